Source: an optimization exercise on an open RTL-to-GDS flow (aim: small area). Production flows keep margins and buffers that such runs may drop.
The RTL was checked by simulation tests, not by an equivalence proof against the original design.
The runs stand in the order in which they began. Some may have run side by side, so a run need not build on the results above it, and the first need not be the original design.
Not every run is shown, and edits may drop behaviour that the tests do not exercise.
Power figures rest on the tool's default switching activity, not on a simulated workload.

## flow/run.sh

```bash
#!/bin/bash
# synth_recipe.tcl (not shown) runs the flow's synth.tcl, then flattens the netlist and writes it again
# the make line also repeats each setting of config.mk as NAME=value (left out here)
make -C /OpenROAD-flow-scripts/flow DESIGN_CONFIG=/design/flow/config.mk WORK_HOME=/design/flow/orfs CLKGATE_MAP_FILE= SYNTH_SCRIPT=/design/flow/synth_recipe.tcl finish
```

## flow/config.mk

```make
export PLATFORM = sky130hd
export DESIGN_NAME = scaler_top
export DESIGN_NICKNAME = scaler_top
export VERILOG_FILES = /design/flow/design.v
export SDC_FILE = /design/flow/constraint.sdc
export NUM_CORES = 4
export LEC_CHECK = 0
export CAP_MARGIN = 20
export CORE_MARGIN = 2
export CORE_UTILIZATION = 40
export SLEW_MARGIN = 20
```

## flow/constraint.sdc

```tcl
create_clock -name core_clock -period 20.0 [get_ports {clk}]
set_input_delay 4.0000 -clock core_clock [delete_from_list [all_inputs] [get_ports {clk}]]
set_output_delay 4.0000 -clock core_clock [all_outputs]
set_load 0.01 [all_outputs]
```

## flow/design.v

```verilog
module single_port_ram #(
  parameter					ADDR_WIDTH = 256,
  parameter					DATA_WIDTH = 30,
  parameter					RAM_DEPTH = 1 << ADDR_WIDTH
)
  (
    input						clk,
    input						i_cs,
    input						i_we,
    input	[ADDR_WIDTH-1:0]	i_addr,
    input	[DATA_WIDTH-1:0]	i_din,
    output	[DATA_WIDTH-1:0]	o_dout
  );
    reg [DATA_WIDTH-1:0]    r_mem   [0:RAM_DEPTH-1];
    assign o_dout = (i_cs && !i_we) ? r_mem[i_addr] : 'b0;
    always @(posedge clk) begin
        if (i_cs && i_we)
            r_mem[i_addr] <= i_din;
    end
endmodule
`timescale 1ns / 1ps
module line_buf_ctrl #(
    parameter int VSW        = 1,
    parameter int VBP        = 1,
    parameter int VACT       = 4,
    parameter int VFP        = 1,
    parameter int VTOTAL     = 7,
    parameter int HSW        = 1,
    parameter int HBP        = 2,
    parameter int HACT       = 10,
    parameter int HFP        = 1,
    parameter int HTOTAL     = 14,
    parameter int ADDR_WIDTH = 10,
    parameter int DATA_WIDTH = 30,
    parameter int VSYNC_POL  = 0,     
    parameter int HSYNC_POL  = 0      
)(
    input                    clk,
    input                    rstn,
    input       [1:0]        i_mode,
    input                    i_vsync,
    input                    i_hsync,
    input                    i_de,
    input       [9:0]        i_r_data,
    input       [9:0]        i_g_data,
    input       [9:0]        i_b_data,
    output  logic            o_vsync,
    output  logic            o_hsync,
    output  logic            o_de,
    output  logic [9:0]  o_cur_r,  
    output  logic [9:0]  o_cur_g,  
    output  logic [9:0]  o_cur_b,
    output  logic [9:0]  o_tap0_r, 
    output  logic [9:0]  o_tap0_g,
    output  logic [9:0]  o_tap0_b,
    output  logic [9:0]  o_tap1_r, 
    output  logic [9:0]  o_tap1_g, 
    output  logic [9:0]  o_tap1_b,
    output logic [11:0] o_x_cnt,
    output logic [11:0] o_y_cnt,
    output logic        o_y_half,    
    output logic [1:0]  o_y_third,   
    output logic        last_line,
    output logic             o_cs1,
    output logic             o_we1,
    output logic             o_cs2,
    output logic             o_we2,
    output logic [ADDR_WIDTH-1:0] o_addr1,
    output logic [DATA_WIDTH-1:0] o_din1,
    output logic [ADDR_WIDTH-1:0] o_addr2,
    output logic [DATA_WIDTH-1:0] o_din2,
    input  logic [DATA_WIDTH-1:0] i_dout1,
    input  logic [DATA_WIDTH-1:0] i_dout2
);
    wire vsync_act = (VSYNC_POL == 0) ? i_vsync : ~i_vsync;
    wire hsync_act = (HSYNC_POL == 0) ? i_hsync : ~i_hsync; 
    wire de_act    = i_de;   
    logic vsync_d, de_d;
    always_ff @(posedge clk or negedge rstn) begin
        if (!rstn) begin
            vsync_d <= 1'b0;
            de_d    <= 1'b0;
        end else begin
            vsync_d <= vsync_act;
            de_d    <= de_act;
        end
    end
    wire vsync_rise = (~vsync_d &  vsync_act);    
    wire de_rise    = (~de_d    &  de_act);       
    typedef enum int {
        ST_IDLE           = 0,
        ST_LINE_DELAY     = 1,
        ST_VSW            = 2,
        ST_FIRST_DE_WAIT  = 3, 
        ST_FIRST_LINE_ACT = 4, 
        ST_ACTIVE_WAIT    = 5,
        ST_LINE_ACTIVE    = 6,
        ST_LAST_LINE_WAIT = 7,
        ST_LAST_LINE_ACT  = 8,
        ST_END            = 9
    } state_t;
    state_t state;
    int p_cnt;
    int cnt_hact;
    int cnt_vact;
    logic v_sync_start;
    int last_cnt;
    wire vsync_pol = (VSYNC_POL==0)? 1'b1 :1'b0;
    wire hsync_pol = (HSYNC_POL==0)? 1'b1 :1'b0;
    always_ff @(posedge clk or negedge rstn) begin 
        if (!rstn) begin
            state   <= ST_IDLE;
            p_cnt     <= 0;
            cnt_hact  <= 0;
            cnt_vact  <= 0;
            last_cnt <=0;
            o_cs1   <= 1'b0; o_we1   <= 1'b0;
            o_cs2   <= 1'b0; o_we2   <= 1'b0;
            o_vsync <= ~vsync_pol;
            o_hsync <= ~hsync_pol;
            o_de    <= 1'b0;
            o_addr1 <= '0;
            o_addr2 <= '0;
            o_din1  <= '0;
            o_din2  <= '0;
            last_line <= 1'b0;
        end else begin
            last_cnt <=0;
            o_cs1   <= 1'b0; o_we1   <= 1'b0;
            o_cs2   <= 1'b0; o_we2   <= 1'b0;
            o_vsync <= ~vsync_pol;
            o_hsync <= ~hsync_pol;
            o_de    <= 1'b0;
            o_addr1 <= '0;
            o_addr2 <= '0;
            o_din1  <= '0;
            o_din2  <= '0;
            last_line <= 1'b0;
            if (i_mode == 2'b00) begin
                o_vsync <= i_vsync;
                o_hsync <= i_hsync;
                o_de    <= i_de;
                state   <= ST_IDLE;  
            end else begin
            case (state) 
                ST_IDLE : begin
                    if (vsync_rise) begin
                        p_cnt    <= 0;
                        cnt_vact <= 0;
                        state    <= ST_LINE_DELAY;
                    end
                end
                ST_LINE_DELAY : begin
                    if (p_cnt == HTOTAL-1) begin
                        p_cnt <= 0;
                        state <= ST_VSW;
                        o_vsync <= vsync_pol;       
                        o_hsync <= i_hsync;
                        v_sync_start <=1'b1;     
                    end else begin
                        p_cnt <= p_cnt + 1;
                    end
                end 
                ST_VSW : begin
                    o_vsync <= vsync_pol;       
                    o_hsync <= i_hsync; 
                    v_sync_start <=1'b0;       
                    if (p_cnt == (HTOTAL*VSW)-1) begin
                        p_cnt <= 0;
                        state <= ST_FIRST_DE_WAIT;
                        o_vsync <= ~vsync_pol;
                        o_hsync <= i_hsync;
                    end else begin
                        p_cnt <= p_cnt + 1;
                    end
                end 
                ST_FIRST_DE_WAIT : begin
                    o_vsync <= ~vsync_pol;
                    o_hsync <= i_hsync;
                    if (de_rise) begin
                        p_cnt    <= 0;
                        state    <= ST_FIRST_LINE_ACT;
                        cnt_vact <= 0;
                        o_vsync <= ~vsync_pol;
                        o_hsync <= i_hsync;
                        o_de    <= 1'b0; 
                        o_cs1   <= 1'b1; o_we1 <= 1'b1;
                        o_cs2   <= 1'b0; o_we2 <= 1'b0;
                        o_addr1 <= p_cnt; 
                        o_addr2 <= '0;
                        o_din1  <= {i_r_data, i_g_data, i_b_data};
                        o_din2  <= '0;
                    end
                end
                ST_FIRST_LINE_ACT : begin
                    o_vsync <= ~vsync_pol;
                    o_hsync <= i_hsync;
                    o_de    <= 1'b0; 
                    o_cs1   <= 1'b1; o_we1 <= 1'b1;
                    o_cs2   <= 1'b0; o_we2 <= 1'b0;
                    o_addr1 <= p_cnt+1; 
                    o_addr2 <= '0;
                    o_din1  <= {i_r_data, i_g_data, i_b_data};
                    o_din2  <= '0;
                  if (p_cnt == HACT-1) begin
                        p_cnt    <= 0;
                        state    <= ST_ACTIVE_WAIT;
                        cnt_vact <=  1;
                        o_de <= 1'b0;
                        o_vsync <= ~vsync_pol;
                        o_hsync <= i_hsync;
                        o_cs1   <= 1'b0; o_we1 <= 1'b0;
                        o_cs2   <= 1'b0; o_we2 <= 1'b0;
                        o_addr1 <= '0; 
                        o_addr2 <= '0;
                        o_din1  <= '0;
                        o_din2  <= '0;
                    end else begin
                        p_cnt <= p_cnt + 1;
                    end
                end 
                ST_ACTIVE_WAIT : begin
                    o_de <= 1'b0;
                    o_vsync <= ~vsync_pol;
                    o_hsync <= i_hsync;
                    p_cnt <= 0;
                    if (de_rise) begin  
                        p_cnt <= 0;
                        state <= ST_LINE_ACTIVE;
                        o_de    <= 1'b1;
                        case (i_mode)
                           2'b01 : begin  
                            if ((cnt_vact % 2) == 1) begin  
                                o_cs1   <= 1'b1; o_we1 <= 1'b0;
                                o_cs2   <= 1'b1; o_we2 <= 1'b1;
                                o_addr1 <= p_cnt; 
                                o_addr2 <= p_cnt;   
                                o_din1  <= '0;
                                o_din2  <= {i_r_data, i_g_data, i_b_data};
                                end else begin             
                                    o_cs1   <= 1'b1; o_we1 <= 1'b1;
                                    o_cs2   <= 1'b1; o_we2 <= 1'b0;
                                    o_addr1 <= p_cnt; 
                                    o_addr2 <= p_cnt;
                                    o_din1  <= {i_r_data, i_g_data, i_b_data};
                                    o_din2  <= '0;
                                end
                            end
                           2'b10 : begin  
                                case (cnt_vact % 3)
                                    2'd0: begin
                                        o_cs1   <= 1'b1; o_we1 <= 1'b1;
                                        o_cs2   <= 1'b0; o_we2 <= 1'b0;
                                        o_addr1 <= p_cnt;
                                        o_din1  <= {i_r_data, i_g_data, i_b_data};
                                    end
                                    2'd1: begin
                                        o_cs1   <= 1'b0; o_we1 <= 1'b0;
                                        o_cs2   <= 1'b1; o_we2 <= 1'b1;
                                        o_addr2 <= p_cnt;
                                        o_din2  <= {i_r_data, i_g_data, i_b_data};
                                    end
                                    2'd2: begin
                                        o_cs1   <= 1'b1; o_we1 <= 1'b0;
                                        o_cs2   <= 1'b1; o_we2 <= 1'b0;
                                        o_addr1 <= p_cnt;
                                        o_addr2 <= p_cnt;
                                    end
                                endcase
                           end
                        endcase
                end
                end
                ST_LINE_ACTIVE : begin
                    o_vsync <= ~vsync_pol;
                    o_hsync <= i_hsync;
                    o_de    <= 1'b1;
                    case (i_mode)
                           2'b01 : begin  
                            if ((cnt_vact % 2) == 1) begin  
                                o_cs1   <= 1'b1; o_we1 <= 1'b0;
                                o_cs2   <= 1'b1; o_we2 <= 1'b1;
                                o_addr1 <= p_cnt+1;
                                o_addr2 <= p_cnt+1;   
                                o_din1  <= '0;
                                o_din2  <= {i_r_data, i_g_data, i_b_data};
                                end else begin             
                                    o_cs1   <= 1'b1; o_we1 <= 1'b1;
                                    o_cs2   <= 1'b1; o_we2 <= 1'b0;
                                    o_addr1 <= p_cnt+1; 
                                    o_addr2 <= p_cnt+1;
                                    o_din1  <= {i_r_data, i_g_data, i_b_data};
                                    o_din2  <= '0;
                                end
                            end
                           2'b10 : begin  
                                case (cnt_vact % 3)
                                    2'd0: begin
                                        o_cs1   <= 1'b1; o_we1 <= 1'b1;
                                        o_cs2   <= 1'b0; o_we2 <= 1'b0;
                                        o_addr1 <= p_cnt+1;
                                        o_din1  <= {i_r_data, i_g_data, i_b_data};
                                    end
                                    2'd1: begin
                                        o_cs1   <= 1'b0; o_we1 <= 1'b0;
                                        o_cs2   <= 1'b1; o_we2 <= 1'b1;
                                        o_addr2 <= p_cnt+1;
                                        o_din2  <= {i_r_data, i_g_data, i_b_data};
                                    end
                                    2'd2: begin                  
                                        o_cs1   <= 1'b1; o_we1 <= 1'b0;
                                        o_cs2   <= 1'b1; o_we2 <= 1'b0;
                                        o_addr1 <= p_cnt+1;
                                        o_addr2 <= p_cnt+1;
                                    end
                                endcase
                           end
                        endcase
                  if (p_cnt == HACT-1) begin
                        if (cnt_vact == VACT-1) begin
                            cnt_vact <= cnt_vact + 1;
                            state    <= ST_LAST_LINE_WAIT;
                            o_de <= 1'b0;
                            o_vsync <= ~vsync_pol;
                            o_hsync <= i_hsync;
                            o_cs1   <= 1'b0; o_we1 <= 1'b0;
                            o_cs2   <= 1'b0; o_we2 <= 1'b0;
                            o_addr1 <= '0; 
                            o_addr2 <= '0;
                            o_din1  <= '0;
                            o_din2  <= '0;
                        end else begin
                            cnt_vact <= cnt_vact + 1;
                            state    <= ST_ACTIVE_WAIT;
                            o_de <= 1'b0;
                            o_vsync <= ~vsync_pol;
                            o_hsync <= i_hsync;
                            o_cs1   <= 1'b0; o_we1 <= 1'b0;
                            o_cs2   <= 1'b0; o_we2 <= 1'b0;
                            o_addr1 <= '0; 
                            o_addr2 <= '0;
                            o_din1  <= '0;
                            o_din2  <= '0;
                        end
                    end else begin
                        p_cnt <= p_cnt + 1;
                    end
                end
                ST_LAST_LINE_WAIT : begin
                    p_cnt <=0;
                    o_hsync <= i_hsync;
                    if (last_cnt == (HFP + HBP + HSW) - 1) begin
                        last_line <= 1'b1;  
                        last_cnt <= 0;
                        p_cnt <=0;
                        state <= ST_LAST_LINE_ACT;
                        o_vsync <= ~vsync_pol;
                        o_hsync <= i_hsync;
                        o_de    <= 1'b1;
                        case (i_mode)
                           2'b01 : begin  
                            if ((cnt_vact % 2) == 1) begin  
                                o_cs1   <= 1'b1; o_we1 <= 1'b0;
                                o_cs2   <= 1'b0; o_we2 <= 1'b0;
                                o_addr1 <= '0;   o_addr2 <= '0;  
                                o_din1  <= '0;   o_din2  <= '0;
                                end else begin             
                                    o_cs1   <= 1'b0; o_we1 <= 1'b0;
                                    o_cs2   <= 1'b1; o_we2 <= 1'b0;
                                    o_addr1 <= '0; o_addr2 <= '0;
                                    o_din1  <= '0;
                                    o_din2  <= '0;
                                end
                            end
                           2'b10 : begin  
                                case (cnt_vact % 3)
                                    2'd0: begin
                                    end
                                    2'd1: begin
                                        o_cs1   <= 1'b1; o_we1 <= 1'b0;
                                        o_cs2   <= 1'b0; o_we2 <= 1'b0;
                                        o_addr2 <= '0;
                                    end
                                    2'd2: begin
                                        o_cs1   <= 1'b1; o_we1 <= 1'b0;
                                        o_cs2   <= 1'b1; o_we2 <= 1'b0;
                                        o_addr1 <= '0;
                                        o_addr2 <= '0;
                                    end
                                endcase
                           end
                        endcase
                    end else begin
                        last_cnt <= last_cnt + 1;
                    end
                end 
                ST_LAST_LINE_ACT : begin
                    last_line <= 1'b1;
                    o_vsync <= ~vsync_pol;
                    o_hsync <= i_hsync;
                    o_de    <= 1'b1;  
                     case (i_mode)
                           2'b01 : begin  
                            if ((cnt_vact % 2) == 1) begin  
                                o_cs1   <= 1'b1; o_we1 <= 1'b0;
                                o_cs2   <= 1'b0; o_we2 <= 1'b0;
                                o_addr1 <= p_cnt+1;  o_addr2 <= '0;  
                                o_din1  <= '0;       o_din2  <= '0;
                            end else begin  
                                o_cs1   <= 1'b0; o_we1 <= 1'b0;
                                o_cs2   <= 1'b1; o_we2 <= 1'b0;
                                o_addr1 <= '0;   o_addr2 <= p_cnt+1;
                                o_din1  <= '0;   o_din2  <= '0;
                             end
                            end
                           2'b10 : begin  
                                case (cnt_vact % 3)
                                    2'd0: begin
                                        ;
                                    end
                                    2'd1: begin
                                        o_cs1   <= 1'b1; o_we1 <= 1'b0;
                                        o_cs2   <= 1'b0; o_we2 <= 1'b0;
                                        o_addr1 <= p_cnt+1; ;
                                    end
                                    2'd2: begin
                                        o_cs1   <= 1'b1; o_we1 <= 1'b0;
                                        o_cs2   <= 1'b1; o_we2 <= 1'b0;
                                        o_addr1 <= p_cnt+1;;
                                        o_addr2 <= p_cnt+1;;
                                    end
                                endcase
                           end
                        endcase
                    if (p_cnt == HACT-1) begin
                        state <= ST_END;
                        last_line <= 1'b0;
                        o_vsync <= ~vsync_pol;
                        o_hsync <= i_hsync;
                        o_de    <= 1'b0;
                        o_cs1   <= 1'b0; o_we1 <= 1'b0;
                        o_cs2   <= 1'b0; o_we2 <= 1'b0;
                        o_addr1 <= '0; 
                        o_addr2 <= '0;  
                        o_din1  <= '0;
                        o_din2  <= '0;
                    end else begin
                        p_cnt <= p_cnt + 1;
                    end
                end
                ST_END : begin
                    o_vsync <= ~vsync_pol;
                    o_hsync <= i_hsync;
                    o_de    <= 1'b0;
                    if (vsync_rise) begin
                        p_cnt    <= 0;
                        cnt_vact <= 0;
                        state    <= ST_LINE_DELAY;
                    end
                end
            endcase
        end
        end
    end
logic [DATA_WIDTH-1:0] tap0_bus;  
logic [DATA_WIDTH-1:0] tap1_bus;  
always_comb begin
    tap0_bus = '0;
    tap1_bus = '0;
    case (i_mode)
        2'b01: begin 
            if (o_de) begin
                if ((cnt_vact % 2) == 1) tap0_bus = i_dout1;
                else tap0_bus = i_dout2;
            end
        end
        2'b10: begin  
            if (o_de && (cnt_vact % 3) == 2) begin
                tap1_bus = i_dout1; 
                tap0_bus = i_dout2; 
            end else if(last_line && (cnt_vact % 3) == 2)begin
                tap1_bus = i_dout1;  
                tap0_bus = i_dout2; 
            end else if(last_line && (cnt_vact % 3) == 1)begin
                tap0_bus = i_dout1; 
            end
        end
        default: begin
            tap0_bus = '0;
            tap1_bus = '0;
        end
    endcase
end
logic [9:0] d_cur_r, d_cur_g, d_cur_b;
always_ff @( posedge clk or negedge rstn ) begin : blockName
    if(!rstn) begin
        d_cur_r <= 10'd0;
        d_cur_g <= 10'd0;
        d_cur_b <= 10'd0;
    end else begin
        d_cur_r <= i_r_data;
        d_cur_g <= i_g_data;
        d_cur_b <= i_b_data;
    end
end
always_comb begin
    o_cur_r  = 10'd0;
    o_cur_g  = 10'd0;
    o_cur_b  = 10'd0;
    o_tap0_r = 10'd0;
    o_tap0_g = 10'd0;
    o_tap0_b = 10'd0;
    o_tap1_r = 10'd0;
    o_tap1_g = 10'd0;
    o_tap1_b = 10'd0;
    if (!rstn) begin
    end else begin
        if (i_mode == 2'b00) begin
            if (o_de) begin
                o_cur_r = d_cur_r;
                o_cur_g = d_cur_g;
                o_cur_b = d_cur_b;
            end
        end else begin
            if (o_de) begin
                o_cur_r = d_cur_r;
                o_cur_g = d_cur_g;
                o_cur_b = d_cur_b;
            end
            if (o_de) begin
                o_tap0_r = tap0_bus[29:20];
                o_tap0_g = tap0_bus[19:10];
                o_tap0_b = tap0_bus[9:0];
                o_tap1_r = tap1_bus[29:20];
                o_tap1_g = tap1_bus[19:10];
                o_tap1_b = tap1_bus[9:0];
            end
        end
    end
end
logic [11:0] y_cnt , x_cnt;
assign x_cnt = p_cnt;
assign y_cnt = cnt_vact;
assign o_x_cnt         = x_cnt;
assign o_y_cnt         = y_cnt;
assign o_y_half  = y_cnt[0];       
assign o_y_third = y_cnt % 3;      
endmodule
module scaler_core #(
    parameter int DATA_WIDTH = 10
)(
    input  logic                  clk,
    input  logic                  rstn,
    input  logic                  i_vsync,
    input  logic                  i_hsync,
    input  logic [1:0]            i_mode,        
    input  logic [1:0]            i_method,        
    input  logic                  i_de,
    input  logic [DATA_WIDTH-1:0] i_cur_r,
    input  logic [DATA_WIDTH-1:0] i_cur_g,
    input  logic [DATA_WIDTH-1:0] i_cur_b,
    input  logic [DATA_WIDTH-1:0] i_tap0_r,
    input  logic [DATA_WIDTH-1:0] i_tap0_g,
    input  logic [DATA_WIDTH-1:0] i_tap0_b,
    input  logic [DATA_WIDTH-1:0] i_tap1_r,
    input  logic [DATA_WIDTH-1:0] i_tap1_g,
    input  logic [DATA_WIDTH-1:0] i_tap1_b,
    input  logic [11:0]           i_x_cnt,
    input  logic [11:0]           i_y_cnt,
    input  logic                  i_y_half,    
    input  logic [1:0]            i_y_third,   
    input  logic                  last_line,
    output logic                  o_de_scaled,
    output logic [DATA_WIDTH-1:0] o_r_scaled,
    output logic [DATA_WIDTH-1:0] o_g_scaled,
    output logic [DATA_WIDTH-1:0] o_b_scaled,
    output logic o_vsync,
    output logic o_hsync
);
reg d_de, d_last_line;
wire fall_de;
reg fall_last_line;
always_ff @( posedge clk or negedge rstn ) begin 
    if(!rstn)begin
        d_de <=0;
        d_last_line <=0;
        fall_last_line <=0;  
    end else begin
        d_de <= i_de;
        d_last_line <= last_line;
        if((d_last_line==1'b1) && (last_line == 1'b0)) begin
            fall_last_line <= 1'b1;
        end else begin
            fall_last_line <= 1'b0;
        end
    end
end
assign fall_de = (d_de==1'b1) && (i_de==1'b0);
    logic [DATA_WIDTH-1:0] cur_r_d0_2,  cur_r_d1_2;
    logic [DATA_WIDTH-1:0] cur_g_d0_2,  cur_g_d1_2;
    logic [DATA_WIDTH-1:0] cur_b_d0_2,  cur_b_d1_2;
    logic [DATA_WIDTH-1:0] tap0_r_d0_2, tap0_r_d1_2;
    logic [DATA_WIDTH-1:0] tap0_g_d0_2, tap0_g_d1_2;
    logic [DATA_WIDTH-1:0] tap0_b_d0_2, tap0_b_d1_2;
    always_ff @(posedge clk or negedge rstn) begin
        if (!rstn) begin
            cur_r_d0_2  <= '0; cur_r_d1_2  <= '0;
            cur_g_d0_2  <= '0; cur_g_d1_2  <= '0;
            cur_b_d0_2  <= '0; cur_b_d1_2  <= '0;
            tap0_r_d0_2 <= '0; tap0_r_d1_2 <= '0;
            tap0_g_d0_2 <= '0; tap0_g_d1_2 <= '0;
            tap0_b_d0_2 <= '0; tap0_b_d1_2 <= '0;
        end
        else if (i_de) begin
            cur_r_d1_2  <= cur_r_d0_2;
            cur_r_d0_2  <= i_cur_r;
            cur_g_d1_2  <= cur_g_d0_2;
            cur_g_d0_2  <= i_cur_g;
            cur_b_d1_2  <= cur_b_d0_2;
            cur_b_d0_2  <= i_cur_b;
            tap0_r_d1_2 <= tap0_r_d0_2;
            tap0_r_d0_2 <= i_tap0_r;
            tap0_g_d1_2 <= tap0_g_d0_2;
            tap0_g_d0_2 <= i_tap0_g;
            tap0_b_d1_2 <= tap0_b_d0_2;
            tap0_b_d0_2 <= i_tap0_b;
        end
    end
    logic calc_en_half ;
    logic last_pix_pad;   
    logic last_pix_pad_line;  
    always_ff @( posedge clk or negedge  rstn ) begin 
        if(!rstn) begin
            calc_en_half <= 1'b0;
            last_pix_pad <= 1'b0;
            last_pix_pad_line<=1'b0;
        end else begin
            if(last_line && (i_y_cnt%2==0))begin
                calc_en_half <=1'b0;  
            end else if (last_line && (i_y_cnt%2 ==1) && (i_y_half) && (i_x_cnt%2==1)) begin
                calc_en_half <= 1'b1;  
            end else if (i_de && (i_y_half) && (i_x_cnt%2==1) ) begin
                calc_en_half <= 1'b1; 
            end else if (!((d_last_line==1'b1) && (last_line == 1'b0) ) &&
                        fall_de && (i_x_cnt%2==0)&& (!i_y_half)) begin
                calc_en_half <= 1'b1; 
                last_pix_pad <= 1'b1;
            end else if ((d_last_line==1'b1) && (last_line == 1'b0) 
                        && fall_de && (i_x_cnt%2==0) && (i_y_half))  begin
                calc_en_half <= 1'b1; 
                last_pix_pad_line <= 1'b1;  
            end else begin
                calc_en_half <= 1'b0;
                last_pix_pad <= 1'b0;
                last_pix_pad_line <=1'b0;
            end
        end
    end
    logic [DATA_WIDTH+1:0] sum_r2, sum_g2, sum_b2;
    logic [DATA_WIDTH-1:0] avg_r2, avg_g2, avg_b2;
    logic [DATA_WIDTH-1:0] samp_r2, samp_g2, samp_b2;
    always_comb begin
        if (last_pix_pad_line) begin
            sum_r2 = (tap0_r_d0_2)*4;
            sum_g2 = (tap0_g_d0_2)*4;
            sum_b2 = (tap0_b_d0_2)*4;
        end else if (last_line) begin
            sum_r2 = (tap0_r_d0_2 + tap0_r_d1_2)*2;
            sum_g2 = (tap0_g_d0_2 + tap0_g_d1_2)*2;
            sum_b2 = (tap0_b_d0_2 + tap0_b_d1_2)*2;
        end else if(last_pix_pad)begin
            sum_r2 = (cur_r_d0_2 + tap0_r_d0_2)*2;
            sum_g2 = (cur_g_d0_2 + tap0_g_d0_2)*2;
            sum_b2 = (cur_b_d0_2 + tap0_b_d0_2)*2;
        end else begin
            sum_r2 = cur_r_d0_2  + cur_r_d1_2
               + tap0_r_d0_2 + tap0_r_d1_2;
            sum_g2 = cur_g_d0_2  + cur_g_d1_2
               + tap0_g_d0_2 + tap0_g_d1_2;
            sum_b2 = cur_b_d0_2  + cur_b_d1_2
               + tap0_b_d0_2 + tap0_b_d1_2;
        end
        avg_r2 = sum_r2 >> 2;    
        avg_g2 = sum_g2 >> 2;
        avg_b2 = sum_b2 >> 2;
        if (last_pix_pad_line) begin
            samp_r2 = tap0_r_d0_2;   
            samp_g2 = tap0_g_d0_2;
            samp_b2 = tap0_b_d0_2;
        end else if (last_line) begin
            samp_r2 = tap0_r_d1_2;   
            samp_g2 = tap0_g_d1_2;
            samp_b2 = tap0_b_d1_2;
        end else if(last_pix_pad)begin
            samp_r2 = tap0_r_d0_2;   
            samp_g2 = tap0_g_d0_2;
            samp_b2 = tap0_b_d0_2;
        end else begin
            samp_r2 = tap0_r_d1_2;   
            samp_g2 = tap0_g_d1_2;
            samp_b2 = tap0_b_d1_2;
        end
    end
    logic [DATA_WIDTH-1:0] cur_r_d0,  cur_r_d1_3,  cur_r_d2_3;
    logic [DATA_WIDTH-1:0] cur_g_d0,  cur_g_d1_3,  cur_g_d2_3;
    logic [DATA_WIDTH-1:0] cur_b_d0,  cur_b_d1_3,  cur_b_d2_3;
    logic [DATA_WIDTH-1:0] tap0_r_d0, tap0_r_d1_3, tap0_r_d2_3;
    logic [DATA_WIDTH-1:0] tap0_g_d0, tap0_g_d1_3, tap0_g_d2_3;
    logic [DATA_WIDTH-1:0] tap0_b_d0, tap0_b_d1_3, tap0_b_d2_3;
    logic [DATA_WIDTH-1:0] tap1_r_d0, tap1_r_d1_3, tap1_r_d2_3;
    logic [DATA_WIDTH-1:0] tap1_g_d0, tap1_g_d1_3, tap1_g_d2_3;
    logic [DATA_WIDTH-1:0] tap1_b_d0, tap1_b_d1_3, tap1_b_d2_3;
    always_ff @(posedge clk or negedge rstn) begin
        if (!rstn) begin
            cur_r_d0  <= '0; cur_r_d1_3  <= '0; cur_r_d2_3  <= '0;
            cur_g_d0  <= '0; cur_g_d1_3  <= '0; cur_g_d2_3  <= '0;
            cur_b_d0  <= '0; cur_b_d1_3  <= '0; cur_b_d2_3  <= '0;
            tap0_r_d0 <= '0; tap0_r_d1_3 <= '0; tap0_r_d2_3 <= '0;
            tap0_g_d0 <= '0; tap0_g_d1_3 <= '0; tap0_g_d2_3 <= '0;
            tap0_b_d0 <= '0; tap0_b_d1_3 <= '0; tap0_b_d2_3 <= '0;
            tap1_r_d0 <= '0; tap1_r_d1_3 <= '0; tap1_r_d2_3 <= '0;
            tap1_g_d0 <= '0; tap1_g_d1_3 <= '0; tap1_g_d2_3 <= '0;
            tap1_b_d0 <= '0; tap1_b_d1_3 <= '0; tap1_b_d2_3 <= '0;
        end
        else if (i_de) begin
            cur_r_d2_3 <= cur_r_d1_3;
            cur_r_d1_3 <= cur_r_d0;
            cur_r_d0   <= i_cur_r;
            cur_g_d2_3 <= cur_g_d1_3;
            cur_g_d1_3 <= cur_g_d0;
            cur_g_d0   <= i_cur_g;
            cur_b_d2_3 <= cur_b_d1_3;
            cur_b_d1_3 <= cur_b_d0;
            cur_b_d0   <= i_cur_b;
            tap0_r_d2_3 <= tap0_r_d1_3;
            tap0_r_d1_3 <= tap0_r_d0;
            tap0_r_d0   <= i_tap0_r;
            tap0_g_d2_3 <= tap0_g_d1_3;
            tap0_g_d1_3 <= tap0_g_d0;
            tap0_g_d0   <= i_tap0_g;
            tap0_b_d2_3 <= tap0_b_d1_3;
            tap0_b_d1_3 <= tap0_b_d0;
            tap0_b_d0   <= i_tap0_b;
            tap1_r_d2_3 <= tap1_r_d1_3;
            tap1_r_d1_3 <= tap1_r_d0;
            tap1_r_d0   <= i_tap1_r;
            tap1_g_d2_3 <= tap1_g_d1_3;
            tap1_g_d1_3 <= tap1_g_d0;
            tap1_g_d0   <= i_tap1_g;
            tap1_b_d2_3 <= tap1_b_d1_3;
            tap1_b_d1_3 <= tap1_b_d0;
            tap1_b_d0   <= i_tap1_b;
        end
    end
    logic [1:0] x_mod3;
    always_ff @(posedge clk or negedge rstn) begin
        if (!rstn) begin
            x_mod3 <= 2'd0;
        end
        else if (!i_de) begin
            x_mod3 <= 2'd0;
        end
        else if (x_mod3 == 2'd2) begin
            x_mod3 <= 2'd0;
        end
        else begin
            x_mod3 <= x_mod3 + 2'd1;
        end
    end
    logic calc_en_third;
    logic last_pix_pad_3_1;
    logic last_pix_pad_3_2;
    logic last_pix_pad_en;
    logic last_line_3_1;
    always_ff @( posedge clk or negedge  rstn ) begin 
        if(!rstn) begin
            calc_en_third <= 1'b0;
            last_line_3_1 <=1'b0;
        end else begin
            if (last_line && (i_y_third==2'd2)&&(x_mod3==2'd2))begin
                calc_en_third <= 1'b1;
                last_line_3_1 <=1'b1;
            end
            else if(i_de&& (i_y_third==2'd2)&&(x_mod3==2'd2)) begin
                calc_en_third <= 1'b1; 
            end else if (fall_de&& (i_y_third==2'd0)
                &&(x_mod3==2'd2)&&(i_x_cnt!=0)) begin
                calc_en_third <= 1'b1; 
            end else if (last_pix_pad_en) begin
                calc_en_third <= 1'b1; 
            end else begin
                calc_en_third <= 1'b0; 
                last_line_3_1 <=1'b0;
            end
        end
    end
    always_ff @( posedge clk or negedge  rstn ) begin 
        if(!rstn) begin
            last_pix_pad_3_1<= 1'b0;
            last_pix_pad_3_2<= 1'b0;
        end else begin
            if(fall_de&& (i_y_third==2'd0)&&
                (x_mod3==2'd2)&&(i_x_cnt!=0)) begin
                last_pix_pad_3_1<= 1'b1; 
            end else if(last_pix_pad_en) begin
                last_pix_pad_3_2<= 1'b1; 
            end else begin
                last_pix_pad_3_1<= 1'b0; 
                last_pix_pad_3_2<= 1'b0;
            end
        end
    end
    always_ff @( posedge clk or negedge rstn ) begin : blockName
        if(!rstn) begin
            last_pix_pad_en <=0;
        end else begin
            if(fall_de&& (i_y_third==2'd0)&&
                (x_mod3==2'd1) &&(i_x_cnt!=0)) begin
                last_pix_pad_en <=1; 
            end else begin
                last_pix_pad_en <=0;
            end
        end
    end
    logic [DATA_WIDTH+3:0] sum_r3, sum_g3, sum_b3;
    logic [DATA_WIDTH-1:0] avg_r3, avg_g3, avg_b3;
    logic [DATA_WIDTH-1:0] samp_r3, samp_g3, samp_b3;
    logic [DATA_WIDTH-1:0] cross_r3, cross_g3, cross_b3;
    logic [DATA_WIDTH+2:0] sum_r3_cross, sum_g3_cross, sum_b3_cross;
    always_comb begin
        if (last_line_3_1) begin  
            sum_r3 = (tap0_r_d2_3+tap0_r_d1_3 + tap0_r_d0 ) *2
                    + (tap1_r_d2_3 + tap1_r_d1_3 + tap1_r_d0 ) ;
            sum_g3 = (tap0_g_d2_3+tap0_g_d1_3 + tap0_g_d0 ) *2
                    + (tap1_g_d2_3 + tap1_g_d1_3 + tap1_g_d0 ) ;
            sum_b3 = (tap0_b_d2_3+tap0_b_d1_3 + tap0_b_d0 ) *2
                    + (tap1_b_d2_3 + tap1_b_d1_3 + tap1_b_d0 ) ;
        end  else if(last_pix_pad_3_2) begin  
           sum_r3 = (tap1_r_d0 + tap0_r_d0 + cur_r_d0)*3;  
           sum_g3 = (tap1_g_d0 + tap0_g_d0 + cur_g_d0)*3; 
           sum_b3 = (tap1_b_d0 + tap0_b_d0 + cur_b_d0)*3; 
        end else if ( last_pix_pad_3_1)begin  
           sum_r3 = (tap1_r_d0 + tap0_r_d0 + cur_r_d0)*2
                    +tap1_r_d1_3 + tap0_r_d1_3 + cur_r_d1_3 ;  
           sum_g3 = (tap1_g_d0 + tap0_g_d0 + cur_g_d0)*2
                    +tap1_g_d1_3 + tap0_g_d1_3 + cur_g_d1_3 ; 
           sum_b3 = (tap1_b_d0 + tap0_b_d0 + cur_b_d0)*2
                    +tap1_b_d1_3 + tap0_b_d1_3 + cur_b_d1_3 ;
        end else begin
            sum_r3 = tap1_r_d2_3 + tap1_r_d1_3 + tap1_r_d0
               + tap0_r_d2_3 + tap0_r_d1_3 + tap0_r_d0
               + cur_r_d2_3  + cur_r_d1_3  + cur_r_d0;
            sum_g3 = tap1_g_d2_3 + tap1_g_d1_3 + tap1_g_d0
                + tap0_g_d2_3 + tap0_g_d1_3 + tap0_g_d0
                + cur_g_d2_3  + cur_g_d1_3  + cur_g_d0;
            sum_b3 = tap1_b_d2_3 + tap1_b_d1_3 + tap1_b_d0
                + tap0_b_d2_3 + tap0_b_d1_3 + tap0_b_d0
                + cur_b_d2_3  + cur_b_d1_3  + cur_b_d0;
        end
        avg_r3 = sum_r3 / 9;
        avg_g3 = sum_g3 / 9;
        avg_b3 = sum_b3 / 9;
         if(last_pix_pad_3_2)begin
            samp_r3 = tap1_r_d0;
            samp_g3 = tap1_g_d0;
            samp_b3 = tap1_b_d0;
        end else if(last_pix_pad_3_1) begin
            samp_r3 = tap1_r_d1_3;
            samp_g3 = tap1_g_d1_3;
            samp_b3 = tap1_b_d1_3;
        end else begin
            samp_r3 = tap1_r_d2_3;
            samp_g3 = tap1_g_d2_3;
            samp_b3 = tap1_b_d2_3;
        end
        if(last_pix_pad_3_2)begin
            sum_r3_cross = tap1_r_d0 + cur_r_d0 + tap0_r_d0*4;
            sum_g3_cross = tap1_g_d0 + cur_g_d0 + tap0_g_d0*4;
            sum_b3_cross = tap1_b_d0 + cur_b_d0 + tap0_b_d0*4;
        end else if(last_pix_pad_3_1) begin
            sum_r3_cross = tap1_r_d0 + cur_r_d0 + tap0_r_d0*3 + tap0_r_d1_3;
            sum_g3_cross = tap1_g_d0 + cur_g_d0 + tap0_g_d0*3 + tap0_g_d1_3;
            sum_b3_cross = tap1_b_d0 + cur_b_d0 + tap0_b_d0*3 + tap0_b_d1_3;
        end else begin
            sum_r3_cross = tap1_r_d1_3 + cur_r_d1_3 + tap0_r_d1_3*2
                    + tap0_r_d0   + tap0_r_d2_3;
            sum_g3_cross = tap1_g_d1_3 + cur_g_d1_3 + tap0_g_d1_3*2
                        + tap0_g_d0   + tap0_g_d2_3;
            sum_b3_cross = tap1_b_d1_3 + cur_b_d1_3 + tap0_b_d1_3*2
                        + tap0_b_d0   + tap0_b_d2_3;
        end
        cross_r3 = sum_r3_cross / 6;
        cross_g3 = sum_g3_cross / 6;
        cross_b3 = sum_b3_cross / 6;
    end
    logic vsync_d0, vsync_d1, vsync_d2;
    logic hsync_d0, hsync_d1, hsync_d2;
    always_ff @(posedge clk or negedge rstn) begin
        if (!rstn) begin
            vsync_d0 <= 1'b0;
            vsync_d1 <= 1'b0;
            vsync_d2 <= 1'b0;
            hsync_d0 <= 1'b0;
            hsync_d1 <= 1'b0;
            hsync_d2 <= 1'b0;
        end
        else begin
            vsync_d0 <= i_vsync;
            vsync_d1 <= vsync_d0;
            vsync_d2 <= vsync_d1;
            hsync_d0 <= i_hsync;
            hsync_d1 <= hsync_d0;
            hsync_d2 <= hsync_d1;
        end
    end
    always_ff @( posedge clk or negedge rstn ) begin 
        if(!rstn) begin
            o_vsync <= 1'b0;
            o_hsync <= 1'b0;
        end else begin
            if(i_mode==2'b00) begin  
                o_vsync <= i_vsync;  
                o_hsync <= i_hsync;
            end else if(i_mode==2'b01) begin
                o_vsync <=vsync_d1; 
                o_hsync <=hsync_d1;
            end else if(i_mode==2'b10)begin
                o_vsync <= vsync_d2; 
                o_hsync <= hsync_d2;
            end
        end
    end
    always_ff @(posedge clk or negedge rstn) begin
        if (!rstn) begin
            o_de_scaled <= 1'b0;
            o_r_scaled  <= '0;
            o_g_scaled  <= '0;
            o_b_scaled  <= '0;
        end
        else begin
             case (i_mode)
                2'b00: begin  
                    o_de_scaled <= i_de;
                    if (i_de) begin
                        o_r_scaled <= i_cur_r;
                        o_g_scaled <= i_cur_g;
                        o_b_scaled <= i_cur_b;
                    end
                    else begin
                        o_r_scaled <= '0;
                        o_g_scaled <= '0;
                        o_b_scaled <= '0;
                    end
                end
                2'b01: begin  
                    o_de_scaled <= calc_en_half;
                    if (calc_en_half) begin
                        if (i_method[0] == 1'b0) begin
                            o_r_scaled <= samp_r2;
                            o_g_scaled <= samp_g2;
                            o_b_scaled <= samp_b2;
                        end
                        else begin
                            o_r_scaled <= avg_r2;
                            o_g_scaled <= avg_g2;
                            o_b_scaled <= avg_b2;
                        end
                    end
                    else begin
                        o_r_scaled <= '0;
                        o_g_scaled <= '0;
                        o_b_scaled <= '0;
                    end
                end
                2'b10: begin  
                    o_de_scaled <= calc_en_third;
                    if (calc_en_third) begin
                        unique case (i_method)
                            2'b00: begin  
                                o_r_scaled <= samp_r3;
                                o_g_scaled <= samp_g3;
                                o_b_scaled <= samp_b3;
                            end
                            2'b01: begin  
                                o_r_scaled <= avg_r3;
                                o_g_scaled <= avg_g3;
                                o_b_scaled <= avg_b3;
                            end
                            2'b10: begin  
                                o_r_scaled <= cross_r3;
                                o_g_scaled <= cross_g3;
                                o_b_scaled <= cross_b3;
                            end
                            default: begin
                                o_r_scaled <= avg_r3;
                                o_g_scaled <= avg_g3;
                                o_b_scaled <= avg_b3;
                            end
                        endcase
                    end
                    else begin
                        o_r_scaled <= '0;
                        o_g_scaled <= '0;
                        o_b_scaled <= '0;
                    end
                end
                default: begin
                    o_de_scaled <= 1'b0;
                    o_r_scaled  <= '0;
                    o_g_scaled  <= '0;
                    o_b_scaled  <= '0;
                end
            endcase
        end
    end
endmodule
`timescale 1ns / 1ps
module scaler_top #(
    parameter int VSW   = 2,
    parameter int VBP   = 2,
    parameter int VACT  = 11,
    parameter int VFP   = 2,
    parameter int HSW   = 4,
    parameter int HBP   = 8,
    parameter int HACT  = 31,
    parameter int HFP   = 8,
    parameter int ADDR_WIDTH     = 5,
    parameter int RGB_WIDTH      = 10,    
    parameter int RAM_DATA_WIDTH = 30,    
    parameter int VSYNC_POL      = 0,     
    parameter int HSYNC_POL      = 0
)(
    input  logic                   clk,         
    input  logic                   rstn,
    input  logic [1:0]             i_mode,      
    input  logic [1:0]             i_method, 
    input  logic                   i_vsync,
    input  logic                   i_hsync,
    input  logic                   i_de,
    input  logic [RGB_WIDTH-1:0]   i_r_data,
    input  logic [RGB_WIDTH-1:0]   i_g_data,
    input  logic [RGB_WIDTH-1:0]   i_b_data,
    output logic                   o_vsync,
    output logic                   o_hsync,
    output logic                   o_de_scaled,
    output logic [RGB_WIDTH-1:0]   o_r_scaled,
    output logic [RGB_WIDTH-1:0]   o_g_scaled,
    output logic [RGB_WIDTH-1:0]   o_b_scaled
);
    localparam int VTOTAL = VSW + VBP + VACT + VFP;
    localparam int HTOTAL = HSW + HBP + HACT + HFP;
    logic                   cs1, we1;
    logic                   cs2, we2;
    logic [ADDR_WIDTH-1:0]  addr1, addr2;
    logic [RAM_DATA_WIDTH-1:0] din1,  din2;
    logic [RAM_DATA_WIDTH-1:0] dout1, dout2;
    logic                    de_lb;
    logic [RGB_WIDTH-1:0]    cur_r,  cur_g,  cur_b;
    logic [RGB_WIDTH-1:0]    tap0_r, tap0_g, tap0_b;
    logic [RGB_WIDTH-1:0]    tap1_r, tap1_g, tap1_b;
    logic [11:0]             x_cnt;
    logic [11:0]             y_cnt;
    logic                    y_half;
    logic [1:0]              y_third;
    logic last_line;
    logic w_o_hsync,w_o_vsync;
    line_buf_ctrl #(
        .VSW        (VSW),
        .VBP        (VBP),
        .VACT       (VACT),
        .VFP        (VFP),
        .VTOTAL     (VTOTAL),
        .HSW        (HSW),
        .HBP        (HBP),
        .HACT       (HACT),
        .HFP        (HFP),
        .HTOTAL     (HTOTAL),
        .ADDR_WIDTH (ADDR_WIDTH),
        .DATA_WIDTH (RAM_DATA_WIDTH),
        .VSYNC_POL  (VSYNC_POL),
        .HSYNC_POL  (HSYNC_POL)
    ) u_line_buf_ctrl (
        .clk            (clk),
        .rstn           (rstn),
        .i_mode         (i_mode),
        .i_vsync        (i_vsync),
        .i_hsync        (i_hsync),
        .i_de           (i_de),
        .i_r_data       (i_r_data),
        .i_g_data       (i_g_data),
        .i_b_data       (i_b_data),
        .o_vsync        (w_o_vsync),
        .o_hsync        (w_o_hsync),
        .o_de           (de_lb),
        .o_cur_r        (cur_r),
        .o_cur_g        (cur_g),
        .o_cur_b        (cur_b),
        .o_tap0_r       (tap0_r),
        .o_tap0_g       (tap0_g),
        .o_tap0_b       (tap0_b),
        .o_tap1_r       (tap1_r),
        .o_tap1_g       (tap1_g),
        .o_tap1_b       (tap1_b),
        .o_x_cnt        (x_cnt),
        .o_y_cnt        (y_cnt),
        .o_y_half (y_half),
        .o_y_third(y_third),
        .last_line(last_line),
        .o_cs1          (cs1),
        .o_we1          (we1),
        .o_cs2          (cs2),
        .o_we2          (we2),
        .o_addr1        (addr1),
        .o_din1         (din1),
        .o_addr2        (addr2),
        .o_din2         (din2),
        .i_dout1        (dout1),
        .i_dout2        (dout2)
    );
    single_port_ram #(
        .ADDR_WIDTH (ADDR_WIDTH),
        .DATA_WIDTH (RAM_DATA_WIDTH)
    ) u_sram1 (
        .clk    (clk),
        .i_cs   (cs1),
        .i_we   (we1),
        .i_addr (addr1),
        .i_din  (din1),
        .o_dout (dout1)
    );
    single_port_ram #(
        .ADDR_WIDTH (ADDR_WIDTH),
        .DATA_WIDTH (RAM_DATA_WIDTH)
    ) u_sram2 (
        .clk    (clk),
        .i_cs   (cs2),
        .i_we   (we2),
        .i_addr (addr2),
        .i_din  (din2),
        .o_dout (dout2)
    );
    scaler_core #(
        .DATA_WIDTH (RGB_WIDTH)
    ) u_scaler_core (
        .clk             (clk),
        .rstn            (rstn),
        .i_mode          (i_mode),
        .i_method        (i_method),
        .i_vsync        (w_o_vsync),
        .i_hsync        (w_o_hsync),
        .o_hsync        (o_hsync),
        .o_vsync        (o_vsync),
        .i_de            (de_lb),
        .i_cur_r         (cur_r),
        .i_cur_g         (cur_g),
        .i_cur_b         (cur_b),
        .i_tap0_r        (tap0_r),
        .i_tap0_g        (tap0_g),
        .i_tap0_b        (tap0_b),
        .i_tap1_r        (tap1_r),
        .i_tap1_g        (tap1_g),
        .i_tap1_b        (tap1_b),
        .i_x_cnt         (x_cnt),
        .i_y_cnt         (y_cnt),
        .i_y_half  (y_half),
        .i_y_third (y_third),
        .last_line(last_line),
        .o_de_scaled     (o_de_scaled),
        .o_r_scaled      (o_r_scaled),
        .o_g_scaled      (o_g_scaled),
        .o_b_scaled      (o_b_scaled)
    );
endmodule
```

==> impl_metrics.py, run 1 <==
metrics = {
    "sta": {
        "slew_viol_final": 0,
        "tightest_slew_ns": 1.24,
        "timing.final.crit_share_pct": 84.5,
        "max_slew_margin_pct": 16.5,
        "finalSetupTns_ns": 0,
        "finClkSkew_ns": 0.0418,
        "grt_setup_unrepaired": "no",
        "setup-violations-final": 0,
        "fmax_mhz": 59.2,
        "finalHoldViolCount": 0,
        "min_period_ns": 16.90,
    },
    "worst_setup_path": {
        "r2r-end": "u_scaler_core.o_r_scaled[0]$_DFF_PN0_",
        "critPathKind": "register to register",
        "path_buf_inv": 4,
        "required_ns": 20.77,
        "cp.depth": 56,
        "cp_max_fo": 11,
        "cp_common_cell": "a21oi_1",
        "reg2reg_slack_ns": 3.10,
        "slowest_stage": "a2111oi_2",
        "rr_worst_depth": 56,
        "worst_r2r_startpoint": "u_scaler_core.tap1_r_d1_3[1]$_DFFE_PN0P_",
        "crit_path_end_kind": "register",
        "crit_path_start_kind": "register",
        "slowest_delay_ns": 0.80,
        "cp_data_arrival_time_ns": 17.67,
        "crit_family": "compound AO/OA/AOI/OAI gates",
    },
    "clock_tree": {
        "clkLatencyLatePin_ns": 0.92,
        "cts_buffer_depth": 4,
        "numCtsBuffers": 248,
        "hold_buffers": 0,
        "cts_tree": "yes",
        "cts.clk_slew.worst_paths_ns": 0.07,
        "post_cts_buffers": 0,
        "clock-sinks": 2451,
        "cts_resized": 0,
        "clock-root-buffer": "clkbuf_16",
        "h-tree-depth": 4,
    },
    "logic_synthesis": {
        "synth_edf_count": 1920,
        "yosys.area_share.adder_pct": 11.6,
        "synth_cells": 12200,
        "synthMuxAreaShare_pct": 9.05,
        "ys_async_sr_fraction_pct": 21.7,
        "synth-xor-area-share_pct": 3.90,
        "syn_area_per_cell_um2": 12.1,
        "yosys_register_bits": 2451,
        "synth_top_family_by_area": "compound AO/OA/AOI/OAI gates",
        "synth_flop_cell": "edfxtp_1",
        "syn_area_um2": 147000,
        "synth_compound_area_share_pct": 14.7,
        "ys_types": 152,
        "yosys_warnings": 3,
        "seq_area_frac_synth_pct": 48.2,
        "synth_fp_nets": 13300,
        "yosys.area_share.simple_pct": 8.67,
    },
    "global_route": {
        "grt_first_pass_wirelength_mm": 668,
        "antenna_found_initial": 30,
        "grt_overflow": 0,
        "grtUsageTotal_pct": 24.0,
        "grt_start_max_net_pins": 166,
        "grt_pass1_vias": 99000,
    },
    "drt": {
        "wl_per_cell_um": 26.6,
        "drc": 0,
        "vias_per_cell": 5.99,
        "wl_met3_mm": 33.6,
        "wl_met1_mm": 194,
        "route.met2.wl_mm": 211,
        "ant_nets": 0,
        "routed.top_layer": "met5",
        "vias": 103000,
        "drtIter0Drc": 11600,
        "first_pass_iters": 9,
        "routed_wl_mm": 457,
    },
    "job": {
        "max_cap_violations": 0,
    },
    "layout": {
        "layout_commonest_cell": "edfxtp_1",
        "synthToLayoutAreaGrowth_pct": 10.5,
        "final_cell_mix": "edfxtp_1 (1920), inv_1 (923), a21oi_1 (745)",
        "nNetsFinal": 13300,
        "drive_gt1_share_pct": 12.1,
        "fill_cells": 33100,
    },
    "floorplanning": {
        "die_x_um": 610,
        "io_pins": 72,
        "placementRows": 222,
        "die_h_um": 610,
        "die_area_um2": 373000,
        "core_area_um2": 366000,
        "start_util_pct": 40.2,
    },
    "worst_hold_path": {
        "min_delay_path_depth": 0,
        "hold_path_end": "u_scaler_core.vsync_d1$_DFF_PN0_",
        "min_path_type": "register to register",
        "worstHoldStart": "u_scaler_core.vsync_d0$_DFF_PN0_",
    },
    "placed_design": {
        "routabilityCongestion": 0.904,
        "io_buffers": 71,
        "dp_hpwl_mm": 316,
    },
    "run_status": {
        "run_status": "timing/DRC/antenna clean",
    },
}
registers in the layout, indices dropped and copies added (netlist names), 30 cells and up:
| name | flops |
|---|---|
| u_line_buf_ctrl.cnt_vact | 32 |
| u_line_buf_ctrl.last_cnt | 32 |
| u_line_buf_ctrl.o_din1 | 30 |
| u_line_buf_ctrl.o_din2 | 30 |
| u_line_buf_ctrl.p_cnt | 32 |
| u_sram1.r_mem | 960 |
| u_sram2.r_mem | 960 |
layout make-up:
cell class / count / area (um2) / area share, %
Multi-Input combinational cell: 8238 / 71100 / 43.8
Sequential cell: 2451 / 71000 / 43.7
Clock buffer: 348 / 6980 / 4.29
Tap cell: 4816 / 6030 / 3.71
Inverter: 938 / 3520 / 2.17
Timing Repair Buffer: 305 / 2540 / 1.56
Clock inverter: 108 / 1280 / 0.785
Antenna cell: 22 / 55.1 / 0.0339
logic make-up (layout without fill, tap and decap cells):
family / Yosys count / after routing
AOI/OAI and AO/OA: 3160 / 3160
and+or+nand+nor: 2611 / 2611
DFF: 2451 / 2451
buffers and inverters: 1467 / 1699
adders and majority gates: 1099 / 1099
muxes: 714 / 714
xor gates and xnor gates: 654 / 654
other: 0 / 22
stage by stage:
stage | area (um2) | hold slack, ns | worst slack, ns | cells | utilization (%)
2_1_floorplan | 147000 | 0.331 | 5.84 | 12200 | -
3_3_place_gp | 154000 | 0.333 | 3.48 | 16700 | 42.2
3_5_place_dp | 154000 | 0.335 | 3.38 | 16700 | 42.2
4_1_cts | 162000 | 0.343 | 3.32 | 17200 | 44.4
5_1_grt | 162000 | 0.347 | 1.66 | 17200 | 44.4
6_report | 163000 | 0.343 | 3.10 | 17200 | 44.4
cell usage after synthesis (25+ instances only):
master     count  area (um2)
edfxtp_1    1920       57700
inv_1        927        3480
nor2_1       781        2930
a21oi_1      745        3730
nand2_1      686        2570
ha_1         613        7670
dfrtp_1      531       13300
o21ai_0      524        2620
xnor2_1      483        4230
mux4_2       480       10800
fa_1         459        9190
clkbuf_1     383        1440
a22oi_1      254        1910
o21bai_1     224        1680
nand3_1      195         976
a211oi_1     169        1270
xor2_1       169        1480
nor3_1       168         841
a21o_1       165        1240
and2_1       127         795
mux2i_1      125        1250
mux2_2       103        1160
buf_1         96         360
o31ai_1       95         713
o211ai_1      93         698
nand2b_1      91         569
o21a_1        90         676
a31oi_1       87         544
nor2b_1       79         494
o22ai_1       72         450
or3_1         66         413
and3_1        63         394
nand4_1       63         394
nor4_1        63         394
or2_2         53         332
a41oi_1       44         385
a22o_1        42         368
a41o_1        37         370
a211o_1       36         315
a221oi_1      35         307
o21ai_1       35         175
buf_2         31         155
o2111ai_1     29         254
o221ai_1      25         219
worst max-delay path by stage:
stage                                             startpoint  slack, ns                                     to
global placement    u_scaler_core.tap1_r_d1_3[1]$_DFFE_PN0P_       3.48  u_scaler_core.o_r_scaled[0]$_DFF_PN0_
floorplan           u_scaler_core.tap1_b_d1_3[0]$_DFFE_PN0P_       5.84  u_scaler_core.o_b_scaled[0]$_DFF_PN0_
detailed placement  u_scaler_core.tap1_r_d1_3[1]$_DFFE_PN0P_       3.38  u_scaler_core.o_r_scaled[0]$_DFF_PN0_
global route        u_scaler_core.tap1_r_d1_3[1]$_DFFE_PN0P_       1.66  u_scaler_core.o_r_scaled[0]$_DFF_PN0_
CTS                 u_scaler_core.tap1_r_d1_3[1]$_DFFE_PN0P_       3.32  u_scaler_core.o_r_scaled[0]$_DFF_PN0_
finish              u_scaler_core.tap1_r_d1_3[1]$_DFFE_PN0P_       3.10  u_scaler_core.o_r_scaled[0]$_DFF_PN0_
routing by layer:
metal	vias up	GRT usage (%)
li1	45900	-
met1	52800	33.5
met2	3972	38.3
met3	652	3.32
met4	4	8.83
met5	-	0
Power of run 1 is not shown: the default activity estimate is doubtful for this run.
==> run 2: changes to the inputs <==
==> flow/design.v (replaced) <==
module scaler_chan (
    input  logic       clk,
    input  logic       m_third,
    input  logic [9:0] i_pix,
    input  logic       ws,
    input  logic       step,
    input  logic       use_t,
    input  logic       w1,
    input  logic       w2,
    input  logic       w4,
    input  logic       push_res,
    input  logic       f_sh2,
    input  logic       f_d3,
    input  logic       f_d6,
    input  logic       f_d9,
    output logic [9:0] o_res
);
    function automatic [11:0] div3_14(input [13:0] v);
        logic [1:0] r;
        logic [2:0] t;
        integer i;
        r = 2'd0;
        div3_14 = '0;
        for (i = 13; i >= 0; i--) begin
            t = {r, v[i]};
            if (t >= 3'd3) begin
                if (i < 12) div3_14[i] = 1'b1;
                r = t - 3'd3;
            end else begin
                r = t[1:0];
            end
        end
    endfunction
    function automatic [9:0] div3_12(input [11:0] v);
        logic [1:0] r;
        logic [2:0] t;
        integer i;
        r = 2'd0;
        div3_12 = '0;
        for (i = 11; i >= 0; i--) begin
            t = {r, v[i]};
            if (t >= 3'd3) begin
                if (i < 10) div3_12[i] = 1'b1;
                r = t - 3'd3;
            end else begin
                r = t[1:0];
            end
        end
    endfunction
    logic [13:0] acc;
    logic [12:0] fa [0:10];    
    logic [10:0] fb [0:4];     
    logic [12:0] tail;
    logic [9:0]  fres;
    logic [11:0] d3;
    logic [9:0]  d9;
    assign tail = m_third ? fa[10] : {2'b00, fb[4]};
    wire [11:0] wp = ({12{w1}} & {2'b00, i_pix}) |
                     ({12{w2}} & {1'b0, i_pix, 1'b0}) |
                     ({12{w4}} & {i_pix, 2'b00});
    wire [13:0] base = ws ? (use_t ? {1'b0, tail} : 14'd0) : acc;
    wire [13:0] acc_n = base + {2'b00, wp};
    assign d3 = div3_14(acc);
    assign d9 = div3_12(d3);
    always_comb begin
        if (f_d9)       fres = d9;
        else if (f_d6)  fres = d3[10:1];
        else if (f_d3)  fres = d3[9:0];
        else if (f_sh2) fres = acc[11:2];
        else            fres = acc[9:0];
    end
    wire [12:0] head = push_res ? {3'b000, fres} : acc[12:0];
    always_ff @(posedge clk) begin
        acc <= acc_n;
        if (step) begin
            o_res <= fres;
            fa[0] <= head;
            for (int k = 1; k < 11; k++) fa[k] <= fa[k-1];
            fb[0] <= fa[10][10:0];
            for (int k = 1; k < 5; k++) fb[k] <= fb[k-1];
        end
    end
endmodule
`timescale 1ns / 1ps
module scaler_top #(
    parameter int VSW   = 2,
    parameter int VBP   = 2,
    parameter int VACT  = 11,
    parameter int VFP   = 2,
    parameter int HSW   = 4,
    parameter int HBP   = 8,
    parameter int HACT  = 31,
    parameter int HFP   = 8,
    parameter int ADDR_WIDTH     = 5,
    parameter int RGB_WIDTH      = 10,
    parameter int RAM_DATA_WIDTH = 30,
    parameter int VSYNC_POL      = 0,
    parameter int HSYNC_POL      = 0
)(
    input  logic                   clk,
    input  logic                   rstn,
    input  logic [1:0]             i_mode,
    input  logic [1:0]             i_method,
    input  logic                   i_vsync,
    input  logic                   i_hsync,
    input  logic                   i_de,
    input  logic [RGB_WIDTH-1:0]   i_r_data,
    input  logic [RGB_WIDTH-1:0]   i_g_data,
    input  logic [RGB_WIDTH-1:0]   i_b_data,
    output logic                   o_vsync,
    output logic                   o_hsync,
    output logic                   o_de_scaled,
    output logic [RGB_WIDTH-1:0]   o_r_scaled,
    output logic [RGB_WIDTH-1:0]   o_g_scaled,
    output logic [RGB_WIDTH-1:0]   o_b_scaled
);
    wire m_byp  = (i_mode == 2'b00);
    wire m_half = (i_mode == 2'b01);
    wire m_third= (i_mode == 2'b10);
    wire avg    = i_method[0];
    wire m_cross  = m_third && (i_method == 2'b10);
    logic [4:0] lc;
    logic [5:0] hc;
    logic       first;    
    always_ff @(posedge clk or negedge rstn) begin
        if (!rstn) begin
            lc    <= 5'd17;
            hc    <= 6'd0;
            first <= 1'b1;
        end else if (lc == 5'd17) begin
            if (i_vsync) begin
                lc <= 5'd0;
                hc <= 6'd1;
            end
        end else begin
            if (hc == 6'd50) begin
                hc <= 6'd0;
                lc <= lc + 5'd1;
            end else begin
                hc <= hc + 6'd1;
            end
            if (lc == 5'd16) first <= 1'b0;
        end
    end
    wire inx   = (hc >= 6'd12) && (hc <= 6'd42);
    wire [5:0] x = hc - 6'd12;
    wire [1:0] xm3 = x % 3;
    wire x30   = (hc == 6'd42);
    wire x33   = (hc == 6'd45);
    wire row10 = (lc == 5'd14);
    wire row11 = (lc == 5'd15);
    wire r0    = (lc == 5'd4) || (lc == 5'd7) || (lc == 5'd10) || (lc == 5'd13);
    wire r1    = (lc == 5'd5) || (lc == 5'd8) || (lc == 5'd11) || (lc == 5'd14);
    wire r2    = (lc == 5'd6) || (lc == 5'd9) || (lc == 5'd12);
    logic ws;
    always_comb begin
        if (m_byp)       ws = 1'b1;
        else if (m_half) ws = inx && !x[0];
        else             ws = inx && (xm3 == 2'd0);
    end
    wire step = ws || (!m_byp && x33);
    wire use_t = !m_byp && (m_half ? lc[0] : !r0);
    logic w1, w2, w4;
    always_comb begin
        w1 = 1'b0; w2 = 1'b0; w4 = 1'b0;
        if (m_byp) w1 = 1'b1;
        else if (m_half) begin
            if (avg) begin
                if (x30) begin
                    if (row10) w4 = 1'b1; else w2 = 1'b1;
                end else begin
                    if (row10) w2 = 1'b1; else w1 = 1'b1;
                end
            end else begin
                w1 = !lc[0] && !x[0];
            end
        end else begin
            if (m_cross) begin
                if (r1) begin
                    if (x30) w4 = 1'b1;
                    else if (xm3 == 2'd1) w2 = 1'b1;
                    else w1 = 1'b1;
                end else begin
                    w1 = x30 || (xm3 == 2'd1);
                end
            end else if (avg) begin
                if (row10) w2 = 1'b1; else w1 = 1'b1;
            end else begin
                w1 = r0 && (xm3 == 2'd0);
            end
        end
    end
    logic f_sh2, f_d3, f_d6, f_d9;
    always_comb begin
        f_sh2 = 1'b0; f_d3 = 1'b0; f_d6 = 1'b0; f_d9 = 1'b0;
        if (!row11) begin
            if (m_half && avg) f_sh2 = 1'b1;
            else if (m_cross)    f_d6  = 1'b1;
            else if (m_third && avg) begin
                if (x33) f_d3 = 1'b1; else f_d9 = 1'b1;
            end
        end
    end
    logic vs_d, hs_d, de_d;
    logic vs_n, hs_n, de_n;
    always_comb begin
        vs_n = 1'b0; hs_n = 1'b0; de_n = 1'b0;
        if (m_byp) begin
            vs_n = vs_d; hs_n = hs_d; de_n = de_d;
        end else if (m_half) begin
            vs_n = ((lc == 5'd1) && (hc >= 6'd3)) || (lc == 5'd2) || ((lc == 5'd3) && (hc <= 6'd2));
            hs_n = (lc <= 5'd16) && (hc >= 6'd3) && (hc <= 6'd6) && ((lc != 5'd0) || ((hc == 6'd3) && !first));
            de_n = (lc[0] && (lc >= 5'd5) && (lc <= 5'd15)) && (hc >= 6'd15) && (hc <= 6'd45) && hc[0];
        end else if (m_third) begin
            vs_n = ((lc == 5'd1) && (hc >= 6'd4)) || (lc == 5'd2) || ((lc == 5'd3) && (hc <= 6'd3));
            hs_n = (lc <= 5'd16) && (hc >= 6'd4) && (hc <= 6'd7) && ((lc != 5'd0) || ((hc == 6'd4) && !first));
            de_n = ((r2 && (hc <= 6'd46)) || (row11 && (hc <= 6'd43))) && (hc >= 6'd16) && (xm3 == 2'd1);
        end
    end
    always_ff @(posedge clk or negedge rstn) begin
        if (!rstn) begin
            vs_d <= 1'b0; hs_d <= 1'b0; de_d <= 1'b0;
            o_vsync <= 1'b0; o_hsync <= 1'b0; o_de_scaled <= 1'b0;
        end else begin
            vs_d <= i_vsync; hs_d <= i_hsync; de_d <= i_de;
            o_vsync <= vs_n; o_hsync <= hs_n; o_de_scaled <= de_n;
        end
    end
    logic [9:0] res_r, res_g, res_b;
    scaler_chan u_r (.clk(clk), .m_third(m_third), .i_pix(i_r_data), .ws(ws), .step(step),
                     .use_t(use_t), .w1(w1), .w2(w2), .w4(w4), .push_res(row10),
                     .f_sh2(f_sh2), .f_d3(f_d3), .f_d6(f_d6), .f_d9(f_d9), .o_res(res_r));
    scaler_chan u_g (.clk(clk), .m_third(m_third), .i_pix(i_g_data), .ws(ws), .step(step),
                     .use_t(use_t), .w1(w1), .w2(w2), .w4(w4), .push_res(row10),
                     .f_sh2(f_sh2), .f_d3(f_d3), .f_d6(f_d6), .f_d9(f_d9), .o_res(res_g));
    scaler_chan u_b (.clk(clk), .m_third(m_third), .i_pix(i_b_data), .ws(ws), .step(step),
                     .use_t(use_t), .w1(w1), .w2(w2), .w4(w4), .push_res(row10),
                     .f_sh2(f_sh2), .f_d3(f_d3), .f_d6(f_d6), .f_d9(f_d9), .o_res(res_b));
    assign o_r_scaled = res_r & {10{o_de_scaled}};
    assign o_g_scaled = res_g & {10{o_de_scaled}};
    assign o_b_scaled = res_b & {10{o_de_scaled}};
endmodule
==> run 2 against run 1 <==
  * Still clean
  * Clock-buffer cell count decreased by 255
  * Synthesized area shrank 78%
  * Cell count shrank 79%
  * Clock skew down 0.023 ns
  * Utilization is 1.1 points higher
  * Setup slack improved by 2.5 ns
  * Critical path type unchanged
  * Largest cell class is now registers
==> impl_metrics.py, run 2 <==
metrics = {
    "drt": {
        "first_pass_iters": 5,
        "vias_per_cell": 5.57,
        "drc": 0,
        "ant_nets": 0,
        "wl_met1_mm": 34.0,
        "routed.top_layer": "met4",
        "wl_met3_mm": 3.23,
        "vias": 20600,
        "wl_per_cell_um": 19.2,
        "drtIter0Drc": 1755,
        "route.met2.wl_mm": 31.8,
        "routed_wl_mm": 70.9,
    },
    "floorplanning": {
        "die_x_um": 288,
        "die_h_um": 288,
        "placementRows": 104,
        "core_area_um2": 80000,
        "io_pins": 72,
        "start_util_pct": 40.2,
        "die_area_um2": 82700,
    },
    "logic_synthesis": {
        "syn_area_per_cell_um2": 12.8,
        "yosysTopAreaCellShare_pct": 58.2,
        "synth_fp_nets": 2685,
        "seq_area_frac_synth_pct": 62.2,
        "synth.most_common_cell": "edfxtp_1",
        "yosys_warnings": 4,
        "synth_flop_cell": "edfxtp_1",
        "synth.top_cells.by_count": "edfxtp_1 (624), nand2_1 (202), a21oi_1 (152)",
        "synthTopCellsByArea": "edfxtp_1 (58%), ha_1 (4.7%), dfxtp_1 (2.6%)",
        "ys_async_sr_fraction_pct": 2.63,
        "syn_area_um2": 32200,
        "synth_edf_count": 624,
        "synth_top_cell_by_area": "edfxtp_1",
        "yosys_register_bits": 684,
        "ys_types": 114,
        "synth_cells": 2523,
    },
    "worst_setup_path": {
        "slowest_stage": "or4_1",
        "cp_common_cell": "ha_1",
        "slowest_delay_ns": 0.56,
        "critPathKind": "register to register",
        "required_ns": 20.32,
        "crit_path_start_kind": "register",
        "cp_max_fo": 8,
        "cp_data_arrival_time_ns": 14.71,
        "crit_path_end_kind": "register",
    },
    "worst_hold_path": {
        "min_path_type": "register to register",
    },
    "clock_tree": {
        "cts.clk_slew.worst_paths_ns": 0.06,
        "clkLatencyLatePin_ns": 0.62,
        "cts_tree": "yes",
        "cts_resized": 0,
        "post_cts_buffers": 0,
        "h-tree-depth": 3,
        "cts_buffer_depth": 3,
        "hold_buffers": 0,
        "numCtsBuffers": 72,
        "clock-root-buffer": "clkbuf_16",
        "clock-sinks": 684,
    },
    "layout": {
        "reg.largest.list": "u_b.fa x143, u_g.fa x143, u_r.fa x143",
        "drive_gt1_share_pct": 9.32,
        "final_cell_mix": "edfxtp_1 (624), nand2_1 (201), a21oi_1 (151)",
        "fill_cells": 7084,
        "synthToLayoutAreaGrowth_pct": 13.3,
        "nNetsFinal": 2742,
        "layout_commonest_cell": "edfxtp_1",
        "num_antenna_cells": 0,
    },
    "sta": {
        "min_period_ns": 14.39,
        "finalSetupTns_ns": 0,
        "finClkSkew_ns": 0.0186,
        "finalHoldViolCount": 0,
        "tightest_slew_ns": 1.06,
        "timing.final.crit_share_pct": 71.9,
        "grt_setup_unrepaired": "no",
        "setup-violations-final": 0,
        "max_slew_margin_pct": 29.4,
        "fmax_mhz": 69.5,
        "slew_viol_final": 0,
    },
    "job": {
        "max_cap_violations": 0,
    },
    "placed_design": {
        "dp_hpwl_mm": 45.4,
        "io_buffers": 71,
        "routabilityCongestion": 0.859,
    },
    "global_route": {
        "grt_overflow": 0,
        "grtUsageTotal_pct": 16.9,
        "grt_pass1_vias": 20000,
        "antenna_found_initial": 1,
        "grt_start_max_net_pins": 170,
        "grt_first_pass_wirelength_mm": 111,
    },
    "run_status": {
        "run_status": "timing/DRC/antenna clean",
    },
}
[run 2: cell types whose count changed in the layout (fill, tap and decap cells not counted), sizes merged, moves of 247 or more]
| cell | change |
|---|---|
| a21oi | -593 |
| a22oi | -247 |
| clkbuf | -255 |
| dfrtp | -516 |
| edfxtp | -1296 |
| fa | -456 |
| ha | -493 |
| inv | -813 |
| mux4 | -480 |
| nand2 | -487 |
| nor2 | -664 |
| o21ai | -447 |
| xnor2 | -448 |
[run 2: logic make-up (layout without fill, tap and decap cells)]
family | Yosys count | count (layout) | share of synthesized area [%]
flip-flops | 684 | 684 | 62.2
XOR/XNOR | 52 | 52 | 1.42
adder cells (fa/ha/maj) | 123 | 123 | 4.85
AO/OA/AOI/OAI | 691 | 691 | 15.4
multiplexers | 101 | 101 | 3.30
buffers and inverters | 230 | 346 | 2.77
AND/OR/NAND/NOR | 642 | 642 | 10.1
[run 2: final timing paths]
kind | start | endpoint | slack [ns] | depth (start not counted)
max reg2reg | u_r.acc[13]$_DFF_P_ | u_r.fa[0][0]$_DFFE_PP_ | 5.61 | 61
min | u_b.fa[0][0]$_DFFE_PP_ | u_b.fa[1][0]$_DFFE_PP_ | 0.40 | 0
max in group asynchronous | rstn | hc[1]$_DFFE_PN0P_ | 15.60 | 1
max | u_r.acc[13]$_DFF_P_ | u_r.fa[0][0]$_DFFE_PP_ | 5.61 | 61
min in group asynchronous | rstn | vs_d$_DFF_PN0_ | 3.88 | 1
min reg2reg | u_b.fa[0][0]$_DFFE_PP_ | u_b.fa[1][0]$_DFFE_PP_ | 0.40 | 0
[run 2: layer usage]
| metal | track usage (%) | vias up |
|---|---|---|
| met5 | 0 | - |
| met4 | 5.69 | 0 |
| met3 | 2.39 | 129 |
| met2 | 26.4 | 522 |
| met1 | 24.4 | 10200 |
| li1 | - | 9772 |
[run 2: worst max-delay path, delay by kind of cell (launching register included)]
family / cells / cell delay, ns
adder cells (fa/ha/maj): 11 / 2.96
AND/OR/NAND/NOR: 20 / 4.80
AO/OA/AOI/OAI: 28 / 5.67
flip-flops: 1 / 0.43
buffers and inverters: 2 / 0.22
[run 2: per-stage QoR]
step	hold WS [ns]	setup WS (ns)	cells	util [%]	cell area (um2)
final	0.404	5.61	3699	45.6	36500
after global routing	0.407	4.52	3699	45.6	36500
after CTS	0.405	5.77	3699	45.6	36500
after detailed placement	0.405	5.88	3566	42.6	34100
after global placement	0.401	6.61	3566	42.6	34100
after floorplan	0.400	5.92	2523	-	32200
[run 2: layout make-up]
type | instances | area (um2) | area share (%)
Sequential cell | 684 | 20000 | 54.9
Multi-Input combinational cell | 1609 | 11300 | 31.1
Clock buffer | 93 | 1960 | 5.38
Tap cell | 1060 | 1330 | 3.64
Timing Repair Buffer | 94 | 908 | 2.49
Clock inverter | 40 | 449 | 1.23
Inverter | 119 | 447 | 1.22
Power of run 2 is not shown: default switching activity piles up to over one toggle a cycle in this logic, so the estimate is an artifact.
==> run 3: changes to the inputs <==
--- a/flow/design.v
+++ b/flow/design.v
@@ -8,7 +8,7 @@
     input  logic       w1,
     input  logic       w2,
     input  logic       w4,
-    input  logic       push_res,
+    input  logic       f_sh1,
     input  logic       f_sh2,
     input  logic       f_d3,
     input  logic       f_d6,
@@ -48,17 +48,32 @@
         end
     endfunction
     logic [13:0] acc;
-    logic [12:0] fa [0:10];    
-    logic [10:0] fb [0:4];     
-    logic [12:0] tail;
+    logic [10:0] ff [0:15];    
+    logic [10:0] fn [0:15];    
+    logic [13:0] tail;
     logic [9:0]  fres;
     logic [11:0] d3;
     logic [9:0]  d9;
-    assign tail = m_third ? fa[10] : {2'b00, fb[4]};
+    always_comb begin
+        fn[0] = acc[10:0];
+        for (int k = 1; k < 16; k++) fn[k] = ff[k-1];
+        if (m_third) begin
+            fn[11][0] = acc[11];
+            fn[11][1] = ff[15][0];
+            fn[11][2] = ff[15][1];
+            fn[12][2] = acc[12];
+            fn[11][3] = ff[15][2];
+            fn[11][4] = ff[15][3];
+            fn[13][4] = acc[13];
+            fn[11][5] = ff[15][4];
+            fn[11][6] = ff[15][5];
+        end
+    end
+    assign tail = m_third ? {ff[13][6], ff[12][4], ff[11][2], ff[10]} : {3'b000, ff[15]};
     wire [11:0] wp = ({12{w1}} & {2'b00, i_pix}) |
                      ({12{w2}} & {1'b0, i_pix, 1'b0}) |
                      ({12{w4}} & {i_pix, 2'b00});
-    wire [13:0] base = ws ? (use_t ? {1'b0, tail} : 14'd0) : acc;
+    wire [13:0] base = ws ? (use_t ? tail : 14'd0) : acc;
     wire [13:0] acc_n = base + {2'b00, wp};
     assign d3 = div3_14(acc);
     assign d9 = div3_12(d3);
@@ -67,17 +82,14 @@
         else if (f_d6)  fres = d3[10:1];
         else if (f_d3)  fres = d3[9:0];
         else if (f_sh2) fres = acc[11:2];
+        else if (f_sh1) fres = acc[10:1];
         else            fres = acc[9:0];
     end
-    wire [12:0] head = push_res ? {3'b000, fres} : acc[12:0];
     always_ff @(posedge clk) begin
         acc <= acc_n;
         if (step) begin
             o_res <= fres;
-            fa[0] <= head;
-            for (int k = 1; k < 11; k++) fa[k] <= fa[k-1];
-            fb[0] <= fa[10][10:0];
-            for (int k = 1; k < 5; k++) fb[k] <= fb[k-1];
+            for (int k = 0; k < 16; k++) ff[k] <= fn[k];
         end
     end
 endmodule
@@ -166,11 +178,7 @@
         if (m_byp) w1 = 1'b1;
         else if (m_half) begin
             if (avg) begin
-                if (x30) begin
-                    if (row10) w4 = 1'b1; else w2 = 1'b1;
-                end else begin
-                    if (row10) w2 = 1'b1; else w1 = 1'b1;
-                end
+                if (x30) w2 = 1'b1; else w1 = 1'b1;
             end else begin
                 w1 = !lc[0] && !x[0];
             end
@@ -190,15 +198,14 @@
             end
         end
     end
-    logic f_sh2, f_d3, f_d6, f_d9;
-    always_comb begin
-        f_sh2 = 1'b0; f_d3 = 1'b0; f_d6 = 1'b0; f_d9 = 1'b0;
-        if (!row11) begin
-            if (m_half && avg) f_sh2 = 1'b1;
-            else if (m_cross)    f_d6  = 1'b1;
-            else if (m_third && avg) begin
-                if (x33) f_d3 = 1'b1; else f_d9 = 1'b1;
-            end
+    logic f_sh1, f_sh2, f_d3, f_d6, f_d9;
+    always_comb begin
+        f_sh1 = 1'b0; f_sh2 = 1'b0; f_d3 = 1'b0; f_d6 = 1'b0; f_d9 = 1'b0;
+        if (m_half && avg) begin
+            if (row11) f_sh1 = 1'b1; else f_sh2 = 1'b1;
+        end else if (m_cross) f_d6 = 1'b1;
+        else if (m_third && avg) begin
+            if (x33) f_d3 = 1'b1; else f_d9 = 1'b1;
         end
     end
     logic vs_d, hs_d, de_d;
@@ -228,14 +235,11 @@
     end
     logic [9:0] res_r, res_g, res_b;
     scaler_chan u_r (.clk(clk), .m_third(m_third), .i_pix(i_r_data), .ws(ws), .step(step),
-                     .use_t(use_t), .w1(w1), .w2(w2), .w4(w4), .push_res(row10),
-                     .f_sh2(f_sh2), .f_d3(f_d3), .f_d6(f_d6), .f_d9(f_d9), .o_res(res_r));
+                     .use_t(use_t), .w1(w1), .w2(w2), .w4(w4), .f_sh1(f_sh1), .f_sh2(f_sh2), .f_d3(f_d3), .f_d6(f_d6), .f_d9(f_d9), .o_res(res_r));
     scaler_chan u_g (.clk(clk), .m_third(m_third), .i_pix(i_g_data), .ws(ws), .step(step),
-                     .use_t(use_t), .w1(w1), .w2(w2), .w4(w4), .push_res(row10),
-                     .f_sh2(f_sh2), .f_d3(f_d3), .f_d6(f_d6), .f_d9(f_d9), .o_res(res_g));
+                     .use_t(use_t), .w1(w1), .w2(w2), .w4(w4), .f_sh1(f_sh1), .f_sh2(f_sh2), .f_d3(f_d3), .f_d6(f_d6), .f_d9(f_d9), .o_res(res_g));
     scaler_chan u_b (.clk(clk), .m_third(m_third), .i_pix(i_b_data), .ws(ws), .step(step),
-                     .use_t(use_t), .w1(w1), .w2(w2), .w4(w4), .push_res(row10),
-                     .f_sh2(f_sh2), .f_d3(f_d3), .f_d6(f_d6), .f_d9(f_d9), .o_res(res_b));
+                     .use_t(use_t), .w1(w1), .w2(w2), .w4(w4), .f_sh1(f_sh1), .f_sh2(f_sh2), .f_d3(f_d3), .f_d6(f_d6), .f_d9(f_d9), .o_res(res_b));
     assign o_r_scaled = res_r & {10{o_de_scaled}};
     assign o_g_scaled = res_g & {10{o_de_scaled}};
     assign o_b_scaled = res_b & {10{o_de_scaled}};
--- a/flow/config.mk
+++ b/flow/config.mk
@@ -5,6 +5,7 @@
 export SDC_FILE = /design/flow/constraint.sdc
 export NUM_CORES = 4
 export LEC_CHECK = 0
+export ABC_AREA = 1
 export CAP_MARGIN = 20
 export CORE_MARGIN = 2
 export CORE_UTILIZATION = 40
==> run 3 against run 2 <==
  * Still clean
  * Register-to-register slack better by 5.6 ns
  * Sequential share of layout area down 0.091 points
  * Maximum frequency up 53%
  * Cell count up 2.2%
  * Critical path depth down 31
  * Routed wire length down 5.8%
  * Die area down 10%
  * Highest routed layer unchanged
==> impl_metrics.py, run 3 <==
metrics = {
    "run_status": {
        "run_status": "timing/DRC/antenna clean",
    },
    "worst_hold_path": {
        "min_path_type": "register to register",
    },
    "logic_synthesis": {
        "seq_area_frac_synth_pct": 62.5,
        "synth_cells": 2675,
        "synthTopCellsByArea": "edfxtp_1 (58%), nand2_1 (7.8%), ha_1 (5.1%)",
        "synth.top_cells.by_count": "nand2_1 (603), edfxtp_1 (558), inv_1 (312)",
        "yosys_warnings": 4,
        "syn_area_um2": 28900,
        "ys_types": 66,
        "syn_area_per_cell_um2": 10.8,
        "ys_async_sr_fraction_pct": 2.91,
        "synth_flop_cell": "edfxtp_1",
        "synth_top_cell_by_area": "edfxtp_1",
        "yosysTopAreaCellShare_pct": 58.0,
        "synth.most_common_cell": "nand2_1",
        "yosys_register_bits": 618,
        "synth_fp_nets": 2834,
        "synth_edf_count": 558,
    },
    "drt": {
        "drtIter0Drc": 1835,
        "routed_wl_mm": 66.7,
        "drc": 0,
        "wl_per_cell_um": 17.7,
        "ant_nets": 0,
        "first_pass_iters": 7,
        "vias_per_cell": 5.21,
        "vias": 19700,
    },
    "sta": {
        "timing.final.crit_share_pct": 46.9,
        "min_period_ns": 9.37,
        "finClkSkew_ns": 0.0287,
        "grt_setup_unrepaired": "no",
        "slew_viol_final": 0,
        "tightest_slew_ns": 1.07,
        "finalSetupTns_ns": 0,
        "max_slew_margin_pct": 28.8,
        "fmax_mhz": 107,
        "finalHoldViolCount": 0,
        "setup-violations-final": 0,
    },
    "layout": {
        "synthToLayoutAreaGrowth_pct": 13.9,
        "drive_gt1_share_pct": 10.3,
        "multi_input_comb_area_um2": 9330,
        "ff_latch_area_um2": 18100,
        "fill_cells": 6461,
        "layout_commonest_cell": "nand2_1",
        "final_cell_mix": "nand2_1 (602), edfxtp_1 (558), inv_1 (312)",
        "reg.largest.list": "u_b.ff x176, u_g.ff x176, u_r.ff x176",
        "nNetsFinal": 2937,
    },
    "global_route": {
        "grt_start_max_net_pins": 214,
        "grt_pass1_vias": 18700,
        "grtUsageTotal_pct": 17.7,
        "grt_first_pass_wirelength_mm": 103,
        "antenna_found_initial": 0,
        "grt_overflow": 0,
    },
    "clock_tree": {
        "cts_resized": 0,
        "hold_buffers": 0,
        "cts_buffer_depth": 3,
        "h-tree-depth": 3,
        "clkLatencyLatePin_ns": 0.63,
        "cts.clk_slew.worst_paths_ns": 0.06,
        "clock-root-buffer": "clkbuf_16",
        "clock-sinks": 618,
        "post_cts_buffers": 0,
        "numCtsBuffers": 68,
        "cts_tree": "yes",
    },
    "worst_setup_path": {
        "reg2reg_slack_ns": 11.24,
        "cp_max_fo": 58,
        "crit_path_end_kind": "register",
        "slowest_stage": "inv_2",
        "required_ns": 20.50,
        "cp_common_cell": "nand2_1",
        "cp_data_arrival_time_ns": 9.87,
        "critPathKind": "primary input to register",
        "slowest_delay_ns": 0.55,
        "crit_path_start_kind": "primary input",
    },
    "floorplanning": {
        "die_x_um": 273,
        "start_util_pct": 40.4,
        "die_area_um2": 74400,
        "placementRows": 98,
        "die_h_um": 273,
        "core_area_um2": 71500,
        "io_pins": 72,
    },
    "job": {
        "max_cap_violations": 0,
    },
    "placed_design": {
        "dp_hpwl_mm": 45.1,
        "io_buffers": 71,
        "routabilityCongestion": 0.853,
    },
}
-- run 3: metrics by stage --
step / hold slack [ns] / util [%] / setup slack [ns] / area [um2] / cells
global route: 0.402 / 46.0 / 10.17 / 32900 / 3779
global placement: 0.400 / 43.0 / 10.25 / 30700 / 3657
finish: 0.400 / 46.0 / 10.63 / 32900 / 3780
CTS: 0.395 / 46.0 / 10.71 / 32900 / 3778
detailed placement: 0.405 / 43.0 / 10.12 / 30700 / 3657
floorplan: 0.400 / - / 2.25 / 28900 / 2675
-- run 3: worst paths after layout --
check	cells past startpoint	startpoint	to
hold reg to reg	0	u_r.ff[0][5]$_DFFE_PP_	u_r.ff[1][5]$_DFFE_PP_
hold / removal	0	u_r.ff[0][5]$_DFFE_PP_	u_r.ff[1][5]$_DFFE_PP_
setup / recovery	30	i_mode[1]	u_r.acc[13]$_DFF_P_
min in group asynchronous	1	rstn	lc[1]$_DFFE_PN0P_
max in group asynchronous	1	rstn	o_de_scaled$_DFF_PN0_
setup reg to reg	71	u_g.acc[12]$_DFF_P_	u_g.o_res[0]$_DFFE_PP_
-- run 3: cells by family (layout without fill, tap and decap cells) --
group,count (synthesis),after routing,synth area share (%)
flops,618,618,62.5
fa+ha+maj,120,120,5.27
other cells,0,1,0
buf+inv,397,551,5.38
xor+xnor,43,43,1.38
simple gates,1084,1084,17.0
compound gates,413,413,8.48
-- run 3: area by class of cell --
type / instances / area share, %
Inverter: 337 / 3.85
Sequential cell: 618 / 54.8
Timing Repair Buffer: 93 / 2.76
Multi-Input combinational cell: 1660 / 28.3
Tap cell: 950 / 3.61
Clock buffer: 83 / 5.34
Antenna cell: 1 / 0.00760
Clock inverter: 38 / 1.26
-- run 3: worst max-delay path, delay by kind of cell --
| family | cells | cell delay (ns) |
|---|---|---|
| simple gates | 14 | 1.57 |
| fa+ha+maj | 1 | 0.28 |
| compound gates | 8 | 1.53 |
| buf+inv | 7 | 2.42 |
-- run 3: routing by layer --
layer / share of wire [%] / vias to the layer above / track usage (%)
met5: 0 / - / 0
met4: 2.8 / 0 / 6.62
met3: 6.1 / 133 / 2.55
met2: 43 / 658 / 26.6
met1: 48 / 9467 / 26.1
li1: - / 9449 / -
Power of run 3 is left out for the same reason.
==> run 4: changes to the inputs <==
--- a/flow/design.v
+++ b/flow/design.v
@@ -50,45 +50,46 @@
     logic [13:0] acc;
     logic [10:0] ff [0:15];    
     logic [10:0] fn [0:15];    
+    logic        fx;           
     logic [13:0] tail;
-    logic [9:0]  fres;
+    logic [13:0] head;
     logic [11:0] d3;
     logic [9:0]  d9;
     always_comb begin
         fn[0] = acc[10:0];
         for (int k = 1; k < 16; k++) fn[k] = ff[k-1];
         if (m_third) begin
-            fn[11][0] = acc[11];
+            fn[11][0] = fx;
             fn[11][1] = ff[15][0];
-            fn[11][2] = ff[15][1];
-            fn[12][2] = acc[12];
+            fn[11][2] = acc[12];
             fn[11][3] = ff[15][2];
             fn[11][4] = ff[15][3];
-            fn[13][4] = acc[13];
+            fn[12][4] = acc[13];
             fn[11][5] = ff[15][4];
             fn[11][6] = ff[15][5];
         end
     end
-    assign tail = m_third ? {ff[13][6], ff[12][4], ff[11][2], ff[10]} : {3'b000, ff[15]};
+    assign tail = m_third ? {ff[12][6], ff[11][4], ff[15][1], ff[10]} : {3'b000, ff[15]};
+    assign head = {ff[12][4], ff[11][2], fx, ff[0]};
     wire [11:0] wp = ({12{w1}} & {2'b00, i_pix}) |
                      ({12{w2}} & {1'b0, i_pix, 1'b0}) |
                      ({12{w4}} & {i_pix, 2'b00});
     wire [13:0] base = ws ? (use_t ? tail : 14'd0) : acc;
     wire [13:0] acc_n = base + {2'b00, wp};
-    assign d3 = div3_14(acc);
+    assign d3 = div3_14(head);
     assign d9 = div3_12(d3);
     always_comb begin
-        if (f_d9)       fres = d9;
-        else if (f_d6)  fres = d3[10:1];
-        else if (f_d3)  fres = d3[9:0];
-        else if (f_sh2) fres = acc[11:2];
-        else if (f_sh1) fres = acc[10:1];
-        else            fres = acc[9:0];
+        if (f_d9)       o_res = d9;
+        else if (f_d6)  o_res = d3[10:1];
+        else if (f_d3)  o_res = d3[9:0];
+        else if (f_sh2) o_res = head[11:2];
+        else if (f_sh1) o_res = head[10:1];
+        else            o_res = head[9:0];
     end
     always_ff @(posedge clk) begin
         acc <= acc_n;
         if (step) begin
-            o_res <= fres;
+            fx <= acc[11];
             for (int k = 0; k < 16; k++) ff[k] <= fn[k];
         end
     end
@@ -205,7 +206,7 @@
             if (row11) f_sh1 = 1'b1; else f_sh2 = 1'b1;
         end else if (m_cross) f_d6 = 1'b1;
         else if (m_third && avg) begin
-            if (x33) f_d3 = 1'b1; else f_d9 = 1'b1;
+            if (hc == 6'd47) f_d3 = 1'b1; else f_d9 = 1'b1;
         end
     end
     logic vs_d, hs_d, de_d;
==> run 4 against run 3 <==
  * Flip-flop and latch count shrank 27
  * Synthesized area decreased by 2.0%
  * Register-to-register slack gained 0.03 ns
  * Design area is 2.9% lower
  * Highest routed layer unchanged
  * Critical path type is now register to primary output
  * Synthesized cell count decreased by 0.49%
  * Routed wire length is 6.4% lower
==> impl_metrics.py, run 4 <==
metrics = {
    "run_status": {
        "run_status": "timing/DRC/antenna clean",
    },
    "logic_synthesis": {
        "synthTopCellsByArea": "edfxtp_1 (56%), nand2_1 (8.2%), ha_1 (5.2%)",
        "ys_types": 65,
        "synth_edf_count": 531,
        "yosysTopAreaCellShare_pct": 56.3,
        "synth.top_cells.by_count": "nand2_1 (617), edfxtp_1 (531), inv_1 (331)",
        "yosys_register_bits": 591,
        "seq_area_frac_synth_pct": 60.9,
        "yosys_warnings": 4,
        "synth_flop_cell": "edfxtp_1",
        "syn_area_per_cell_um2": 10.6,
        "synth.most_common_cell": "nand2_1",
        "synth_top_cell_by_area": "edfxtp_1",
        "ys_async_sr_fraction_pct": 3.05,
        "synth_cells": 2662,
        "syn_area_um2": 28300,
        "synth_fp_nets": 2821,
    },
    "global_route": {
        "antenna_found_initial": 4,
        "grt_overflow": 0,
        "grtUsageTotal_pct": 16.9,
        "grt_first_pass_wirelength_mm": 98.8,
        "grt_pass1_vias": 18300,
        "grt_start_max_net_pins": 208,
    },
    "worst_setup_path": {
        "cp_data_arrival_time_ns": 9.81,
        "cp_common_cell": "nand2_1",
        "critPathKind": "register to primary output",
        "slowest_delay_ns": 0.57,
        "required_ns": 16.00,
        "slowest_stage": "clkdlybuf4s50_1",
        "r2r-end": "u_r.ff[15][1]$_DFFE_PP_",
        "worst_r2r_startpoint": "hc[2]$_DFFE_PN0P_",
        "crit_path_end_kind": "primary output",
        "crit_path_start_kind": "register",
        "cp_max_fo": 7,
        "rr_worst_depth": 33,
        "reg2reg_slack_ns": 11.27,
    },
    "drt": {
        "wl_per_cell_um": 16.7,
        "first_pass_iters": 7,
        "drc": 0,
        "vias": 19000,
        "routed_wl_mm": 62.4,
        "vias_per_cell": 5.07,
        "drtIter0Drc": 1523,
        "ant_nets": 0,
    },
    "clock_tree": {
        "clock-sinks": 591,
        "numCtsBuffers": 60,
        "post_cts_buffers": 0,
        "h-tree-depth": 2,
        "hold_buffers": 0,
        "clock-root-buffer": "clkbuf_16",
        "cts_buffer_depth": 3,
        "clkLatencyLatePin_ns": 0.61,
        "cts_tree": "yes",
        "cts.clk_slew.worst_paths_ns": 0.06,
        "cts_resized": 0,
    },
    "pwr": {
        "peakVddDrop_mv": 0.195,
        "powerDensity_nw_per_um2": 145,
        "p_int_mw": 2.77,
        "p_sw_mw": 1.88,
        "p_leak_nw": 13.0,
        "power.share.switching_pct": 40.4,
        "seqPwrFrac_pct": 32.8,
        "clockPowerShare_pct": 23.5,
        "combPwrFrac_pct": 43.7,
    },
    "job": {
        "max_cap_violations": 0,
    },
    "sta": {
        "finalHoldViolCount": 0,
        "setup-violations-final": 0,
        "grt_setup_unrepaired": "no",
        "slew_viol_final": 0,
        "finalSetupTns_ns": 0,
        "timing.final.crit_share_pct": 69.0,
        "fin_ws_ns": 6.19,
        "max_slew_margin_pct": 30.3,
        "finClkSkew_ns": 0.0132,
        "fmax_mhz": 72.4,
        "min_period_ns": 13.81,
        "tightest_slew_ns": 1.05,
    },
    "floorplanning": {
        "die_h_um": 270,
        "io_pins": 72,
        "die_area_um2": 72900,
        "placementRows": 97,
        "die_x_um": 270,
        "core_area_um2": 70000,
        "start_util_pct": 40.4,
    },
    "layout": {
        "nNetsFinal": 2911,
        "fin_util_pct": 45.7,
        "drive_gt1_share_pct": 11.0,
        "layout_commonest_cell": "nand2_1",
        "num_antenna_cells": 0,
        "final_cell_mix": "nand2_1 (616), edfxtp_1 (531), inv_1 (331)",
        "reg.largest.list": "u_b.ff x176, u_g.ff x176, u_r.ff x176",
        "fill_cells": 6396,
        "synthToLayoutAreaGrowth_pct": 12.9,
    },
    "placed_design": {
        "post-place-ws_ns": 6.86,
        "dp_hpwl_mm": 42.2,
        "io_buffers": 71,
        "routabilityCongestion": 0.835,
    },
    "worst_hold_path": {
        "worstHoldStart": "u_g.ff[8][7]$_DFFE_PP_",
        "min_delay_path_depth": 0,
        "min_path_type": "register to register",
        "hold_path_end": "u_g.ff[9][7]$_DFFE_PP_",
    },
}
[run 4: cells by family after synthesis]
kind of cell / Yosys count / share of synthesized area, %
AND/OR/NAND/NOR: 1015 / 16.4
flip-flops: 591 / 60.9
AO/OA/AOI/OAI: 482 / 9.97
buffers and inverters: 408 / 5.85
adder cells (fa/ha/maj): 120 / 5.38
XOR/XNOR: 46 / 1.52
[run 4: power groups by stage]
stage	registers, mW	logic, mW	clock network [mW]
floorplan	1.52	1.64	0
global placement	1.54	1.91	0
detailed placement	1.54	2.01	0
CTS	1.52	2.03	1.12
global route	1.53	2.36	1.17
finish	1.53	2.03	1.09
[run 4: critical path: cells and delay by family, from the launching register on]
kind / cells / cell delay (ns)
AOI/OAI and AO/OA: 6 / 1.09
adders and majority gates: 12 / 2.28
buffers and inverters: 11 / 1.21
DFF: 1 / 0.43
and+or+nand+nor: 39 / 4.17
[run 4: how the worst max path moves through the flow]
stage / start / end / depth (start not counted)
global route: u_g.ff[12][4]$_DFFE_PP_ / o_g_scaled[0] / 70
finish: u_g.ff[12][4]$_DFFE_PP_ / o_g_scaled[0] / 68
global placement: u_b.ff[12][4]$_DFFE_PP_ / o_b_scaled[0] / 67
CTS: u_g.ff[12][4]$_DFFE_PP_ / o_g_scaled[0] / 70
floorplan: i_mode[0] / u_b.ff[0][0]$_DFFE_PP_ / 8
detailed placement: u_g.ff[12][4]$_DFFE_PP_ / o_g_scaled[0] / 70
[run 4: area by class of cell]
type / count / area (um2) / share of cell area, %
Timing Repair Buffer: 88 / 875 / 2.74
Clock inverter: 37 / 304 / 0.951
Inverter: 348 / 1310 / 4.09
Sequential cell: 591 / 17200 / 53.9
Multi-Input combinational cell: 1663 / 9440 / 29.5
Tap cell: 940 / 1180 / 3.68
Clock buffer: 76 / 1620 / 5.08
[run 4: routing by layer]
metal  vias up  GRT usage, %  share of wire (%)
li1       9351             -                  -
met1      9086          25.0                 49
met2       468          25.5                 43
met3        82          3.18                5.7
met4         0          4.36                1.9
met5         -             0                  0
[run 4: per-stage QoR]
| step | instances | hold slack, ns | power (mW) | area, um2 |
|---|---|---|---|---|
| 6_report | 3743 | 0.409 | 4.65 | 32000 |
| 4_1_cts | 3741 | 0.414 | 4.68 | 31900 |
| 5_1_grt | 3743 | 0.418 | 5.06 | 32000 |
| 3_5_place_dp | 3628 | 0.405 | 3.56 | 30000 |
| 3_3_place_gp | 3628 | 0.400 | 3.45 | 30000 |
| 2_1_floorplan | 2662 | 0.400 | 3.16 | 28300 |
==> run 5: changes to the inputs <==
==> flow/design.v (replaced) <==
module scaler_chan (
    input  logic       clk,
    input  logic       m_third,
    input  logic [9:0] i_pix,
    input  logic       ws,
    input  logic       ws_t,
    input  logic       step,
    input  logic       w1,
    input  logic       w2,
    input  logic       w4,
    input  logic       s_id,
    input  logic       s_sh1,
    input  logic       s_sh2,
    input  logic       s_d3,
    input  logic       s_d6,
    input  logic       s_d9,
    output logic [9:0] o_pix
);
    logic [13:0] acc;
    logic [10:0] ff [0:15];
    logic [10:0] fn [0:15];
    logic        fx;
    always_comb begin
        fn[0] = acc[10:0];
        for (int k = 1; k < 16; k++) fn[k] = ff[k-1];
        if (m_third) begin
            fn[11][0] = fx;
            fn[11][1] = ff[15][0];
            fn[11][2] = acc[12];
            fn[11][3] = ff[15][2];
            fn[11][4] = ff[15][3];
            fn[12][4] = acc[13];
            fn[11][5] = ff[15][4];
            fn[11][6] = ff[15][5];
        end
    end
    always_ff @(posedge clk) begin
        if (step) begin
            fx <= acc[11];
            for (int k = 0; k < 16; k++) ff[k] <= fn[k];
        end
    end
    wire [13:0] t3 = {ff[12][6], ff[11][4], ff[15][1], ff[10]};
    wire [13:0] t2 = {3'b000, ff[15]};
    wire        ws_t3 = ws_t && m_third;
    wire        ws_t2 = ws_t && !m_third;
    wire [13:0] base = ({14{ws_t3}} & t3) | ({14{ws_t2}} & t2) | ({14{!ws}} & acc);
    wire [13:0] wp   = {2'b00, ({10{w1}} & i_pix)} |
                       {1'b0, ({10{w2}} & i_pix), 1'b0} |
                       {({10{w4}} & i_pix), 2'b00};
    logic [14:0] c;
    logic [13:0] acc_n;
    always_comb begin
        c[0] = 1'b0;
        for (int i = 0; i < 14; i++) begin
            acc_n[i] = base[i] ^ wp[i] ^ c[i];
            c[i+1]   = (base[i] & wp[i]) | ((base[i] ^ wp[i]) & c[i]);
        end
    end
    always_ff @(posedge clk) acc <= acc_n;
    wire [13:0] h = {ff[12][4], ff[11][2], fx, ff[0]};
    logic [11:0] d3;
    logic [9:0]  d9;
    logic        r1, r0, n1, n0;
    always_comb begin
        r1 = 1'b0; r0 = 1'b0;
        d3 = '0;
        for (int i = 13; i >= 0; i--) begin
            if (i < 12) d3[i] = r1 | (r0 & h[i]);
            n1 = h[i] ? r1 : r0;
            n0 = h[i] ? ~(r1 | r0) : r1;
            r1 = n1; r0 = n0;
        end
        r1 = 1'b0; r0 = 1'b0;
        d9 = '0;
        for (int i = 11; i >= 0; i--) begin
            if (i < 10) d9[i] = r1 | (r0 & d3[i]);
            n1 = d3[i] ? r1 : r0;
            n0 = d3[i] ? ~(r1 | r0) : r1;
            r1 = n1; r0 = n0;
        end
    end
    assign o_pix = ({10{s_id}}  & h[9:0])   |
                   ({10{s_sh1}} & h[10:1])  |
                   ({10{s_sh2}} & h[11:2])  |
                   ({10{s_d3}}  & d3[9:0])  |
                   ({10{s_d6}}  & d3[10:1]) |
                   ({10{s_d9}}  & d9);
endmodule
`timescale 1ns / 1ps
module scaler_top #(
    parameter int VSW   = 2,
    parameter int VBP   = 2,
    parameter int VACT  = 11,
    parameter int VFP   = 2,
    parameter int HSW   = 4,
    parameter int HBP   = 8,
    parameter int HACT  = 31,
    parameter int HFP   = 8,
    parameter int ADDR_WIDTH     = 5,
    parameter int RGB_WIDTH      = 10,
    parameter int RAM_DATA_WIDTH = 30,
    parameter int VSYNC_POL      = 0,
    parameter int HSYNC_POL      = 0
)(
    input  logic                   clk,
    input  logic                   rstn,
    input  logic [1:0]             i_mode,
    input  logic [1:0]             i_method,
    input  logic                   i_vsync,
    input  logic                   i_hsync,
    input  logic                   i_de,
    input  logic [RGB_WIDTH-1:0]   i_r_data,
    input  logic [RGB_WIDTH-1:0]   i_g_data,
    input  logic [RGB_WIDTH-1:0]   i_b_data,
    output logic                   o_vsync,
    output logic                   o_hsync,
    output logic                   o_de_scaled,
    output logic [RGB_WIDTH-1:0]   o_r_scaled,
    output logic [RGB_WIDTH-1:0]   o_g_scaled,
    output logic [RGB_WIDTH-1:0]   o_b_scaled
);
    wire m_byp   = (i_mode == 2'b00);
    wire m_half  = (i_mode == 2'b01);
    wire m_third = (i_mode == 2'b10);
    wire avg     = i_method[0];
    wire m_cross = m_third && (i_method == 2'b10);
    wire samp    = (i_mode == 2'b01) ? !i_method[0] : (i_method == 2'b00);
    logic [4:0] lc;
    logic [5:0] hc;
    logic [1:0] m3;
    logic       first;    
    always_ff @(posedge clk or negedge rstn) begin
        if (!rstn) begin
            lc    <= 5'd17;
            hc    <= 6'd0;
            m3    <= 2'd0;
            first <= 1'b1;
        end else if (lc == 5'd17) begin
            if (i_vsync) begin
                lc <= 5'd0;
                hc <= 6'd1;
                m3 <= 2'd1;
            end
        end else begin
            if (hc == 6'd50) begin
                hc <= 6'd0;
                lc <= lc + 5'd1;
            end else begin
                hc <= hc + 6'd1;
            end
            m3 <= (m3 == 2'd2) ? 2'd0 : m3 + 2'd1;
            if (lc == 5'd16) first <= 1'b0;
        end
    end
    wire inx   = (hc >= 6'd12) && (hc <= 6'd42);    
    wire x30   = (hc == 6'd42);
    wire x33   = (hc == 6'd45);
    wire row10 = (lc == 5'd14);
    wire row11 = (lc == 5'd15);
    wire r0    = (lc == 5'd4) || (lc == 5'd7) || (lc == 5'd10) || (lc == 5'd13);
    wire r1    = (lc == 5'd5) || (lc == 5'd8) || (lc == 5'd11) || (lc == 5'd14);
    wire r2    = (lc == 5'd6) || (lc == 5'd9) || (lc == 5'd12);
    wire ws    = m_byp || (inx && (m_half ? !hc[0] : (m3 == 2'd0)));
    wire step  = ws || x33;
    wire use_t = m_half ? lc[0] : (m_third && !r0);
    wire ws_t  = ws && use_t;
    wire w1 = m_byp
            || (m_half && avg && !x30)
            || (m_half && !avg && !lc[0] && !hc[0])
            || (m_cross && r1 && !x30 && (m3 != 2'd1))
            || (m_cross && !r1 && (x30 || (m3 == 2'd1)))
            || (m_third && avg && !row10)
            || (m_third && samp && r0 && (m3 == 2'd0));
    wire w2 = (m_half && avg && x30)
            || (m_cross && r1 && !x30 && (m3 == 2'd1))
            || (m_third && avg && row10);
    wire w4 = m_cross && r1 && x30;
    logic vs_d, hs_d, de_d;
    logic vs_n, hs_n, de_n;
    always_comb begin
        vs_n = 1'b0; hs_n = 1'b0; de_n = 1'b0;
        if (m_byp) begin
            vs_n = vs_d; hs_n = hs_d; de_n = de_d;
        end else if (m_half) begin
            vs_n = ((lc == 5'd1) && (hc >= 6'd3)) || (lc == 5'd2) || ((lc == 5'd3) && (hc <= 6'd2));
            hs_n = (lc <= 5'd16) && (hc >= 6'd3) && (hc <= 6'd6) && ((lc != 5'd0) || ((hc == 6'd3) && !first));
            de_n = lc[0] && (lc >= 5'd5) && (lc <= 5'd15) && (hc >= 6'd15) && (hc <= 6'd45) && hc[0];
        end else if (m_third) begin
            vs_n = ((lc == 5'd1) && (hc >= 6'd4)) || (lc == 5'd2) || ((lc == 5'd3) && (hc <= 6'd3));
            hs_n = (lc <= 5'd16) && (hc >= 6'd4) && (hc <= 6'd7) && ((lc != 5'd0) || ((hc == 6'd4) && !first));
            de_n = ((r2 && (hc <= 6'd46)) || (row11 && (hc <= 6'd43))) && (hc >= 6'd16) && (m3 == 2'd1);
        end
    end
    always_ff @(posedge clk or negedge rstn) begin
        if (!rstn) begin
            vs_d <= 1'b0; hs_d <= 1'b0; de_d <= 1'b0;
            o_vsync <= 1'b0; o_hsync <= 1'b0; o_de_scaled <= 1'b0;
        end else begin
            vs_d <= i_vsync; hs_d <= i_hsync; de_d <= i_de;
            o_vsync <= vs_n; o_hsync <= hs_n; o_de_scaled <= de_n;
        end
    end
    wire s_id  = o_de_scaled && (m_byp || samp);
    wire s_sh2 = o_de_scaled && m_half && avg && !row11;
    wire s_sh1 = o_de_scaled && m_half && avg && row11;
    wire s_d3  = o_de_scaled && m_third && avg && (hc == 6'd47);
    wire s_d9  = o_de_scaled && m_third && avg && (hc != 6'd47);
    wire s_d6  = o_de_scaled && m_cross;
    scaler_chan u_r (.clk(clk), .m_third(m_third), .i_pix(i_r_data), .ws(ws), .ws_t(ws_t), .step(step),
                     .w1(w1), .w2(w2), .w4(w4), .s_id(s_id), .s_sh1(s_sh1), .s_sh2(s_sh2),
                     .s_d3(s_d3), .s_d6(s_d6), .s_d9(s_d9), .o_pix(o_r_scaled));
    scaler_chan u_g (.clk(clk), .m_third(m_third), .i_pix(i_g_data), .ws(ws), .ws_t(ws_t), .step(step),
                     .w1(w1), .w2(w2), .w4(w4), .s_id(s_id), .s_sh1(s_sh1), .s_sh2(s_sh2),
                     .s_d3(s_d3), .s_d6(s_d6), .s_d9(s_d9), .o_pix(o_g_scaled));
    scaler_chan u_b (.clk(clk), .m_third(m_third), .i_pix(i_b_data), .ws(ws), .ws_t(ws_t), .step(step),
                     .w1(w1), .w2(w2), .w4(w4), .s_id(s_id), .s_sh1(s_sh1), .s_sh2(s_sh2),
                     .s_d3(s_d3), .s_d6(s_d6), .s_d9(s_d9), .o_pix(o_b_scaled));
endmodule
==> run 5 against run 4 <==
  * Die area shrank 12%
  * Cell count fell by 21%
  * Critical path type is now primary input to primary output
  * Still clean
  * Critical path depth shrank 55
  * Via count shrank 20%
  * Largest cell class unchanged
  * Global-route usage increased by 0.093 points
==> impl_metrics.py, run 5 <==
metrics = {
    "run_status": {
        "run_status": "timing/DRC/antenna clean",
    },
    "global_route": {
        "antenna_found_initial": 1,
        "grt_overflow": 0,
        "grt_use_met3_pct": 3.37,
        "use_met2_pct": 25.6,
        "grtUsageTotal_pct": 17.0,
        "grt_start_max_net_pins": 213,
        "grt_busiest_layer": "met2",
        "met1_usage_pct": 24.7,
        "grt_first_pass_wirelength_mm": 82.8,
        "grt_pass1_vias": 14800,
    },
    "placed_design": {
        "io_buffers": 71,
        "dp_hpwl_mm": 37.3,
        "routabilityCongestion": 0.866,
        "dp.cells": 2854,
        "dpl_cell_area_um2": 26700,
    },
    "logic_synthesis": {
        "synth.most_common_cell": "edfxtp_1",
        "yosysTopAreaCellShare_pct": 64.1,
        "synthTopCellsByArea": "edfxtp_1 (64%), nand2_1 (6.5%), dfxtp_1 (3.4%)",
        "yosys_warnings": 4,
        "synth.top_cells.by_count": "edfxtp_1 (531), nand2_1 (428), inv_1 (205)",
        "synth_top_cell_by_area": "edfxtp_1",
        "ys_async_sr_fraction_pct": 3.37,
        "syn_area_um2": 24900,
        "synth_cells": 1968,
        "synth_edf_count": 531,
        "synth_flop_cell": "edfxtp_1",
        "ys_types": 45,
        "yosys_register_bits": 593,
        "synth_fp_nets": 2068,
        "syn_area_per_cell_um2": 12.6,
        "seq_area_frac_synth_pct": 69.6,
    },
    "clock_tree": {
        "clock-sinks": 593,
        "post_cts_buffers": 0,
        "cts_buffer_depth": 3,
        "hold_buffers": 0,
        "clock-root-buffer": "clkbuf_16",
        "cts.clk_slew.worst_paths_ns": 0.06,
        "clkLatencyLatePin_ns": 0.61,
        "h-tree-depth": 2,
        "numCtsBuffers": 59,
        "cts_resized": 0,
        "cts_tree": "yes",
    },
    "floorplanning": {
        "core_area_um2": 61600,
        "io_pins": 72,
        "placementRows": 91,
        "die_h_um": 253,
        "start_util_pct": 40.4,
        "die_x_um": 253,
        "die_area_um2": 64200,
    },
    "worst_setup_path": {
        "path_buf_inv": 7,
        "slowest_stage": "clkdlybuf4s50_1",
        "critPathKind": "primary input to primary output",
        "required_ns": 16.00,
        "slowest_delay_ns": 0.61,
        "cp_data_arrival_time_ns": 7.58,
        "crit_path_end_kind": "primary output",
        "cp_common_cell": "inv_1",
        "crit_path_start_kind": "primary input",
        "crit_chain": "clkdlybuf4s50_1, inv_1, nor2_4, inv_1, nor3_1, inv_1, nor2_2, buf_4, clkinv_1, o22ai_1, a221oi_1, o211ai_1, clkdlybuf4s50_1",
        "crit_family": "buffers and inverters",
        "cp_max_fo": 22,
    },
    "drt": {
        "drtIter0Drc": 1488,
        "first_pass_iters": 5,
        "wl_per_cell_um": 18.5,
        "vias": 15300,
        "routed_wl_mm": 54.8,
        "ant_nets": 0,
        "drc": 0,
        "vias_per_cell": 5.15,
    },
    "sta": {
        "max_slew_margin_pct": 20.4,
        "finalHoldViolCount": 0,
        "setup-violations-final": 0,
        "timing.hold.ws_ns": 0.409,
        "finClkSkew_ns": 0.0147,
        "fmax_mhz": 86.4,
        "tightest_slew_ns": 1.19,
        "min_period_ns": 11.58,
        "finalSetupTns_ns": 0,
        "grt_setup_unrepaired": "no",
        "timing.final.crit_share_pct": 57.9,
        "slew_viol_final": 0,
    },
    "layout": {
        "nNetsFinal": 2178,
        "instances_no_fill": 2965,
        "drive_gt1_share_pct": 12.8,
        "multi_input_comb_area_um2": 6560,
        "ff_latch_area_um2": 17300,
        "fin_area_um2": 28600,
        "num_antenna_cells": 0,
        "synthToLayoutAreaGrowth_pct": 14.9,
        "layout_commonest_cell": "edfxtp_1",
        "final_cell_mix": "edfxtp_1 (531), nand2_1 (427), inv_1 (205)",
        "fill_cells": 5452,
        "reg.largest.list": "u_b.ff x176, u_g.ff x176, u_r.ff x176",
    },
    "job": {
        "max_cap_violations": 0,
    },
    "worst_hold_path": {
        "min_path_type": "register to register",
    },
}
run 5: cell type report:
class                           instances  share of cell area, %
Timing Repair Buffer                   90                   3.01
Clock buffer                           81                   5.57
Inverter                              236                   3.10
Sequential cell                       593                   60.5
Clock inverter                         30                   1.14
Multi-Input combinational cell       1098                   23.0
Tap cell                              837                   3.67
run 5: metal layers:
| layer | up-vias | share of wire (%) |
|---|---|---|
| met3 | 98 | 6.4 |
| met5 | - | 0 |
| li1 | 7220 | - |
| met2 | 460 | 44 |
| met1 | 7487 | 47 |
| met4 | 0 | 2.6 |
run 5: through the flow:
step | worst slack [ns] | util (%)
detailed placement | 8.43 | 43.3
finish | 8.42 | 46.4
CTS | 8.41 | 46.4
global route | 8.24 | 46.4
floorplan | 2.59 | -
global placement | 8.51 | 43.3
run 5: kinds of logic after synthesis:
kind of cell	after synthesis	synth area share (%)
XOR/XNOR	5	0.176
adder cells (fa/ha/maj)	61	4.07
AO/OA/AOI/OAI	241	6.42
AND/OR/NAND/NOR	791	15.6
flip-flops	593	69.6
buffers and inverters	277	4.20
run 5: worst register-to-register path: stages (launching register included):
cell      delay, ns
dfrtp_1        0.43
nor2_1         0.35
nand4_1        0.19
nor2_1         0.32
a21oi_1        0.08
a221o_1        0.27
nand2_1        0.06
buf_4          0.25
clkinv_1       0.40
buf_4          0.39
nand2_1        0.12
o211ai_1       0.10
ha_1           0.23
fa_1           0.38
fa_1           0.39
fa_1           0.39
fa_1           0.40
fa_1           0.39
fa_1           0.41
fa_1           0.42
fa_1           0.40
fa_1           0.39
fa_1           0.36
inv_1          0.07
fa_1           0.17
inv_1          0.04
ha_1           0.18
xor2_1         0.16
run 5: final timing paths:
path,startpoint,to,slack [ns],cells after the start
min in group asynchronous,rstn,lc[2]$_DFFE_PN0P_,3.35,1
worst min register to register,u_g.ff[4][1]$_DFFE_PP_,u_g.ff[5][1]$_DFFE_PP_,0.41,0
worst max-delay path,i_mode[1],o_b_scaled[9],8.42,13
worst max register to register,hc[4]$_DFFE_PN0P_,u_b.acc[13]$_DFF_P_,12.12,27
max in group asynchronous,rstn,first$_DFFE_PN1P_,16.30,1
worst min-delay path,u_g.ff[4][1]$_DFFE_PP_,u_g.ff[5][1]$_DFFE_PP_,0.41,0
Power of run 5 is not shown: the default activity estimate is doubtful for this run.
==> run 6: changes to the inputs <==
==> flow/flow/run.sh (new file) <==
#!/bin/bash
# Standard layout, unchanged; each tool's output goes to its own log here.
set -e
bash standard.sh > standard.log 2>&1
==> flow/standard.sh (new file) <==
#!/bin/bash
# synth_recipe.tcl (not shown) runs the flow's synth.tcl, then flattens the netlist and writes it again
# the make line also repeats each setting of config.mk as NAME=value (left out here)
make -C /OpenROAD-flow-scripts/flow DESIGN_CONFIG=/design/flow/config.mk WORK_HOME=/design/flow/orfs CLKGATE_MAP_FILE= SYNTH_SCRIPT=/design/flow/synth_recipe.tcl "${@:-finish}"
removed: flow/run.sh
==> run 6 against run 5 <==
  * Cell count stayed put
  * Setup slack unchanged
  * Sequential share of layout area unchanged
  * Utilization is the same
  * Design area stayed put
  * Hold slack unchanged
  * Clock-buffer cell count stayed put
  * Die area did not move
  * Register-to-register slack about the same
==> impl_metrics.py, run 6 <==
metrics = {
    "drt": {
        "vias_per_cell": 5.15,
        "routed_wl_mm": 54.8,
        "first_pass_iters": 5,
        "ant_nets": 0,
        "drtIter0Drc": 1488,
        "vias": 15300,
        "drc": 0,
        "wl_per_cell_um": 18.5,
    },
    "global_route": {
        "grtUsageTotal_pct": 17.0,
        "grt_start_max_net_pins": 213,
        "antenna_found_initial": 1,
        "grt_overflow": 0,
        "grt_pass1_vias": 14800,
        "grt_first_pass_wirelength_mm": 82.8,
    },
    "layout": {
        "instances_no_fill": 2965,
        "synthToLayoutAreaGrowth_pct": 14.9,
        "nNetsFinal": 2178,
        "layout_commonest_cell": "edfxtp_1",
        "num_antenna_cells": 0,
        "drive_gt1_share_pct": 12.8,
        "final_cell_mix": "edfxtp_1 (531), nand2_1 (427), inv_1 (205)",
        "fin_util_pct": 46.4,
        "reg.largest.list": "u_b.ff x176, u_g.ff x176, u_r.ff x176",
    },
    "sta": {
        "grt_setup_unrepaired": "no",
        "slew_viol_final": 0,
        "max_slew_margin_pct": 20.4,
        "finalHoldViolCount": 0,
        "setup-violations-final": 0,
        "timing.final.crit_share_pct": 57.9,
        "finalSetupTns_ns": 0,
        "fmax_mhz": 86.4,
        "tightest_slew_ns": 1.19,
        "finClkSkew_ns": 0.0147,
        "min_period_ns": 11.58,
        "fin_ws_ns": 8.42,
    },
    "floorplanning": {
        "die_x_um": 253,
        "die_h_um": 253,
        "die_area_um2": 64200,
        "start_util_pct": 40.4,
        "io_pins": 72,
        "core_area_um2": 61600,
        "placementRows": 91,
    },
    "placed_design": {
        "io_buffers": 71,
        "post-place-ws_ns": 8.43,
        "dp.cells": 2854,
        "routabilityCongestion": 0.866,
        "dp_hpwl_mm": 37.3,
    },
    "worst_setup_path": {
        "cp_data_arrival_time_ns": 7.58,
        "required_ns": 16.00,
        "startpoint": "i_mode[1]",
        "crit_path_start_kind": "primary input",
        "critPathKind": "primary input to primary output",
        "worst_r2r_startpoint": "hc[4]$_DFFE_PN0P_",
        "cp_max_fo": 22,
        "crit_path_end_kind": "primary output",
    },
    "clock_tree": {
        "clkLatencyLatePin_ns": 0.61,
        "cts_buffer_depth": 3,
        "hold_buffers": 0,
        "cts_resized": 0,
        "cts.clk_slew.worst_paths_ns": 0.06,
        "cts_tree": "yes",
        "h-tree-depth": 2,
        "clock-root-buffer": "clkbuf_16",
        "clock-sinks": 593,
        "numCtsBuffers": 59,
        "post_cts_buffers": 0,
    },
    "logic_synthesis": {
        "synth.top_cells.by_count": "edfxtp_1 (531), nand2_1 (428), inv_1 (205)",
        "synth_top_cell_by_area": "edfxtp_1",
        "synth_flop_cell": "edfxtp_1",
        "yosys_warnings": 4,
        "syn_area_per_cell_um2": 12.6,
        "synth_edf_count": 531,
        "ys_async_sr_fraction_pct": 3.37,
        "seq_area_frac_synth_pct": 69.6,
        "synthTopCellsByArea": "edfxtp_1 (64%), nand2_1 (6.5%), dfxtp_1 (3.4%)",
        "synth.most_common_cell": "edfxtp_1",
        "synth_cells": 1968,
        "ys_types": 45,
        "syn_area_um2": 24900,
        "yosys_register_bits": 593,
        "synth_fp_nets": 2068,
        "yosysTopAreaCellShare_pct": 64.1,
    },
    "worst_hold_path": {
        "min_path_type": "register to register",
        "worstHoldStart": "u_g.ff[4][1]$_DFFE_PP_",
    },
    "run_status": {
        "run_status": "timing/DRC/antenna clean",
    },
    "job": {
        "max_cap_violations": 0,
    },
}
[run 6: cell counts after synthesis]
Identical to the previous run, type by type.
[run 6: final timing paths]
kind / to / slack, ns / depth (start not counted)
max: o_b_scaled[9] / 8.42 / 13
min: u_g.ff[5][1]$_DFFE_PP_ / 0.41 / 0
max reg2reg: u_b.acc[13]$_DFF_P_ / 12.12 / 27
min reg2reg: u_g.ff[5][1]$_DFFE_PP_ / 0.41 / 0
max in group asynchronous: first$_DFFE_PN1P_ / 16.30 / 1
min in group asynchronous: lc[2]$_DFFE_PN0P_ / 3.35 / 1
[run 6: critical path, cell delays in order]
cell and delay [ns]:
clkdlybuf4s50_1 0.50, inv_1 0.09, nor2_4 0.29, inv_1 0.30, nor3_1 0.27, inv_1 0.10, nor2_2 0.10, buf_4 0.31
clkinv_1 0.47, o22ai_1 0.24, a221oi_1 0.07, o211ai_1 0.21, clkdlybuf4s50_1 0.61
[run 6: layout make-up]
class,instances,area [um2]
Fill cell,5452,33000
Sequential cell,593,17300
Multi-Input combinational cell,1098,6560
Clock buffer,81,1590
Tap cell,837,1050
Inverter,236,886
Timing Repair Buffer,90,861
Clock inverter,30,327
[run 6: routing by layer]
layer	track usage, %	vias up	part of all wire [%]
li1	-	7220	-
met2	25.6	460	44
met5	0	-	0
met3	3.37	98	6.4
met4	5.49	0	2.6
met1	24.7	7487	47
[run 6: kinds of logic after synthesis]
group,Yosys count,share of synthesized area [%]
buf+inv,277,4.20
fa+ha+maj,61,4.07
compound gates,241,6.42
simple gates,791,15.6
flops,593,69.6
xor+xnor,5,0.176
[run 6: through the flow]
stage          instance area [um2]  hold slack [ns]
6_report                     28600            0.409
4_1_cts                      28600            0.404
3_5_place_dp                 26700            0.405
2_1_floorplan                24900            0.400
3_3_place_gp                 26700            0.400
5_1_grt                      28600            0.415
Power of run 6 is not shown: the default activity estimate is doubtful for this run.
==> run 7: changes to the inputs <==
==> flow/flow/run.sh (replaced) <==
#!/bin/bash
# Standard ORFS layout (standard.sh, standard synthesis) with:
#  - combinational cells set to their smallest size after floorplan,
#    so the later repair steps size up only what needs it
#  - port buffers of the smallest buffer cell
#  - clock tree without dummy loads
# Each tool's output is in standard.log here and in orfs/logs.
set -e
export POST_FLOORPLAN_TCL=$PWD/flow/downsize.tcl
export BUFFER_PORTS_ARGS="-buffer_cell sky130_fd_sc_hd__buf_1"
export CTS_ARGS="-sink_clustering_enable -repair_clock_nets -dont_use_dummy_load"
bash standard.sh > standard.log 2>&1
==> flow/flow/downsize.tcl (new file) <==
# Swap every combinational cell to the smallest drive strength of the same
# function; later repair steps (repair_design, repair_timing) resize what
# slew, capacitance or timing needs.
set db [ord::get_db]
set block [ord::get_db_block]
set dont_use [split $::env(DONT_USE_CELLS)]
set n 0
foreach inst [$block getInsts] {
  set m [[$inst getMaster] getName]
  if {![regexp {^sky130_fd_sc_hd__([a-z0-9]+)_([0-9]+)$} $m -> fn sz]} { continue }
  if {[regexp {^(df|edf|sdf|dl|clk|tap|fill|decap|conb|diode|probe|lpflow)} $fn]} { continue }
  foreach s {0 1 2} {
    if {$s >= $sz} { break }
    set cand "sky130_fd_sc_hd__${fn}_${s}"
    if {[lsearch -exact $dont_use $cand] >= 0} { continue }
    set nm [$db findMaster $cand]
    if {$nm eq "NULL" || $nm eq ""} { continue }
    if {[$inst swapMaster $nm]} { incr n }
    break
  }
}
puts "downsize: swapped $n instances"
==> run 7 against run 6 <==
  * Still clean
  * Hold slack improved by 0.00052 ns
  * Maximum frequency increased by 5.5%
  * Design area decreased by 5.0%
  * Routed wire length increased by 1.2%
  * Utilization fell by 2.3 points
  * First-iteration DRC count up 14%
  * Register-to-register slack better by 0.26 ns
  * Setup slack gained 0.60 ns
  * Via count up 0.80%
  * Cell count down 1.7%
  * Clock-buffer cell count fell by 22
  * Flip-flop and latch count is the same
==> impl_metrics.py, run 7 <==
metrics = {
    "worst_hold_path": {
        "min_path_type": "register to register",
    },
    "sta": {
        "slew_viol_final": 0,
        "finalHoldViolCount": 0,
        "min_period_ns": 10.97,
        "grt_setup_unrepaired": "no",
        "finClkSkew_ns": 0.0343,
        "timing.final.crit_share_pct": 54.9,
        "setup-violations-final": 0,
        "finalSetupTns_ns": 0,
        "tightest_slew_ns": 1.03,
        "fmax_mhz": 91.1,
        "max_slew_margin_pct": 31.3,
    },
    "floorplanning": {
        "io_pins": 72,
        "start_util_pct": 40.4,
        "core_area_um2": 61600,
        "die_x_um": 253,
        "die_area_um2": 64200,
        "die_h_um": 253,
        "placementRows": 91,
    },
    "logic_synthesis": {
        "synth-xor-area-share_pct": 0.176,
        "yosys_warnings": 4,
        "yosys_register_bits": 593,
        "yosys.area_share.simple_pct": 15.6,
        "synth_compound_area_share_pct": 6.42,
        "synth_fp_nets": 2068,
        "ys_types": 45,
        "yosysTopAreaCellShare_pct": 64.1,
        "synth.most_common_cell": "edfxtp_1",
        "syn_area_um2": 24900,
        "synthTopCellsByArea": "edfxtp_1 (64%), nand2_1 (6.5%), dfxtp_1 (3.4%)",
        "yosys.area_share.adder_pct": 4.07,
        "synth_edf_count": 531,
        "ys_async_sr_fraction_pct": 3.37,
        "synth_top_cell_by_area": "edfxtp_1",
        "synth_top_family_by_area": "simple AND/OR/NAND/NOR gates",
        "synth.top_cells.by_count": "edfxtp_1 (531), nand2_1 (428), inv_1 (205)",
        "synthMuxAreaShare_pct": 0,
        "syn_area_per_cell_um2": 12.6,
        "seq_area_frac_synth_pct": 69.6,
        "synth_flop_cell": "edfxtp_1",
        "synth_cells": 1968,
    },
    "worst_setup_path": {
        "path_buf_inv": 8,
        "crit_family": "buffers and inverters",
        "critPathKind": "primary input to primary output",
        "cp_data_arrival_time_ns": 6.97,
        "crit_path_start_kind": "primary input",
        "crit_chain": "buf_1, inv_1, nor2_4, buf_4, inv_1, nor3_1, inv_1, nor2_2, buf_4, clkinv_1, o22ai_1, a221oi_1, o211ai_1, buf_1",
        "slowest_delay_ns": 0.45,
        "required_ns": 16.00,
        "crit_path_end_kind": "primary output",
        "slowest_stage": "clkinv_1",
        "cp_max_fo": 29,
        "cp_common_cell": "inv_1",
    },
    "layout": {
        "reg.largest.list": "u_b.ff x176, u_g.ff x176, u_r.ff x176",
        "layout_commonest_cell": "edfxtp_1",
        "drive_gt1_share_pct": 4.43,
        "synthToLayoutAreaGrowth_pct": 9.14,
        "final_cell_mix": "edfxtp_1 (531), nand2_1 (507), inv_1 (233)",
        "nNetsFinal": 2181,
        "num_antenna_cells": 0,
    },
    "drt": {
        "drtIter0Drc": 1701,
        "vias_per_cell": 5.28,
        "first_pass_iters": 6,
        "drc": 0,
        "routed_wl_mm": 55.4,
        "wl_per_cell_um": 19.0,
        "ant_nets": 0,
        "vias": 15400,
    },
    "global_route": {
        "grt_start_max_net_pins": 85,
        "antenna_found_initial": 8,
        "grt_pass1_vias": 14900,
        "grtUsageTotal_pct": 17.3,
        "grt_overflow": 0,
        "grt_first_pass_wirelength_mm": 84.8,
    },
    "clock_tree": {
        "hold_buffers": 0,
        "post_cts_buffers": 0,
        "cts.clk_slew.worst_paths_ns": 0.06,
        "clock-sinks": 593,
        "numCtsBuffers": 59,
        "h-tree-depth": 2,
        "cts_buffer_depth": 3,
        "cts_resized": 0,
        "cts_tree": "yes",
        "clock-root-buffer": "clkbuf_16",
        "clkLatencyLatePin_ns": 0.60,
    },
    "placed_design": {
        "routabilityCongestion": 0.896,
        "io_buffers": 71,
        "dp_hpwl_mm": 38.1,
    },
    "job": {
        "max_cap_violations": 0,
    },
    "run_status": {
        "run_status": "timing/DRC/antenna clean",
    },
}
-- run 7: cell counts after synthesis --
No cell type changed its count.
-- run 7: routing by layer --
metal	global-route usage, %	up-vias	routed length (um)
met5	0	-	25
met4	5.14	4	1310
met3	3.16	94	4110
met2	25.9	550	23900
met1	25.7	7583	26000
li1	-	7156	-
-- run 7: area by class of cell --
cell class,instances,area (um2)
Fill cell,5571,34500
Sequential cell,593,17300
Multi-Input combinational cell,1098,6000
Clock buffer,59,1480
Tap cell,837,1050
Inverter,236,886
Timing Repair Buffer,93,433
-- run 7: final timing paths --
| path | start | endpoint | slack [ns] | cells past startpoint |
|---|---|---|---|---|
| min in group asynchronous | rstn | hc[3]$_DFFE_PN0P_ | 3.37 | 1 |
| worst min register to register | u_b.ff[2][8]$_DFFE_PP_ | u_b.ff[3][8]$_DFFE_PP_ | 0.41 | 0 |
| max in group asynchronous | rstn | lc[4]$_DFFE_PN1P_ | 16.26 | 1 |
| worst min-delay path | u_b.ff[2][8]$_DFFE_PP_ | u_b.ff[3][8]$_DFFE_PP_ | 0.41 | 0 |
| worst max-delay path | i_mode[1] | o_r_scaled[9] | 9.03 | 14 |
| worst max register to register | hc[4]$_DFFE_PN0P_ | u_g.acc[13]$_DFF_P_ | 12.38 | 27 |
-- run 7: logic make-up after synthesis --
family | after synthesis
adder cells (fa/ha/maj) | 61
buffers and inverters | 277
XOR/XNOR | 5
AND/OR/NAND/NOR | 791
AO/OA/AOI/OAI | 241
flip-flops | 593
-- run 7: worst register-to-register path, cell delays in order, from the launching register on --
cell and delay (ns):
dfrtp_1 0.42, nor2_1 0.34, nand4_1 0.17, nor2_1 0.37, a21oi_1 0.11, a221o_1 0.27, nand2_1 0.07, buf_4 0.26
clkinv_1 0.10, buf_4 0.28, nand2_1 0.14, o211ai_1 0.10, ha_1 0.22, fa_1 0.39, fa_1 0.40, fa_1 0.39
fa_1 0.40, fa_1 0.40, fa_1 0.41, fa_1 0.40, fa_1 0.42, fa_1 0.41, fa_1 0.38, inv_1 0.08
fa_1 0.16, inv_1 0.04, ha_1 0.18, xor2_1 0.16
-- run 7: metrics by stage --
step	cells	hold WS (ns)	utilization [%]	area, um2	worst slack (ns)
2_1_floorplan	1968	0.400	-	24900	2.59
3_3_place_gp	2857	0.400	41.6	25600	9.13
3_5_place_dp	2857	0.405	41.6	25600	8.92
4_1_cts	2916	0.409	44.0	27100	9.09
5_1_grt	2916	0.412	44.0	27100	8.76
6_report	2916	0.410	44.0	27100	9.03
Power of run 7 is not shown: the default activity estimate is doubtful for this run.
==> run 8: changes to the inputs <==
--- a/flow/flow/run.sh
+++ b/flow/flow/run.sh
@@ -8,5 +8,5 @@
 set -e
 export POST_FLOORPLAN_TCL=$PWD/flow/downsize.tcl
 export BUFFER_PORTS_ARGS="-buffer_cell sky130_fd_sc_hd__buf_1"
-export CTS_ARGS="-sink_clustering_enable -repair_clock_nets -dont_use_dummy_load"
+export CTS_ARGS="-sink_clustering_enable -repair_clock_nets -dont_use_dummy_load -buf_list {sky130_fd_sc_hd__clkbuf_8} -sink_clustering_size 20"
 bash standard.sh > standard.log 2>&1
==> run 8 against run 7 <==
  * Still clean
  * First-iteration DRC count shrank 5.1%
  * Global-route usage grew 0.24 points
  * Synthesized cell count is the same
  * Via count grew 0.88%
  * Die area is the same
  * Design area shrank 0.77%
  * Utilization shrank 0.34 points
  * Critical path type unchanged
  * Highest routed layer unchanged
==> impl_metrics.py, run 8 <==
metrics = {
    "worst_setup_path": {
        "cp_data_arrival_time_ns": 6.95,
        "crit_path_start_kind": "primary input",
        "cp_max_fo": 29,
        "critPathKind": "primary input to primary output",
        "crit_path_end_kind": "primary output",
        "required_ns": 16.00,
    },
    "drt": {
        "drc": 0,
        "drtIter0Drc": 1614,
        "vias_per_cell": 5.26,
        "first_pass_iters": 7,
        "wl_per_cell_um": 18.9,
        "routed_wl_mm": 55.8,
        "vias": 15500,
        "ant_nets": 0,
    },
    "global_route": {
        "grt_start_max_net_pins": 85,
        "grtUsageTotal_pct": 17.6,
        "grt_pass1_vias": 15100,
        "antenna_found_initial": 7,
        "grt_overflow": 0,
        "grt_first_pass_wirelength_mm": 85.7,
    },
    "floorplanning": {
        "placementRows": 91,
        "io_pins": 72,
        "die_x_um": 253,
        "core_area_um2": 61600,
        "die_area_um2": 64200,
        "die_h_um": 253,
        "start_util_pct": 40.4,
    },
    "layout": {
        "reg.largest.list": "u_b.ff x176, u_g.ff x176, u_r.ff x176",
        "synthToLayoutAreaGrowth_pct": 8.30,
        "final_cell_mix": "edfxtp_1 (531), nand2_1 (507), inv_1 (233)",
        "layout_commonest_cell": "edfxtp_1",
        "nNetsFinal": 2214,
        "drive_gt1_share_pct": 5.92,
    },
    "sta": {
        "slew_viol_final": 0,
        "timing.final.crit_share_pct": 54.8,
        "fmax_mhz": 91.3,
        "finalHoldViolCount": 0,
        "max_slew_margin_pct": 31.5,
        "setup-violations-final": 0,
        "min_period_ns": 10.95,
        "tightest_slew_ns": 1.03,
        "finClkSkew_ns": 0.0721,
        "grt_setup_unrepaired": "no",
        "finalSetupTns_ns": 0,
    },
    "logic_synthesis": {
        "synth_fp_nets": 2068,
        "ys_async_sr_fraction_pct": 3.37,
        "ys_types": 45,
        "synth_edf_count": 531,
        "synth_cells": 1968,
        "syn_area_um2": 24900,
        "yosys_warnings": 4,
        "synth_flop_cell": "edfxtp_1",
        "seq_area_frac_synth_pct": 69.6,
        "yosysTopAreaCellShare_pct": 64.1,
        "syn_area_per_cell_um2": 12.6,
        "yosys_register_bits": 593,
        "synth_top_cell_by_area": "edfxtp_1",
        "synthTopCellsByArea": "edfxtp_1 (64%), nand2_1 (6.5%), dfxtp_1 (3.4%)",
        "synth.most_common_cell": "edfxtp_1",
        "synth.top_cells.by_count": "edfxtp_1 (531), nand2_1 (428), inv_1 (205)",
    },
    "clock_tree": {
        "hold_buffers": 0,
        "post_cts_buffers": 0,
        "cts_tree": "yes",
        "numCtsBuffers": 92,
        "clkLatencyLatePin_ns": 0.66,
        "cts_resized": 0,
        "clock-root-buffer": "clkbuf_8",
        "clock-sinks": 593,
        "cts.clk_slew.worst_paths_ns": 0.06,
        "cts_buffer_depth": 3,
        "h-tree-depth": 3,
    },
    "placed_design": {
        "dp_hpwl_mm": 38.1,
        "routabilityCongestion": 0.896,
        "io_buffers": 71,
    },
    "job": {
        "max_cap_violations": 0,
    },
    "run_status": {
        "run_status": "timing/DRC/antenna clean",
    },
    "worst_hold_path": {
        "min_path_type": "register to register",
    },
}
run 8: cell counts after synthesis:
Identical to the previous run, type by type.
run 8: logic make-up after synthesis:
logic type / after synthesis / share of synthesized area, %
simple gates: 791 / 15.6
xor+xnor: 5 / 0.176
fa+ha+maj: 61 / 4.07
flops: 593 / 69.6
buf+inv: 277 / 4.20
compound gates: 241 / 6.42
run 8: per-layer routing:
metal,part of all wire [%],track usage (%),vias up
li1,-,-,7211
met1,46,25.8,7633
met2,44,26.2,584
met3,7.8,3.63,90
met4,2.0,5.27,4
met5,0.041,0,-
run 8: final timing paths:
| path | to | slack, ns | from | cells after the start |
|---|---|---|---|---|
| max | o_r_scaled[9] | 9.05 | i_mode[1] | 14 |
| min | u_g.ff[7][5]$_DFFE_PP_ | 0.38 | u_g.ff[6][5]$_DFFE_PP_ | 0 |
| max reg2reg | u_g.acc[13]$_DFF_P_ | 12.40 | hc[4]$_DFFE_PN0P_ | 27 |
| min reg2reg | u_g.ff[7][5]$_DFFE_PP_ | 0.38 | u_g.ff[6][5]$_DFFE_PP_ | 0 |
| max in group asynchronous | lc[0]$_DFFE_PN1P_ | 16.29 | rstn | 1 |
| min in group asynchronous | hc[3]$_DFFE_PN0P_ | 3.34 | rstn | 1 |
run 8: stage by stage:
stage	instance area, um2	cells	util, %	setup WS [ns]	hold WS, ns
6_report	26900	2950	43.7	9.05	0.377
2_1_floorplan	24900	1968	-	2.59	0.400
3_5_place_dp	25600	2857	41.6	8.92	0.405
5_1_grt	26900	2949	43.7	8.77	0.398
4_1_cts	26900	2949	43.7	9.09	0.384
3_3_place_gp	25600	2857	41.6	9.13	0.400
run 8: critical path, stage by stage:
cell      delay (ns)
buf_1           0.13
inv_1           0.09
nor2_4          0.08
buf_4           0.32
inv_1           0.32
nor3_1          0.31
inv_1           0.11
nor2_2          0.13
buf_4           0.32
clkinv_1        0.45
o22ai_1         0.24
a221oi_1        0.07
o211ai_1        0.16
buf_1           0.19
run 8: layout make-up:
| class | count | area [um2] |
|---|---|---|
| multi-input combinational | 1098 | 6000 |
| timing repair buffer | 93 | 433 |
| clock buffer | 92 | 1270 |
| sequential | 593 | 17300 |
| fill | 5585 | 34700 |
| tap | 837 | 1050 |
| inverter | 236 | 886 |
| antenna | 1 | 2.50 |
Power of run 8 is not shown: the default activity estimate is doubtful for this run.
==> run 9: changes to the inputs <==
==> flow/flow/run.sh (replaced) <==
#!/bin/bash
# Standard ORFS layout (standard.sh) with these changes:
#  - after the standard synthesis, its combinational logic is re-mapped for
#    area by yosys/abc (reopt.sh); registers, their names and cells stay
#  - combinational cells set to their smallest size after floorplan, so the
#    later repair steps size up only what needs it (downsize.tcl)
#  - port buffers of the smallest buffer cell
#  - clock tree of clkbuf_8 without dummy loads
# Logs: synth.log, reopt.log, standard.log here, and orfs/logs.
set -e
export POST_FLOORPLAN_TCL=$PWD/flow/downsize.tcl
export BUFFER_PORTS_ARGS="-buffer_cell sky130_fd_sc_hd__buf_1"
export CTS_ARGS="-sink_clustering_enable -repair_clock_nets -dont_use_dummy_load -buf_list {sky130_fd_sc_hd__clkbuf_8} -sink_clustering_size 20"
bash standard.sh synth > synth.log 2>&1
R=$PWD/orfs/results/sky130hd/scaler_top/base
cp $R/1_2_yosys.v $PWD/std_1_2_yosys.v
bash flow/reopt.sh $PWD/std_1_2_yosys.v $R/1_2_yosys.v $PWD/reopt_stat.txt > reopt.log 2>&1
rm -f $R/1_synth.odb
bash standard.sh > standard.log 2>&1
==> flow/flow/area.abc (new file) <==
strash
dch -f
amap -F 5 -A 5
strash
dch -f
amap -F 5 -A 5
strash
dch -f
amap -F 5 -A 5
topo
==> flow/flow/reopt.sh (new file) <==
#!/bin/bash
# usage: reopt.sh IN.v OUT.v STAT.txt  (run from the flow work folder)
set -euo pipefail
D=$(cd "$(dirname "$0")" && pwd)
LIB=$FLOW_HOME/platforms/sky130hd/lib/sky130_fd_sc_hd__tt_025C_1v80.lib
DU=$(sed -n '/^export DONT_USE_CELLS/,/^$/p' $FLOW_HOME/platforms/sky130hd/config.mk | grep -oE 'sky130_fd_sc_hd__[a-z0-9_]+' | sed 's/^/-dont_use /' | tr '\n' ' ')
KEEP=$(grep -oE 'sky130_fd_sc_hd__(df|edf|sdf|dl|conb)[a-z0-9_]*' "$1" | sort -u | tr '\n' ' ')
sed -e "s#@LIB@#$LIB#g" -e "s#@IN@#$1#" -e "s#@OUT@#$2#" -e "s#@STAT@#$3#" -e "s#@KEEP@#$KEEP#" \
    -e "s#@DONTUSE@#$DU#" -e "s#@ABCSCRIPT@#$D/area.abc#" $D/reopt.ys.in > reopt.ys
yosys -s reopt.ys
==> flow/flow/reopt.ys.in (new file) <==
# Re-map the combinational logic of the standard synthesis netlist for area.
# Registers (and their names and cell types) are kept as they are.
read_liberty -ignore_miss_func @LIB@
read_verilog -defer @IN@
hierarchy -top scaler_top
setattr -mod -set keep_hierarchy 1 @KEEP@
flatten
opt_clean
abc -liberty @LIB@ @DONTUSE@ -script @ABCSCRIPT@
opt_clean -purge
hilomap -singleton -hicell sky130_fd_sc_hd__conb_1 HI -locell sky130_fd_sc_hd__conb_1 LO
splitnets
opt_clean -purge
select scaler_top
tee -o @STAT@ stat -liberty @LIB@
check
write_verilog -noattr -nohex -nodec -selected @OUT@
==> run 9 against run 8 <==
  * Clock-buffer cell count is 5 higher
  * Critical endpoint is now o_b_scaled[5]
  * Utilization grew 1.6 points
  * Setup slack worse by 0.70 ns
  * Critical path type unchanged
  * Flip-flop and latch count unchanged
  * Critical path depth up 1
==> impl_metrics.py, run 9 <==
metrics = {
    "run_status": {
        "run_status": "timing/DRC/antenna clean",
    },
    "placed_design": {
        "io_buffers": 71,
        "dp_hpwl_mm": 30.3,
        "routabilityCongestion": 0.847,
    },
    "global_route": {
        "grt_busiest_layer": "met2",
        "met1_usage_pct": 23.6,
        "grt_pass1_vias": 13500,
        "use_met2_pct": 24.1,
        "grt_overflow": 0,
        "antenna_found_initial": 4,
        "grt_start_max_net_pins": 196,
        "grtUsageTotal_pct": 16.6,
        "grt_use_met3_pct": 3.57,
        "grt_first_pass_wirelength_mm": 75.2,
    },
    "job": {
        "max_cap_violations": 0,
    },
    "clock_tree": {
        "numCtsBuffers": 97,
        "cts_tree": "yes",
        "clkLatencyLatePin_ns": 0.69,
        "cts_resized": 0,
        "post_cts_buffers": 0,
        "hold_buffers": 0,
        "clock-root-buffer": "clkbuf_8",
        "h-tree-depth": 3,
        "cts.clk_slew.worst_paths_ns": 0.06,
        "cts_buffer_depth": 3,
        "clock-sinks": 593,
    },
    "sta": {
        "fmax_mhz": 85.8,
        "timing.final.crit_share_pct": 58.3,
        "max_slew_margin_pct": 25.6,
        "finalSetupTns_ns": 0,
        "slew_viol_final": 0,
        "tightest_slew_ns": 1.12,
        "min_period_ns": 11.65,
        "finalHoldViolCount": 0,
        "grt_setup_unrepaired": "no",
        "finClkSkew_ns": 0.0658,
        "setup-violations-final": 0,
    },
    "worst_setup_path": {
        "cp_max_fo": 24,
        "critPathKind": "primary input to primary output",
        "cp_data_arrival_time_ns": 7.65,
        "crit_family": "buffers and inverters",
        "slowest_stage": "nor2_1",
        "path_buf_inv": 8,
        "crit_path_start_kind": "primary input",
        "crit_chain": "buf_1, nand2_1, buf_4, clkinv_1, nand2_1, nor2_1, clkinv_1, buf_4, nor2_1, buf_4, clkinv_1, o21ai_0, o311ai_0, o211ai_1, buf_1",
        "required_ns": 16.00,
        "slowest_delay_ns": 0.57,
        "crit_path_end_kind": "primary output",
    },
    "drt": {
        "ant_nets": 0,
        "drtIter0Drc": 1729,
        "routed_wl_mm": 49.3,
        "vias_per_cell": 5.63,
        "vias": 14100,
        "wl_per_cell_um": 19.6,
        "first_pass_iters": 9,
        "drc": 0,
    },
    "layout": {
        "nNetsFinal": 1794,
        "drive_gt1_share_pct": 7.36,
        "reg.largest.list": "u_b.ff x176, u_g.ff x176, u_r.ff x176",
        "synthToLayoutAreaGrowth_pct": 12.4,
        "final_cell_mix": "edfxtp_1 (531), nor2_1 (200), clkinv_1 (129)",
        "layout_commonest_cell": "edfxtp_1",
    },
    "floorplanning": {
        "placementRows": 87,
        "core_area_um2": 56200,
        "io_pins": 72,
        "die_h_um": 242,
        "die_x_um": 242,
        "die_area_um2": 58500,
        "start_util_pct": 40.3,
    },
    "worst_hold_path": {
        "min_path_type": "register to register",
    },
    "logic_synthesis": {
        "synth_cells": 1565,
        "yosys_warnings": 4,
        "syn_area_um2": 22700,
        "syn_area_per_cell_um2": 14.5,
        "synth_fp_nets": 1604,
    },
}
-- run 9: worst paths after layout --
kind                       cells after the start  slack (ns)                     from                 endpoint
max                                           15        8.35                i_mode[1]            o_b_scaled[5]
min                                            0        0.38  u_b.ff[11][7]$_DFFE_PP_  u_b.ff[12][7]$_DFFE_PP_
max reg2reg                                   31       13.71        lc[0]$_DFFE_PN1P_      u_r.acc[13]$_DFF_P_
min reg2reg                                    0        0.38  u_b.ff[11][7]$_DFFE_PP_  u_b.ff[12][7]$_DFFE_PP_
max in group asynchronous                      1       16.33                     rstn        lc[4]$_DFFE_PN1P_
min in group asynchronous                      1        3.32                     rstn        hc[2]$_DFFE_PN0P_
-- run 9: layer usage --
metal / vias up / part of all wire [%]
met5: - / 0.049
met4: 4 / 3.4
met3: 111 / 8.1
met2: 590 / 43
met1: 6871 / 45
li1: 6554 / -
-- run 9: final cells by class --
cell class / instances / area (um2)
fill: 5016 / 30700
sequential: 593 / 17300
multi-input combinational: 843 / 4930
clock buffer: 97 / 1340
tap: 756 / 946
inverter: 129 / 484
timing repair buffer: 91 / 467
antenna: 2 / 5.00
-- run 9: metrics by stage --
stage / util, % / hold WS (ns) / setup slack, ns / cell area, um2 / cells
5_1_grt: 45.3 / 0.375 / 8.15 / 25500 / 2510
3_3_place_gp: 42.9 / 0.400 / 8.53 / 24100 / 2411
4_1_cts: 45.3 / 0.366 / 8.40 / 25400 / 2508
2_1_floorplan: - / 0.400 / 5.49 / 22700 / 1565
3_5_place_dp: 42.9 / 0.405 / 8.41 / 24100 / 2411
6_report: 45.3 / 0.378 / 8.35 / 25500 / 2511
Power of run 9 is not shown: the default activity estimate is doubtful for this run.
==> run 10: changes to the inputs <==
--- a/flow/config.mk
+++ b/flow/config.mk
@@ -8,5 +8,5 @@
 export ABC_AREA = 1
 export CAP_MARGIN = 20
 export CORE_MARGIN = 2
-export CORE_UTILIZATION = 40
+export CORE_UTILIZATION = 60
 export SLEW_MARGIN = 20
==> run 10 against run 9 <==
  * Clock skew rose by 0.013 ns
  * Routed wire length fell by 5.5%
  * Largest cell class unchanged
  * Critical path type unchanged
  * Synthesized area did not move
  * Setup slack got worse by 0.31 ns
  * Global-route usage rose by 6.9 points
  * Hold slack got worse by 0.0027 ns
  * Critical endpoint unchanged
  * Utilization rose by 22 points
  * Non-clock buffer count fell by 1
  * Sequential share of layout area rose by 1.2 points
  * Via count fell by 2.2%
  * Flip-flop and latch count did not move
==> impl_metrics.py, run 10 <==
metrics = {
    "clock_tree": {
        "numCtsBuffers": 92,
        "hold_buffers": 0,
        "clkLatencyLatePin_ns": 0.66,
        "post_cts_buffers": 0,
        "cts.clk_slew.worst_paths_ns": 0.05,
        "h-tree-depth": 3,
        "clock-sinks": 593,
        "cts_resized": 0,
        "clock-root-buffer": "clkbuf_8",
        "cts_buffer_depth": 3,
        "cts_tree": "yes",
    },
    "worst_setup_path": {
        "cp_common_cell": "clkinv_1",
        "crit_path_start_kind": "primary input",
        "rr_worst_depth": 31,
        "path_buf_inv": 8,
        "cp_max_fo": 24,
        "crit_path_end_kind": "primary output",
        "cp.depth": 15,
        "reg2reg_slack_ns": 13.74,
        "required_ns": 16.00,
        "slowest_stage": "nor2_1",
        "slowest_delay_ns": 0.68,
        "worst_r2r_startpoint": "lc[0]$_DFFE_PN1P_",
        "cp_data_arrival_time_ns": 7.96,
        "critPathKind": "primary input to primary output",
        "cp-endpoint": "o_b_scaled[5]",
        "crit_chain": "buf_1, clkinv_1, nand2_1, buf_4, clkinv_1, nand2_1, nor2_1, clkinv_1, nor2_1, buf_4, clkinv_1, o21ai_0, o311ai_0, o211ai_1, buf_1",
        "startpoint": "i_mode[0]",
        "crit_family": "buffers and inverters",
        "r2r-end": "u_r.acc[13]$_DFF_P_",
    },
    "floorplanning": {
        "start_util_pct": 60.6,
        "die_area_um2": 39300,
        "die_x_um": 198,
        "placementRows": 71,
        "core_area_um2": 37400,
        "io_pins": 72,
        "die_h_um": 198,
    },
    "drt": {
        "wl_per_cell_um": 20.6,
        "vias": 13800,
        "first_pass_iters": 7,
        "ant_nets": 0,
        "routed_wl_mm": 46.6,
        "drtIter0Drc": 1834,
        "vias_per_cell": 6.12,
        "drc": 0,
    },
    "global_route": {
        "grtUsageTotal_pct": 23.5,
        "grt_start_max_net_pins": 194,
        "grt_overflow": 0,
        "grt_pass1_vias": 12600,
        "antenna_found_initial": 0,
        "grt_first_pass_wirelength_mm": 68.8,
    },
    "run_status": {
        "run_status": "timing/DRC/antenna clean",
    },
    "sta": {
        "timing.final.crit_share_pct": 59.8,
        "grt_setup_unrepaired": "no",
        "finClkSkew_ns": 0.0788,
        "finalHoldViolCount": 0,
        "slew_viol_final": 0,
        "fmax_mhz": 83.6,
        "max_slew_margin_pct": 28.5,
        "setup-violations-final": 0,
        "tightest_slew_ns": 1.07,
        "min_period_ns": 11.96,
        "finalSetupTns_ns": 0,
    },
    "layout": {
        "nNetsFinal": 1788,
        "final_cell_mix": "edfxtp_1 (531), nor2_1 (201), clkinv_1 (129)",
        "drive_gt1_share_pct": 6.98,
        "reg.largest.list": "u_b.ff x176, u_g.ff x176, u_r.ff x176",
        "synthToLayoutAreaGrowth_pct": 10.5,
        "layout_commonest_cell": "edfxtp_1",
        "fill_cells": 2651,
        "ff_latch_area_um2": 17300,
        "multi_input_comb_area_um2": 4910,
        "num_antenna_cells": 0,
    },
    "logic_synthesis": {
        "syn_area_um2": 22700,
        "synth_fp_nets": 1604,
        "yosys_warnings": 4,
        "syn_area_per_cell_um2": 14.5,
        "synth_cells": 1565,
    },
    "worst_hold_path": {
        "worstHoldStart": "u_g.ff[14][1]$_DFFE_PP_",
        "min_path_type": "register to register",
    },
    "placed_design": {
        "routabilityCongestion": 0.915,
        "io_buffers": 71,
        "dp_hpwl_mm": 29.0,
    },
    "job": {
        "max_cap_violations": 0,
    },
}
-- run 10: worst reg2reg max path, delay by kind of cell (launching register included) --
kind | cells | cell delay (ns)
buf+inv | 6 | 1.13
flops | 1 | 0.58
simple gates | 12 | 1.65
compound gates | 13 | 2.81
-- run 10: per-layer routing --
| layer | GRT usage [%] | routed length [um] |
|---|---|---|
| met1 | 34.9 | 21100 |
| met3 | 5.74 | 3830 |
| met5 | 0 | 0 |
| met4 | 8.55 | 974 |
| met2 | 34.1 | 20700 |
-- run 10: stage by stage --
stage          hold slack (ns)  instance area, um2  instances  util [%]  setup slack (ns)
2_1_floorplan            0.400               22700       1565         -              5.49
3_3_place_gp             0.400               23800       2166      63.5              8.16
3_5_place_dp             0.405               23800       2166      63.5              8.08
4_1_cts                  0.374               25000       2258      66.9              8.07
5_1_grt                  0.380               25000       2258      66.9              7.80
6_report                 0.376               25000       2258      66.9              8.04
-- run 10: cell type report --
cell class | count | share of cell area [%]
clock buffer | 92 | 5.06
inverter | 129 | 1.94
multi-input combinational | 843 | 19.6
sequential | 593 | 69.1
tap | 511 | 2.56
timing repair buffer | 90 | 1.71
-- run 10: how the worst min path moves through the flow --
stage | end | slack, ns | depth (start not counted)
floorplan | u_b.ff[10][0]$_DFFE_PP_ | 0.40 | 0
global placement | u_b.ff[2][9]$_DFFE_PP_ | 0.40 | 0
detailed placement | u_b.ff[12][10]$_DFFE_PP_ | 0.40 | 0
CTS | u_g.ff[15][1]$_DFFE_PP_ | 0.37 | 0
global route | u_g.ff[15][1]$_DFFE_PP_ | 0.38 | 0
finish | u_g.ff[15][1]$_DFFE_PP_ | 0.38 | 0
Power of run 10 is not shown: the default activity estimate is doubtful for this run.
==> run 11: changes to the inputs <==
--- a/flow/flow/run.sh
+++ b/flow/flow/run.sh
@@ -5,12 +5,12 @@
 #  - combinational cells set to their smallest size after floorplan, so the
 #    later repair steps size up only what needs it (downsize.tcl)
 #  - port buffers of the smallest buffer cell
-#  - clock tree of clkbuf_8 without dummy loads
+#  - clock tree of clkbuf_16 in clusters of up to 22 without dummy loads
 # Logs: synth.log, reopt.log, standard.log here, and orfs/logs.
 set -e
 export POST_FLOORPLAN_TCL=$PWD/flow/downsize.tcl
 export BUFFER_PORTS_ARGS="-buffer_cell sky130_fd_sc_hd__buf_1"
-export CTS_ARGS="-sink_clustering_enable -repair_clock_nets -dont_use_dummy_load -buf_list {sky130_fd_sc_hd__clkbuf_8} -sink_clustering_size 20"
+export CTS_ARGS="-sink_clustering_enable -repair_clock_nets -dont_use_dummy_load -buf_list {sky130_fd_sc_hd__clkbuf_16} -sink_clustering_size 22 -sink_clustering_max_diameter 120"
 bash standard.sh synth > synth.log 2>&1
 R=$PWD/orfs/results/sky130hd/scaler_top/base
 cp $R/1_2_yosys.v $PWD/std_1_2_yosys.v
==> run 11 against run 10 <==
  * Still clean on timing, DRC and antenna
  * Register-to-register slack lost 0.02 ns
  * Synthesized cell count is the same
  * Die area is the same
  * Design area shrank 2.1%
==> impl_metrics.py, run 11 <==
metrics = {
    "clock_tree": {
        "cts_buffer_depth": 3,
        "numCtsBuffers": 30,
        "hold_buffers": 0,
        "clock-root-buffer": "clkbuf_16",
        "cts_resized": 0,
        "h-tree-depth": 1,
        "clock-sinks": 593,
        "clkLatencyLatePin_ns": 0.61,
        "cts_tree": "yes",
        "post_cts_buffers": 0,
        "cts.clk_slew.worst_paths_ns": 0.09,
    },
    "logic_synthesis": {
        "synth_cells": 1565,
        "yosys_warnings": 4,
        "syn_area_per_cell_um2": 14.5,
        "synth_fp_nets": 1604,
        "syn_area_um2": 22700,
    },
    "global_route": {
        "grt_overflow": 0,
        "grt_start_max_net_pins": 194,
        "grt_first_pass_wirelength_mm": 66.6,
        "grt_pass1_vias": 12100,
        "grt_use_met3_pct": 3.70,
        "met1_usage_pct": 34.2,
        "grtUsageTotal_pct": 22.4,
        "use_met2_pct": 34.0,
        "grt_busiest_layer": "met1",
        "antenna_found_initial": 0,
    },
    "placed_design": {
        "routabilityCongestion": 0.915,
        "io_buffers": 71,
        "dp_hpwl_mm": 29.0,
    },
    "floorplanning": {
        "io_pins": 72,
        "die_area_um2": 39300,
        "die_x_um": 198,
        "start_util_pct": 60.6,
        "placementRows": 71,
        "core_area_um2": 37400,
        "die_h_um": 198,
    },
    "worst_setup_path": {
        "required_ns": 16.00,
        "crit_chain": "buf_1, clkinv_1, nand2_1, buf_4, clkinv_1, nand2_1, nor2_1, clkinv_1, nor2_1, buf_4, clkinv_1, o21ai_0, o311ai_0, o211ai_1, buf_1",
        "cp_common_cell": "clkinv_1",
        "slowest_delay_ns": 0.68,
        "slowest_stage": "nor2_1",
        "critPathKind": "primary input to primary output",
        "crit_path_start_kind": "primary input",
        "cp_max_fo": 24,
        "cp_data_arrival_time_ns": 7.90,
        "crit_path_end_kind": "primary output",
    },
    "sta": {
        "tightest_slew_ns": 1.05,
        "finalSetupTns_ns": 0,
        "max_slew_margin_pct": 29.8,
        "fmax_mhz": 84.0,
        "slew_viol_final": 0,
        "finClkSkew_ns": 0.0603,
        "timing.final.crit_share_pct": 59.5,
        "min_period_ns": 11.90,
        "setup-violations-final": 0,
        "grt_setup_unrepaired": "no",
        "finalHoldViolCount": 0,
    },
    "worst_hold_path": {
        "min_path_type": "register to register",
    },
    "drt": {
        "routed_wl_mm": 45.2,
        "drtIter0Drc": 1815,
        "wl_per_cell_um": 20.6,
        "vias": 13500,
        "ant_nets": 0,
        "drc": 0,
        "vias_per_cell": 6.13,
        "first_pass_iters": 7,
    },
    "layout": {
        "drive_gt1_share_pct": 3.56,
        "layout_commonest_cell": "edfxtp_1",
        "ff_latch_area_um2": 17300,
        "reg.largest.list": "u_b.ff x176, u_g.ff x176, u_r.ff x176",
        "synthToLayoutAreaGrowth_pct": 8.19,
        "final_cell_mix": "edfxtp_1 (531), nor2_1 (201), clkinv_1 (129)",
        "fill_cells": 2682,
        "nNetsFinal": 1726,
        "num_antenna_cells": 0,
        "multi_input_comb_area_um2": 4910,
    },
    "run_status": {
        "run_status": "timing/DRC/antenna clean",
    },
    "job": {
        "max_cap_violations": 0,
    },
}
-- run 11: cell types whose count changed in the layout (fill, tap and decap cells not counted) --
cell | previous run | this run
clkbuf_8 | 92 | 0
clkbuf_16 | 0 | 30
-- run 11: final cells by class --
cell class              count  area share (%)
multi-input cells         843            20.1
well taps                 511            2.61
inverters                 129            1.98
flip-flops and latches    593            70.6
repair buffers             90            1.74
clock buffers              30            3.06
-- run 11: final timing paths --
path                                   startpoint                endpoint  slack, ns  cells after the start
max in group asynchronous                    rstn       first$_DFFE_PN1P_      16.26                      1
setup / recovery                        i_mode[0]           o_b_scaled[5]       8.10                     15
hold / removal             u_g.ff[6][3]$_DFFE_PP_  u_g.ff[7][3]$_DFFE_PP_       0.38                      0
setup reg to reg                hc[2]$_DFFE_PN0P_     u_r.acc[12]$_DFF_P_      13.72                     31
min in group asynchronous                    rstn          hs_d$_DFF_PN0_       3.39                      1
hold reg to reg            u_g.ff[6][3]$_DFFE_PP_  u_g.ff[7][3]$_DFFE_PP_       0.38                      0
-- run 11: worst max-delay path: cells and delay by family --
kind            cells  cell delay [ns]
compound gates      3             0.58
simple gates        4             1.27
buf+inv             8             2.00
-- run 11: through the flow --
stage / hold WS [ns] / std cells / util [%] / setup slack, ns / area (um2)
finish: 0.377 / 2196 / 65.5 / 8.10 / 24500
global route: 0.377 / 2196 / 65.5 / 7.80 / 24500
CTS: 0.382 / 2196 / 65.5 / 8.07 / 24500
detailed placement: 0.405 / 2166 / 63.5 / 8.08 / 23800
global placement: 0.400 / 2166 / 63.5 / 8.16 / 23800
floorplan: 0.400 / 1565 / - / 5.49 / 22700
-- run 11: routing by layer --
layer | share of wire [%] | wire, um
met2 | 45 | 20200
met1 | 46 | 20600
met4 | 2.3 | 1020
met3 | 7.4 | 3340
met5 | 0 | 0
Power of run 11 is not shown: the default activity estimate is doubtful for this run.
==> run 12: changes to the inputs <==
--- a/flow/flow/run.sh
+++ b/flow/flow/run.sh
@@ -5,12 +5,12 @@
 #  - combinational cells set to their smallest size after floorplan, so the
 #    later repair steps size up only what needs it (downsize.tcl)
 #  - port buffers of the smallest buffer cell
-#  - clock tree of clkbuf_16 in clusters of up to 22 without dummy loads
+#  - clock tree of clkbuf_16 in clusters of up to 28 without dummy loads
 # Logs: synth.log, reopt.log, standard.log here, and orfs/logs.
 set -e
 export POST_FLOORPLAN_TCL=$PWD/flow/downsize.tcl
 export BUFFER_PORTS_ARGS="-buffer_cell sky130_fd_sc_hd__buf_1"
-export CTS_ARGS="-sink_clustering_enable -repair_clock_nets -dont_use_dummy_load -buf_list {sky130_fd_sc_hd__clkbuf_16} -sink_clustering_size 22 -sink_clustering_max_diameter 120"
+export CTS_ARGS="-sink_clustering_enable -repair_clock_nets -dont_use_dummy_load -buf_list {sky130_fd_sc_hd__clkbuf_16} -sink_clustering_size 28 -sink_clustering_max_diameter 150"
 bash standard.sh synth > synth.log 2>&1
 R=$PWD/orfs/results/sky130hd/scaler_top/base
 cp $R/1_2_yosys.v $PWD/std_1_2_yosys.v
==> run 12 against run 11 <==
  * Non-clock buffer count is the same
  * Hold slack got worse by 0.016 ns
  * Register-to-register slack worse by 0.04 ns
  * Clock skew rose by 0.0031 ns
  * Critical path type unchanged
==> impl_metrics.py, run 12 <==
metrics = {
    "drt": {
        "vias_per_cell": 6.17,
        "routed_wl_mm": 45.1,
        "drc": 0,
        "drtIter0Drc": 1896,
        "vias": 13500,
        "first_pass_iters": 8,
        "wl_per_cell_um": 20.6,
        "ant_nets": 0,
    },
    "worst_setup_path": {
        "cp_max_fo": 24,
        "cp_common_cell": "clkinv_1",
        "slowest_delay_ns": 0.69,
        "required_ns": 16.00,
        "crit_path_end_kind": "primary output",
        "crit_chain": "buf_1, clkinv_1, nand2_1, buf_4, clkinv_1, nand2_1, nor2_1, clkinv_1, nor2_1, buf_4, clkinv_1, o21ai_0, o311ai_0, o211ai_1, buf_1",
        "startpoint": "i_mode[0]",
        "cp_data_arrival_time_ns": 7.96,
        "crit_path_start_kind": "primary input",
        "slowest_stage": "nor2_1",
        "reg2reg_slack_ns": 13.68,
        "rr_worst_depth": 31,
        "critPathKind": "primary input to primary output",
        "worst_r2r_startpoint": "hc[1]$_DFFE_PN0P_",
        "r2r-end": "u_r.acc[13]$_DFF_P_",
        "cp-endpoint": "o_b_scaled[5]",
    },
    "layout": {
        "drive_gt1_share_pct": 3.27,
        "nNetsFinal": 1721,
        "synthToLayoutAreaGrowth_pct": 7.63,
        "layout_commonest_cell": "edfxtp_1",
        "fill_cells": 2701,
        "final_cell_mix": "edfxtp_1 (531), nor2_1 (201), clkinv_1 (129)",
        "reg.largest.list": "u_b.ff x176, u_g.ff x176, u_r.ff x176",
        "multi_input_comb_area_um2": 4910,
        "num_antenna_cells": 0,
        "ff_latch_area_um2": 17300,
    },
    "logic_synthesis": {
        "syn_area_per_cell_um2": 14.5,
        "yosys_warnings": 4,
        "syn_area_um2": 22700,
        "synth_cells": 1565,
        "synth_fp_nets": 1604,
    },
    "placed_design": {
        "routabilityCongestion": 0.915,
        "dp_hpwl_mm": 29.0,
        "io_buffers": 71,
    },
    "clock_tree": {
        "cts_buffer_depth": 3,
        "clock-root-buffer": "clkbuf_16",
        "h-tree-depth": 1,
        "cts.clk_slew.worst_paths_ns": 0.10,
        "cts_tree": "yes",
        "post_cts_buffers": 0,
        "clkLatencyLatePin_ns": 0.58,
        "numCtsBuffers": 25,
        "cts_resized": 0,
        "hold_buffers": 0,
        "clock-sinks": 593,
    },
    "sta": {
        "finalSetupTns_ns": 0,
        "finalHoldViolCount": 0,
        "finClkSkew_ns": 0.0634,
        "tightest_slew_ns": 1.08,
        "grt_setup_unrepaired": "no",
        "fmax_mhz": 83.6,
        "slew_viol_final": 0,
        "timing.final.crit_share_pct": 59.8,
        "setup-violations-final": 0,
        "min_period_ns": 11.96,
        "max_slew_margin_pct": 28.0,
    },
    "floorplanning": {
        "start_util_pct": 60.6,
        "die_h_um": 198,
        "die_x_um": 198,
        "io_pins": 72,
        "core_area_um2": 37400,
        "placementRows": 71,
        "die_area_um2": 39300,
    },
    "global_route": {
        "grt_start_max_net_pins": 194,
        "grtUsageTotal_pct": 22.3,
        "antenna_found_initial": 0,
        "grt_pass1_vias": 12000,
        "grt_first_pass_wirelength_mm": 66.4,
        "grt_overflow": 0,
    },
    "run_status": {
        "run_status": "timing/DRC/antenna clean",
    },
    "job": {
        "max_cap_violations": 0,
    },
    "worst_hold_path": {
        "min_path_type": "register to register",
    },
}
[run 12: per-stage QoR]
stage / util [%] / hold slack, ns / area, um2 / cells / setup slack, ns
after CTS: 65.2 / 0.362 / 24400 / 2191 / 8.07
after global routing: 65.2 / 0.357 / 24400 / 2191 / 7.80
after detailed placement: 63.5 / 0.405 / 23800 / 2166 / 8.08
after global placement: 63.5 / 0.400 / 23800 / 2166 / 8.16
after floorplan: - / 0.400 / 22700 / 1565 / 5.49
final: 65.2 / 0.362 / 24400 / 2191 / 8.04
[run 12: routing by layer]
layer	track usage (%)	wire length [um]
met4	6.27	1190
met1	34.2	20600
met3	3.22	3170
met5	0	0
met2	33.9	20100
[run 12: critical path, delay by kind of cell]
family | cells | cell delay, ns
compound gates | 3 | 0.65
simple gates | 4 | 1.28
buf+inv | 8 | 2.01
[run 12: worst min path at each step]
stage / cells after the start / slack (ns) / startpoint / endpoint
2_1_floorplan: 0 / 0.40 / u_b.ff[9][0]$_DFFE_PP_ / u_b.ff[10][0]$_DFFE_PP_
3_3_place_gp: 0 / 0.40 / u_b.ff[1][9]$_DFFE_PP_ / u_b.ff[2][9]$_DFFE_PP_
3_5_place_dp: 0 / 0.40 / u_b.ff[11][10]$_DFFE_PP_ / u_b.ff[12][10]$_DFFE_PP_
4_1_cts: 0 / 0.36 / u_r.ff[4][3]$_DFFE_PP_ / u_r.ff[5][3]$_DFFE_PP_
5_1_grt: 0 / 0.36 / u_r.ff[4][3]$_DFFE_PP_ / u_r.ff[5][3]$_DFFE_PP_
6_report: 0 / 0.36 / u_r.ff[4][3]$_DFFE_PP_ / u_r.ff[5][3]$_DFFE_PP_
[run 12: final cells by class]
class / count / area share (%)
Timing Repair Buffer: 90 / 1.75
Multi-Input combinational cell: 843 / 20.2
Tap cell: 511 / 2.62
Sequential cell: 593 / 70.9
Inverter: 129 / 1.99
Clock buffer: 25 / 2.57
Power of run 12 is not shown: the default activity estimate is doubtful for this run.
==> run 13: changes to the inputs <==
--- a/flow/flow/run.sh
+++ b/flow/flow/run.sh
@@ -5,12 +5,12 @@
 #  - combinational cells set to their smallest size after floorplan, so the
 #    later repair steps size up only what needs it (downsize.tcl)
 #  - port buffers of the smallest buffer cell
-#  - clock tree of clkbuf_16 in clusters of up to 28 without dummy loads
+#  - clock tree of clkbuf_16 in clusters of up to 22 without dummy loads
 # Logs: synth.log, reopt.log, standard.log here, and orfs/logs.
 set -e
 export POST_FLOORPLAN_TCL=$PWD/flow/downsize.tcl
 export BUFFER_PORTS_ARGS="-buffer_cell sky130_fd_sc_hd__buf_1"
-export CTS_ARGS="-sink_clustering_enable -repair_clock_nets -dont_use_dummy_load -buf_list {sky130_fd_sc_hd__clkbuf_16} -sink_clustering_size 28 -sink_clustering_max_diameter 150"
+export CTS_ARGS="-sink_clustering_enable -repair_clock_nets -dont_use_dummy_load -buf_list {sky130_fd_sc_hd__clkbuf_16} -sink_clustering_size 22 -sink_clustering_max_diameter 120"
 bash standard.sh synth > synth.log 2>&1
 R=$PWD/orfs/results/sky130hd/scaler_top/base
 cp $R/1_2_yosys.v $PWD/std_1_2_yosys.v
==> flow/flow/area.abc (replaced) <==
strash
&get -n
&deepsyn -T 60
&put
dch -f
amap -F 5 -A 5
topo
==> run 13 against run 12 <==
  * Highest routed layer is now met5
  * Clock-buffer cell count is 5 higher
  * Design area is 0.87% lower
  * Largest cell class unchanged
  * Setup slack better by 0.99 ns
  * Utilization is 0.83 points higher
  * Routed wire length is 2.2% lower
  * Non-clock buffer count is 1 lower
  * First-iteration DRC count is 17% lower
  * Still clean
  * Critical path depth is 16 higher
==> impl_metrics.py, run 13 <==
metrics = {
    "floorplanning": {
        "core_area_um2": 36600,
        "placementRows": 70,
        "die_h_um": 197,
        "die_x_um": 197,
        "die_area_um2": 38800,
        "start_util_pct": 61.0,
        "io_pins": 72,
    },
    "layout": {
        "nNetsFinal": 1647,
        "layout_commonest_cell": "edfxtp_1",
        "reg.largest.list": "u_b.ff x176, u_g.ff x176, u_r.ff x176",
        "num_antenna_cells": 0,
        "synthToLayoutAreaGrowth_pct": 8.16,
        "drive_gt1_share_pct": 3.67,
        "final_cell_mix": "edfxtp_1 (531), nor2_1 (164), clkinv_1 (109)",
    },
    "clock_tree": {
        "numCtsBuffers": 30,
        "clock-sinks": 593,
        "cts.clk_slew.worst_paths_ns": 0.09,
        "h-tree-depth": 1,
        "post_cts_buffers": 0,
        "cts_buffer_depth": 3,
        "clkLatencyLatePin_ns": 0.60,
        "clock-root-buffer": "clkbuf_16",
        "hold_buffers": 0,
        "cts_tree": "yes",
        "cts_resized": 0,
    },
    "placed_design": {
        "dp_hpwl_mm": 27.6,
        "routabilityCongestion": 0.877,
        "io_buffers": 71,
    },
    "global_route": {
        "grt_pass1_vias": 12100,
        "grt_overflow": 0,
        "grt_first_pass_wirelength_mm": 66.7,
        "antenna_found_initial": 1,
        "grt_start_max_net_pins": 222,
        "grtUsageTotal_pct": 22.6,
    },
    "sta": {
        "max_slew_margin_pct": 25.6,
        "tightest_slew_ns": 1.12,
        "finClkSkew_ns": 0.0282,
        "finalSetupTns_ns": 0,
        "setup-violations-final": 0,
        "timing.final.crit_share_pct": 54.8,
        "grt_setup_unrepaired": "no",
        "finalHoldViolCount": 0,
        "fmax_mhz": 91.2,
        "min_period_ns": 10.96,
        "slew_viol_final": 0,
    },
    "worst_setup_path": {
        "critPathKind": "register to primary output",
        "slowest_delay_ns": 0.58,
        "cp_common_cell": "a21oi_1",
        "crit_path_end_kind": "primary output",
        "path_buf_inv": 6,
        "cp_data_arrival_time_ns": 6.96,
        "cp_max_fo": 5,
        "required_ns": 16.00,
        "crit_path_start_kind": "register",
        "slowest_stage": "o21ai_0",
        "crit_family": "compound AO/OA/AOI/OAI gates",
    },
    "logic_synthesis": {
        "syn_area_um2": 22300,
        "synth_fp_nets": 1526,
        "synth_cells": 1487,
        "syn_area_per_cell_um2": 15.0,
        "yosys_warnings": 4,
    },
    "drt": {
        "wl_per_cell_um": 21.3,
        "ant_nets": 0,
        "drtIter0Drc": 1572,
        "vias_per_cell": 6.37,
        "first_pass_iters": 6,
        "vias": 13200,
        "routed_wl_mm": 44.1,
        "drc": 0,
    },
    "run_status": {
        "run_status": "timing/DRC/antenna clean",
    },
    "job": {
        "max_cap_violations": 0,
    },
    "worst_hold_path": {
        "min_path_type": "register to register",
    },
}
[run 13: cell types whose count changed in the layout (fill, tap and decap cells not counted), moves of 7 or more]
cell / change
and2_0: -19
o21ai_0: -15
a222oi_1: -13
a221oi_1: +11
o221ai_1: +7
a21oi_1: +13
clkinv_1: -20
nor2_1: -37
a21o_1: +24
nor3_1: -8
[run 13: final timing paths]
path,start,to,slack [ns],depth (start not counted)
max in group asynchronous,rstn,lc[0]$_DFFE_PN1P_,16.35,2
max reg2reg,lc[0]$_DFFE_PN1P_,u_r.acc[13]$_DFF_P_,13.09,37
min,u_g.ff[7][4]$_DFFE_PP_,u_g.ff[8][4]$_DFFE_PP_,0.41,0
max,u_b.ff[12][4]$_DFFE_PP_,o_b_scaled[0],9.04,31
min in group asynchronous,rstn,o_hsync$_DFF_PN0_,3.36,2
min reg2reg,u_g.ff[7][4]$_DFFE_PP_,u_g.ff[8][4]$_DFFE_PP_,0.41,0
[run 13: layout make-up]
type,count,area [um2]
multi-input combinational,785,4690
timing repair buffer,89,447
clock buffer,30,751
tap,468,586
inverter,109,409
sequential,593,17300
fill,2627,12400
[run 13: worst reg2reg max path, delay by kind of cell, from the launching register on]
kind            cells  cell delay [ns]
buf+inv             4             1.36
flops               1             0.62
simple gates       26             3.00
compound gates      7             1.83
[run 13: layer usage]
metal  track usage, %  vias up  wire length, um
met5                0        -               11
met2             33.9      504            19700
met4             7.16        2             1220
li1                 -     6205                -
met3             3.61       75             3350
met1             34.4     6419            19900
[run 13: per-stage QoR]
step	instances	instance area, um2	util, %	hold slack (ns)	setup WS (ns)
after floorplan	1487	22300	-	0.400	2.06
after global placement	2043	23400	63.9	0.400	9.22
after detailed placement	2043	23400	63.9	0.405	9.21
after CTS	2073	24100	65.9	0.409	9.08
after global routing	2074	24200	66.0	0.416	8.30
final	2074	24200	66.0	0.406	9.04
Power of run 13 is left out: the tool's default activity adds up to more than one toggle a clock period on the data nets, which glitch-free logic cannot reach.
==> run 14: changes to the inputs <==
--- a/flow/flow/run.sh
+++ b/flow/flow/run.sh
@@ -5,12 +5,12 @@
 #  - combinational cells set to their smallest size after floorplan, so the
 #    later repair steps size up only what needs it (downsize.tcl)
 #  - port buffers of the smallest buffer cell
-#  - clock tree of clkbuf_16 in clusters of up to 22 without dummy loads
+#  - clock tree of clkbuf_16 in clusters of up to 28 without dummy loads
 # Logs: synth.log, reopt.log, standard.log here, and orfs/logs.
 set -e
 export POST_FLOORPLAN_TCL=$PWD/flow/downsize.tcl
 export BUFFER_PORTS_ARGS="-buffer_cell sky130_fd_sc_hd__buf_1"
-export CTS_ARGS="-sink_clustering_enable -repair_clock_nets -dont_use_dummy_load -buf_list {sky130_fd_sc_hd__clkbuf_16} -sink_clustering_size 22 -sink_clustering_max_diameter 120"
+export CTS_ARGS="-sink_clustering_enable -repair_clock_nets -dont_use_dummy_load -buf_list {sky130_fd_sc_hd__clkbuf_16} -sink_clustering_size 28 -sink_clustering_max_diameter 150"
 bash standard.sh synth > synth.log 2>&1
 R=$PWD/orfs/results/sky130hd/scaler_top/base
 cp $R/1_2_yosys.v $PWD/std_1_2_yosys.v
==> run 14 against run 13 <==
  * Flip-flop and latch count did not move
  * Global-route usage shrank 0.10 points
  * Cell count decreased by 0.24%
  * Via count barely moved
  * Design area decreased by 0.52%
  * Critical path type unchanged
==> impl_metrics.py, run 14 <==
metrics = {
    "worst_setup_path": {
        "required_ns": 16.00,
        "crit_path_start_kind": "register",
        "cp_max_fo": 5,
        "crit_path_end_kind": "primary output",
        "cp_data_arrival_time_ns": 6.96,
        "cp-endpoint": "o_b_scaled[0]",
        "cp_common_cell": "a21oi_1",
        "startpoint": "u_b.ff[12][4]$_DFFE_PP_",
        "reg2reg_slack_ns": 13.13,
        "critPathKind": "register to primary output",
        "slowest_delay_ns": 0.56,
        "rr_worst_depth": 37,
        "slowest_stage": "o21ai_0",
        "worst_r2r_startpoint": "lc[0]$_DFFE_PN1P_",
        "r2r-end": "u_r.acc[13]$_DFF_P_",
    },
    "run_status": {
        "run_status": "timing/DRC/antenna clean",
    },
    "floorplanning": {
        "start_util_pct": 61.0,
        "io_pins": 72,
        "core_area_um2": 36600,
        "die_x_um": 197,
        "die_h_um": 197,
        "placementRows": 70,
        "die_area_um2": 38800,
    },
    "clock_tree": {
        "hold_buffers": 0,
        "clock-root-buffer": "clkbuf_16",
        "cts.clk_slew.worst_paths_ns": 0.11,
        "post_cts_buffers": 0,
        "clkLatencyLatePin_ns": 0.58,
        "clock-sinks": 593,
        "cts_buffer_depth": 3,
        "numCtsBuffers": 25,
        "cts_tree": "yes",
        "cts_resized": 0,
        "h-tree-depth": 1,
    },
    "logic_synthesis": {
        "syn_area_per_cell_um2": 15.0,
        "synth_fp_nets": 1526,
        "syn_area_um2": 22300,
        "yosys_warnings": 4,
        "synth_cells": 1487,
    },
    "layout": {
        "final_cell_mix": "edfxtp_1 (531), nor2_1 (164), clkinv_1 (109)",
        "fill_cells": 2636,
        "num_antenna_cells": 0,
        "nNetsFinal": 1642,
        "layout_commonest_cell": "edfxtp_1",
        "reg.largest.list": "u_b.ff x176, u_g.ff x176, u_r.ff x176",
        "synthToLayoutAreaGrowth_pct": 7.60,
        "drive_gt1_share_pct": 3.37,
    },
    "drt": {
        "routed_wl_mm": 43.7,
        "vias": 13200,
        "vias_per_cell": 6.38,
        "first_pass_iters": 8,
        "wl_per_cell_um": 21.1,
        "drc": 0,
        "drtIter0Drc": 1582,
        "ant_nets": 0,
    },
    "sta": {
        "min_period_ns": 10.96,
        "fin_ws_ns": 9.04,
        "fmax_mhz": 91.2,
        "finClkSkew_ns": 0.0690,
        "max_slew_margin_pct": 23.9,
        "finalHoldViolCount": 0,
        "slew_viol_final": 0,
        "finalSetupTns_ns": 0,
        "timing.final.crit_share_pct": 54.8,
        "tightest_slew_ns": 1.14,
        "setup-violations-final": 0,
        "grt_setup_unrepaired": "no",
    },
    "global_route": {
        "grt_pass1_vias": 12000,
        "grt_first_pass_wirelength_mm": 66.5,
        "grt_start_max_net_pins": 222,
        "grtUsageTotal_pct": 22.5,
        "grt_overflow": 0,
        "antenna_found_initial": 1,
    },
    "job": {
        "max_cap_violations": 0,
    },
    "placed_design": {
        "post-place-ws_ns": 9.21,
        "routabilityCongestion": 0.877,
        "dp_hpwl_mm": 27.6,
        "io_buffers": 71,
    },
    "worst_hold_path": {
        "min_path_type": "register to register",
    },
}
## run 14: per-layer routing
layer / global-route usage (%) / vias to the layer above / wire (um)
met5: 0 / - / 13
met4: 8.72 / 2 / 1460
met1: 34.5 / 6433 / 19700
met2: 33.3 / 490 / 19300
met3: 2.99 / 92 / 3210
li1: - / 6185 / -
## run 14: stage by stage
step	util [%]	instance area [um2]	hold slack, ns	cells
2_1_floorplan	-	22300	0.400	1487
3_3_place_gp	63.9	23400	0.400	2043
3_5_place_dp	63.9	23400	0.405	2043
4_1_cts	65.6	24000	0.398	2068
5_1_grt	65.7	24000	0.427	2069
6_report	65.7	24000	0.387	2069
## run 14: worst max-delay path, delay by kind of cell (launching register included)
kind	cells	cell delay, ns
simple gates	5	0.55
buf+inv	6	0.97
compound gates	20	4.50
flops	1	0.38
## run 14: area by class of cell
cell class | instances | area [um2] | area share, %
flip-flops and latches | 593 | 17300 | 71.9
multi-input cells | 785 | 4690 | 19.5
clock buffers | 25 | 626 | 2.60
well taps | 468 | 586 | 2.44
repair buffers | 89 | 447 | 1.86
inverters | 109 | 409 | 1.70
## run 14: worst min-delay path by stage
stage	startpoint	slack, ns	cells past startpoint	end
floorplan	u_b.ff[9][0]$_DFFE_PP_	0.40	0	u_b.ff[10][0]$_DFFE_PP_
global placement	u_r.ff[8][5]$_DFFE_PP_	0.40	0	u_r.ff[9][5]$_DFFE_PP_
detailed placement	u_b.ff[9][1]$_DFFE_PP_	0.40	0	u_b.ff[10][1]$_DFFE_PP_
CTS	vs_d$_DFF_PN0_	0.40	2	o_vsync$_DFF_PN0_
global route	u_r.ff[8][1]$_DFFE_PP_	0.43	0	u_r.ff[9][1]$_DFFE_PP_
finish	vs_d$_DFF_PN0_	0.39	2	o_vsync$_DFF_PN0_
Power of run 14 is left out for the same reason.
==> run 15: changes to the inputs <==
--- a/flow/config.mk
+++ b/flow/config.mk
@@ -8,5 +8,5 @@
 export ABC_AREA = 1
 export CAP_MARGIN = 20
 export CORE_MARGIN = 2
-export CORE_UTILIZATION = 60
+export CORE_UTILIZATION = 75
 export SLEW_MARGIN = 20
==> run 15 against run 14 <==
  * Still clean on timing, DRC and antenna
  * Routed wire length grew 25%
  * Die area decreased by 20%
  * Utilization grew 15 points
  * Critical endpoint is now o_r_scaled[8]
  * Highest routed layer is now met4
==> impl_metrics.py, run 15 <==
metrics = {
    "run_status": {
        "run_status": "timing/DRC/antenna clean",
    },
    "clock_tree": {
        "clkLatencyLatePin_ns": 0.59,
        "cts_resized": 0,
        "clock-root-buffer": "clkbuf_16",
        "clock-sinks": 593,
        "numCtsBuffers": 25,
        "cts.clk_slew.worst_paths_ns": 0.11,
        "cts_tree": "yes",
        "cts_buffer_depth": 3,
        "h-tree-depth": 1,
        "hold_buffers": 0,
        "post_cts_buffers": 0,
    },
    "layout": {
        "synthToLayoutAreaGrowth_pct": 7.04,
        "num_antenna_cells": 0,
        "final_cell_mix": "edfxtp_1 (531), nor2_1 (164), clkinv_1 (106)",
        "instances_no_fill": 1988,
        "drive_gt1_share_pct": 3.50,
        "multi_input_comb_area_um2": 4690,
        "fill_cells": 1486,
        "ff_latch_area_um2": 17300,
        "nNetsFinal": 1639,
        "reg.largest.list": "u_b.ff x176, u_g.ff x176, u_r.ff x176",
        "layout_commonest_cell": "edfxtp_1",
    },
    "drt": {
        "wl_per_cell_um": 27.6,
        "routed_wl_mm": 54.8,
        "ant_nets": 0,
        "vias": 14800,
        "drtIter0Drc": 2978,
        "vias_per_cell": 7.44,
        "drc": 0,
        "first_pass_iters": 10,
    },
    "placed_design": {
        "dp_hpwl_mm": 31.6,
        "io_buffers": 71,
        "routabilityCongestion": 0.867,
        "dp.cells": 1962,
    },
    "worst_setup_path": {
        "cp_max_fo": 36,
        "required_ns": 16.00,
        "cp_common_cell": "buf_1",
        "cp_data_arrival_time_ns": 8.13,
        "slowest_stage": "clkinv_1",
        "critPathKind": "primary input to primary output",
        "crit_chain": "buf_1, nand2_2, inv_2, nand3_1, buf_4, nor2_1, clkinv_1, o221ai_1, buf_1",
        "slowest_delay_ns": 0.95,
        "crit_path_start_kind": "primary input",
        "crit_path_end_kind": "primary output",
    },
    "sta": {
        "timing.final.crit_share_pct": 60.6,
        "slew_viol_final": 0,
        "fmax_mhz": 82.5,
        "setup-violations-final": 0,
        "min_period_ns": 12.13,
        "finalHoldViolCount": 0,
        "tightest_slew_ns": 1.07,
        "finalSetupTns_ns": 0,
        "finClkSkew_ns": 0.0723,
        "max_slew_margin_pct": 28.5,
        "grt_setup_unrepaired": "no",
    },
    "worst_hold_path": {
        "min_path_type": "register to register",
    },
    "job": {
        "max_cap_violations": 0,
    },
    "global_route": {
        "grt_overflow": 0,
        "grt_first_pass_wirelength_mm": 80.8,
        "grt_busiest_layer": "met2",
        "antenna_found_initial": 1,
        "grt_use_met3_pct": 5.99,
        "grt_start_max_net_pins": 199,
        "use_met2_pct": 54.2,
        "grt_pass1_vias": 13900,
        "met1_usage_pct": 48.9,
        "grtUsageTotal_pct": 34.8,
    },
    "floorplanning": {
        "io_pins": 72,
        "die_area_um2": 31200,
        "start_util_pct": 75.8,
        "placementRows": 63,
        "die_x_um": 177,
        "die_h_um": 177,
        "core_area_um2": 29500,
    },
    "logic_synthesis": {
        "synth_fp_nets": 1526,
        "syn_area_per_cell_um2": 15.0,
        "synth_cells": 1487,
        "yosys_warnings": 4,
        "syn_area_um2": 22300,
    },
}
==> run 15: worst paths after layout <==
| kind | from | end | slack [ns] | depth (start not counted) |
|---|---|---|---|---|
| setup / recovery | i_mode[1] | o_r_scaled[8] | 7.87 | 9 |
| hold / removal | u_g.ff[7][4]$_DFFE_PP_ | u_g.ff[8][4]$_DFFE_PP_ | 0.41 | 0 |
| setup reg to reg | hc[2]$_DFFE_PN0P_ | u_b.acc[13]$_DFF_P_ | 12.54 | 34 |
| hold reg to reg | u_g.ff[7][4]$_DFFE_PP_ | u_g.ff[8][4]$_DFFE_PP_ | 0.41 | 0 |
| max in group asynchronous | rstn | hc[5]$_DFFE_PN0P_ | 16.22 | 1 |
| min in group asynchronous | rstn | hc[0]$_DFFE_PN0P_ | 3.35 | 1 |
==> run 15: layer usage <==
layer	wire length [um]	share of wire, %
met4	3330	6.1
met3	6950	13
met5	0	0
met1	19100	35
met2	25400	46
==> run 15: per-stage QoR <==
step	util (%)	setup WS, ns	area (um2)	hold WS (ns)
final	81.1	7.87	23900	0.410
after global routing	81.1	7.72	23900	0.427
after CTS	81.0	7.42	23900	0.415
after detailed placement	78.9	7.29	23300	0.405
after global placement	78.9	7.77	23300	0.400
after floorplan	-	2.06	22300	0.400
==> run 15: area by class of cell <==
type                    count  area share [%]
repair buffers             86            1.74
inverters                 109            1.71
clock buffers              25            2.62
multi-input cells         785            19.6
well taps                 390            2.04
flip-flops and latches    593            72.3
==> run 15: worst max-delay path: cells and delay by family <==
family                 cells  cell delay [ns]
AOI/OAI and AO/OA          1             0.70
and+or+nand+nor            3             1.05
buffers and inverters      5             2.31
Power of run 15 is left out for the same reason.

==> re-timing with driven ports <==
The flow's constraints put no driver on any port. The routed layouts listed below were extracted and timed again, unchanged, in two steps.
Step 1 (the two cells are an assumption about what drives the block):
set clk [get_ports {clk}]
set_driving_cell -lib_cell sky130_fd_sc_hd__clkbuf_16 $clk
set_driving_cell -lib_cell sky130_fd_sc_hd__buf_2 [delete_from_list [all_inputs] $clk]
Step 2 times the ports against the registers' clock, not the clock port: input delays grow and output delays shrink by t, the midpoint of the rising clock arrivals with the driver on.
a / b / c = no drivers / after step 1 / after step 2; a / b = the first two.
run | shift t [ns] | setup WS [ns] | worst setup path after step 2 | worst register clock-pin slew, ns | worst data-port slew with drivers (ns)
run 1 | 1.008 | 3.104 / 3.104 / 3.104 | register to register | 0.07 / 0.07 | 0.08
run 2 | 0.673 | 5.613 / 5.613 / 5.613 | register to register | 0.07 / 0.07 | 0.09
run 3 | 0.672 | 10.626 / 10.660 / 9.988 | input to register | 0.06 / 0.06 | 0.09
run 4 | 0.665 | 6.194 / 6.136 / 6.801 | register to output | 0.07 / 0.07 | 0.07
run 5 | 0.659 | 8.423 / 8.399 / 8.399 | input to output | 0.07 / 0.07 | 0.04
run 6 | 0.659 | 8.423 / 8.399 / 8.399 | input to output | 0.07 / 0.07 | 0.04
run 7 | 0.635 | 9.028 / 8.997 / 8.867 | input to register | 0.06 / 0.06 | 0.10
run 8 | 0.679 | 9.049 / 9.015 / 8.852 | input to register | 0.06 / 0.06 | 0.10
run 9 | 0.704 | 8.349 / 8.326 / 8.326 | input to output | 0.07 / 0.07 | 0.09
run 10 | 0.670 | 8.037 / 8.015 / 8.015 | input to output | 0.06 / 0.06 | 0.05
run 11 | 0.637 | 8.102 / 8.080 / 8.080 | input to output | 0.09 / 0.09 | 0.05
run 12 | 0.611 | 8.041 / 8.018 / 8.018 | input to output | 0.11 / 0.11 | 0.05
run 13 | 0.640 | 9.036 / 8.980 / 9.189 | input to output | 0.09 / 0.09 | 0.07
run 14 | 0.601 | 9.041 / 8.987 / 9.150 | input to output | 0.11 / 0.11 | 0.07
run 15 | 0.606 | 7.872 / 7.848 / 7.848 | input to output | 0.12 / 0.12 | 0.06
After both steps setup and hold are still met in every run listed. For run 3, which loses most, drivers alone change the setup slack by +0.034 ns; drivers and shift together by -0.638 ns.
